Background: an optimization exercise with open tools, aiming at small area. Do not read the settings as production practice. Where RTL was checked, it was by simulation tests only, not by an equivalence proof against the original. The runs stand in the order in which they began. Some may have run side by side, so a run need not build on the results above it, and the first need not be the original design. Not every run is shown, and edits may drop behaviour that the tests do not exercise. The RTL of runs 8, 9 and 20 was laid out without a check of its function. No driver is modelled on the clock port, so clocking that relies on it looks cheaper here than on a real chip.

==> flow/design.v <==
module phase_accumulator (
	input 			clk,
	input			En,
	input 	[19:0] 	FCW,
	output 			Vld,
	output 	reg [1:0]	Aout,
	output 	reg		ISout
);
	integer i;
    reg     [6:0]   RdyCtl;
	always @(posedge clk) begin
		if(!En) RdyCtl <= 7'b0100000;
		else begin  
			RdyCtl[0] <= RdyCtl[6];
			for (i=0; i<6; i=i+1)
				RdyCtl[i+1] <= RdyCtl[i];
		end	
	end 
	assign Vld = RdyCtl[6];
	reg [19:0] acc_reg;
	reg [11:0] Atmp;
	always @(posedge clk) begin
		if (!En) begin
			acc_reg <= 20'd0;
			Atmp <= 12'd0;
		end
		else begin
			if (RdyCtl[6]) begin
				acc_reg <= acc_reg + FCW; 
				if 		(acc_reg[19:18] == 2'b01) 
					Atmp <= {2'b11, acc_reg[17:8]};  
				else if (acc_reg[19:18] == 2'b10) 
					Atmp <= {2'b00, acc_reg[17:8]};  
				else 
					Atmp <= acc_reg[19:8];
			end
		end
	end
	always @(posedge clk) begin
		if (En && RdyCtl[6]) begin
			if (acc_reg[19]^acc_reg[18]) ISout <= 1;
			else ISout <= 0;
		end
	end
	always @* begin
		if		(RdyCtl[0])		Aout = Atmp[1:0];
		else if (RdyCtl[1]) 	Aout = Atmp[3:2];
		else if (RdyCtl[2]) 	Aout = Atmp[5:4];
		else if (RdyCtl[3]) 	Aout = Atmp[7:6];
		else if (RdyCtl[4]) 	Aout = Atmp[9:8];
		else if (RdyCtl[5]) 	Aout = Atmp[11:10];
		else 					Aout = 2'b00;
	end
endmodule
module cordic_element ( 
	input 			clk,
	input 	[1:0] 	Xin,
	output 	[1:0] 	Xout,
	input 	[1:0] 	Yin,
	output 	[1:0] 	Yout,
	input 	[1:0]	Ain,
	output 	[1:0]	Aout,  
	input 			ISin, 
	output	reg		ISout,  
/*verilator coverage_off*/ 
	input	[2:0]	Stg,  
/*verilator coverage_on*/ 
	input 			Rdy, 
	output 			Vld  
);
/*verilator coverage_off*/ 
	localparam signed [11:0] oneOverK = 12'd1242;
	localparam signed [11:0] atan0 = 12'd511; 
	localparam signed [11:0] atan1 = 12'd301; 
	localparam signed [11:0] atan2 = 12'd159; 
	localparam signed [11:0] atan3 = 12'd80;  
	localparam signed [11:0] atan4 = 12'd40;  
	localparam signed [11:0] atan5 = 12'd19;  
	localparam signed [11:0] atan6 = 12'd9;   
	localparam signed [11:0] atan7 = 12'd4;   
/*verilator coverage_on*/ 
	integer i;
    reg     [6:0]   LoadCtl;
    always @(posedge clk)
    begin
        LoadCtl[0] <= Rdy;
        for (i=0; i<6; i=i+1)
            LoadCtl[i+1] <= LoadCtl[i];
    end
	assign Vld = LoadCtl[6];
	always @(posedge clk) if(LoadCtl[6]) ISout <= ISin;    
	reg [1:0] Xin5, Xin4, Xin3, Xin2, Xin1, Xin0;
	reg [1:0] Yin5, Yin4, Yin3, Yin2, Yin1, Yin0;
	reg [1:0] Ain5, Ain4, Ain3, Ain2, Ain1, Ain0;
	always @(posedge clk) begin
        if 		(LoadCtl[0]) begin Xin0 <= Xin; Yin0 <= Yin; Ain0 <= Ain; end
        else if (LoadCtl[1]) begin Xin1 <= Xin; Yin1 <= Yin; Ain1 <= Ain; end
		else if (LoadCtl[2]) begin Xin2 <= Xin; Yin2 <= Yin; Ain2 <= Ain; end
        else if (LoadCtl[3]) begin Xin3 <= Xin; Yin3 <= Yin; Ain3 <= Ain; end
		else if (LoadCtl[4]) begin Xin4 <= Xin; Yin4 <= Yin; Ain4 <= Ain; end
        else if (LoadCtl[5]) begin Xin5 <= Xin; Yin5 <= Yin; Ain5 <= Ain; end
    end
/*verilator coverage_off*/ 
	reg signed [11:0] atan;
	always@* begin
		case(Stg)
			3'd0:atan = atan0;
			3'd1:atan = atan1;
			3'd2:atan = atan2;
			3'd3:atan = atan3;
			3'd4:atan = atan4;
			3'd5:atan = atan5;
			3'd6:atan = atan6;
			3'd7:atan = atan7;
		endcase
	end
/*verilator coverage_on*/ 
	wire signed [11:0] Xin12b = {Xin5, Xin4, Xin3, Xin2, Xin1, Xin0}; 
	wire signed [11:0] Yin12b = {Yin5, Yin4, Yin3, Yin2, Yin1, Yin0};
	wire signed [11:0] Ain12b = {Ain5, Ain4, Ain3, Ain2, Ain1, Ain0};
	reg signed [11:0] Xcalc, Ycalc, Acalc;
	always@(posedge clk) begin
		if (LoadCtl[6]) begin
			if(Stg != 3'd0) begin
				if(Ain12b[11] == 0) begin  
					Xcalc <= Xin12b - ( Yin12b >>> Stg );
					Ycalc <= Yin12b + ( Xin12b >>> Stg );
					Acalc <= Ain12b - atan;
				end
				else begin
					Xcalc <= Xin12b + ( Yin12b >>> Stg );
					Ycalc <= Yin12b - ( Xin12b >>> Stg );
					Acalc <= Ain12b + atan;
				end
			end
			else begin  
				if(Ain12b[11] == 0) begin  
					Xcalc <= oneOverK;
					Ycalc <= oneOverK;
					Acalc <= Ain12b - atan;
				end
				else begin
					Xcalc <= oneOverK;
					Ycalc <= -oneOverK;
					Acalc <= Ain12b + atan;
				end
			end
		end
	end
	reg [1:0] X_, Y_, A_;
	always@* begin
		if 		(LoadCtl[0]) begin X_ = Xcalc[1:0]  ; Y_ = Ycalc[1:0]  ; A_ = Acalc[1:0]  ; end
		else if (LoadCtl[1]) begin X_ = Xcalc[3:2]  ; Y_ = Ycalc[3:2]  ; A_ = Acalc[3:2]  ; end
		else if (LoadCtl[2]) begin X_ = Xcalc[5:4]  ; Y_ = Ycalc[5:4]  ; A_ = Acalc[5:4]  ; end
		else if (LoadCtl[3]) begin X_ = Xcalc[7:6]  ; Y_ = Ycalc[7:6]  ; A_ = Acalc[7:6]  ; end
		else if (LoadCtl[4]) begin X_ = Xcalc[9:8]  ; Y_ = Ycalc[9:8]  ; A_ = Acalc[9:8]  ; end
		else if (LoadCtl[5]) begin X_ = Xcalc[11:10]; Y_ = Ycalc[11:10]; A_ = Acalc[11:10]; end
		else 				 begin X_ = 2'b00		; Y_ = 2'b00	   ; A_ = 2'b00		  ; end			 
	end
	assign Xout = X_;
	assign Yout = Y_;
	assign Aout = A_;
endmodule
module output_terminal(
	input 			clk,
/*verilator coverage_off*/
	input			selXY, 	 
	input			selSign, 
/*verilator coverage_on*/ 
	input 	[1:0] 	Xin,
	input 	[1:0] 	Yin,
	output 	[11:0] 	Dout,
	input			Rdy,
	output			Vld,
	input			ISin
);
	integer i;
    reg     [6:0]   LoadCtl;
    always @(posedge clk)
    begin
        LoadCtl[0] <= Rdy;
        for (i=0; i<6; i=i+1)
            LoadCtl[i+1] <= LoadCtl[i];
    end
	assign Vld = LoadCtl[6];	
	reg [1:0] Xin5, Xin4, Xin3, Xin2, Xin1, Xin0;
	reg [1:0] Yin5, Yin4, Yin3, Yin2, Yin1, Yin0;
	always @(posedge clk) begin
        if 		(LoadCtl[0]) begin Xin0 <= Xin; Yin0 <= Yin; end
        else if (LoadCtl[1]) begin Xin1 <= Xin; Yin1 <= Yin; end
		else if (LoadCtl[2]) begin Xin2 <= Xin; Yin2 <= Yin; end
        else if (LoadCtl[3]) begin Xin3 <= Xin; Yin3 <= Yin; end
		else if (LoadCtl[4]) begin Xin4 <= Xin; Yin4 <= Yin; end
        else if (LoadCtl[5]) begin Xin5 <= Xin; Yin5 <= Yin; end
    end
/*verilator coverage_off*/ 
	reg [11:0] bias;
/*verilator coverage_on*/ 
	always@* begin
		if(selSign) bias = 12'h800;
		else bias = 12'h000;
	end
	wire [11:0] Xin12b = {Xin5, Xin4, Xin3, Xin2, Xin1, Xin0}; 
	wire [11:0] Yin12b = {Yin5, Yin4, Yin3, Yin2, Yin1, Yin0};
	reg  [11:0] Xcalc, Ycalc;
	always@(posedge clk) begin
		if(LoadCtl[6]) begin
			if(ISin) begin
				Xcalc <= ~Xin12b + 1 + bias;
				Ycalc <= ~Yin12b + 1 + bias;
			end
			else begin
				Xcalc <= Xin12b + bias;
				Ycalc <= Yin12b + bias;
			end
		end
	end
	assign Dout = (selXY) ? Xcalc : Ycalc;
endmodule
module nco(
	input clk,
/*verilator coverage_off*/
	input En,
/*verilator coverage_on*/ 
	input [19:0] FCW,
/*verilator coverage_off*/
	input selXY,
	input selSign,
/*verilator coverage_on*/ 
	output Vld,
	output [11:0] Dout
);
/*verilator coverage_off*/
	wire [1:0] x [8:0];
	wire [1:0] y [8:0];
	wire [1:0] a [8:0];
	wire [8:0] is, rdy;
	wire [2:0] stg [8:0];
/*verilator coverage_on*/ 
	assign stg[0] = 3'd0;
	assign stg[1] = 3'd1;
	assign stg[2] = 3'd2;
	assign stg[3] = 3'd3;
	assign stg[4] = 3'd4;
	assign stg[5] = 3'd5;
	assign stg[6] = 3'd6;
	assign stg[7] = 3'd7;
	assign stg[8] = 3'd0;
	assign x[0] = 2'b00;
	assign y[0] = 2'b00;
	phase_accumulator u_pa(
		.clk(clk),
		.En(En),
		.FCW(FCW),
		.Vld(rdy[0]),
		.Aout(a[0]),
		.ISout(is[0])
	);
	genvar i;
	generate
		for(i=0; i<8; i=i+1) begin
			cordic_element u_ce(
				.clk	(clk),
				.Xin	(x[i]),
				.Xout	(x[i+1]),
				.Yin	(y[i]),
				.Yout	(y[i+1]),
				.Ain	(a[i]),
				.Aout	(a[i+1]),
				.ISin	(is[i]),
				.ISout	(is[i+1]),
				.Stg	(stg[i]),
				.Rdy	(rdy[i]),
				.Vld	(rdy[i+1])
			);
		end
	endgenerate
	output_terminal u_ot(
		.clk(clk),
		.selXY(selXY),
		.selSign(selSign),
		.Xin(x[8]),
		.Yin(y[8]),
		.Dout(Dout),
		.Rdy(rdy[8]),
		.Vld(Vld),
		.ISin(is[8])
	);
endmodule
==> flow/run.sh <==
#!/bin/bash
# synth_recipe.tcl (not shown) runs the flow's synth.tcl, then flattens the netlist and writes it again
# the make line also repeats each setting of config.mk as NAME=value (left out here)
make -C /OpenROAD-flow-scripts/flow DESIGN_CONFIG=/design/flow/config.mk WORK_HOME=/design/flow/orfs CLKGATE_MAP_FILE= SYNTH_SCRIPT=/design/flow/synth_recipe.tcl finish
==> flow/config.mk <==
export PLATFORM = sky130hd
export DESIGN_NAME = nco
export DESIGN_NICKNAME = nco
export VERILOG_FILES = /design/flow/design.v
export SDC_FILE = /design/flow/constraint.sdc
export NUM_CORES = 4
export LEC_CHECK = 0
export CAP_MARGIN = 20
export CORE_MARGIN = 2
export CORE_UTILIZATION = 40
export SLEW_MARGIN = 20
==> flow/constraint.sdc <==
create_clock -name core_clock -period 6.0 [get_ports {clk}]
set_input_delay 1.2000 -clock core_clock [delete_from_list [all_inputs] [get_ports {clk}]]
set_output_delay 1.2000 -clock core_clock [all_outputs]
set_load 0.01 [all_outputs]
==> run_results.csv, run 1 <==
group,metric,value,unit
synth,muxShareOfSynthArea,1.99,%
setup_path,cpMostUsedCell,"clkdlybuf4s50_1",
synth,synth_top_family_by_area,"compound AO/OA/AOI/OAI gates",
cts,cts_tree,"done",
synth,synthAdderAreaFrac,11.1,%
synth,syn-cell-area,34400,µm²
setup_path,cp_num_buf_inv,2,
die,die_w,297,µm
global_routing,grt_pass1_vias,21911,
worst_hold_path,hold_path_class,"reg -> reg",
cells_and_area,largestRegisters,"genblk1.u_ce.Ycalc: 86 flops, genblk1.u_ce.Xcalc: 84 flops, genblk1.u_ce.Acalc: 78 flops",
synth,yosys_warnings,4,
cts,htree_levels,3,
global_routing,overflow,0,
synth,synthFlopType,"edfxtp_1",
die,io_pins,37,
drt,post-route-drc-count,0,
cts,insertion_delay,0.62,ns
setup_path,max_stage_delay,0.78,ns
cts,clock_sinks,659,
synth,synth-seq-cells,659,
timing,fmaxAchievable,246,MHz
synth,synthXorXnorAreaFrac,8.04,%
timing,worst_pin_slew,1.17,ns
synth,synth_compound_area_share,12.5,%
synth,synth_area_per_cell,12.0,µm²
cells_and_area,fin_nets,3250,
setup_path,crit_family,"buffers and inverters",
drt,dr.pass1.iters,5,
timing,setup_viol,0,
cells_and_area,fin_cells,4137,
synth,async_reset_ff_share,0,%
placement,place.gp.congestion,0.870,
setup_path,critical_path_arrival,2.87,ns
cts,clockBufferDepth,3,
cells_and_area,diodes,0,
drt,routedWlPerCell,16.8,µm
timing,slew_headroom,21.2,%
cells_and_area,largest_reg_flops,86,
drt,drt_iter0_drc,1178,
cells_and_area,fin_util,45.2,%
die,die_y,297,µm
setup_path,critPathMaxFanout,12,
cells_and_area,final_common_cell,"edfxtp_1",
cts,postCtsHoldBufs,0,
drt,ant_nets,0,
setup_path,reg2reg_from,"genblk1[4].u_ce.Ain5[1]$_DFFE_PP_",
global_routing,grtUsageTotal,15.5,%
global_routing,grt_pass1_wl,112,mm
global_routing,antenna_found_initial,0,
timing,slew_violations,0,
timing,rsz0062_at_grt,"no",
timing,min_period,4.07,ns
flow_run,cap_violations,0,
drt,via_per_inst,5.25,
placement,dp_hpwl,51.8,mm
timing,fin_crit_sh,67.9,%
placement,place_inst,4002,
placement,io_buffers,36,
synth,ys_seq_area_share,54.5,%
cts,cts_resized,0,
worst_hold_path,hold_start,"u_ot.LoadCtl[5]$_DFF_P_",
setup_path,cp-startpoint,"selXY",
synth,synth_edf_count,558,
setup_path,path_class,"in -> out",
synth,ys_types,71,
cells_and_area,fillCellCount,7643,
setup_path,required,4.80,ns
synth,synthSimpleGateAreaFrac,9.57,%
cells_and_area,area_growth_syn_to_layout,12.0,%
cells_and_area,drive_gt1_share,5.91,%
cells_and_area,layout_common_cells,"edfxtp_1 (558), ha_1 (271), xnor2_1 (219), a21oi_1 (213), nor2_1 (206)",
die,coreArea,85300,µm²
timing,tns,0,ns
status,run_status,"finished clean",
cts,path_clk_slew,0.05,ns
setup_path,startpoint_type,"input port",
synth,syn-instance-count,2874,
die,fp-row-count,107,
cells_and_area,top_register,"genblk1.u_ce.Ycalc",
drt,routed_wl,69.4,mm
setup_path,path_cells,"clkdlybuf4s50_1 > mux2_2 > clkdlybuf4s50_1",
die,die-area,88400,µm²
cts,numCtsBuffers,74,
cts,root_buffer,"clkbuf_16",
drt,vias,21716,
setup_path,worst_path_max_delay_cell,"clkdlybuf4s50_1",
cts,post-cts-setup-buffers,0,
die,start_util,40.4,%
global_routing,grt_max_degree,43,
timing,finalHoldViolations,0,
setup_path,worstSetupEndpointType,"output pin",
timing,finalClockSkew,0.0335,ns
-- Yosys cell counts, types with 6 or more instances --
master      n  area share (%)
edfxtp_1  558              49
ha_1      271             9.8
xnor2_1   219             5.6
a21oi_1   213             3.1
nor2_1    206             2.2
nand2_1   161             1.8
inv_1     140             1.5
o21ai_0   134             1.9
dfxtp_1   101             5.9
xor2_1     97             2.5
nor3_1     74             1.1
nor2b_1    68             1.2
a21o_1     58             1.3
clkbuf_1   57            0.62
mux2i_1    38             1.1
o221ai_1   31            0.79
a22oi_1    30            0.65
nand3_1    28            0.41
mux2_2     27            0.88
o21bai_1   27            0.59
a221o_1    26            0.76
nor3b_1    24            0.52
fa_1       21             1.2
or3_1      21            0.38
nand2b_1   19            0.35
nand3b_1   16            0.35
a31oi_1    15            0.27
nor4_1     14            0.25
and2_1     13            0.24
o211ai_1   12            0.26
o31ai_1    12            0.26
a2111o_1   11            0.36
a211oi_1   11            0.24
o21a_1     11            0.24
a31o_2      8            0.20
buf_1       8           0.087
a221oi_1    7            0.18
o41ai_1     7            0.18
nor4b_1     6            0.15
-- worst paths after layout --
kind         slack, ns                                  end  cells past startpoint
max               1.93                              Dout[3]                      3
max reg2reg       2.15  genblk1[4].u_ce.Xcalc[11]$_DFFE_PP_                      9
min               0.35              u_ot.LoadCtl[6]$_DFF_P_                      0
min reg2reg       0.35              u_ot.LoadCtl[6]$_DFF_P_                      0
-- per-layer routing --
layer | global-route usage (%) | vias to the layer above | share of wire (%)
li1 | - | 10779 | -
met1 | 18.5 | 10427 | 43
met2 | 28.0 | 380 | 50
met3 | 2.02 | 130 | 3.4
met4 | 6.13 | 0 | 3.5
met5 | 0 | - | 0
-- kinds of logic (layout without fill, tap and decap cells) --
kind of cell,after synthesis,count (layout)
and+or+nand+nor,674,674
AOI/OAI and AO/OA,659,659
DFF,659,659
xor gates and xnor gates,316,316
adders and majority gates,292,292
buffers and inverters,209,328
muxes,65,65
-- stage by stage --
stage	hold slack, ns	cell area, µm²	setup slack (ns)
floorplan	0.324	34400	2.70
global placement	0.332	36100	1.96
detailed placement	0.339	36100	1.88
CTS	0.358	38500	1.90
global route	0.363	38600	1.85
finish	0.353	38600	1.93
-- worst register-to-register path, delay by kind of cell (launching register included) --
| kind | cells | cell delay [ns] |
|---|---|---|
| AOI/OAI and AO/OA | 5 | 1.84 |
| adders and majority gates | 1 | 0.26 |
| buffers and inverters | 1 | 0.42 |
| DFF | 1 | 0.80 |
| xor gates and xnor gates | 2 | 0.29 |
-- cell type report --
class	instances	area [µm²]	area share [%]
sequential	659	18800	48.7
multi-input combinational	2006	14900	38.7
clock buffer	112	2110	5.46
tap	1144	1430	3.71
inverter	140	526	1.36
timing repair buffer	53	488	1.27
clock inverter	23	320	0.831
Power of run 1 is not shown: the default activity estimate is doubtful for this run.
==> inputs of run 2 (changes only) <==
==> flow/design.v (replaced) <==
module rca #(parameter W = 12) (
	input  [W-1:0] a,
	input  [W-1:0] b,
	input          ci,
	output [W-1:0] s
);
	wire [W:0] c;
	assign c[0] = ci;
	genvar i;
	generate
		for (i = 0; i < W; i = i + 1) begin : g
			assign s[i] = a[i] ^ b[i] ^ c[i];
			assign c[i+1] = (a[i] & b[i]) | (c[i] & (a[i] ^ b[i]));
		end
	endgenerate
endmodule
module nco(
	input clk,
	input En,
	input [19:0] FCW,
	input selXY,
	input selSign,
	output Vld,
	output [11:0] Dout
);
	reg [2:0] p;
	reg [3:0] f;
	wire p1 = (p == 3'd1);
	always @(posedge clk) begin
		if (!En) begin
			p <= 3'd0;
			f <= 4'd0;
		end else begin
			p <= (p == 3'd6) ? 3'd0 : p + 3'd1;
			if (p == 3'd6 && !(f[3] & f[0])) f <= f + 4'd1;
		end
	end
	assign Vld = p1 & f[3] & f[0];
	reg [19:0] acc;
	wire [19:0] acc_n;
	rca #(20) u_acc (.a(acc), .b(FCW), .ci(1'b0), .s(acc_n));
	always @(posedge clk) begin
		if (!En) acc <= 20'd0;
		else if (p1) acc <= acc_n;
	end
	reg signed [10:0] A;
	reg [8:0] at;
	always @* begin
		case (p)
			3'd2: at = 9'd301;
			3'd3: at = 9'd159;
			3'd4: at = 9'd80;
			3'd5: at = 9'd40;
			3'd6: at = 9'd19;
			default: at = 9'd9;
		endcase
	end
	wire signed [10:0] A0 = {acc[18], acc[17:8]};
	wire signed [10:0] Ab = p1 ? A0 : A;
	wire signed [10:0] Ac = p1 ? 11'sd511 : {2'b00, at};
	wire [10:0] An;
	rca #(11) u_a (.a(Ab), .b(Ac ^ {11{~Ab[10]}}), .ci(~Ab[10]), .s(An));
	always @(posedge clk) A <= An;
	reg [56:0] L;
	always @(posedge clk) L <= {L[55:0], A[10]};
	reg [1:0] Q [0:8];
	integer j;
	always @(posedge clk) if (p1) begin
		Q[0] <= acc[19:18];
		for (j = 1; j < 9; j = j + 1) Q[j] <= Q[j-1];
	end
	wire d0 = Q[8][0];
	wire IS = Q[8][1] ^ Q[8][0];
	reg signed [11:0] X, Y;
	wire dk = L[55];
	wire d1 = L[56];
	reg [2:0] k;
	always @* begin
		case (p)
			3'd4: k = 3'd3;
			3'd5: k = 3'd4;
			3'd6: k = 3'd5;
			3'd0: k = 3'd6;
			default: k = 3'd7;
		endcase
	end
	wire signed [11:0] Ys = Y >>> k;
	wire signed [11:0] Xs = X >>> k;
	wire signed [11:0] Xn, Yn;
	rca #(12) u_x (.a(X), .b(Ys ^ {12{~dk}}), .ci(~dk), .s(Xn));
	rca #(12) u_y (.a(Y), .b(Xs ^ {12{dk}}), .ci(dk), .s(Yn));
	reg signed [11:0] X3, Y3;
	always @* begin
		case ({d0, d1, dk})
			3'b000: begin X3 = 12'sd156;  Y3 = 12'sd2018;  end
			3'b001: begin X3 = 12'sd1086; Y3 = 12'sd1708;  end
			3'b010: begin X3 = 12'sd1708; Y3 = 12'sd1086;  end
			3'b011: begin X3 = 12'sd2018; Y3 = 12'sd156;   end
			3'b100: begin X3 = 12'sd2019; Y3 = -12'sd156;  end
			3'b101: begin X3 = 12'sd1707; Y3 = -12'sd1086; end
			3'b110: begin X3 = 12'sd1087; Y3 = -12'sd1708; end
			default: begin X3 = 12'sd155; Y3 = -12'sd2018; end
		endcase
	end
	always @(posedge clk) begin
		if (p == 3'd3) begin X <= X3; Y <= Y3; end
		else begin X <= Xn; Y <= Yn; end
	end
	reg [11:0] Xo, Yo;
	reg ISo, SSo;
	always @(posedge clk) if (p1) begin
		Xo <= Xn;
		Yo <= Yn;
		ISo <= IS;
		SSo <= selSign;
	end
	wire [11:0] M = (selXY ? Xo : Yo) ^ {12{ISo}};
	wire [12:0] ic;
	wire [11:0] R;
	assign ic[0] = ISo;
	genvar gi;
	generate
		for (gi = 0; gi < 12; gi = gi + 1) begin : ginc
			assign R[gi] = M[gi] ^ ic[gi];
			assign ic[gi+1] = M[gi] & ic[gi];
		end
	endgenerate
	assign Dout = R ^ {SSo, 11'd0};
endmodule
--- a/flow/config.mk
+++ b/flow/config.mk
@@ -5,6 +5,7 @@
 export SDC_FILE = /design/flow/constraint.sdc
 export NUM_CORES = 4
 export LEC_CHECK = 0
+export ABC_AREA = 1
 export CAP_MARGIN = 20
 export CORE_MARGIN = 2
 export CORE_UTILIZATION = 40
==> run 2 against run 1 <==
Now fails the layout checks on negative setup slack. Design area is 77% lower. Critical path depth rose by 21. Critical endpoint is now acc[19]$_SDFFE_PN0P_. Non-clock buffer count rose by 34. Hold slack got worse by 0.031 ns. Cell count down 76%. Die area fell by 78%. Global-route usage fell by 0.20 points. Sequential cell count decreased by 496.
==> run_results.csv, run 2 <==
group,metric,value,unit
placement,dp_hpwl,10.2,mm
timing,slew_violations,0,
timing,min_period,7.79,ns
timing,finalHoldViolations,0,
synth,synth_commonest_cells,"dfxtp_1 (119), nand2_1 (97), inv_1 (79)",
synth,syn-instance-count,692,
timing,fin_crit_sh,130,%
global_routing,grt_pass1_wl,23.5,mm
synth,ys_types,36,
setup_path,path_class,"in -> reg",
drt,drt_iter0_drc,293,
setup_path,critPathMaxFanout,2,
cts,htree_levels,4,
global_routing,antenna_found_initial,0,
timing,whs,0.321,ns
timing,slew_headroom,53.0,%
cts,cts_tree,"done",
synth,synth.top_cell.area_share,32.5,%
status,so_faults,"negative setup slack",
drt,dr.pass1.iters,5,
global_routing,grt-busiest-layer,"met2",
cells_and_area,drive_gt1_share,20.8,%
die,fp-row-count,49,
cts,numCtsBuffers,17,
global_routing,use_met1,18.6,%
setup_path,required,6.31,ns
global_routing,grt_pass1_vias,4985,
timing,finalClockSkew,0.0137,ns
synth,synth-seq-cells,163,
timing,fin_ws,-1.79,ns
global_routing,grt_util_met3,3.82,%
timing,fmaxAchievable,128,MHz
die,die-area,19400,µm²
cts,clock_sinks,163,
setup_path,worstSetupEndpointType,"register",
die,start_util,40.8,%
global_routing,grtUsageTotal,15.3,%
global_routing,overflow,0,
die,io_pins,37,
synth,synth.most_common_cell,"dfxtp_1",
timing,worst_pin_slew,0.703,ns
cts,insertion_delay,0.43,ns
worst_hold_path,hold_path_class,"reg -> reg",
placement,place.gp.congestion,0.840,
timing,setup_viol,6,
placement,placed_area,8240,µm²
cells_and_area,fillCellCount,1584,
placement,io_buffers,36,
die,coreArea,18000,µm²
synth,synth_area_leaders,"dfxtp_1 (33%), edfxtp_1 (18%), fa_1 (13%), nand2_1 (5.0%), inv_1 (4.0%)",
synth,async_reset_ff_share,0,%
synth,synth_area_per_cell,10.6,µm²
drt,via_per_inst,4.78,
synth,yosys.area.top_type,"dfxtp_1",
synth,syn-cell-area,7320,µm²
synth,synth_edf_count,44,
cts,path_clk_slew,0.07,ns
drt,post-route-drc-count,0,
cells_and_area,diodes,0,
flow_run,cap_violations,0,
timing,rsz0062_at_grt,"yes",
cells_and_area,area_growth_syn_to_layout,23.0,%
die,die_y,139,µm
cells_and_area,final_common_cell,"dfxtp_1",
die,die_w,139,µm
cells_and_area,final_cell_area,9010,µm²
drt,routedWlPerCell,13.8,µm
synth,ys_seq_area_share,50.6,%
setup_path,startpoint_type,"input port",
global_routing,grt_max_degree,61,
cells_and_area,top_register,"L",
cells_and_area,largestRegisters,"L: 57 flops, acc: 20 flops, Q: 18 flops",
placement,post-place-ws,-2.59,ns
cells_and_area,largest_reg_flops,57,
cts,clockBufferDepth,2,
synth,synthFlopType,"dfxtp_1",
setup_path,critical_path_arrival,8.10,ns
drt,vias,4841,
cells_and_area,fin_nets,865,
global_routing,use_met2,26.3,%
synth,yosys_warnings,2,
cts,root_buffer,"clkbuf_16",
drt,ant_nets,0,
status,run_status,"finished with violations",
drt,routed_wl,14.0,mm
cells_and_area,layout_common_cells,"dfxtp_1 (117), nand2_1 (93), inv_1 (76), buf_4 (50)",
[run 2: cell types whose count changed after synthesis, moves of 73 or more]
cell      before  now
edfxtp_1     558   44
ha_1         271   23
a21oi_1      213   14
xnor2_1      219   21
nor2_1       206   47
o21ai_0      134   51
nor3_1        74    1
xor2_1        97   24
[run 2: area by class of cell]
cell class / instances / area [µm²] / area share (%)
Clock buffer: 17 / 425 / 4.72
Clock inverter: 15 / 161 / 1.79
Multi-Input combinational cell: 420 / 3370 / 37.4
Sequential cell: 163 / 3710 / 41.2
Tap cell: 229 / 287 / 3.18
Inverter: 82 / 308 / 3.42
Timing Repair Buffer: 87 / 751 / 8.34
[run 2: metrics by stage]
step / cells / setup TNS (ns) / utilization (%)
4_1_cts: 1013 / -6.66 / 49.7
3_5_place_dp: 977 / -14.37 / 45.9
2_1_floorplan: 692 / -7.50 / -
5_1_grt: 1013 / -7.46 / 50.1
3_3_place_gp: 977 / -13.71 / 45.9
6_report: 1013 / -6.62 / 50.1
[run 2: metal layers]
layer  up-vias  share of wire (%)
met1      2309                 44
met5         -                  0
met4         0                1.9
met2       122                 50
met3        19                4.7
li1       2391                  -
[run 2: logic make-up after synthesis]
family	share of synthesized area (%)
XOR/XNOR	5.38
flip-flops	50.6
AO/OA/AOI/OAI	7.69
AND/OR/NAND/NOR	10.5
adder cells (fa/ha/maj)	16.8
multiplexers	2.90
buffers and inverters	6.17
[run 2: repair_timing]
item                       CTS  global route
pin swaps                    4             5
gates resized for setup     29            28
hold buffers                 0             0
setup buffers                4             0
setup endpoints to repair   16            16
[run 2: final timing paths]
path	start	end	slack (ns)	cells past startpoint
setup / recovery	FCW[0]	acc[19]$_SDFFE_PN0P_	-1.79	24
hold / removal	L[49]$_DFF_P_	L[50]$_DFF_P_	0.32	0
hold reg to reg	L[49]$_DFF_P_	L[50]$_DFF_P_	0.32	0
setup reg to reg	acc[0]$_SDFFE_PN0P_	acc[19]$_SDFFE_PN0P_	-1.28	23
[run 2: worst max-delay path: stages]
cell and delay (ns):
buf_6 0.10, ha_4 0.15, fa_2 0.38, fa_2 0.35, fa_2 0.35, fa_2 0.35
fa_2 0.35, fa_2 0.35, fa_2 0.35, fa_2 0.34, fa_2 0.34, fa_2 0.35
fa_2 0.35, fa_2 0.35, fa_2 0.35, fa_2 0.35, fa_2 0.35, fa_2 0.34
fa_2 0.34, fa_2 0.35, a21oi_2 0.11, o21ai_1 0.08, o21ai_1 0.11, a21oi_1 0.06
Power of run 2 is not shown: the default activity estimate is doubtful for this run.
==> inputs of run 3 (changes only) <==
==> flow/design.v (replaced) <==
module rca #(parameter W = 12) (
	input  [W-1:0] a,
	input  [W-1:0] b,
	input          ci,
	output [W-1:0] s
);
	wire [W:0] c;
	assign c[0] = ci;
	genvar i;
	generate
		for (i = 0; i < W; i = i + 1) begin : g
			assign s[i] = a[i] ^ b[i] ^ c[i];
			assign c[i+1] = (a[i] & b[i]) | (c[i] & (a[i] ^ b[i]));
		end
	endgenerate
endmodule
module b_ctrl(input clk, input En, output reg [2:0] s, output Vld);
	reg [3:0] f;
	wire s7 = &s;
	always @(posedge clk) begin
		if (!En) begin
			s <= 3'd6;
			f <= 4'd0;
		end else begin
			s <= s7 ? 3'd1 : s + 3'd1;
			if (s7 && !(f[3] & f[0])) f <= f + 4'd1;
		end
	end
	assign Vld = s7 & f[3] & f[0];
endmodule
module b_acc(input clk, input En, input p1, input [19:0] FCW, output reg [19:0] acc);
	reg c10;
	wire [19:0] b = FCW & {20{p1}};
	wire [9:0] lo;
	wire [9:0] hi;
	wire [10:0] cl;
	wire [10:0] ch;
	assign cl[0] = 1'b0;
	assign ch[0] = c10;
	genvar i;
	generate
		for (i = 0; i < 10; i = i + 1) begin : g
			assign lo[i] = acc[i] ^ b[i] ^ cl[i];
			assign cl[i+1] = (acc[i] & b[i]) | (cl[i] & (acc[i] ^ b[i]));
			assign hi[i] = acc[i+10] ^ b[i+10] ^ ch[i];
			assign ch[i+1] = (acc[i+10] & b[i+10]) | (ch[i] & (acc[i+10] ^ b[i+10]));
		end
	endgenerate
	always @(posedge clk) begin
		acc <= {hi, lo} & {20{En}};
		c10 <= cl[10];
	end
endmodule
module b_ang(input clk, input [2:0] s, input [10:0] A0, output sgn);
	reg signed [10:0] A;
	reg [8:0] at;
	wire p1 = &s;
	always @* begin
		case (s)
			3'd1: at = 9'd301;
			3'd2: at = 9'd159;
			3'd3: at = 9'd80;
			3'd4: at = 9'd40;
			3'd5: at = 9'd19;
			default: at = 9'd9;
		endcase
	end
	wire signed [10:0] Ab = p1 ? A0 : A;
	wire signed [10:0] Ac = p1 ? 11'sd511 : {2'b00, at};
	wire [10:0] An;
	rca #(11) u_a (.a(Ab), .b(Ac ^ {11{~Ab[10]}}), .ci(~Ab[10]), .s(An));
	always @(posedge clk) A <= An;
	assign sgn = A[10];
endmodule
module b_lane(input clk, input p1, input sgn, input [1:0] q, output dk, output [1:0] q7, output [1:0] q8);
	reg [55:0] L;
	always @(posedge clk) L <= {L[54:0], sgn};
	reg [1:0] Q [0:8];
	integer j;
	always @(posedge clk) if (p1) begin
		Q[0] <= q;
		for (j = 1; j < 9; j = j + 1) Q[j] <= Q[j-1];
	end
	assign dk = L[55];
	assign q7 = Q[7];
	assign q8 = Q[8];
endmodule
module b_shr(input [11:0] v, input [2:0] s, output [11:0] o, output st);
	wire [11:0] a = s[0] ? {v[11], v[11:1]} : v;
	wire [11:0] b = s[1] ? {{2{a[11]}}, a[11:2]} : a;
	assign o = s[2] ? {{4{b[11]}}, b[11:4]} : b;
	assign st = (s[0] & v[0]) | (s[1] & (a[1] | a[0])) | (s[2] & (|b[3:0]));
endmodule
module b_xy(input clk, input [2:0] s, input dk, input [1:0] q7, input IS, output [11:0] Xn, output [11:0] Yn);
	reg [11:0] X, Y;
	wire [11:0] Xs, Ys;
	wire stX, stY;
	b_shr u_sx(.v(X), .s(s), .o(Xs), .st(stX));
	b_shr u_sy(.v(Y), .s(s), .o(Ys), .st(stY));
	rca #(12) u_x (.a(X), .b(Ys ^ {12{~dk}}), .ci(~dk ^ (IS & stY)), .s(Xn));
	rca #(12) u_y (.a(Y), .b(Xs ^ {12{dk}}), .ci(dk ^ (IS & stX)), .s(Yn));
	wire nx = q7[0] ^ q7[1];
	wire ny = q7[1];
	wire [11:0] X1 = nx ? 12'hB26 : 12'h4DA;
	wire [11:0] Y1 = ny ? 12'hB26 : 12'h4DA;
	always @(posedge clk) begin
		if (&s) begin X <= X1; Y <= Y1; end
		else begin X <= Xn; Y <= Yn; end
	end
endmodule
module b_out(input clk, input p1, input [11:0] Xn, input [11:0] Yn, input selSign, input selXY, output [11:0] Dout);
	reg [11:0] Xo, Yo;
	always @(posedge clk) if (p1) begin
		Xo <= Xn ^ {selSign, 11'd0};
		Yo <= Yn ^ {selSign, 11'd0};
	end
	assign Dout = selXY ? Xo : Yo;
endmodule
module nco(
	input clk,
	input En,
	input [19:0] FCW,
	input selXY,
	input selSign,
	output Vld,
	output [11:0] Dout
);
	wire [2:0] s;
	wire p1 = &s;
	wire [19:0] acc;
	wire sgn, dk;
	wire [1:0] q7, q8;
	wire [11:0] Xn, Yn;
	b_ctrl u_ctrl(.clk(clk), .En(En), .s(s), .Vld(Vld));
	b_acc u_acc(.clk(clk), .En(En), .p1(p1), .FCW(FCW), .acc(acc));
	b_ang u_ang(.clk(clk), .s(s), .A0({acc[18], acc[17:8]}), .sgn(sgn));
	b_lane u_lane(.clk(clk), .p1(p1), .sgn(sgn), .q(acc[19:18]), .dk(dk), .q7(q7), .q8(q8));
	b_xy u_xy(.clk(clk), .s(s), .dk(dk), .q7(q7), .IS(q8[1] ^ q8[0]), .Xn(Xn), .Yn(Yn));
	b_out u_out(.clk(clk), .p1(p1), .Xn(Xn), .Yn(Yn), .selSign(selSign), .selXY(selXY), .Dout(Dout));
endmodule
==> run 3 against run 2 <==
The run now finishes clean. Sequential cell count is 2 lower. Critical path depth is 2 higher. Global-route usage is 0.86 points higher. Non-clock buffer count is 10 lower. Hold slack better by 0.00093 ns. Fmax is 34% higher. Core utilization is 0.16 points lower. Critical endpoint is now u_out.Xo[11]$_DFFE_PP_.
==> run_results.csv, run 3 <==
group,metric,value,unit
status,run_status,"finished clean",
setup_path,critical_path_arrival,5.98,ns
timing,setup_viol,0,
worst_hold_path,hold_start,"u_lane.L[24]$_DFF_P_",
die,io_pins,37,
global_routing,grtUsageTotal,16.1,%
drt,drt_iter0_drc,314,
synth,yosys.area.top_type,"dfxtp_1",
die,start_util,40.7,%
placement,place.gp.congestion,0.857,
timing,finalClockSkew,0.0106,ns
timing,slew_headroom,57.8,%
cts,clock_sinks,161,
cells_and_area,largest_reg_flops,56,
setup_path,max_stage_delay,0.39,ns
global_routing,use_met2,26.4,%
timing,tns,0,ns
global_routing,use_met1,20.6,%
global_routing,grt_util_met3,4.14,%
drt,via_per_inst,4.63,
worst_hold_path,hold_path_class,"reg -> reg",
timing,fmaxAchievable,172,MHz
cts,path_clk_slew,0.07,ns
worst_hold_path,holdPathEnd,"u_lane.L[25]$_DFF_P_",
drt,routed_wl,13.7,mm
global_routing,overflow,0,
cts,numCtsBuffers,17,
synth,synth_area_leaders,"dfxtp_1 (34%), edfxtp_1 (18%), fa_1 (14%), nand2_1 (7.2%), inv_1 (5.3%)",
die,coreArea,17200,µm²
synth,synth_commonest_cells,"nand2_1 (134), dfxtp_1 (119), inv_1 (98)",
synth,synth-seq-cells,161,
die,die-area,18600,µm²
cts,insertion_delay,0.42,ns
timing,slew_violations,0,
setup_path,critPathMaxFanout,6,
global_routing,grt_pass1_wl,22.7,mm
timing,fin_crit_sh,96.7,%
cts,cts_tree,"done",
timing,min_period,5.80,ns
cells_and_area,top_register,"u_lane.L",
flow_run,cap_violations,0,
global_routing,grt_max_degree,41,
synth,ys_types,28,
setup_path,startpoint_type,"register",
drt,routedWlPerCell,13.8,µm
synth,synth.top_cell.area_share,34.0,%
drt,vias,4600,
synth,syn-cell-area,7000,µm²
drt,ant_nets,0,
drt,dr.pass1.iters,5,
cts,htree_levels,4,
cells_and_area,area_growth_syn_to_layout,22.7,%
synth,async_reset_ff_share,0,%
worst_hold_path,min_path_cells,0,
setup_path,r2r-end,"u_out.Xo[11]$_DFFE_PP_",
cells_and_area,final_common_cell,"nand2_1",
setup_path,cp-startpoint,"u_ctrl.s[0]$_SDFF_PN0_",
placement,io_buffers,36,
setup_path,worst_path_max_delay_cell,"dfxtp_4",
timing,worst_pin_slew,0.629,ns
cts,clockBufferDepth,2,
cts,root_buffer,"clkbuf_16",
setup_path,reg2reg_from,"u_ctrl.s[0]$_SDFF_PN0_",
die,die_y,136,µm
die,fp-row-count,48,
synth,synth_edf_count,42,
cells_and_area,largestRegisters,"u_lane.L: 56 flops, u_acc.acc: 20 flops, u_lane.Q: 18 flops",
timing,finalHoldViolations,0,
die,die_w,136,µm
synth,synthFlopType,"dfxtp_1",
setup_path,required,6.17,ns
cells_and_area,fin_nets,838,
setup_path,cpMostUsedCell,"fa_2",
synth,yosys_warnings,7,
timing,rsz0062_at_grt,"no",
cells_and_area,drive_gt1_share,15.9,%
setup_path,path_class,"reg -> reg",
setup_path,rr_worst_depth,26,
global_routing,grt-busiest-layer,"met2",
synth,synth.most_common_cell,"nand2_1",
placement,dp_hpwl,9.75,mm
global_routing,grt_pass1_vias,4739,
synth,syn-instance-count,686,
cells_and_area,diodes,0,
drt,post-route-drc-count,0,
setup_path,r2r_setup_slack,0.20,ns
cells_and_area,layout_common_cells,"nand2_1 (134), dfxtp_1 (117), inv_1 (97), o21ai_0 (55), edfxtp_1 (42)",
setup_path,worstSetupEndpointType,"register",
synth,ys_seq_area_share,52.1,%
global_routing,antenna_found_initial,0,
synth,synth_area_per_cell,10.2,µm²
## run 3: timing repair
action                                  in CTS  in global routing
hold buffers                                 0                  0
cloned                                       1                  1
resized for setup                           22                 18
hold endpoints to repair                     0                  0
pin swaps                                    4                 16
setup buffers                                2                  1
endpoints found under the setup margin       8                  7
## run 3: layout make-up
type | instances | area, µm²
repair inverters | 1 | 7.51
flip-flops and latches | 161 | 3650
clock buffers | 20 | 468
repair buffers | 77 | 702
well taps | 225 | 282
clock inverters | 12 | 120
fillers | 1584 | 8590
inverters | 102 | 392
multi-input cells | 396 | 2960
## run 3: cells by family (layout without fill, tap and decap cells)
| family | Yosys count | count (layout) | share of synthesized area, % |
|---|---|---|---|
| and+or+nand+nor | 198 | 198 | 11.4 |
| xor gates and xnor gates | 39 | 39 | 4.88 |
| buffers and inverters | 129 | 212 | 7.17 |
| muxes | 17 | 17 | 2.65 |
| AOI/OAI and AO/OA | 84 | 84 | 6.20 |
| adders and majority gates | 58 | 58 | 15.6 |
| DFF | 161 | 161 | 52.1 |
## run 3: per-stage QoR
stage	hold slack, ns	worst slack [ns]	util, %	cells	cell area (µm²)
after floorplan	0.310	-0.00103	-	686	7030
after global placement	0.313	-0.364	45.7	957	7840
after detailed placement	0.312	-0.411	45.7	957	7840
after CTS	0.320	0.00642	49.5	992	8500
after global routing	0.326	0.00541	50.0	994	8580
final	0.322	0.197	50.0	994	8580
## run 3: worst max-delay path by stage
stage	endpoint	slack (ns)	cells past startpoint
detailed placement	u_out.Xo[11]$_DFFE_PP_	-0.41	23
CTS	u_out.Yo[11]$_DFFE_PP_	0.006	26
floorplan	u_acc.acc[19]$_DFF_P_	-0.001	20
global placement	u_out.Xo[11]$_DFFE_PP_	-0.36	23
global route	u_out.Yo[11]$_DFFE_PP_	0.005	27
finish	u_out.Xo[11]$_DFFE_PP_	0.20	26
## run 3: routing by layer
| layer | routed length, µm | up-vias | share of wire [%] |
|---|---|---|---|
| met4 | 311 | 0 | 2.3 |
| li1 | - | 2294 | - |
| met2 | 6420 | 124 | 47 |
| met5 | 0 | - | 0 |
| met1 | 6330 | 2160 | 46 |
| met3 | 638 | 22 | 4.7 |
## run 3: critical path: cells and delay by family (launching register included)
| family | cells | cell delay (ns) |
|---|---|---|
| adder cells (fa/ha/maj) | 11 | 3.82 |
| AND/OR/NAND/NOR | 9 | 0.72 |
| flip-flops | 1 | 0.39 |
| buffers and inverters | 4 | 0.33 |
| XOR/XNOR | 1 | 0.17 |
| AO/OA/AOI/OAI | 1 | 0.11 |
Power of run 3 is not shown: the default activity estimate is doubtful for this run.
==> inputs of run 4 (changes only) <==
--- a/flow/config.mk
+++ b/flow/config.mk
@@ -8,5 +8,8 @@
 export ABC_AREA = 1
 export CAP_MARGIN = 20
 export CORE_MARGIN = 2
-export CORE_UTILIZATION = 40
+export CORE_UTILIZATION = 65
+export CTS_BUF_LIST = sky130_fd_sc_hd__clkbuf_4 sky130_fd_sc_hd__clkbuf_8
+export CTS_CLUSTER_DIAMETER = 100
+export CTS_CLUSTER_SIZE = 30
 export SLEW_MARGIN = 20
==> run 4 against run 3 <==
Critical path type unchanged. Core utilization grew 29 points. Synthesized cell count unchanged. Synthesized area unchanged. Count of clock-buffer cells in the layout fell by 2. Via count rose by 2.4%. Still clean on timing, DRC and antenna.
==> run_results.csv, run 4 <==
group,metric,value,unit
status,run_status,"finished clean",
cells_and_area,area_growth_syn_to_layout,17.5,%
synth,synth_commonest_cells,"nand2_1 (134), dfxtp_1 (119), inv_1 (98)",
cts,clockBufferDepth,2,
die,die_y,108,µm
worst_hold_path,hold_path_class,"reg -> reg",
synth,yosys_warnings,7,
cells_and_area,top_register,"u_lane.L",
global_routing,grt_pass1_vias,4809,
cells_and_area,fin_nets,834,
timing,rsz0062_at_grt,"no",
timing,slew_violations,0,
cts,insertion_delay,0.47,ns
synth,synth.top_cell.area_share,34.0,%
setup_path,crit_family,"adder cells",
placement,placed_area,7720,µm²
synth,synth_area_per_cell,10.2,µm²
cells_and_area,fin_cells,901,
synth,async_reset_ff_share,0,%
setup_path,cpMostUsedCell,"fa_2",
synth,synth.most_common_cell,"nand2_1",
global_routing,antenna_found_initial,0,
setup_path,max_stage_delay,0.39,ns
timing,finalHoldViolations,0,
timing,fmaxAchievable,173,MHz
cts,postCtsHoldBufs,0,
synth,yosys.area.top_type,"dfxtp_1",
die,io_pins,37,
die,die-area,11600,µm²
placement,dp_hpwl,10.3,mm
global_routing,grt_max_degree,52,
global_routing,overflow,0,
cts,cts_tree,"done",
global_routing,grtUsageTotal,26.7,%
drt,routed_wl,14.2,mm
cells_and_area,diodes,0,
cts,clock_sinks,161,
placement,io_buffers,36,
setup_path,critical_path_arrival,6.01,ns
die,start_util,67.5,%
cells_and_area,drive_gt1_share,15.7,%
cts,htree_levels,4,
timing,finalClockSkew,0.0116,ns
setup_path,path_class,"reg -> reg",
drt,ant_nets,0,
setup_path,worst_path_max_delay_cell,"dfxtp_4",
cts,numCtsBuffers,17,
setup_path,cp_num_buf_inv,4,
cells_and_area,largestRegisters,"u_lane.L: 56 flops, u_acc.acc: 20 flops, u_lane.Q: 18 flops",
global_routing,grt_pass1_wl,23.0,mm
timing,fin_ws,0.218,ns
synth,ys_types,28,
setup_path,startpoint_type,"register",
synth,syn-cell-area,7000,µm²
timing,worst_pin_slew,0.612,ns
synth,synth-seq-cells,161,
die,die_w,108,µm
timing,min_period,5.78,ns
cells_and_area,final_cell_area,8220,µm²
placement,place_inst,867,
die,coreArea,10400,µm²
synth,syn-instance-count,686,
flow_run,cap_violations,0,
synth,synthFlopType,"dfxtp_1",
timing,setup_viol,0,
drt,via_per_inst,5.23,
cts,path_clk_slew,0.09,ns
setup_path,critPathMaxFanout,11,
timing,slew_headroom,59.0,%
drt,routedWlPerCell,15.7,µm
setup_path,required,6.23,ns
drt,vias,4712,
cells_and_area,layout_common_cells,"nand2_1 (133), dfxtp_1 (117), inv_1 (95), o21ai_0 (58), edfxtp_1 (42)",
timing,fin_crit_sh,96.4,%
setup_path,worstSetupEndpointType,"register",
drt,post-route-drc-count,0,
drt,drt_iter0_drc,236,
placement,place.gp.congestion,0.898,
cells_and_area,final_common_cell,"nand2_1",
cts,root_buffer,"clkbuf_8",
placement,post-place-ws,-0.335,ns
drt,dr.pass1.iters,5,
die,fp-row-count,37,
cells_and_area,largest_reg_flops,56,
synth,ys_seq_area_share,52.1,%
synth,synth_area_leaders,"dfxtp_1 (34%), edfxtp_1 (18%), fa_1 (14%), nand2_1 (7.2%), inv_1 (5.3%)",
synth,synth_edf_count,42,
-- run 4: cell counts after synthesis --
Identical to the previous run, type by type.
-- run 4: worst paths after layout --
check | from | to | slack, ns | depth (start not counted)
worst max-delay path | u_ctrl.s[0]$_SDFF_PN0_ | u_out.Yo[11]$_DFFE_PP_ | 0.22 | 26
worst min-delay path | u_lane.L[7]$_DFF_P_ | u_lane.L[8]$_DFF_P_ | 0.32 | 0
worst max register to register | u_ctrl.s[0]$_SDFF_PN0_ | u_out.Yo[11]$_DFFE_PP_ | 0.22 | 26
worst min register to register | u_lane.L[7]$_DFF_P_ | u_lane.L[8]$_DFF_P_ | 0.32 | 0
-- run 4: per-stage QoR --
stage | hold slack, ns | util [%] | setup TNS (ns)
4_1_cts | 0.329 | 78.9 | 0
5_1_grt | 0.331 | 79.3 | 0
6_report | 0.325 | 79.3 | 0
2_1_floorplan | 0.310 | - | -0.00103
3_3_place_gp | 0.312 | 74.5 | -0.881
3_5_place_dp | 0.312 | 74.5 | -1.23
-- run 4: repair_timing --
action / 4_1_cts / 5_1_grt
gates cloned: 1 / 0
pin swaps: 2 / 13
resized for setup: 18 / 16
setup buffers: 0 / 1
endpoints found under the setup margin: 8 / 7
-- run 4: cells by family after synthesis --
kind of cell | count (synthesis) | share of synthesized area (%)
muxes | 17 | 2.65
and+or+nand+nor | 198 | 11.4
DFF | 161 | 52.1
buffers and inverters | 129 | 7.17
adders and majority gates | 58 | 15.6
xor gates and xnor gates | 39 | 4.88
AOI/OAI and AO/OA | 84 | 6.20
-- run 4: per-layer routing --
layer | up-vias | part of all wire (%) | GRT usage [%]
met5 | - | 0 | 0
met3 | 22 | 6.3 | 6.60
li1 | 2282 | - | -
met4 | 0 | 1.5 | 9.52
met2 | 153 | 51 | 45.1
met1 | 2255 | 41 | 33.6
-- run 4: area by class of cell --
type	count	area (µm²)
flip-flops and latches	161	3650
multi-input cells	396	2950
fillers	680	2150
repair buffers	73	653
inverters	102	392
clock buffers	18	248
well taps	136	170
clock inverters	14	153
repair inverters	1	7.51
-- run 4: worst register-to-register path: stages (launching register included) --
cell	delay (ns)
dfxtp_4	0.39
buf_8	0.15
nand2_1	0.10
nand3_1	0.11
nand2_1	0.08
nand2_1	0.05
o21ai_1	0.15
nand2_1	0.09
nand3_1	0.08
nand2_1	0.08
fa_2	0.35
fa_2	0.37
fa_2	0.36
fa_2	0.36
fa_2	0.37
fa_2	0.37
fa_2	0.38
fa_2	0.36
inv_2	0.06
fa_1	0.15
inv_1	0.05
fa_2	0.36
fa_2	0.39
xor2_2	0.19
inv_1	0.06
nand2_1	0.05
nand2_1	0.05
Power of run 4 is not shown: the default activity estimate is doubtful for this run.
==> inputs of run 5 (changes only) <==
--- a/flow/config.mk
+++ b/flow/config.mk
@@ -8,7 +8,7 @@
 export ABC_AREA = 1
 export CAP_MARGIN = 20
 export CORE_MARGIN = 2
-export CORE_UTILIZATION = 65
+export CORE_UTILIZATION = 40
 export CTS_BUF_LIST = sky130_fd_sc_hd__clkbuf_4 sky130_fd_sc_hd__clkbuf_8
 export CTS_CLUSTER_DIAMETER = 100
 export CTS_CLUSTER_SIZE = 30
==> run 5 against run 4 <==
Design area up 2.2%. Fmax shrank 0.75%. First-iteration DRC count grew 38%. Via count shrank 3.7%. Sequential cell count did not move. Die area is 60% higher. Clock skew is 0.0063 ns higher. Hold slack better by 0.0019 ns.
==> run_results.csv, run 5 <==
group,metric,value,unit
status,run_status,"finished clean",
cells_and_area,final_common_cell,"nand2_1",
synth,synth_area_per_cell,10.2,µm²
placement,place.gp.congestion,0.857,
setup_path,path_class,"reg -> reg",
synth,yosys.area.top_type,"dfxtp_1",
synth,synth-seq-cells,161,
timing,fin_crit_sh,97.1,%
die,die_y,136,µm
drt,post-route-drc-count,0,
synth,ys_types,28,
setup_path,worstSetupEndpointType,"register",
die,io_pins,37,
setup_path,rr_worst_depth,26,
drt,drt_iter0_drc,325,
flow_run,cap_violations,0,
cells_and_area,area_growth_syn_to_layout,20.1,%
global_routing,grtUsageTotal,16.1,%
die,fp-row-count,48,
drt,via_per_inst,4.56,
global_routing,grt_pass1_wl,22.7,mm
cts,clock_sinks,161,
setup_path,startpoint_type,"register",
cells_and_area,fin_cells,994,
global_routing,grt_pass1_vias,4731,
global_routing,overflow,0,
synth,syn-cell-area,7000,µm²
synth,synthFlopType,"dfxtp_1",
timing,worst_pin_slew,0.628,ns
timing,finalHoldViolations,0,
worst_hold_path,min_path_cells,0,
placement,dp_hpwl,9.75,mm
synth,synth.top_cell.area_share,34.0,%
die,die-area,18600,µm²
cells_and_area,top_register,"u_lane.L",
synth,synth_commonest_cells,"nand2_1 (134), dfxtp_1 (119), inv_1 (98)",
cells_and_area,largestRegisters,"u_lane.L: 56 flops, u_acc.acc: 20 flops, u_lane.Q: 18 flops",
cts,postCtsHoldBufs,0,
global_routing,grt_max_degree,41,
setup_path,required,6.21,ns
drt,ant_nets,0,
cells_and_area,layout_common_cells,"nand2_1 (134), dfxtp_1 (117), inv_1 (97), o21ai_0 (55), edfxtp_1 (42)",
synth,async_reset_ff_share,0,%
cells_and_area,diodes,0,
cts,cts_tree,"done",
cts,clockBufferDepth,2,
placement,placed_area,7840,µm²
setup_path,max_stage_delay,0.40,ns
synth,yosys_warnings,7,
placement,place_inst,957,
timing,fin_ws,0.174,ns
die,die_w,136,µm
setup_path,cpMostUsedCell,"fa_2",
synth,syn-instance-count,686,
synth,synth_area_leaders,"dfxtp_1 (34%), edfxtp_1 (18%), fa_1 (14%), nand2_1 (7.2%), inv_1 (5.3%)",
synth,ys_seq_area_share,52.1,%
drt,routed_wl,13.6,mm
worst_hold_path,hold_path_class,"reg -> reg",
worst_hold_path,holdPathEnd,"u_lane.L[45]$_DFF_P_",
setup_path,critical_path_arrival,6.03,ns
cts,root_buffer,"clkbuf_8",
setup_path,reg2reg_from,"u_ctrl.s[0]$_SDFF_PN0_",
placement,io_buffers,36,
cts,htree_levels,4,
die,coreArea,17200,µm²
synth,synth_edf_count,42,
setup_path,worst_path_max_delay_cell,"dfxtp_4",
drt,vias,4537,
setup_path,cp-startpoint,"u_ctrl.s[0]$_SDFF_PN0_",
timing,setup_viol,0,
setup_path,r2r_setup_slack,0.17,ns
cells_and_area,fin_nets,838,
cts,insertion_delay,0.46,ns
cts,numCtsBuffers,17,
timing,finalClockSkew,0.0179,ns
drt,routedWlPerCell,13.7,µm
timing,whs,0.326,ns
timing,fmaxAchievable,172,MHz
global_routing,antenna_found_initial,0,
timing,slew_headroom,57.9,%
placement,post-place-ws,-0.411,ns
synth,synth.most_common_cell,"nand2_1",
cells_and_area,drive_gt1_share,16.0,%
worst_hold_path,hold_start,"u_lane.L[44]$_DFF_P_",
cts,path_clk_slew,0.08,ns
die,start_util,40.7,%
drt,dr.pass1.iters,6,
timing,slew_violations,0,
timing,min_period,5.83,ns
cells_and_area,largest_reg_flops,56,
cells_and_area,final_cell_area,8400,µm²
setup_path,critPathMaxFanout,6,
setup_path,r2r-end,"u_out.Xo[11]$_DFFE_PP_",
[run 5: cell count changes in the layout (fill, tap and decap cells not counted), sizes merged]
cell      delta
buf          +3
clkbuf       +2
clkinv       +2
clkinvlp     -2
inv          -1
[run 5: per-layer routing]
| layer | vias up | part of all wire (%) | global-route usage, % |
|---|---|---|---|
| met3 | 22 | 4.1 | 3.91 |
| met5 | - | 0 | 0 |
| met2 | 88 | 47 | 26.3 |
| met1 | 2137 | 47 | 20.6 |
| li1 | 2290 | - | - |
| met4 | 0 | 2.1 | 6.71 |
[run 5: cell families (layout without fill, tap and decap cells)]
family | count (synthesis) | count (layout) | share of synthesized area (%)
compound gates | 84 | 84 | 6.20
xor+xnor | 39 | 39 | 4.88
fa+ha+maj | 58 | 58 | 15.6
buf+inv | 129 | 212 | 7.17
flops | 161 | 161 | 52.1
mux | 17 | 17 | 2.65
simple gates | 198 | 198 | 11.4
[run 5: metrics by stage]
step / TNS (ns) / util, %
floorplan: -0.00103 / -
global placement: -1.55 / 45.7
detailed placement: -1.64 / 45.7
CTS: 0 / 48.4
global route: -0.00234 / 48.9
finish: 0 / 48.9
[run 5: how the worst max path moves through the flow]
stage                                        end  slack [ns]  cells after the start
final                     u_out.Xo[11]$_DFFE_PP_        0.17                     26
after global placement    u_out.Xo[11]$_DFFE_PP_       -0.36                     23
after detailed placement  u_out.Xo[11]$_DFFE_PP_       -0.41                     23
after CTS                 u_out.Yo[11]$_DFFE_PP_       0.002                     25
after floorplan            u_acc.acc[19]$_DFF_P_      -0.001                     20
after global routing      u_out.Xo[11]$_DFFE_PP_      -0.002                     27
[run 5: critical path: cells and delay by family (launching register included)]
kind,cells,cell delay [ns]
AOI/OAI and AO/OA,1,0.13
xor gates and xnor gates,1,0.17
adders and majority gates,11,3.84
buffers and inverters,4,0.34
DFF,1,0.40
and+or+nand+nor,9,0.70
[run 5: final cells by class]
class	instances	area, µm²
clock buffer	19	255
clock inverter	13	150
fill	1617	8770
inverter	102	392
multi-input combinational	396	2960
sequential	161	3650
tap	225	282
timing repair buffer	77	704
timing repair inverter	1	7.51
[run 5: what timing repair did]
action,4_1_cts,5_1_grt
pin swaps,4,15
setup endpoints to repair,8,7
setup buffers,2,1
resized for setup,21,19
hold endpoints to repair,0,0
gates cloned,1,1
Power of run 5 is not shown: the default activity estimate is doubtful for this run.
==> inputs of run 6 (changes only) <==
==> flow/flow/run.sh (new file) <==
#!/bin/bash
# Standard ORFS layout with smaller port buffers and a clock tree without dummy loads.
set -euo pipefail
bash standard.sh \
  BUFFER_PORTS_ARGS="-buffer_cell sky130_fd_sc_hd__buf_1" \
  CTS_ARGS="-sink_clustering_enable -repair_clock_nets -dont_use_dummy_load -buf_list sky130_fd_sc_hd__clkbuf_8" \
  finish > make.log 2>&1
==> flow/standard.sh (new file) <==
#!/bin/bash
# synth_recipe.tcl (not shown) runs the flow's synth.tcl, then flattens the netlist and writes it again
# the make line also repeats each setting of config.mk as NAME=value (left out here)
make -C /OpenROAD-flow-scripts/flow DESIGN_CONFIG=/design/flow/config.mk WORK_HOME=/design/flow/orfs CLKGATE_MAP_FILE= SYNTH_SCRIPT=/design/flow/synth_recipe.tcl "${@:-finish}"
==> flow/config.mk (replaced) <==
export PLATFORM = sky130hd
export DESIGN_NAME = nco
export DESIGN_NICKNAME = nco
export VERILOG_FILES = /design/flow/design.v
export SDC_FILE = /design/flow/constraint.sdc
export NUM_CORES = 4
export LEC_CHECK = 0
export ABC_AREA = 1
export CAP_MARGIN = 20
export CORE_MARGIN = 2
export CORE_UTILIZATION = 65
export GPL_TIMING_DRIVEN = 0
export SLEW_MARGIN = 20
removed: flow/run.sh
==> run 6 against run 5 <==
Critical endpoint unchanged. Count of clock-buffer cells in the layout fell by 2. Clock skew is 0.0088 ns higher. Via count is 4.3% higher. Core utilization increased by 26 points. Register-to-register slack got worse by 0.08 ns. Non-clock buffer count down 9.
==> run_results.csv, run 6 <==
group,metric,value,unit
synth,synth_commonest_cells,"nand2_1 (134), dfxtp_1 (119), inv_1 (98)",
synth,yosys.area.top_type,"dfxtp_1",
drt,routedWlPerCell,17.6,µm
setup_path,worst_path_max_delay_cell,"dfxtp_4",
drt,vias,4731,
global_routing,overflow,0,
synth,ys_types,28,
die,die_y,108,µm
setup_path,cpMostUsedCell,"fa_2",
synth,async_reset_ff_share,0,%
die,die-area,11600,µm²
die,die_w,108,µm
drt,drt_iter0_drc,316,
cts,clockBufferDepth,2,
cells_and_area,layout_common_cells,"nand2_1 (134), dfxtp_1 (117), inv_1 (96), o21ai_0 (58), edfxtp_1 (42)",
global_routing,grt_pass1_vias,5008,
drt,ant_nets,0,
timing,setup_viol,0,
setup_path,max_stage_delay,0.41,ns
setup_path,critPathMaxFanout,11,
die,coreArea,10400,µm²
die,start_util,67.5,%
global_routing,grtUsageTotal,29.3,%
setup_path,crit_family,"adder cells",
cells_and_area,final_common_cell,"nand2_1",
setup_path,reg2reg_from,"u_ctrl.s[0]$_SDFF_PN0_",
cells_and_area,drive_gt1_share,12.6,%
timing,tns,0,ns
cells_and_area,largest_reg_flops,56,
cts,clock_sinks,161,
timing,rsz0062_at_grt,"yes",
timing,fmaxAchievable,169,MHz
cts,postCtsHoldBufs,0,
cells_and_area,area_growth_syn_to_layout,11.4,%
cts,root_buffer,"clkbuf_8",
synth,synthFlopType,"dfxtp_1",
cts,cts_tree,"done",
setup_path,required,6.22,ns
synth,synth-seq-cells,161,
setup_path,startpoint_type,"register",
timing,slew_violations,0,
timing,fin_crit_sh,98.4,%
setup_path,cp-startpoint,"u_ctrl.s[0]$_SDFF_PN0_",
drt,via_per_inst,5.38,
setup_path,critical_path_arrival,6.12,ns
cells_and_area,fin_nets,828,
synth,synth_area_leaders,"dfxtp_1 (34%), edfxtp_1 (18%), fa_1 (14%), nand2_1 (7.2%), inv_1 (5.3%)",
placement,place.gp.congestion,0.976,
drt,post-route-drc-count,0,
setup_path,r2r_setup_slack,0.1,ns
cts,htree_levels,4,
cells_and_area,diodes,0,
timing,finalHoldViolations,0,
global_routing,grt_max_degree,22,
worst_hold_path,hold_start,"u_lane.L[51]$_DFF_P_",
status,run_status,"finished clean",
synth,ys_seq_area_share,52.1,%
cts,numCtsBuffers,17,
synth,syn-instance-count,686,
cts,path_clk_slew,0.08,ns
synth,yosys_warnings,7,
synth,synth_edf_count,42,
synth,synth.most_common_cell,"nand2_1",
global_routing,grt_pass1_wl,24.7,mm
die,fp-row-count,37,
global_routing,antenna_found_initial,0,
timing,slew_headroom,53.6,%
timing,worst_pin_slew,0.697,ns
cells_and_area,top_register,"u_lane.L",
placement,io_buffers,35,
synth,synth_area_per_cell,10.2,µm²
timing,min_period,5.90,ns
worst_hold_path,hold_path_class,"reg -> reg",
setup_path,worstSetupEndpointType,"register",
drt,dr.pass1.iters,8,
timing,finalClockSkew,0.0267,ns
synth,synth.top_cell.area_share,34.0,%
drt,routed_wl,15.5,mm
cells_and_area,largestRegisters,"u_lane.L: 56 flops, u_acc.acc: 20 flops, u_lane.Q: 18 flops",
flow_run,cap_violations,0,
synth,syn-cell-area,7000,µm²
die,io_pins,37,
placement,dp_hpwl,11.2,mm
cts,insertion_delay,0.45,ns
setup_path,path_class,"reg -> reg",
setup_path,cp_num_buf_inv,5,
-- run 6: cell counts after synthesis --
No cell type changed its count.
-- run 6: timing repair --
item / in CTS / in global routing
buffers inserted: 3 / 3
pin swaps: 7 / 11
gates resized for setup: 43 / 20
setup endpoints to repair: 22 / 9
-- run 6: layout make-up --
cell class	instances	area (µm²)
Multi-Input combinational cell	396	2970
Clock buffer	17	234
Timing Repair Buffer	41	200
Tap cell	136	170
Buffer	27	188
Sequential cell	161	3650
Inverter	102	388
Fill cell	720	2570
-- run 6: through the flow --
stage | std cells | utilization (%) | setup slack, ns | cell area, µm² | hold WS (ns)
4_1_cts | 877 | 74.4 | 0.0158 | 7720 | 0.318
3_5_place_dp | 857 | 70.7 | -1.25 | 7330 | 0.312
6_report | 880 | 75.2 | 0.0982 | 7800 | 0.315
5_1_grt | 880 | 75.2 | -0.102 | 7800 | 0.322
3_3_place_gp | 857 | 70.7 | -1.10 | 7330 | 0.315
2_1_floorplan | 686 | - | -0.00103 | 7030 | 0.310
-- run 6: cell families after synthesis --
logic type / Yosys count / synth area share (%)
AND/OR/NAND/NOR: 198 / 11.4
flip-flops: 161 / 52.1
buffers and inverters: 129 / 7.17
AO/OA/AOI/OAI: 84 / 6.20
adder cells (fa/ha/maj): 58 / 15.6
XOR/XNOR: 39 / 4.88
multiplexers: 17 / 2.65
-- run 6: per-layer routing --
layer	routed length [µm]	global-route usage [%]	vias up
li1	-	-	2251
met1	6390	35.5	2305
met4	395	12.5	0
met5	0	0	-
met3	859	7.93	30
met2	7820	49.5	145
-- run 6: worst paths after layout --
check,end,depth (start not counted)
min,u_lane.L[52]$_DFF_P_,0
min reg2reg,u_lane.L[52]$_DFF_P_,0
max,u_out.Xo[11]$_DFFE_PP_,27
max reg2reg,u_out.Xo[11]$_DFFE_PP_,27
Power of run 6 is not shown: the default activity estimate is doubtful for this run.
==> inputs of run 7 (changes only) <==
==> flow/flow/run.sh (replaced) <==
#!/bin/bash
# Standard ORFS layout with smaller port buffers and a clock tree without dummy loads.
set -euo pipefail
bash standard.sh \
  BUFFER_PORTS_ARGS="-buffer_cell sky130_fd_sc_hd__buf_1" \
  CTS_ARGS="-sink_clustering_enable -repair_clock_nets -dont_use_dummy_load -buf_list sky130_fd_sc_hd__clkbuf_8 -sink_clustering_size 25 -sink_clustering_max_diameter 60" \
  finish > make.log 2>&1
==> run 7 against run 6 <==
Synthesized area stayed put. Wire length stayed put. Die area stayed put. Fmax stayed put. Synthesized cell count stayed put. Register-to-register slack hardly changed.
==> run_results.csv, run 7 <==
group,metric,value,unit
synth,synth_commonest_cells,"nand2_1 (134), dfxtp_1 (119), inv_1 (98)",
drt,routed_wl,15.5,mm
cells_and_area,largest_reg_flops,56,
cells_and_area,drive_gt1_share,12.6,%
global_routing,overflow,0,
timing,slew_violations,0,
timing,fin_crit_sh,98.4,%
cells_and_area,fin_cells,880,
placement,io_buffers,35,
status,run_status,"finished clean",
setup_path,startpoint_type,"register",
cts,path_clk_slew,0.08,ns
global_routing,grt-busiest-layer,"met2",
timing,slew_headroom,53.6,%
timing,min_period,5.90,ns
cells_and_area,fin_nets,828,
global_routing,antenna_found_initial,0,
drt,vias,4731,
timing,fmaxAchievable,169,MHz
synth,ys_types,28,
die,die-area,11600,µm²
global_routing,grtUsageTotal,29.3,%
cts,clockBufferDepth,2,
cells_and_area,layout_common_cells,"nand2_1 (134), dfxtp_1 (117), inv_1 (96), o21ai_0 (58), edfxtp_1 (42)",
setup_path,cpMostUsedCell,"fa_2",
cells_and_area,diodes,0,
cts,cts_tree,"done",
setup_path,critical_path_arrival,6.12,ns
synth,synth_area_leaders,"dfxtp_1 (34%), edfxtp_1 (18%), fa_1 (14%), nand2_1 (7.2%), inv_1 (5.3%)",
timing,finalHoldViolations,0,
global_routing,use_met2,49.5,%
setup_path,r2r-end,"u_out.Xo[11]$_DFFE_PP_",
setup_path,r2r_setup_slack,0.1,ns
synth,syn-instance-count,686,
setup_path,required,6.22,ns
setup_path,worst_path_max_delay_cell,"dfxtp_4",
drt,dr.pass1.iters,8,
die,start_util,67.5,%
synth,yosys_warnings,7,
cts,htree_levels,4,
setup_path,rr_worst_depth,27,
global_routing,use_met1,35.5,%
drt,ant_nets,0,
synth,synth-seq-cells,161,
cts,insertion_delay,0.45,ns
flow_run,cap_violations,0,
cells_and_area,final_common_cell,"nand2_1",
die,die_y,108,µm
synth,synth_edf_count,42,
worst_hold_path,hold_path_class,"reg -> reg",
cells_and_area,area_growth_syn_to_layout,11.4,%
setup_path,path_class,"reg -> reg",
setup_path,reg2reg_from,"u_ctrl.s[0]$_SDFF_PN0_",
synth,yosys.area.top_type,"dfxtp_1",
synth,ys_seq_area_share,52.1,%
global_routing,grt_util_met3,7.93,%
cells_and_area,largestRegisters,"u_lane.L: 56 flops, u_acc.acc: 20 flops, u_lane.Q: 18 flops",
synth,synthFlopType,"dfxtp_1",
timing,tns,0,ns
setup_path,crit_end,"u_out.Xo[11]$_DFFE_PP_",
synth,synth_area_per_cell,10.2,µm²
setup_path,worstSetupEndpointType,"register",
timing,setup_viol,0,
die,die_w,108,µm
cells_and_area,fin_util,75.2,%
synth,synth.top_cell.area_share,34.0,%
synth,syn-cell-area,7000,µm²
placement,dp_hpwl,11.2,mm
drt,drt_iter0_drc,316,
synth,async_reset_ff_share,0,%
cts,postCtsHoldBufs,0,
global_routing,grt_max_degree,22,
setup_path,critPathMaxFanout,11,
die,fp-row-count,37,
cts,numCtsBuffers,17,
synth,synth.most_common_cell,"nand2_1",
global_routing,grt_pass1_wl,24.7,mm
cells_and_area,top_register,"u_lane.L",
placement,place.gp.congestion,0.976,
drt,post-route-drc-count,0,
cts,root_buffer,"clkbuf_8",
global_routing,grt_pass1_vias,5008,
cts,clock_sinks,161,
setup_path,cp-startpoint,"u_ctrl.s[0]$_SDFF_PN0_",
die,io_pins,37,
timing,rsz0062_at_grt,"yes",
setup_path,max_stage_delay,0.41,ns
timing,worst_pin_slew,0.697,ns
drt,via_per_inst,5.38,
timing,finalClockSkew,0.0267,ns
placement,place_inst,857,
drt,routedWlPerCell,17.6,µm
die,coreArea,10400,µm²
==> run 7: cell counts in the layout (fill, tap and decap cells not counted) <==
No cell type changed its count.
==> run 7: stage by stage <==
step | hold WS [ns] | setup slack, ns | area, µm²
finish | 0.315 | 0.0982 | 7800
global route | 0.322 | -0.102 | 7800
CTS | 0.318 | 0.0158 | 7720
detailed placement | 0.312 | -1.25 | 7330
global placement | 0.315 | -1.10 | 7330
floorplan | 0.310 | -0.00103 | 7030
==> run 7: per-layer routing <==
layer / share of wire [%] / up-vias / wire, µm
li1: - / 2251 / -
met5: 0 / - / 0
met1: 41 / 2305 / 6390
met4: 2.6 / 0 / 395
met2: 51 / 145 / 7820
met3: 5.6 / 30 / 859
==> run 7: worst max-delay path, delay by kind of cell (launching register included) <==
family | cells | cell delay [ns]
xor gates and xnor gates | 1 | 0.17
buffers and inverters | 5 | 0.43
adders and majority gates | 11 | 3.85
AOI/OAI and AO/OA | 1 | 0.15
and+or+nand+nor | 9 | 0.66
DFF | 1 | 0.41
==> run 7: cell families (layout without fill, tap and decap cells) <==
logic type | Yosys count | count (layout) | synth area share [%]
flops | 161 | 161 | 52.1
buf+inv | 129 | 187 | 7.17
xor+xnor | 39 | 39 | 4.88
fa+ha+maj | 58 | 58 | 15.6
simple gates | 198 | 198 | 11.4
mux | 17 | 17 | 2.65
compound gates | 84 | 84 | 6.20
==> run 7: final cells by class <==
type | count | area, µm²
fill | 720 | 2570
timing repair buffer | 41 | 200
inverter | 102 | 388
buffer | 27 | 188
sequential | 161 | 3650
clock buffer | 17 | 234
multi-input combinational | 396 | 2970
tap | 136 | 170
==> run 7: worst min path at each step <==
stage	start	endpoint	slack, ns	depth (start not counted)
floorplan	u_lane.L[9]$_DFF_P_	u_lane.L[10]$_DFF_P_	0.31	0
global placement	u_lane.L[38]$_DFF_P_	u_lane.L[39]$_DFF_P_	0.31	0
detailed placement	u_lane.L[35]$_DFF_P_	u_lane.L[36]$_DFF_P_	0.31	0
CTS	u_lane.L[51]$_DFF_P_	u_lane.L[52]$_DFF_P_	0.32	0
global route	u_lane.L[51]$_DFF_P_	u_lane.L[52]$_DFF_P_	0.32	0
finish	u_lane.L[51]$_DFF_P_	u_lane.L[52]$_DFF_P_	0.32	0
==> run 7: repair_timing <==
item,in CTS,in global routing
pin swaps,7,11
buffers inserted,3,3
setup endpoints to repair,22,9
gates resized for setup,43,20
Power of run 7 is not shown: the default activity estimate is doubtful for this run.
==> inputs of run 8 (changes only) <==
--- a/flow/design.v
+++ b/flow/design.v
@@ -28,27 +28,25 @@
 	end
 	assign Vld = s7 & f[3] & f[0];
 endmodule
-module b_acc(input clk, input En, input p1, input [19:0] FCW, output reg [19:0] acc);
-	reg c10;
+module b_acc(input clk, input En, input p1, input [19:0] FCW, output [19:0] acc);
+	reg [19:0] nacc;
+	reg c7, c14;
+	assign acc = ~nacc;
 	wire [19:0] b = FCW & {20{p1}};
-	wire [9:0] lo;
-	wire [9:0] hi;
-	wire [10:0] cl;
-	wire [10:0] ch;
-	assign cl[0] = 1'b0;
-	assign ch[0] = c10;
+	wire [19:0] sum;
+	wire [20:0] c;
 	genvar i;
 	generate
-		for (i = 0; i < 10; i = i + 1) begin : g
-			assign lo[i] = acc[i] ^ b[i] ^ cl[i];
-			assign cl[i+1] = (acc[i] & b[i]) | (cl[i] & (acc[i] ^ b[i]));
-			assign hi[i] = acc[i+10] ^ b[i+10] ^ ch[i];
-			assign ch[i+1] = (acc[i+10] & b[i+10]) | (ch[i] & (acc[i+10] ^ b[i+10]));
+		for (i = 0; i < 20; i = i + 1) begin : g
+			wire ci = (i == 0) ? 1'b0 : (i == 7) ? c7 : (i == 14) ? c14 : c[i];
+			assign sum[i] = acc[i] ^ b[i] ^ ci;
+			assign c[i+1] = (acc[i] & b[i]) | (ci & (acc[i] ^ b[i]));
 		end
 	endgenerate
 	always @(posedge clk) begin
-		acc <= {hi, lo} & {20{En}};
-		c10 <= cl[10];
+		nacc <= ~(sum & {20{En}});
+		c7 <= c[7];
+		c14 <= c[14];
 	end
 endmodule
 module b_ang(input clk, input [2:0] s, input [10:0] A0, output sgn);
==> flow/flow/run.sh (replaced) <==
#!/bin/bash
# Standard ORFS layout with smaller port buffers and a clock tree without dummy loads.
set -euo pipefail
bash standard.sh \
  BUFFER_PORTS_ARGS="-buffer_cell sky130_fd_sc_hd__buf_1" \
  CTS_ARGS="-sink_clustering_enable -repair_clock_nets -dont_use_dummy_load -buf_list sky130_fd_sc_hd__clkbuf_8" \
  finish > make.log 2>&1
==> run 8 against run 7 <==
Global-route usage down 1.3 points. Synthesized cell count down 0.73%. Hold slack better by 0.0050 ns. Count of clock-buffer cells in the layout unchanged. First-iteration DRC count down 14%. Design area up 0.51%. Wire length down 3.3%. Synthesized area up 0.11%. Cell count down 0.34%. Still clean. Clock skew up 0.011 ns.
==> run_results.csv, run 8 <==
group,metric,value,unit
synth,synth-seq-cells,162,
worst_hold_path,hold_path_class,"reg -> reg",
timing,slew_violations,0,
placement,post-place-ws,-0.709,ns
drt,dr.pass1.iters,4,
die,io_pins,37,
drt,post-route-drc-count,0,
synth,syn-cell-area,7010,µm²
cts,path_clk_slew,0.07,ns
cts,root_buffer,"clkbuf_8",
cells_and_area,seq_area,3670,µm²
synth,async_reset_ff_share,0,%
cells_and_area,diodes,0,
synth,yosys.area.top_type,"dfxtp_1",
placement,place.gp.congestion,0.932,
setup_path,startpoint_type,"register",
cells_and_area,fin_util,75.2,%
cts,postCtsHoldBufs,0,
setup_path,r2r-end,"u_out.Xo[11]$_DFFE_PP_",
timing,setup_viol,0,
die,coreArea,10400,µm²
setup_path,path_class,"reg -> reg",
synth,synthFlopType,"dfxtp_1",
worst_hold_path,hold_start,"u_lane.L[42]$_DFF_P_",
synth,ys_types,28,
synth,syn-instance-count,681,
drt,vias,4749,
cells_and_area,fin_nets,825,
flow_run,cap_violations,0,
global_routing,grt_pass1_wl,23.6,mm
cells_and_area,top_register,"u_lane.L",
setup_path,required,6.20,ns
cts,clock_sinks,162,
synth,synth_edf_count,42,
cells_and_area,multiInputGateArea,2970,µm²
setup_path,reg2reg_from,"u_ctrl.s[0]$_SDFF_PN0_",
drt,drt_iter0_drc,271,
die,die_y,108,µm
worst_hold_path,holdPathEnd,"u_lane.L[43]$_DFF_P_",
drt,routedWlPerCell,17.1,µm
drt,ant_nets,0,
synth,synth.most_common_cell,"nand2_1",
timing,fin_crit_sh,97.6,%
setup_path,worstSetupEndpointType,"register",
setup_path,r2r_setup_slack,0.14,ns
timing,whs,0.320,ns
synth,synth_area_per_cell,10.3,µm²
global_routing,grt_max_degree,37,
setup_path,rr_worst_depth,27,
cts,numCtsBuffers,17,
worst_hold_path,min_path_cells,0,
global_routing,overflow,0,
global_routing,grtUsageTotal,28.0,%
synth,synth.top_cell.area_share,34.3,%
die,fp-row-count,37,
timing,worst_pin_slew,0.786,ns
drt,via_per_inst,5.42,
setup_path,critical_path_arrival,6.06,ns
timing,finalClockSkew,0.0376,ns
cts,cts_tree,"done",
cts,clockBufferDepth,2,
timing,min_period,5.86,ns
synth,synth_area_leaders,"dfxtp_1 (34%), edfxtp_1 (18%), fa_1 (14%), nand2_1 (7.6%), inv_1 (5.3%)",
global_routing,antenna_found_initial,0,
placement,io_buffers,36,
die,start_util,67.3,%
cells_and_area,largestRegisters,"u_lane.L: 56 flops, u_acc.nacc: 20 flops, u_lane.Q: 18 flops",
cells_and_area,area_growth_syn_to_layout,11.9,%
timing,fin_ws,0.144,ns
synth,yosys_warnings,7,
cells_and_area,layout_common_cells,"nand2_1 (139), dfxtp_1 (118), inv_1 (96), o21ai_0 (53), edfxtp_1 (42)",
die,die_w,108,µm
drt,routed_wl,15.0,mm
cells_and_area,fillCellCount,705,
timing,slew_headroom,47.4,%
cells_and_area,drive_gt1_share,13.6,%
cts,htree_levels,4,
cells_and_area,largest_reg_flops,56,
timing,fmaxAchievable,171,MHz
global_routing,grt_pass1_vias,4824,
cells_and_area,final_common_cell,"nand2_1",
status,run_status,"finished clean",
synth,ys_seq_area_share,52.3,%
setup_path,critPathMaxFanout,10,
timing,finalHoldViolations,0,
die,die-area,11600,µm²
synth,synth_commonest_cells,"nand2_1 (142), dfxtp_1 (120), inv_1 (98)",
cts,insertion_delay,0.45,ns
placement,dp_hpwl,11.1,mm
run 8: changes by cell type after synthesis, moves of 2 or more:
cell / previous run / this run
or2_2: 3 / 8
a21oi_1: 9 / 11
nand2_1: 134 / 142
nor2_1: 26 / 6
clkbuf_1: 13 / 10
o21ai_1: 7 / 16
buf_2: 7 / 10
mux2i_1: 5 / 2
o21ai_0: 63 / 57
run 8: critical path, cell delays in order, from the launching register on:
cell and delay (ns):
dfxtp_4 0.44, inv_6 0.08, buf_8 0.13, nand2_1 0.08
nand3_2 0.10, nand2_2 0.08, nand2_1 0.05, o21ai_1 0.13
nand2_1 0.10, nand3_1 0.08, nand2_1 0.07, fa_2 0.35
fa_2 0.37, fa_2 0.37, fa_2 0.35, fa_2 0.36
fa_2 0.38, fa_2 0.35, fa_2 0.36, inv_2 0.07
fa_1 0.16, inv_1 0.05, fa_2 0.34, fa_2 0.41
xnor2_4 0.19, inv_1 0.06, nand2_1 0.06, nand2_1 0.04
run 8: cells by family after synthesis:
| group | Yosys count | synth area share [%] |
|---|---|---|
| compound gates | 90 | 6.70 |
| xor+xnor | 39 | 4.88 |
| fa+ha+maj | 58 | 15.6 |
| buf+inv | 128 | 7.20 |
| flops | 162 | 52.3 |
| mux | 14 | 2.21 |
| simple gates | 190 | 11.1 |
run 8: area by class of cell:
class	instances	share of cell area [%]
buffer	27	2.35
inverter	101	4.93
sequential	162	46.8
clock buffer	17	2.99
tap	136	2.17
timing repair buffer	43	2.78
multi-input combinational	391	37.9
run 8: worst max-delay path by stage:
| stage | end | cells after the start | slack (ns) | start |
|---|---|---|---|---|
| 2_1_floorplan | u_out.Xo[11]$_DFFE_PP_ | 27 | -0.04 | u_ctrl.s[0]$_SDFF_PN0_ |
| 3_3_place_gp | u_out.Xo[11]$_DFFE_PP_ | 22 | -0.62 | u_ctrl.s[0]$_SDFF_PN0_ |
| 3_5_place_dp | u_out.Xo[11]$_DFFE_PP_ | 22 | -0.71 | u_ctrl.s[0]$_SDFF_PN0_ |
| 4_1_cts | u_out.Yo[11]$_DFFE_PP_ | 27 | 0.001 | u_ctrl.s[0]$_SDFF_PN0_ |
| 5_1_grt | u_out.Xo[11]$_DFFE_PP_ | 27 | -0.01 | u_ctrl.s[0]$_SDFF_PN0_ |
| 6_report | u_out.Xo[11]$_DFFE_PP_ | 27 | 0.14 | u_ctrl.s[0]$_SDFF_PN0_ |
run 8: layer usage:
layer  up-vias  wire length [µm]  global-route usage, %
li1       2249                 -                      -
met1      2336              6140                   33.7
met2       137              7760                   47.9
met3        27               733                   6.60
met4         0               340                   12.7
met5         -                 0                      0
run 8: timing repair:
action                                  CTS  global route
resized for setup                        40            20
setup buffers                             4             1
pin swaps                                 9            20
cloned                                    0             1
endpoints found under the setup margin   10             8
run 8: metrics by stage:
| step | instance area (µm²) | instances | setup TNS [ns] |
|---|---|---|---|
| 6_report | 7840 | 877 | 0 |
| 5_1_grt | 7840 | 877 | -0.0109 |
| 2_1_floorplan | 7030 | 681 | -0.0360 |
| 4_1_cts | 7730 | 875 | 0 |
| 3_3_place_gp | 7330 | 853 | -4.28 |
| 3_5_place_dp | 7360 | 854 | -3.92 |
Power of run 8 is not shown: the default activity estimate is doubtful for this run.
==> inputs of run 9 (changes only) <==
--- a/flow/design.v
+++ b/flow/design.v
@@ -30,23 +30,27 @@
 endmodule
 module b_acc(input clk, input En, input p1, input [19:0] FCW, output [19:0] acc);
 	reg [19:0] nacc;
-	reg c7, c14;
+	reg c10;
 	assign acc = ~nacc;
 	wire [19:0] b = FCW & {20{p1}};
-	wire [19:0] sum;
-	wire [20:0] c;
+	wire [9:0] lo;
+	wire [9:0] hi;
+	wire [10:0] cl;
+	wire [10:0] ch;
+	assign cl[0] = 1'b0;
+	assign ch[0] = c10;
 	genvar i;
 	generate
-		for (i = 0; i < 20; i = i + 1) begin : g
-			wire ci = (i == 0) ? 1'b0 : (i == 7) ? c7 : (i == 14) ? c14 : c[i];
-			assign sum[i] = acc[i] ^ b[i] ^ ci;
-			assign c[i+1] = (acc[i] & b[i]) | (ci & (acc[i] ^ b[i]));
+		for (i = 0; i < 10; i = i + 1) begin : g
+			assign lo[i] = acc[i] ^ b[i] ^ cl[i];
+			assign cl[i+1] = (acc[i] & b[i]) | (cl[i] & (acc[i] ^ b[i]));
+			assign hi[i] = acc[i+10] ^ b[i+10] ^ ch[i];
+			assign ch[i+1] = (acc[i+10] & b[i+10]) | (ch[i] & (acc[i+10] ^ b[i+10]));
 		end
 	endgenerate
 	always @(posedge clk) begin
-		nacc <= ~(sum & {20{En}});
-		c7 <= c[7];
-		c14 <= c[14];
+		nacc <= ~({hi, lo} & {20{En}});
+		c10 <= cl[10];
 	end
 endmodule
 module b_ang(input clk, input [2:0] s, input [10:0] A0, output sgn);
@@ -108,11 +112,13 @@
 endmodule
 module b_out(input clk, input p1, input [11:0] Xn, input [11:0] Yn, input selSign, input selXY, output [11:0] Dout);
 	reg [11:0] Xo, Yo;
+	reg SSo;
 	always @(posedge clk) if (p1) begin
-		Xo <= Xn ^ {selSign, 11'd0};
-		Yo <= Yn ^ {selSign, 11'd0};
+		Xo <= Xn;
+		Yo <= Yn;
+		SSo <= selSign;
 	end
-	assign Dout = selXY ? Xo : Yo;
+	assign Dout = (selXY ? Xo : Yo) ^ {SSo, 11'd0};
 endmodule
 module nco(
 	input clk,
==> run 9 against run 8 <==
Critical endpoint unchanged. Design area shrank 1.3%. Non-clock buffer count fell by 4. Synthesized cell count is 0.59% lower. Critical path type unchanged.
==> run_results.csv, run 9 <==
group,metric,value,unit
die,die-area,11600,µm²
synth,syn-instance-count,677,
cts,clockBufferDepth,2,
cells_and_area,final_cell_area,7740,µm²
setup_path,path_class,"reg -> reg",
cells_and_area,area_growth_syn_to_layout,10.6,%
placement,placed_area,7310,µm²
timing,fin_crit_sh,97.4,%
cts,htree_levels,4,
cts,numCtsBuffers,17,
drt,via_per_inst,5.36,
synth,synth_edf_count,43,
setup_path,worst_path_max_delay_cell,"fa_2",
global_routing,grt_pass1_vias,4820,
die,start_util,67.4,%
cells_and_area,final_common_cell,"nand2_1",
status,run_status,"finished clean",
cts,path_clk_slew,0.08,ns
drt,routedWlPerCell,16.4,µm
drt,routed_wl,14.2,mm
setup_path,critPathMaxFanout,10,
cts,insertion_delay,0.46,ns
setup_path,required,6.22,ns
setup_path,cp_num_buf_inv,4,
setup_path,max_stage_delay,0.43,ns
setup_path,startpoint_type,"register",
drt,ant_nets,0,
synth,yosys.area.top_type,"dfxtp_1",
synth,synth_area_leaders,"dfxtp_1 (34%), edfxtp_1 (18%), fa_1 (14%), nand2_1 (7.6%), inv_1 (5.2%)",
die,die_y,108,µm
timing,worst_pin_slew,0.719,ns
timing,finalClockSkew,0.0187,ns
synth,synth.top_cell.area_share,34.1,%
setup_path,crit_family,"adder cells",
synth,synth-seq-cells,162,
setup_path,cpMostUsedCell,"fa_2",
synth,synth.most_common_cell,"nand2_1",
synth,synthFlopType,"dfxtp_1",
die,io_pins,37,
timing,finalHoldViolations,0,
cells_and_area,diodes,0,
timing,slew_headroom,52.1,%
drt,vias,4658,
global_routing,grt_max_degree,23,
die,die_w,108,µm
cells_and_area,top_register,"u_lane.L",
setup_path,path_cells,"buf_4 > o21ai_1 > o21ai_1 > o21ai_1 > xor2_1 > fa_2 > fa_2 > fa_2 > fa_2 > fa_2 > fa_2 > fa_2 > fa_1 > inv_1 > fa_1 > inv_1 > fa_1 > fa_2 > xnor2_2 > inv_1",
synth,ys_types,28,
setup_path,critical_path_arrival,6.06,ns
drt,dr.pass1.iters,8,
cts,cts_tree,"done",
synth,synth_area_per_cell,10.3,µm²
setup_path,worstSetupEndpointType,"register",
timing,tns,0,ns
timing,slew_violations,0,
die,fp-row-count,37,
cts,clock_sinks,162,
cells_and_area,drive_gt1_share,12.1,%
cells_and_area,largestRegisters,"u_lane.L: 56 flops, u_acc.nacc: 20 flops, u_lane.Q: 18 flops",
timing,setup_viol,0,
timing,min_period,5.84,ns
synth,async_reset_ff_share,0,%
placement,io_buffers,36,
global_routing,antenna_found_initial,0,
global_routing,grtUsageTotal,27.3,%
cells_and_area,fin_nets,817,
timing,fmaxAchievable,171,MHz
global_routing,grt_pass1_wl,23.1,mm
synth,synth_commonest_cells,"nand2_1 (141), dfxtp_1 (119), inv_1 (96)",
worst_hold_path,hold_path_class,"reg -> reg",
synth,syn-cell-area,6990,µm²
cells_and_area,layout_common_cells,"nand2_1 (139), dfxtp_1 (117), inv_1 (96), edfxtp_1 (43), o21ai_0 (42)",
die,coreArea,10400,µm²
drt,post-route-drc-count,0,
cells_and_area,fillCellCount,736,
global_routing,overflow,0,
drt,drt_iter0_drc,353,
cts,root_buffer,"clkbuf_8",
synth,yosys_warnings,7,
placement,place.gp.congestion,0.921,
flow_run,cap_violations,0,
synth,ys_seq_area_share,52.5,%
cells_and_area,largest_reg_flops,56,
placement,dp_hpwl,10.4,mm
## run 9: changes by cell type after synthesis, moves of 3 or more
cell	change
o21ai_0	-12
o21ai_1	+10
buf_2	+3
buf_1	-4
## run 9: layout make-up
cell class / instances / area (µm²) / area share (%)
clock buffers: 17 / 234 / 3.02
multi-input cells: 389 / 2920 / 37.7
inverters: 99 / 379 / 4.90
plain buffers: 27 / 171 / 2.22
repair buffers: 39 / 181 / 2.35
flip-flops and latches: 162 / 3680 / 47.6
well taps: 136 / 170 / 2.20
## run 9: stage by stage
stage	setup slack, ns	hold WS (ns)	std cells	utilization, %
2_1_floorplan	0.00219	0.310	677	-
3_3_place_gp	-0.503	0.313	849	70.5
3_5_place_dp	-0.624	0.314	849	70.5
4_1_cts	0.0155	0.322	869	74.2
5_1_grt	-0.00985	0.329	869	74.6
6_report	0.158	0.322	869	74.6
## run 9: routing by layer
layer	wire length (µm)	GRT usage, %
met1	5670	33.3
met4	221	9.43
met2	7260	47.2
met5	0	0
met3	1100	7.02
## run 9: kinds of logic after synthesis
logic type | after synthesis | share of synthesized area [%]
AOI/OAI and AO/OA | 85 | 6.26
xor gates and xnor gates | 39 | 4.89
adders and majority gates | 58 | 15.6
buffers and inverters | 126 | 7.12
DFF | 162 | 52.5
muxes | 14 | 2.20
and+or+nand+nor | 193 | 11.3
## run 9: path summary, 6_finish.rpt
check                               from                     end  slack, ns  depth (start not counted)
setup reg to reg  u_ctrl.s[0]$_SDFF_PN0_  u_out.Xo[11]$_DFFE_PP_       0.16                         20
hold / removal       u_lane.L[2]$_DFF_P_     u_lane.L[3]$_DFF_P_       0.32                          0
hold reg to reg      u_lane.L[2]$_DFF_P_     u_lane.L[3]$_DFF_P_       0.32                          0
setup / recovery  u_ctrl.s[0]$_SDFF_PN0_  u_out.Xo[11]$_DFFE_PP_       0.16                         20
## run 9: timing repair
action,in CTS,in global routing
pin swaps,3,10
resized for setup,39,12
endpoints found under the setup margin,17,9
setup buffers,3,0
hold buffers,0,0
Power of run 9 is not shown: the default activity estimate is doubtful for this run.
==> inputs of run 10 (changes only) <==
--- a/flow/design.v
+++ b/flow/design.v
@@ -112,13 +112,11 @@
 endmodule
 module b_out(input clk, input p1, input [11:0] Xn, input [11:0] Yn, input selSign, input selXY, output [11:0] Dout);
 	reg [11:0] Xo, Yo;
-	reg SSo;
 	always @(posedge clk) if (p1) begin
-		Xo <= Xn;
-		Yo <= Yn;
-		SSo <= selSign;
+		Xo <= Xn ^ {selSign, 11'd0};
+		Yo <= Yn ^ {selSign, 11'd0};
 	end
-	assign Dout = (selXY ? Xo : Yo) ^ {SSo, 11'd0};
+	assign Dout = selXY ? Xo : Yo;
 endmodule
 module nco(
 	input clk,
==> run 10 against run 9 <==
Still clean. Global-route usage is 0.14 points lower. Die area down 0.18%. Fmax up 0.12%. Non-clock buffer count is 4 higher. Clock skew is 0.0076 ns higher. Critical path depth rose by 4. Count of clock-buffer cells in the layout is the same. Synthesized cell count up 0.89%. Cell count increased by 1.2%. Core utilization up 0.62 points. Hold slack improved by 0.0046 ns. Wire length up 1.6%. Largest cell class unchanged.
==> run_results.csv, run 10 <==
group,metric,value,unit
placement,post-place-ws,-0.771,ns
cells_and_area,fin_util,75.2,%
worst_hold_path,holdPathEnd,"u_lane.L[32]$_DFF_P_",
die,fp-row-count,37,
placement,place.gp.congestion,0.919,
cells_and_area,top_register,"u_lane.L",
timing,whs,0.327,ns
setup_path,startpoint_type,"register",
cells_and_area,fillCellCount,709,
global_routing,overflow,0,
synth,yosys.area.top_type,"dfxtp_1",
setup_path,critical_path_arrival,6.04,ns
cells_and_area,area_growth_syn_to_layout,11.8,%
cts,htree_levels,4,
cells_and_area,final_common_cell,"nand2_1",
setup_path,required,6.20,ns
global_routing,antenna_found_initial,0,
global_routing,grt_pass1_wl,23.1,mm
synth,synth_commonest_cells,"nand2_1 (148), dfxtp_1 (119), inv_1 (98)",
drt,dr.pass1.iters,5,
global_routing,grtUsageTotal,27.2,%
drt,via_per_inst,5.26,
setup_path,rr_worst_depth,24,
die,die_w,108,µm
die,io_pins,37,
setup_path,critPathMaxFanout,10,
synth,synth_area_per_cell,10.2,µm²
cells_and_area,drive_gt1_share,13.3,%
cts,root_buffer,"clkbuf_8",
timing,fin_ws,0.165,ns
global_routing,grt_pass1_vias,4870,
cts,clock_sinks,161,
setup_path,reg2reg_from,"u_ctrl.s[0]$_SDFF_PN0_",
synth,synth_area_leaders,"dfxtp_1 (34%), edfxtp_1 (18%), fa_1 (14%), nand2_1 (8.0%), inv_1 (5.3%)",
timing,min_period,5.83,ns
synth,async_reset_ff_share,0,%
synth,synthFlopType,"dfxtp_1",
cells_and_area,fin_cells,879,
setup_path,path_class,"reg -> reg",
cells_and_area,largestRegisters,"u_lane.L: 56 flops, u_acc.nacc: 20 flops, u_lane.Q: 18 flops",
worst_hold_path,hold_start,"u_lane.L[31]$_DFF_P_",
drt,vias,4626,
synth,synth.most_common_cell,"nand2_1",
drt,post-route-drc-count,0,
synth,syn-instance-count,683,
cts,clockBufferDepth,2,
cts,cts_tree,"done",
timing,finalClockSkew,0.0263,ns
cells_and_area,fin_nets,827,
synth,synth_edf_count,42,
synth,synth.top_cell.area_share,34.1,%
cells_and_area,seq_area,3650,µm²
timing,setup_viol,0,
cts,path_clk_slew,0.07,ns
flow_run,cap_violations,0,
die,start_util,67.3,%
worst_hold_path,min_path_cells,0,
worst_hold_path,hold_path_class,"reg -> reg",
timing,slew_violations,0,
drt,routedWlPerCell,16.5,µm
cts,postCtsHoldBufs,0,
timing,rsz0062_at_grt,"yes",
synth,ys_seq_area_share,52.2,%
placement,io_buffers,36,
timing,fin_crit_sh,97.2,%
cells_and_area,layout_common_cells,"nand2_1 (147), dfxtp_1 (117), inv_1 (95), o21ai_0 (51), edfxtp_1 (42)",
timing,worst_pin_slew,0.683,ns
cts,insertion_delay,0.45,ns
synth,synth-seq-cells,161,
placement,place_inst,855,
timing,finalHoldViolations,0,
synth,ys_types,28,
setup_path,r2r-end,"u_out.Yo[11]$_DFFE_PP_",
setup_path,worstSetupEndpointType,"register",
synth,yosys_warnings,7,
cells_and_area,diodes,0,
synth,syn-cell-area,6980,µm²
placement,dp_hpwl,10.3,mm
drt,ant_nets,0,
die,die-area,11600,µm²
timing,fmaxAchievable,171,MHz
die,die_y,108,µm
status,run_status,"finished clean",
global_routing,grt_max_degree,22,
timing,slew_headroom,54.5,%
drt,routed_wl,14.5,mm
drt,drt_iter0_drc,206,
cells_and_area,multiInputGateArea,2950,µm²
cts,numCtsBuffers,17,
setup_path,r2r_setup_slack,0.17,ns
die,coreArea,10400,µm²
cells_and_area,largest_reg_flops,56,
run 10: worst max-delay path by stage:
stage | start | to | slack (ns)
after floorplan | u_ctrl.s[0]$_SDFF_PN0_ | u_out.Xo[11]$_DFFE_PP_ | -0.14
after global placement | u_ctrl.s[2]$_SDFF_PN1_ | u_out.Xo[11]$_DFFE_PP_ | -0.69
after detailed placement | u_ctrl.s[2]$_SDFF_PN1_ | u_out.Xo[11]$_DFFE_PP_ | -0.77
after CTS | u_ctrl.s[0]$_SDFF_PN0_ | u_out.Yo[11]$_DFFE_PP_ | -0.04
after global routing | u_ctrl.s[0]$_SDFF_PN0_ | u_out.Xo[11]$_DFFE_PP_ | -0.04
final | u_ctrl.s[0]$_SDFF_PN0_ | u_out.Yo[11]$_DFFE_PP_ | 0.17
run 10: final cells by class:
class                   instances  area share, %
plain buffers                  27           2.52
well taps                     136           2.18
multi-input cells             395           37.8
inverters                     100           4.94
repair buffers                 43           2.71
flip-flops and latches        161           46.8
clock buffers                  17           3.00
run 10: layer usage:
metal / vias to the layer above / part of all wire, % / GRT usage [%]
met5: - / 0 / 0
met1: 2233 / 42 / 33.0
li1: 2252 / - / -
met2: 115 / 50 / 47.3
met4: 0 / 2.4 / 8.97
met3: 26 / 5.0 / 6.96
run 10: worst max-delay path, cell delays in order (launching register included):
cell and delay, ns:
dfxtp_4 0.42, buf_6 0.17, nand2_1 0.06, o21ai_1 0.10
nand2_1 0.10, nand3_1 0.10, o21ai_0 0.12, xor2_1 0.18
fa_2 0.43, fa_2 0.37, fa_2 0.36, fa_2 0.36
fa_2 0.36, fa_2 0.36, fa_2 0.35, fa_2 0.35
inv_1 0.09, fa_1 0.16, inv_1 0.05, fa_2 0.36
fa_2 0.37, xor2_2 0.20, inv_1 0.07, nand2_1 0.06
nand2_1 0.04
run 10: cells by family after synthesis:
family | count (synthesis) | share of synthesized area (%)
XOR/XNOR | 37 | 4.64
AO/OA/AOI/OAI | 86 | 6.35
multiplexers | 14 | 2.22
AND/OR/NAND/NOR | 200 | 11.7
buffers and inverters | 127 | 7.17
adder cells (fa/ha/maj) | 58 | 15.7
flip-flops | 161 | 52.2
run 10: per-stage QoR:
stage	cell area, µm²	TNS [ns]
floorplan	7000	-0.139
global placement	7300	-4.95
detailed placement	7300	-6.27
CTS	7740	-0.0696
global route	7800	-0.0631
finish	7800	0
run 10: repair_timing:
item                                    4_1_cts  5_1_grt
pin swaps                                     5       17
endpoints found under the setup margin       17       10
endpoints found under the hold margin         0        0
gates resized for setup                      48       22
buffers inserted                              7        0
Power of run 10 is not shown: the default activity estimate is doubtful for this run.
==> inputs of run 11 (changes only) <==
--- a/flow/design.v
+++ b/flow/design.v
@@ -74,18 +74,20 @@
 	always @(posedge clk) A <= An;
 	assign sgn = A[10];
 endmodule
-module b_lane(input clk, input p1, input sgn, input [1:0] q, output dk, output [1:0] q7, output [1:0] q8);
+module b_lane(input clk, input p1, input sgn, input [1:0] q, output dk, output [1:0] q7, output IS);
 	reg [55:0] L;
 	always @(posedge clk) L <= {L[54:0], sgn};
-	reg [1:0] Q [0:8];
+	reg [1:0] Q [0:7];
+	reg ISr;
 	integer j;
 	always @(posedge clk) if (p1) begin
 		Q[0] <= q;
-		for (j = 1; j < 9; j = j + 1) Q[j] <= Q[j-1];
+		for (j = 1; j < 8; j = j + 1) Q[j] <= Q[j-1];
+		ISr <= Q[7][1] ^ Q[7][0];
 	end
 	assign dk = L[55];
 	assign q7 = Q[7];
-	assign q8 = Q[8];
+	assign IS = ISr;
 endmodule
 module b_shr(input [11:0] v, input [2:0] s, output [11:0] o, output st);
 	wire [11:0] a = s[0] ? {v[11], v[11:1]} : v;
@@ -111,12 +113,12 @@
 	end
 endmodule
 module b_out(input clk, input p1, input [11:0] Xn, input [11:0] Yn, input selSign, input selXY, output [11:0] Dout);
-	reg [11:0] Xo, Yo;
+	reg [11:0] NXo, NYo;
 	always @(posedge clk) if (p1) begin
-		Xo <= Xn ^ {selSign, 11'd0};
-		Yo <= Yn ^ {selSign, 11'd0};
+		NXo <= ~(Xn ^ {selSign, 11'd0});
+		NYo <= ~(Yn ^ {selSign, 11'd0});
 	end
-	assign Dout = selXY ? Xo : Yo;
+	assign Dout = ~(selXY ? NXo : NYo);
 endmodule
 module nco(
 	input clk,
@@ -131,12 +133,13 @@
 	wire p1 = &s;
 	wire [19:0] acc;
 	wire sgn, dk;
-	wire [1:0] q7, q8;
+	wire [1:0] q7;
+	wire IS;
 	wire [11:0] Xn, Yn;
 	b_ctrl u_ctrl(.clk(clk), .En(En), .s(s), .Vld(Vld));
 	b_acc u_acc(.clk(clk), .En(En), .p1(p1), .FCW(FCW), .acc(acc));
 	b_ang u_ang(.clk(clk), .s(s), .A0({acc[18], acc[17:8]}), .sgn(sgn));
-	b_lane u_lane(.clk(clk), .p1(p1), .sgn(sgn), .q(acc[19:18]), .dk(dk), .q7(q7), .q8(q8));
-	b_xy u_xy(.clk(clk), .s(s), .dk(dk), .q7(q7), .IS(q8[1] ^ q8[0]), .Xn(Xn), .Yn(Yn));
+	b_lane u_lane(.clk(clk), .p1(p1), .sgn(sgn), .q(acc[19:18]), .dk(dk), .q7(q7), .IS(IS));
+	b_xy u_xy(.clk(clk), .s(s), .dk(dk), .q7(q7), .IS(IS), .Xn(Xn), .Yn(Yn));
 	b_out u_out(.clk(clk), .p1(p1), .Xn(Xn), .Yn(Yn), .selSign(selSign), .selXY(selXY), .Dout(Dout));
 endmodule
==> run 11 against run 10 <==
Count of clock-buffer cells in the layout unchanged. Synthesized cell count down 1.9%. First-iteration DRC count up 17%. Clock skew about the same. Register-to-register slack worse by 0.20 ns. Global-route usage up 0.33 points. Non-clock buffer count up 2. Now fails the layout checks on negative setup slack. Synthesized area about the same. Sequential cell count down 1. Design area up 0.59%.
==> run_results.csv, run 11 <==
group,metric,value,unit
status,so_faults,"negative setup slack",
synth,synth_area_leaders,"dfxtp_1 (34%), edfxtp_1 (18%), fa_1 (14%), nand2_1 (7.9%), inv_1 (4.3%)",
die,die_w,108,µm
synth,async_reset_ff_share,0,%
placement,io_buffers,36,
cts,numCtsBuffers,17,
cells_and_area,top_register,"u_lane.L",
drt,vias,4606,
timing,min_period,6.03,ns
synth,synth.top_cell.area_share,34.1,%
cells_and_area,drive_gt1_share,16.3,%
cts,clock_sinks,160,
synth,synth_area_per_cell,10.4,µm²
die,die_y,108,µm
timing,finalHoldViolations,0,
die,fp-row-count,37,
global_routing,grt_pass1_wl,23.2,mm
synth,synthFlopType,"dfxtp_1",
cells_and_area,layout_common_cells,"nand2_1 (141), dfxtp_1 (117), inv_1 (79), edfxtp_1 (41), buf_1 (36)",
timing,fin_ws,-0.0340,ns
timing,finalClockSkew,0.0264,ns
die,coreArea,10400,µm²
timing,whs,0.317,ns
worst_hold_path,hold_path_class,"reg -> reg",
cells_and_area,fin_nets,816,
setup_path,critPathMaxFanout,10,
setup_path,startpoint_type,"register",
cells_and_area,multiInputGateArea,3060,µm²
drt,routedWlPerCell,16.8,µm
synth,yosys.area.top_type,"dfxtp_1",
cells_and_area,diodes,0,
global_routing,grt_max_degree,22,
setup_path,required,6.20,ns
placement,place.gp.congestion,0.931,
cts,cts_tree,"done",
drt,post-route-drc-count,0,
timing,fmaxAchievable,166,MHz
timing,slew_headroom,56.4,%
timing,tns,-0.0340,ns
synth,ys_seq_area_share,51.8,%
cells_and_area,seq_area,3620,µm²
drt,via_per_inst,5.31,
global_routing,grt_pass1_vias,4732,
global_routing,overflow,0,
cts,insertion_delay,0.45,ns
setup_path,rr_worst_depth,20,
setup_path,worstSetupEndpointType,"register",
synth,syn-cell-area,6980,µm²
synth,synth-seq-cells,160,
die,io_pins,37,
setup_path,reg2reg_from,"u_ctrl.s[0]$_SDFF_PN0_",
timing,rsz0062_at_grt,"yes",
cells_and_area,final_common_cell,"nand2_1",
cells_and_area,largest_reg_flops,56,
placement,dp_hpwl,10.3,mm
flow_run,cap_violations,0,
cts,clockBufferDepth,2,
timing,worst_pin_slew,0.654,ns
drt,drt_iter0_drc,240,
synth,yosys_warnings,7,
synth,syn-instance-count,670,
global_routing,antenna_found_initial,0,
setup_path,r2r_setup_slack,-0.03,ns
status,run_status,"finished with violations",
cells_and_area,area_growth_syn_to_layout,12.5,%
setup_path,critical_path_arrival,6.23,ns
cts,postCtsHoldBufs,0,
die,start_util,67.3,%
synth,synth.most_common_cell,"nand2_1",
synth,ys_types,32,
cts,path_clk_slew,0.08,ns
setup_path,crit_end,"u_out.NXo[11]$_DFFE_PP_",
timing,slew_violations,0,
cts,root_buffer,"clkbuf_8",
synth,synth_commonest_cells,"nand2_1 (147), dfxtp_1 (119), inv_1 (79)",
synth,synth_edf_count,41,
cells_and_area,largestRegisters,"u_lane.L: 56 flops, u_acc.nacc: 20 flops, u_lane.Q: 16 flops",
timing,fin_crit_sh,101,%
die,die-area,11600,µm²
setup_path,cp-startpoint,"u_ctrl.s[0]$_SDFF_PN0_",
drt,routed_wl,14.5,mm
global_routing,grtUsageTotal,27.5,%
setup_path,path_class,"reg -> reg",
placement,post-place-ws,-0.542,ns
drt,ant_nets,0,
drt,dr.pass1.iters,4,
timing,setup_viol,1,
setup_path,r2r-end,"u_out.NXo[11]$_DFFE_PP_",
cells_and_area,fillCellCount,737,
cts,htree_levels,4,
==> run 11: final cells by class <==
type | count | share of cell area (%)
inverter | 83 | 4.16
timing repair buffer | 47 | 3.25
sequential | 160 | 46.1
clock buffer | 17 | 2.98
tap | 136 | 2.17
buffer | 25 | 2.34
multi-input combinational | 400 | 38.9
==> run 11: how the worst min path moves through the flow <==
stage / start / end / depth (start not counted)
5_1_grt: u_lane.L[28]$_DFF_P_ / u_lane.L[29]$_DFF_P_ / 0
3_3_place_gp: u_lane.L[13]$_DFF_P_ / u_lane.L[14]$_DFF_P_ / 0
6_report: u_lane.L[28]$_DFF_P_ / u_lane.L[29]$_DFF_P_ / 0
2_1_floorplan: u_lane.L[9]$_DFF_P_ / u_lane.L[10]$_DFF_P_ / 0
3_5_place_dp: u_lane.L[38]$_DFF_P_ / u_lane.L[39]$_DFF_P_ / 0
4_1_cts: u_lane.L[38]$_DFF_P_ / u_lane.L[39]$_DFF_P_ / 0
==> run 11: cell families after synthesis <==
kind of cell | after synthesis | share of synthesized area [%]
flops | 160 | 51.8
buf+inv | 110 | 6.81
simple gates | 208 | 12.5
xor+xnor | 37 | 4.75
fa+ha+maj | 58 | 15.7
mux | 12 | 1.72
compound gates | 85 | 6.74
==> run 11: stage by stage <==
step	cells	cell area, µm²	util [%]
finish	868	7850	75.7
global route	868	7850	75.7
CTS	860	7630	73.6
detailed placement	842	7300	70.4
global placement	842	7300	70.4
floorplan	670	6990	-
==> run 11: worst max-delay path, cell delays in order (launching register included) <==
cell	delay (ns)
dfxtp_4	0.37
buf_8	0.13
buf_6	0.16
nand2_1	0.08
nand3_1	0.10
nand2_1	0.12
o21ai_2	0.17
xor2_1	0.13
fa_2	0.43
fa_2	0.40
fa_2	0.38
fa_2	0.35
fa_2	0.36
fa_2	0.41
fa_2	0.40
fa_2	0.34
fa_2	0.36
fa_2	0.38
fa_2	0.37
xor2_2	0.19
xor2_1	0.15
==> run 11: timing repair <==
action | 4_1_cts | 5_1_grt
setup buffers | 2 | 8
gates cloned | 0 | 1
pin swaps | 5 | 25
gates resized for setup | 21 | 43
endpoints found under the setup margin | 17 | 12
==> run 11: layer usage <==
metal	track usage, %	wire length, µm
met4	10.3	322
met2	46.3	7200
met1	35.3	6180
met5	0	0
met3	5.69	839
Power of run 11 is not shown: the default activity estimate is doubtful for this run.
==> inputs of run 12 (changes only) <==
--- a/flow/design.v
+++ b/flow/design.v
@@ -74,20 +74,18 @@
 	always @(posedge clk) A <= An;
 	assign sgn = A[10];
 endmodule
-module b_lane(input clk, input p1, input sgn, input [1:0] q, output dk, output [1:0] q7, output IS);
+module b_lane(input clk, input p1, input sgn, input [1:0] q, output dk, output [1:0] q7, output [1:0] q8);
 	reg [55:0] L;
 	always @(posedge clk) L <= {L[54:0], sgn};
-	reg [1:0] Q [0:7];
-	reg ISr;
+	reg [1:0] Q [0:8];
 	integer j;
 	always @(posedge clk) if (p1) begin
 		Q[0] <= q;
-		for (j = 1; j < 8; j = j + 1) Q[j] <= Q[j-1];
-		ISr <= Q[7][1] ^ Q[7][0];
+		for (j = 1; j < 9; j = j + 1) Q[j] <= Q[j-1];
 	end
 	assign dk = L[55];
 	assign q7 = Q[7];
-	assign IS = ISr;
+	assign q8 = Q[8];
 endmodule
 module b_shr(input [11:0] v, input [2:0] s, output [11:0] o, output st);
 	wire [11:0] a = s[0] ? {v[11], v[11:1]} : v;
@@ -133,13 +131,12 @@
 	wire p1 = &s;
 	wire [19:0] acc;
 	wire sgn, dk;
-	wire [1:0] q7;
-	wire IS;
+	wire [1:0] q7, q8;
 	wire [11:0] Xn, Yn;
 	b_ctrl u_ctrl(.clk(clk), .En(En), .s(s), .Vld(Vld));
 	b_acc u_acc(.clk(clk), .En(En), .p1(p1), .FCW(FCW), .acc(acc));
 	b_ang u_ang(.clk(clk), .s(s), .A0({acc[18], acc[17:8]}), .sgn(sgn));
-	b_lane u_lane(.clk(clk), .p1(p1), .sgn(sgn), .q(acc[19:18]), .dk(dk), .q7(q7), .IS(IS));
-	b_xy u_xy(.clk(clk), .s(s), .dk(dk), .q7(q7), .IS(IS), .Xn(Xn), .Yn(Yn));
+	b_lane u_lane(.clk(clk), .p1(p1), .sgn(sgn), .q(acc[19:18]), .dk(dk), .q7(q7), .q8(q8));
+	b_xy u_xy(.clk(clk), .s(s), .dk(dk), .q7(q7), .IS(q8[1] ^ q8[0]), .Xn(Xn), .Yn(Yn));
 	b_out u_out(.clk(clk), .p1(p1), .Xn(Xn), .Yn(Yn), .selSign(selSign), .selXY(selXY), .Dout(Dout));
 endmodule
--- a/flow/flow/run.sh
+++ b/flow/flow/run.sh
@@ -4,4 +4,5 @@
 bash standard.sh \
   BUFFER_PORTS_ARGS="-buffer_cell sky130_fd_sc_hd__buf_1" \
   CTS_ARGS="-sink_clustering_enable -repair_clock_nets -dont_use_dummy_load -buf_list sky130_fd_sc_hd__clkbuf_8" \
+  REMOVE_ABC_BUFFERS=1 \
   finish > make.log 2>&1
==> run 12 against run 11 <==
Now clean on timing, DRC and antenna. Worst setup slack improved by 0.23 ns. Count of clock-buffer cells in the layout unchanged. Synthesized area increased by 0.68%. Die area increased by 0.66%. Sequential share of layout area increased by 1.4 points. Global-route usage decreased by 4.0 points. Design area decreased by 2.1%. Critical endpoint unchanged.
==> run_results.csv, run 12 <==
group,metric,value,unit
status,run_status,"finished clean",
cts,htree_levels,4,
cells_and_area,seq_area,3660,µm²
die,coreArea,10400,µm²
cts,cts_tree,"done",
timing,min_period,5.81,ns
setup_path,worstSetupEndpointType,"register",
timing,finalClockSkew,0.0246,ns
die,io_pins,37,
drt,drt_iter0_drc,209,
cts,clock_sinks,161,
cts,root_buffer,"clkbuf_8",
drt,top_layer,"met4",
global_routing,grt_pass1_vias,4455,
die,fp-row-count,37,
synth,async_reset_ff_share,0,%
timing,tns,0,ns
cells_and_area,area_growth_syn_to_layout,9.35,%
synth,synth_edf_count,42,
timing,setup_viol,0,
worst_hold_path,hold_path_class,"reg -> reg",
global_routing,antenna_found_initial,0,
cts,clockBufferDepth,2,
drt,routed-wl-met2,6.24,mm
setup_path,crit_family,"adder cells",
placement,placed_area,7210,µm²
synth,ys_seq_area_share,51.9,%
cts,postCtsHoldBufs,0,
setup_path,cp_num_buf_inv,1,
setup_path,r2r_setup_slack,0.19,ns
timing,fin_crit_sh,96.8,%
global_routing,overflow,0,
synth,synth_commonest_cells,"nand2_1 (142), dfxtp_1 (119), inv_1 (75)",
synth,synth_area_leaders,"dfxtp_1 (34%), edfxtp_1 (18%), fa_1 (14%), nand2_1 (7.6%), inv_1 (4.0%)",
cells_and_area,drive_gt1_share,13.3,%
cells_and_area,final_common_cell,"nand2_1",
cells_and_area,diodes,0,
drt,routedWlPerCell,14.8,µm
setup_path,required,6.19,ns
drt,via_per_inst,5.25,
timing,worst_pin_slew,1.03,ns
synth,synth.most_common_cell,"nand2_1",
cells_and_area,fillCellCount,755,
synth,syn-cell-area,7020,µm²
drt,post-route-drc-count,0,
die,die-area,11700,µm²
flow_run,cap_violations,0,
timing,whs,0.314,ns
placement,io_buffers,36,
timing,rsz0062_at_grt,"no",
synth,yosys.area.top_type,"dfxtp_1",
cts,numCtsBuffers,17,
cells_and_area,largest_reg_flops,56,
drt,drt-met1-wl,5.40,mm
placement,dp_hpwl,8.25,mm
die,die_w,108,µm
setup_path,path_cells,"buf_4 > nand2_1 > nand3_2 > nand2_1 > nand2_1 > o21ai_1 > nand2_1 > nand3_1 > nand2_1 > fa_2 > fa_2 > fa_2 > fa_2 > fa_2 > fa_2 > fa_2 > fa_2 > fa_2 > fa_2 > fa_2 > xor2_2 > xor2_1",
synth,synthFlopType,"dfxtp_1",
setup_path,cpMostUsedCell,"fa_2",
drt,dr_wl_met3,565,µm
synth,synth_area_per_cell,10.6,µm²
global_routing,grtUsageTotal,23.5,%
cts,insertion_delay,0.46,ns
cells_and_area,final_cell_area,7680,µm²
setup_path,path_class,"reg -> reg",
cells_and_area,layout_common_cells,"nand2_1 (141), dfxtp_1 (115), inv_1 (74), edfxtp_1 (42), buf_1 (36)",
setup_path,worst_path_max_delay_cell,"fa_2",
global_routing,grt_pass1_wl,20.5,mm
die,die_y,108,µm
global_routing,grt_max_degree,63,
synth,synth-seq-cells,161,
die,start_util,67.4,%
setup_path,startpoint_type,"register",
cells_and_area,fin_nets,793,
setup_path,critical_path_arrival,6.00,ns
cells_and_area,top_register,"u_lane.L",
timing,finalHoldViolations,0,
synth,syn-instance-count,665,
timing,slew_violations,0,
drt,vias,4440,
drt,routed_wl,12.5,mm
cells_and_area,multiInputGateArea,2990,µm²
cts,path_clk_slew,0.08,ns
cells_and_area,largestRegisters,"u_lane.L: 56 flops, u_acc.nacc: 20 flops, u_lane.Q: 18 flops",
timing,fmaxAchievable,172,MHz
drt,dr.pass1.iters,5,
synth,ys_types,35,
timing,slew_headroom,31.1,%
drt,ant_nets,0,
placement,place.gp.congestion,0.818,
setup_path,critPathMaxFanout,4,
synth,yosys_warnings,7,
setup_path,max_stage_delay,0.40,ns
synth,synth.top_cell.area_share,33.9,%
-- run 12: layout make-up --
| type | instances | share of cell area [%] |
|---|---|---|
| flip-flops and latches | 161 | 47.6 |
| multi-input cells | 398 | 38.9 |
| inverters | 79 | 4.37 |
| repair buffers | 53 | 3.78 |
| clock buffers | 17 | 3.05 |
| well taps | 136 | 2.22 |
| repair inverters | 1 | 0.0652 |
-- run 12: worst reg2reg max path: cells and delay by family, from the launching register on --
family | cells | cell delay, ns
AOI/OAI and AO/OA | 1 | 0.13
adders and majority gates | 11 | 3.97
buffers and inverters | 1 | 0.16
DFF | 1 | 0.38
xor gates and xnor gates | 2 | 0.34
and+or+nand+nor | 7 | 0.57
-- run 12: metal layers --
layer,track usage (%),up-vias
li1,-,2190
met1,28.9,2134
met2,39.3,94
met3,6.69,22
met4,9.62,0
met5,0,-
-- run 12: worst paths after layout --
check / start / cells after the start / endpoint
max: u_ctrl.s[0]$_SDFF_PN0_ / 22 / u_out.NXo[11]$_DFFE_PP_
min: u_lane.L[15]$_DFF_P_ / 0 / u_lane.L[16]$_DFF_P_
max reg2reg: u_ctrl.s[0]$_SDFF_PN0_ / 22 / u_out.NXo[11]$_DFFE_PP_
min reg2reg: u_lane.L[15]$_DFF_P_ / 0 / u_lane.L[16]$_DFF_P_
-- run 12: repair_timing --
item | CTS | global route
endpoints found under the hold margin | 0 | 0
cloned | 1 | 0
resized for setup | 31 | 9
setup endpoints to repair | 21 | 11
setup buffers | 7 | 9
pin swaps | 0 | 17
-- run 12: cells by family after synthesis --
| logic type | count (synthesis) | synth area share [%] |
|---|---|---|
| mux | 12 | 1.71 |
| fa+ha+maj | 58 | 15.6 |
| xor+xnor | 38 | 5.22 |
| compound gates | 86 | 6.72 |
| simple gates | 204 | 12.3 |
| buf+inv | 106 | 6.66 |
| flops | 161 | 51.9 |
-- run 12: stage by stage --
stage,cells,util (%),setup WS (ns)
3_3_place_gp,810,68.8,-3.83
4_1_cts,836,72.8,0.0153
3_5_place_dp,811,69.2,-1.57
2_1_floorplan,638,-,-1.98
5_1_grt,845,73.7,0.00286
6_report,845,73.7,0.194
Power of run 12 is not shown: the default activity estimate is doubtful for this run.
==> inputs of run 13 (changes only) <==
--- a/flow/design.v
+++ b/flow/design.v
@@ -74,18 +74,20 @@
 	always @(posedge clk) A <= An;
 	assign sgn = A[10];
 endmodule
-module b_lane(input clk, input p1, input sgn, input [1:0] q, output dk, output [1:0] q7, output [1:0] q8);
+module b_lane(input clk, input p1, input sgn, input [1:0] q, output dk, output [1:0] q7, output IS);
 	reg [55:0] L;
 	always @(posedge clk) L <= {L[54:0], sgn};
-	reg [1:0] Q [0:8];
+	reg [1:0] Q [0:7];
+	reg ISr;
 	integer j;
 	always @(posedge clk) if (p1) begin
 		Q[0] <= q;
-		for (j = 1; j < 9; j = j + 1) Q[j] <= Q[j-1];
+		for (j = 1; j < 8; j = j + 1) Q[j] <= Q[j-1];
+		ISr <= Q[7][1] ^ Q[7][0];
 	end
 	assign dk = L[55];
 	assign q7 = Q[7];
-	assign q8 = Q[8];
+	assign IS = ISr;
 endmodule
 module b_shr(input [11:0] v, input [2:0] s, output [11:0] o, output st);
 	wire [11:0] a = s[0] ? {v[11], v[11:1]} : v;
@@ -131,12 +133,13 @@
 	wire p1 = &s;
 	wire [19:0] acc;
 	wire sgn, dk;
-	wire [1:0] q7, q8;
+	wire [1:0] q7;
+	wire IS;
 	wire [11:0] Xn, Yn;
 	b_ctrl u_ctrl(.clk(clk), .En(En), .s(s), .Vld(Vld));
 	b_acc u_acc(.clk(clk), .En(En), .p1(p1), .FCW(FCW), .acc(acc));
 	b_ang u_ang(.clk(clk), .s(s), .A0({acc[18], acc[17:8]}), .sgn(sgn));
-	b_lane u_lane(.clk(clk), .p1(p1), .sgn(sgn), .q(acc[19:18]), .dk(dk), .q7(q7), .q8(q8));
-	b_xy u_xy(.clk(clk), .s(s), .dk(dk), .q7(q7), .IS(q8[1] ^ q8[0]), .Xn(Xn), .Yn(Yn));
+	b_lane u_lane(.clk(clk), .p1(p1), .sgn(sgn), .q(acc[19:18]), .dk(dk), .q7(q7), .IS(IS));
+	b_xy u_xy(.clk(clk), .s(s), .dk(dk), .q7(q7), .IS(IS), .Xn(Xn), .Yn(Yn));
 	b_out u_out(.clk(clk), .p1(p1), .Xn(Xn), .Yn(Yn), .selSign(selSign), .selXY(selXY), .Dout(Dout));
 endmodule
==> run 13 against run 12 <==
Die area decreased by 0.66%. Via count decreased by 1.3%. Still clean. Count of clock-buffer cells in the layout unchanged. Design area decreased by 0.64%. Wire length decreased by 0.80%. Non-clock buffer count decreased by 6.
==> run_results.csv, run 13 <==
group,metric,value,unit
setup_path,r2r_setup_slack,0.18,ns
worst_hold_path,hold_path_class,"reg -> reg",
cts,root_buffer,"clkbuf_8",
drt,post-route-drc-count,0,
setup_path,crit_end,"u_out.NXo[11]$_DFFE_PP_",
cts,clockBufferDepth,2,
synth,synth_edf_count,41,
die,die-area,11600,µm²
setup_path,max_stage_delay,0.40,ns
cts,htree_levels,4,
timing,worst_pin_slew,0.965,ns
drt,vias,4383,
die,fp-row-count,37,
placement,dp_hpwl,8.36,mm
setup_path,path_cells,"buf_12 > buf_4 > buf_6 > nand2_1 > nand2_1 > o21ai_1 > o21ai_1 > xor2_1 > fa_2 > fa_2 > fa_2 > fa_2 > fa_2 > fa_2 > fa_2 > fa_2 > fa_2 > fa_2 > xor2_2 > xor2_1",
synth,syn-instance-count,670,
worst_hold_path,hold_start,"u_lane.L[33]$_DFF_P_",
die,start_util,67.3,%
timing,finalClockSkew,0.0239,ns
setup_path,cpMostUsedCell,"fa_2",
setup_path,rr_worst_depth,20,
timing,rsz0062_at_grt,"no",
cts,postCtsHoldBufs,0,
global_routing,grt_max_degree,56,
timing,slew_headroom,35.7,%
cts,clock_sinks,160,
synth,syn-cell-area,6980,µm²
timing,finalHoldViolations,0,
synth,synth-seq-cells,160,
cells_and_area,diodes,0,
setup_path,path_class,"reg -> reg",
drt,routed_wl,12.4,mm
drt,dr.pass1.iters,5,
setup_path,reg2reg_from,"u_ctrl.s[0]$_SDFF_PN0_",
setup_path,startpoint_type,"register",
synth,ys_seq_area_share,51.8,%
placement,place_inst,816,
synth,synth_area_leaders,"dfxtp_1 (34%), edfxtp_1 (18%), fa_1 (14%), nand2_1 (7.9%), inv_1 (4.3%)",
synth,ys_types,32,
global_routing,overflow,0,
synth,synth_commonest_cells,"nand2_1 (147), dfxtp_1 (119), inv_1 (79)",
drt,via_per_inst,5.20,
synth,synth_area_per_cell,10.4,µm²
setup_path,r2r-end,"u_out.NXo[11]$_DFFE_PP_",
setup_path,cp-startpoint,"u_ctrl.s[0]$_SDFF_PN0_",
status,run_status,"finished clean",
drt,ant_nets,0,
cts,numCtsBuffers,17,
cts,insertion_delay,0.45,ns
timing,slew_violations,0,
global_routing,grt-busiest-layer,"met2",
placement,place.gp.congestion,0.911,
placement,io_buffers,36,
cells_and_area,largestRegisters,"u_lane.L: 56 flops, u_acc.nacc: 20 flops, u_lane.Q: 16 flops",
cells_and_area,largest_reg_flops,56,
synth,synth.most_common_cell,"nand2_1",
cells_and_area,fin_nets,791,
global_routing,grt_pass1_vias,4300,
die,die_w,108,µm
synth,yosys_warnings,7,
timing,fmaxAchievable,172,MHz
setup_path,crit_cells,20,
timing,whs,0.318,ns
setup_path,worstSetupEndpointType,"register",
drt,routedWlPerCell,14.7,µm
cts,cts_tree,"done",
setup_path,crit_family,"adder cells",
setup_path,critical_path_arrival,6.01,ns
timing,fin_crit_sh,97.0,%
global_routing,use_met2,39.4,%
cts,path_clk_slew,0.09,ns
setup_path,worst_path_max_delay_cell,"fa_2",
cells_and_area,area_growth_syn_to_layout,9.40,%
synth,yosys.area.top_type,"dfxtp_1",
placement,post-place-ws,-1.54,ns
die,io_pins,37,
cells_and_area,final_common_cell,"nand2_1",
setup_path,cp_num_buf_inv,3,
synth,synth.top_cell.area_share,34.1,%
cells_and_area,top_register,"u_lane.L",
cells_and_area,drive_gt1_share,13.3,%
cells_and_area,fin_cells,843,
drt,drt_iter0_drc,257,
cells_and_area,layout_common_cells,"nand2_1 (147), dfxtp_1 (115), inv_1 (79), edfxtp_1 (41), buf_1 (36)",
global_routing,use_met1,30.9,%
timing,fin_ws,0.178,ns
die,coreArea,10400,µm²
setup_path,critPathMaxFanout,16,
synth,synthFlopType,"dfxtp_1",
die,die_y,108,µm
global_routing,grtUsageTotal,23.9,%
global_routing,antenna_found_initial,0,
synth,async_reset_ff_share,0,%
global_routing,grt_pass1_wl,20.5,mm
global_routing,grt_util_met3,6.36,%
timing,min_period,5.82,ns
setup_path,required,6.19,ns
timing,setup_viol,0,
flow_run,cap_violations,0,
timing,tns,0,ns
run 13: changes by cell type after synthesis, moves of 2 or more:
| cell | before | now |
|---|---|---|
| o21ai_0 | 35 | 33 |
| nand2_1 | 142 | 147 |
| xor2_1 | 31 | 33 |
| buf_2 | 10 | 13 |
| inv_1 | 75 | 79 |
run 13: worst min-delay path by stage:
stage | to | slack (ns) | cells after the start
final | u_lane.L[34]$_DFF_P_ | 0.32 | 0
after global routing | u_lane.L[34]$_DFF_P_ | 0.33 | 0
after CTS | u_lane.L[34]$_DFF_P_ | 0.32 | 0
after detailed placement | u_lane.L[34]$_DFF_P_ | 0.31 | 0
after global placement | u_lane.L[29]$_DFF_P_ | 0.31 | 0
after floorplan | u_lane.L[10]$_DFF_P_ | 0.31 | 0
run 13: metal layers:
metal | part of all wire (%) | vias up
met1 | 44 | 2065
li1 | - | 2186
met2 | 49 | 112
met5 | 0 | -
met3 | 5.2 | 20
met4 | 1.4 | 0
run 13: what timing repair did:
action	CTS	global route
setup endpoints to repair	22	12
pin swaps	3	19
resized for setup	34	13
setup buffers	10	0
run 13: area by class of cell:
| type | count | area (µm²) |
|---|---|---|
| tap | 136 | 170 |
| timing repair buffer | 47 | 258 |
| sequential | 160 | 3630 |
| multi-input combinational | 400 | 3000 |
| clock buffer | 17 | 234 |
| fill | 784 | 2740 |
| inverter | 83 | 342 |
run 13: cells by family (layout without fill, tap and decap cells):
group | count (synthesis) | after routing | share of synthesized area (%)
AOI/OAI and AO/OA | 85 | 85 | 6.74
xor gates and xnor gates | 37 | 37 | 4.75
adders and majority gates | 58 | 58 | 15.7
buffers and inverters | 110 | 147 | 6.81
DFF | 160 | 160 | 51.8
muxes | 12 | 12 | 1.72
and+or+nand+nor | 208 | 208 | 12.5
run 13: per-stage QoR:
step	utilization, %	cell area (µm²)
after floorplan	-	6830
after global placement	68.8	7130
after detailed placement	69.1	7160
after CTS	73.2	7590
after global routing	73.6	7630
final	73.6	7630
Power of run 13 is not shown: the default activity estimate is doubtful for this run.
==> inputs of run 14 (changes only) <==
==> flow/flow/run.sh (replaced) <==
#!/bin/bash
# Standard ORFS layout (standard.sh) with: port buffers of buf_1, no buffer removal at
# floorplan beyond yosys/abc's own buffers, a clock tree of clkbuf_4 without dummy loads, and a
# POST_CTS hook (flow/post_cts.tcl) that upsizes any clock buffer whose sinks see too slow a slew.
# make's output goes to make.log; each ORFS step keeps its own log under orfs/logs.
set -euo pipefail
here=$(pwd)
bash standard.sh \
  BUFFER_PORTS_ARGS="-buffer_cell sky130_fd_sc_hd__buf_1" \
  CTS_ARGS="-sink_clustering_enable -repair_clock_nets -dont_use_dummy_load -buf_list sky130_fd_sc_hd__clkbuf_4" \
  POST_CTS_TCL="$here/flow/post_cts.tcl" \
  REMOVE_ABC_BUFFERS=1 \
  finish > make.log 2>&1
==> flow/flow/post_cts.tcl (new file) <==
estimate_parasitics -placement
set my_upsized 0
foreach inst [get_cells -filter "ref_name == sky130_fd_sc_hd__clkbuf_4"] {
  set outp [get_pins -of_objects $inst -filter "direction == output"]
  set worst 0
  foreach p [get_pins -of_objects [get_nets -of_objects $outp] -filter "direction == input"] {
    set s [get_property $p slew_max]
    if {$s > $worst} { set worst $s }
  }
  if {$worst > 0.115} {
    puts "post_cts: [get_property $inst name] load slew $worst, upsized to clkbuf_8"
    replace_cell $inst sky130_fd_sc_hd__clkbuf_8
    incr my_upsized
  }
}
if {$my_upsized > 0} {
  detailed_placement
  check_placement -verbose
  estimate_parasitics -placement
}
==> run 14 against run 13 <==
Worst setup slack improved by 0.011 ns. Wire length decreased by 0.76%. Sequential share of layout area is 0.55 points higher. Fmax is 0.19% higher. Core utilization decreased by 0.84 points. Cell count unchanged. Sequential cell count did not move. Die area unchanged. Clock skew up 0.0089 ns. Global-route usage fell by 0.18 points. Critical path depth increased by 2. Synthesized area is the same. Highest routed layer unchanged.
==> run_results.csv, run 14 <==
group,metric,value,unit
timing,finalClockSkew,0.0328,ns
setup_path,rr_worst_depth,22,
cells_and_area,fin_cells,843,
flow_run,cap_violations,0,
setup_path,r2r-end,"u_out.NYo[11]$_DFFE_PP_",
timing,fin_ws,0.189,ns
die,die_w,108,µm
die,die_y,108,µm
worst_hold_path,hold_path_class,"reg -> reg",
synth,synth.top_cell.area_share,34.1,%
setup_path,path_class,"reg -> reg",
cells_and_area,fin_util,72.8,%
drt,routedWlPerCell,14.6,µm
cts,path_clk_slew,0.11,ns
cells_and_area,largest_reg_flops,56,
cells_and_area,seq_area,3630,µm²
placement,io_buffers,36,
timing,finalHoldViolations,0,
setup_path,cp-startpoint,"u_ctrl.s[0]$_SDFF_PN0_",
setup_path,crit_end,"u_out.NYo[11]$_DFFE_PP_",
die,coreArea,10400,µm²
timing,min_period,5.81,ns
synth,async_reset_ff_share,0,%
drt,top_layer,"met4",
drt,drt-met1-wl,5.52,mm
global_routing,antenna_found_initial,0,
synth,synth_edf_count,41,
cells_and_area,diodes,0,
cells_and_area,multiInputGateArea,3000,µm²
die,io_pins,37,
placement,place.gp.congestion,0.911,
setup_path,critical_path_arrival,5.99,ns
drt,drt_iter0_drc,200,
cts,cts_tree,"done",
synth,synth-seq-cells,160,
drt,post-route-drc-count,0,
synth,ys_seq_area_share,51.8,%
cells_and_area,layout_common_cells,"nand2_1 (147), dfxtp_1 (115), inv_1 (79), edfxtp_1 (41), buf_1 (36)",
cells_and_area,final_common_cell,"nand2_1",
cells_and_area,top_register,"u_lane.L",
synth,synth_commonest_cells,"nand2_1 (147), dfxtp_1 (119), inv_1 (79)",
drt,via_per_inst,5.17,
placement,dp_hpwl,8.36,mm
worst_hold_path,min_path_cells,0,
timing,tns,0,ns
synth,yosys.area.top_type,"dfxtp_1",
timing,slew_headroom,34.5,%
global_routing,grt_pass1_wl,20.4,mm
setup_path,r2r_setup_slack,0.19,ns
setup_path,startpoint_type,"register",
die,die-area,11600,µm²
drt,routed_wl,12.3,mm
cells_and_area,largestRegisters,"u_lane.L: 56 flops, u_acc.nacc: 20 flops, u_lane.Q: 16 flops",
synth,synth_area_per_cell,10.4,µm²
synth,yosys_warnings,7,
global_routing,grt_max_degree,56,
synth,synthFlopType,"dfxtp_1",
timing,fmaxAchievable,172,MHz
status,run_status,"finished clean",
die,fp-row-count,37,
die,start_util,67.3,%
placement,post-place-ws,-1.54,ns
cells_and_area,area_growth_syn_to_layout,8.14,%
setup_path,reg2reg_from,"u_ctrl.s[0]$_SDFF_PN0_",
timing,worst_pin_slew,0.983,ns
setup_path,critPathMaxFanout,9,
global_routing,grt_pass1_vias,4266,
cts,clock_sinks,160,
global_routing,grtUsageTotal,23.7,%
cells_and_area,fillCellCount,807,
setup_path,required,6.18,ns
synth,synth.most_common_cell,"nand2_1",
drt,dr.pass1.iters,5,
timing,fin_crit_sh,96.9,%
drt,ant_nets,0,
global_routing,overflow,0,
timing,slew_violations,0,
setup_path,worstSetupEndpointType,"register",
placement,place_inst,816,
timing,setup_viol,0,
drt,routed-wl-met2,6.07,mm
drt,vias,4358,
synth,syn-instance-count,670,
cells_and_area,fin_nets,791,
cts,insertion_delay,0.43,ns
synth,synth_area_leaders,"dfxtp_1 (34%), edfxtp_1 (18%), fa_1 (14%), nand2_1 (7.9%), inv_1 (4.3%)",
cells_and_area,drive_gt1_share,13.3,%
timing,rsz0062_at_grt,"no",
drt,dr_wl_met3,570,µm
synth,syn-cell-area,6980,µm²
synth,ys_types,32,
==> run 14: cell counts after synthesis <==
Identical to the previous run, type by type.
==> run 14: cells by family after synthesis <==
logic type / share of synthesized area (%)
AND/OR/NAND/NOR: 12.5
flip-flops: 51.8
buffers and inverters: 6.81
AO/OA/AOI/OAI: 6.74
adder cells (fa/ha/maj): 15.7
XOR/XNOR: 4.75
multiplexers: 1.72
==> run 14: critical path, stage by stage (launching register included) <==
cell and delay [ns]:
dfxtp_4 0.38, buf_12 0.14, buf_4 0.18, or2_1 0.25, o21ai_2 0.07, nand2_1 0.08
nand3_1 0.08, o21ai_1 0.09, xor2_1 0.21, fa_2 0.25, fa_2 0.21, inv_1 0.07
fa_2 0.36, fa_2 0.36, fa_2 0.37, fa_2 0.36, fa_2 0.37, fa_2 0.36
fa_2 0.37, fa_2 0.35, fa_2 0.36, xnor2_2 0.16, xor2_1 0.14
==> run 14: cell type report <==
type	count	share of cell area, %
well taps	136	2.26
flip-flops and latches	160	48.1
inverters	83	4.53
clock buffers	17	1.94
repair buffers	47	3.42
multi-input cells	400	39.8
==> run 14: how the worst min path moves through the flow <==
stage,start,end,slack (ns)
global placement,u_lane.L[28]$_DFF_P_,u_lane.L[29]$_DFF_P_,0.31
floorplan,u_lane.L[9]$_DFF_P_,u_lane.L[10]$_DFF_P_,0.31
detailed placement,u_lane.L[33]$_DFF_P_,u_lane.L[34]$_DFF_P_,0.31
global route,u_lane.L[19]$_DFF_P_,u_lane.L[20]$_DFF_P_,0.31
finish,u_lane.L[15]$_DFF_P_,u_lane.L[16]$_DFF_P_,0.29
==> run 14: stage by stage <==
step | hold slack (ns) | area, µm²
2_1_floorplan | 0.310 | 6830
3_3_place_gp | 0.313 | 7130
3_5_place_dp | 0.312 | 7160
5_1_grt | 0.315 | 7540
6_report | 0.293 | 7540
==> run 14: routing by layer <==
metal  vias to the layer above  GRT usage, %
met3                        15          5.57
met5                         -             0
met4                         0          8.52
met1                      2053          30.7
met2                       104          39.1
li1                       2186             -
Power of run 14 is not shown: the default activity estimate is doubtful for this run.
==> inputs of run 15 (changes only) <==
--- a/flow/config.mk
+++ b/flow/config.mk
@@ -8,6 +8,6 @@
 export ABC_AREA = 1
 export CAP_MARGIN = 20
 export CORE_MARGIN = 2
-export CORE_UTILIZATION = 65
+export CORE_UTILIZATION = 75
 export GPL_TIMING_DRIVEN = 0
 export SLEW_MARGIN = 20
==> run 15 against run 14 <==
Now fails the layout checks on negative setup slack. Synthesized area is the same. First-iteration DRC count rose by 35%. Die area is 13% lower. Wire length grew 7.7%. Design area grew 0.43%. Hold slack worse by 0.0030 ns. Critical path type unchanged. Critical endpoint is now u_out.NXo[11]$_DFFE_PP_. Largest cell class unchanged.
==> run_results.csv, run 15 <==
group,metric,value,unit
synth,synth_edf_count,41,
drt,dr_wl_met3,813,µm
timing,finalHoldViolations,0,
synth,synth.most_common_cell,"nand2_1",
global_routing,grt_max_degree,67,
setup_path,critPathMaxFanout,6,
cells_and_area,fin_nets,789,
synth,async_reset_ff_share,0,%
cells_and_area,multiInputGateArea,3010,µm²
global_routing,grt_pass1_wl,21.8,mm
die,io_pins,37,
cells_and_area,final_cell_area,7580,µm²
timing,min_period,6.00,ns
placement,dp_hpwl,9.09,mm
setup_path,cp-startpoint,"u_ctrl.s[0]$_SDFF_PN0_",
synth,synthAdderAreaFrac,15.7,%
cells_and_area,diodes,0,
setup_path,critical_path_arrival,6.15,ns
cells_and_area,area_growth_syn_to_layout,8.61,%
synth,synthSimpleGateAreaFrac,12.5,%
synth,synth_compound_area_share,6.74,%
cts,cts_tree,"done",
synth,syn-instance-count,670,
die,die_y,100,µm
timing,fin_crit_sh,100,%
synth,synthFlopType,"dfxtp_1",
cts,path_clk_slew,0.11,ns
setup_path,r2r-end,"u_out.NXo[11]$_DFFE_PP_",
cells_and_area,final_common_cell,"nand2_1",
synth,synth_area_per_cell,10.4,µm²
cells_and_area,fillCellCount,511,
drt,routed_wl,13.3,mm
setup_path,crit_end,"u_out.NXo[11]$_DFFE_PP_",
placement,io_buffers,36,
drt,dr.pass1.iters,5,
placement,place.gp.congestion,0.911,
timing,setup_viol,1,
setup_path,reg2reg_from,"u_ctrl.s[0]$_SDFF_PN0_",
synth,muxShareOfSynthArea,1.72,%
status,run_status,"finished with violations",
placement,placed_area,7170,µm²
timing,finalClockSkew,0.0361,ns
die,die_w,100,µm
cells_and_area,layout_common_cells,"nand2_1 (142), dfxtp_1 (115), inv_1 (79), edfxtp_1 (41), buf_1 (36)",
drt,drt-met1-wl,5.16,mm
timing,slew_violations,0,
timing,tns,-0.00202,ns
cells_and_area,largestRegisters,"u_lane.L: 56 flops, u_acc.nacc: 20 flops, u_lane.Q: 16 flops",
synth,ys_types,32,
synth,synthXorXnorAreaFrac,4.75,%
flow_run,cap_violations,0,
drt,routedWlPerCell,16.3,µm
synth,synth-seq-cells,160,
worst_hold_path,hold_path_class,"reg -> reg",
cts,insertion_delay,0.42,ns
synth,yosys_warnings,7,
synth,synth_area_leaders,"dfxtp_1 (34%), edfxtp_1 (18%), fa_1 (14%), nand2_1 (7.9%), inv_1 (4.3%)",
cts,clock_sinks,160,
timing,rsz0062_at_grt,"yes",
setup_path,path_class,"reg -> reg",
setup_path,startpoint_type,"register",
timing,whs,0.290,ns
timing,fin_ws,-0.00202,ns
cells_and_area,top_register,"u_lane.L",
die,fp-row-count,35,
drt,drt_iter0_drc,269,
drt,ant_nets,0,
drt,top_layer,"met4",
synth,synth_commonest_cells,"nand2_1 (147), dfxtp_1 (119), inv_1 (79)",
cells_and_area,largest_reg_flops,56,
worst_hold_path,min_path_cells,0,
global_routing,grtUsageTotal,28.9,%
worst_hold_path,hold_start,"u_lane.L[23]$_DFF_P_",
global_routing,grt_pass1_vias,4683,
timing,slew_headroom,31.7,%
status,so_faults,"negative setup slack",
die,die-area,10100,µm²
synth,ys_seq_area_share,51.8,%
global_routing,overflow,0,
timing,fmaxAchievable,167,MHz
die,start_util,76.2,%
setup_path,worstSetupEndpointType,"register",
timing,worst_pin_slew,1.02,ns
cells_and_area,drive_gt1_share,13.3,%
setup_path,rr_worst_depth,23,
placement,place_inst,792,
cells_and_area,seq_area,3630,µm²
die,coreArea,9150,µm²
setup_path,r2r_setup_slack,-0.002,ns
global_routing,antenna_found_initial,0,
cells_and_area,fin_cells,816,
drt,via_per_inst,5.62,
setup_path,required,6.15,ns
drt,post-route-drc-count,0,
synth,syn-cell-area,6980,µm²
synth,yosys.area.top_type,"dfxtp_1",
drt,vias,4585,
synth,synth_top_family_by_area,"adder cells",
synth,synth.top_cell.area_share,34.1,%
drt,routed-wl-met2,7.08,mm
-- run 15: cell types whose count changed in the layout (fill, tap and decap cells not counted), moves of 5 or more --
cell	change
nand2_1	-5
nand3_1	-6
fa_2	-7
nand2_2	+5
nand3_2	+6
fa_1	+7
-- run 15: cells by family (layout without fill, tap and decap cells) --
| kind of cell | Yosys count | in the layout |
|---|---|---|
| buf+inv | 110 | 145 |
| simple gates | 208 | 208 |
| mux | 12 | 12 |
| xor+xnor | 37 | 37 |
| flops | 160 | 160 |
| compound gates | 85 | 85 |
| fa+ha+maj | 58 | 58 |
-- run 15: area by class of cell --
class / instances / area share (%)
Sequential cell: 160 / 47.9
Timing Repair inverter: 1 / 0.0826
Timing Repair Buffer: 44 / 3.80
Inverter: 83 / 4.47
Tap cell: 111 / 1.83
Clock buffer: 17 / 2.18
Multi-Input combinational cell: 400 / 39.8
-- run 15: metrics by stage --
stage	setup WS, ns	utilization, %
finish	-0.00202	82.8
global route	-0.152	82.8
detailed placement	-1.54	78.3
global placement	-3.09	77.6
floorplan	-1.44	-
-- run 15: worst min path at each step --
stage,end,slack [ns]
after floorplan,u_lane.L[10]$_DFF_P_,0.31
after global placement,u_lane.L[42]$_DFF_P_,0.31
final,u_lane.L[24]$_DFF_P_,0.29
after global routing,u_lane.L[24]$_DFF_P_,0.29
after detailed placement,u_lane.L[22]$_DFF_P_,0.31
-- run 15: critical path, stage by stage (launching register included) --
cell and delay (ns):
dfxtp_4 0.47, buf_16 0.15, nand2_1 0.08, nand3_1 0.12, nand2_1 0.07, nand2_1 0.06
o21ai_1 0.06, nand2_1 0.12, nand2_1 0.08, nand2_2 0.08, nand2_2 0.06, fa_2 0.36
fa_2 0.36, fa_2 0.36, fa_2 0.38, fa_2 0.36, fa_2 0.39, fa_2 0.41
fa_2 0.37, fa_2 0.36, fa_2 0.35, fa_2 0.36, xor2_2 0.19, xor2_1 0.16
-- run 15: layer usage --
metal  vias up  track usage [%]
met5         -                0
met3        27             6.93
met4         0             9.48
met1      2205             34.7
met2       171             51.3
li1       2182                -
Power of run 15 is not shown: the default activity estimate is doubtful for this run.
==> inputs of run 16 (changes only) <==
==> flow/design.v (replaced) <==
module rca #(parameter W = 12) (
	input  [W-1:0] a,
	input  [W-1:0] b,
	input          ci,
	output [W-1:0] s
);
	wire [W:0] c;
	assign c[0] = ci;
	genvar i;
	generate
		for (i = 0; i < W; i = i + 1) begin : g
			assign s[i] = a[i] ^ b[i] ^ c[i];
			assign c[i+1] = (a[i] & b[i]) | (c[i] & (a[i] ^ b[i]));
		end
	endgenerate
endmodule
module b_ctrl(input clk, input En, output reg [2:0] t, output Vld);
	reg [3:0] f;
	wire p1 = (t == 3'd6);
	always @(posedge clk) begin
		if (!En) begin
			t <= 3'd5;
			f <= 4'd0;
		end else begin
			t <= p1 ? 3'd0 : t + 3'd1;
			if (p1 && !(f[3] & f[0])) f <= f + 4'd1;
		end
	end
	assign Vld = p1 & f[3] & f[0];
endmodule
module b_acc(input clk, input En, input p1, input [19:0] FCW, output reg [19:0] acc);
	reg c10;
	wire [19:0] b = FCW & {20{p1}};
	wire [9:0] lo;
	wire [9:0] hi;
	wire [10:0] cl;
	wire [10:0] ch;
	assign cl[0] = 1'b0;
	assign ch[0] = c10;
	genvar i;
	generate
		for (i = 0; i < 10; i = i + 1) begin : g
			assign lo[i] = acc[i] ^ b[i] ^ cl[i];
			assign cl[i+1] = (acc[i] & b[i]) | (cl[i] & (acc[i] ^ b[i]));
			assign hi[i] = acc[i+10] ^ b[i+10] ^ ch[i];
			assign ch[i+1] = (acc[i+10] & b[i+10]) | (ch[i] & (acc[i+10] ^ b[i+10]));
		end
	endgenerate
	always @(posedge clk) begin
		acc <= {hi, lo} & {20{En}};
		c10 <= cl[10];
	end
endmodule
module b_ang(input clk, input [2:0] t, input [10:0] A0, output sgn);
	reg signed [10:0] A;
	reg [8:0] at;
	wire p1 = (t == 3'd6);
	always @* begin
		case (t)
			3'd0: at = 9'd301;
			3'd1: at = 9'd159;
			3'd2: at = 9'd80;
			3'd3: at = 9'd40;
			3'd4: at = 9'd19;
			default: at = 9'd9;
		endcase
	end
	wire signed [10:0] Ab = p1 ? A0 : A;
	wire signed [10:0] Ac = p1 ? 11'sd511 : {2'b00, at};
	wire [10:0] An;
	rca #(11) u_a (.a(Ab), .b(Ac ^ {11{~Ab[10]}}), .ci(~Ab[10]), .s(An));
	always @(posedge clk) A <= An;
	assign sgn = A[10];
endmodule
module b_lane(input clk, input p1, input sgn, input [1:0] q, output dk, output [1:0] q7, output IS);
	reg [55:0] L;
	always @(posedge clk) L <= {L[54:0], sgn};
	reg [1:0] Q [0:7];
	reg ISr;
	integer j;
	always @(posedge clk) if (p1) begin
		Q[0] <= q;
		for (j = 1; j < 8; j = j + 1) Q[j] <= Q[j-1];
		ISr <= Q[7][1] ^ Q[7][0];
	end
	assign dk = L[55];
	assign q7 = Q[7];
	assign IS = ISr;
endmodule
module b_shr(input [11:0] v, input [2:0] t, output [11:0] o, output st);
	wire [11:0] w = {v[11], v[11:1]};
	wire [11:0] a = t[0] ? {w[11], w[11:1]} : w;
	wire [11:0] b = t[1] ? {{2{a[11]}}, a[11:2]} : a;
	assign o = t[2] ? {{4{b[11]}}, b[11:4]} : b;
	assign st = v[0] | (t[0] & w[0]) | (t[1] & (a[1] | a[0])) | (t[2] & (|b[3:0]));
endmodule
module b_xy(input clk, input [2:0] t, input dk, input [1:0] q7, input IS, output [11:0] Xn, output [11:0] Yn);
	reg [11:0] NX, NY;
	wire [11:0] X = ~NX;
	wire [11:0] Y = ~NY;
	wire [11:0] Xs, Ys;
	wire stX, stY;
	b_shr u_sx(.v(X), .t(t), .o(Xs), .st(stX));
	b_shr u_sy(.v(Y), .t(t), .o(Ys), .st(stY));
	rca #(12) u_x (.a(X), .b(Ys ^ {12{~dk}}), .ci(~dk ^ (IS & stY)), .s(Xn));
	rca #(12) u_y (.a(Y), .b(Xs ^ {12{dk}}), .ci(dk ^ (IS & stX)), .s(Yn));
	wire nx = q7[0] ^ q7[1];
	wire ny = q7[1];
	wire [11:0] X1 = nx ? 12'hB26 : 12'h4DA;
	wire [11:0] Y1 = ny ? 12'hB26 : 12'h4DA;
	always @(posedge clk) begin
		if (t == 3'd6) begin NX <= ~X1; NY <= ~Y1; end
		else begin NX <= ~Xn; NY <= ~Yn; end
	end
endmodule
module b_out(input clk, input p1, input [11:0] Xn, input [11:0] Yn, input selSign, input selXY, output [11:0] Dout);
	reg [11:0] NXo, NYo;
	always @(posedge clk) if (p1) begin
		NXo <= ~(Xn ^ {selSign, 11'd0});
		NYo <= ~(Yn ^ {selSign, 11'd0});
	end
	assign Dout = ~(selXY ? NXo : NYo);
endmodule
module nco(
	input clk,
	input En,
	input [19:0] FCW,
	input selXY,
	input selSign,
	output Vld,
	output [11:0] Dout
);
	wire [2:0] t;
	wire p1 = (t == 3'd6);
	wire [19:0] acc;
	wire sgn, dk;
	wire [1:0] q7;
	wire IS;
	wire [11:0] Xn, Yn;
	b_ctrl u_ctrl(.clk(clk), .En(En), .t(t), .Vld(Vld));
	b_acc u_acc(.clk(clk), .En(En), .p1(p1), .FCW(FCW), .acc(acc));
	b_ang u_ang(.clk(clk), .t(t), .A0({acc[18], acc[17:8]}), .sgn(sgn));
	b_lane u_lane(.clk(clk), .p1(p1), .sgn(sgn), .q(acc[19:18]), .dk(dk), .q7(q7), .IS(IS));
	b_xy u_xy(.clk(clk), .t(t), .dk(dk), .q7(q7), .IS(IS), .Xn(Xn), .Yn(Yn));
	b_out u_out(.clk(clk), .p1(p1), .Xn(Xn), .Yn(Yn), .selSign(selSign), .selXY(selXY), .Dout(Dout));
endmodule
--- a/flow/config.mk
+++ b/flow/config.mk
@@ -8,6 +8,7 @@
 export ABC_AREA = 1
 export CAP_MARGIN = 20
 export CORE_MARGIN = 2
-export CORE_UTILIZATION = 75
+export CORE_UTILIZATION = 65
 export GPL_TIMING_DRIVEN = 0
+export SETUP_SLACK_MARGIN = 0.1
 export SLEW_MARGIN = 20
==> run 16 against run 15 <==
Now clean on timing, DRC and antenna. Clock skew increased by 0.0069 ns. Via count decreased by 5.8%. Synthesized cell count decreased by 2.7%. Critical path depth increased by 2. Count of clock-buffer cells in the layout unchanged. Fmax increased by 2.8%. Critical path type unchanged. Largest cell class unchanged.
==> run_results.csv, run 16 <==
group,metric,value,unit
cts,insertion_delay,0.43,ns
setup_path,critical_path_arrival,6.00,ns
timing,slew_headroom,47.7,%
cells_and_area,largestRegisters,"u_lane.L: 56 flops, u_acc.acc: 20 flops, u_lane.Q: 16 flops",
timing,fmaxAchievable,171,MHz
cells_and_area,drive_gt1_share,13.5,%
worst_hold_path,holdPathEnd,"u_lane.L[18]$_DFF_P_",
timing,finalHoldViolations,0,
synth,synth_area_leaders,"dfxtp_1 (35%), edfxtp_1 (18%), fa_1 (14%), nand2_1 (8.4%), xor2_1 (3.3%)",
drt,via_per_inst,5.23,
synth,syn-instance-count,652,
status,run_status,"finished clean",
synth,synthFlopType,"dfxtp_1",
placement,place.gp.congestion,0.889,
synth,synth_commonest_cells,"nand2_1 (152), dfxtp_1 (119), inv_1 (56)",
cts,cts_tree,"done",
cells_and_area,fin_cells,826,
cells_and_area,layout_common_cells,"nand2_1 (143), dfxtp_1 (115), inv_1 (54), edfxtp_1 (41), buf_1 (36)",
timing,tns,0,ns
drt,dr.pass1.iters,5,
cells_and_area,area_growth_syn_to_layout,9.75,%
die,coreArea,10300,µm²
global_routing,grt_max_degree,52,
synth,syn-cell-area,6820,µm²
worst_hold_path,hold_path_class,"reg -> reg",
cells_and_area,top_register,"u_lane.L",
drt,ant_nets,0,
timing,rsz0062_at_grt,"yes",
timing,worst_pin_slew,0.785,ns
timing,finalClockSkew,0.0430,ns
global_routing,overflow,0,
timing,min_period,5.84,ns
worst_hold_path,hold_start,"u_lane.L[17]$_DFF_P_",
synth,ys_seq_area_share,53.0,%
global_routing,antenna_found_initial,0,
cells_and_area,largest_reg_flops,56,
synth,synth.top_cell.area_share,34.9,%
cells_and_area,diodes,0,
synth,synth-seq-cells,160,
setup_path,rr_worst_depth,25,
global_routing,grt_pass1_wl,20.2,mm
flow_run,cap_violations,0,
drt,routedWlPerCell,14.7,µm
synth,async_reset_ff_share,0,%
drt,drt_iter0_drc,270,
worst_hold_path,min_path_cells,0,
cells_and_area,seq_area,3630,µm²
synth,yosys.area.top_type,"dfxtp_1",
synth,synth_edf_count,41,
setup_path,reg2reg_from,"u_ctrl.t[0]$_SDFF_PN1_",
die,io_pins,37,
global_routing,grt_pass1_vias,4381,
placement,place_inst,798,
synth,yosys_warnings,7,
synth,synth.most_common_cell,"nand2_1",
die,die_y,106,µm
timing,fin_crit_sh,97.3,%
cells_and_area,multiInputGateArea,2990,µm²
setup_path,r2r_setup_slack,0.16,ns
drt,vias,4319,
cells_and_area,fin_nets,773,
setup_path,path_class,"reg -> reg",
timing,setup_viol,0,
die,fp-row-count,37,
setup_path,critPathMaxFanout,13,
drt,routed_wl,12.2,mm
placement,io_buffers,36,
die,start_util,66.4,%
drt,post-route-drc-count,0,
synth,ys_types,27,
cells_and_area,final_common_cell,"nand2_1",
setup_path,r2r-end,"u_out.NYo[11]$_DFFE_PP_",
setup_path,worstSetupEndpointType,"register",
cts,path_clk_slew,0.11,ns
timing,slew_violations,0,
die,die_w,106,µm
die,die-area,11300,µm²
cts,clock_sinks,160,
setup_path,startpoint_type,"register",
placement,dp_hpwl,7.73,mm
global_routing,grtUsageTotal,23.6,%
synth,synth_area_per_cell,10.5,µm²
cells_and_area,fillCellCount,783,
setup_path,required,6.16,ns
==> run 16: cell types whose count changed after synthesis, moves of 3 or more <==
cell,change
nor2_1,+25
inv_1,-23
o21ai_2,-8
xnor2_1,+7
xor2_1,-7
nand2_2,-6
nand2_1,+5
o21ai_1,-3
==> run 16: kinds of logic after synthesis <==
family                   Yosys count  synth area share (%)
adder cells (fa/ha/maj)           57                  15.8
AND/OR/NAND/NOR                  225                  13.3
AO/OA/AOI/OAI                     69                  5.12
flip-flops                       160                  53.0
buffers and inverters             90                  5.90
XOR/XNOR                          37                  4.86
multiplexers                      14                  2.05
==> run 16: worst max-delay path by stage <==
| stage | from | to | slack [ns] | cells past startpoint |
|---|---|---|---|---|
| 6_report | u_ctrl.t[0]$_SDFF_PN1_ | u_out.NYo[11]$_DFFE_PP_ | 0.16 | 25 |
| 5_1_grt | u_ctrl.t[0]$_SDFF_PN1_ | u_out.NYo[11]$_DFFE_PP_ | 0.001 | 25 |
| 3_5_place_dp | u_ctrl.t[0]$_SDFF_PN1_ | u_ang.A[9]$_DFF_P_ | -1.84 | 18 |
| 3_3_place_gp | u_ctrl.t[0]$_SDFF_PN1_ | u_ang.A[9]$_DFF_P_ | -2.66 | 17 |
| 2_1_floorplan | u_ctrl.t[0]$_SDFF_PN1_ | u_ang.A[9]$_DFF_P_ | -1.15 | 17 |
==> run 16: through the flow <==
stage | setup WS, ns | hold WS (ns) | utilization, % | instance area [µm²]
after floorplan | -1.15 | 0.310 | - | 6660
after global placement | -2.66 | 0.313 | 67.8 | 6970
after detailed placement | -1.84 | 0.312 | 68.0 | 6990
after global routing | 0.00113 | 0.309 | 72.9 | 7490
final | 0.161 | 0.307 | 72.9 | 7490
==> run 16: worst max-delay path: stages, from the launching register on <==
cell	delay, ns
dfxtp_4	0.42
inv_8	0.12
nand2_2	0.08
nand3_1	0.11
nand2_1	0.09
nor2_2	0.16
nand2_1	0.08
nand2_1	0.07
nand2_2	0.05
nand3_1	0.08
nand2_2	0.07
fa_2	0.37
fa_2	0.35
fa_2	0.36
fa_2	0.35
fa_2	0.39
fa_2	0.37
fa_2	0.36
fa_2	0.35
fa_2	0.36
inv_2	0.06
fa_1	0.15
inv_1	0.06
fa_2	0.40
xnor2_2	0.16
xnor2_1	0.13
==> run 16: layout make-up <==
class | count | share of cell area, %
clock buffer | 17 | 2.04
tap | 136 | 2.27
timing repair inverter | 1 | 0.0835
timing repair buffer | 46 | 3.68
multi-input combinational | 403 | 40.0
inverter | 63 | 3.54
sequential | 160 | 48.4
==> run 16: per-layer routing <==
| metal | vias up | global-route usage [%] | wire, µm |
|---|---|---|---|
| li1 | 2131 | - | - |
| met1 | 2029 | 29.6 | 5350 |
| met2 | 128 | 39.1 | 5990 |
| met3 | 31 | 5.89 | 556 |
| met4 | 0 | 10.1 | 268 |
| met5 | - | 0 | 0 |
Power of run 16 is not shown: the default activity estimate is doubtful for this run.
==> inputs of run 17 (changes only) <==
--- a/flow/config.mk
+++ b/flow/config.mk
@@ -10,5 +10,4 @@
 export CORE_MARGIN = 2
 export CORE_UTILIZATION = 65
 export GPL_TIMING_DRIVEN = 0
-export SETUP_SLACK_MARGIN = 0.1
 export SLEW_MARGIN = 20
==> run 17 against run 16 <==
Via count fell by 0.74%. Global-route usage fell by 0.067 points. Fmax fell by 1.1%. Cell count fell by 0.48%. Worst setup slack got worse by 0.066 ns. Synthesized cell count did not move. Clock skew fell by 0.00065 ns. Core utilization fell by 1.1 points. Critical path depth fell by 1. Die area did not move. Synthesized area did not move.
==> run_results.csv, run 17 <==
group,metric,value,unit
setup_path,r2r_setup_slack,0.1,ns
synth,synth_commonest_cells,"nand2_1 (152), dfxtp_1 (119), inv_1 (56)",
timing,slew_violations,0,
global_routing,overflow,0,
timing,tns,0,ns
worst_hold_path,hold_path_class,"reg -> reg",
die,die_y,106,µm
timing,rsz0062_at_grt,"yes",
synth,synthFlopType,"dfxtp_1",
timing,finalClockSkew,0.0423,ns
synth,syn-cell-area,6820,µm²
status,run_status,"finished clean",
timing,worst_pin_slew,0.785,ns
setup_path,max_stage_delay,0.52,ns
synth,synth-seq-cells,160,
die,fp-row-count,37,
cells_and_area,top_register,"u_lane.L",
cells_and_area,area_growth_syn_to_layout,8.16,%
synth,ys_seq_area_share,53.0,%
flow_run,cap_violations,0,
placement,place.gp.congestion,0.889,
cts,cts_tree,"done",
synth,synth.top_cell.area_share,34.9,%
drt,drt_iter0_drc,197,
drt,routed_wl,11.8,mm
die,die_w,106,µm
cts,insertion_delay,0.44,ns
global_routing,antenna_found_initial,0,
drt,ant_nets,0,
cells_and_area,largestRegisters,"u_lane.L: 56 flops, u_acc.acc: 20 flops, u_lane.Q: 16 flops",
synth,yosys_warnings,7,
global_routing,grt_pass1_vias,4384,
cells_and_area,largest_reg_flops,56,
setup_path,path_cells,"inv_8 > nand3_1 > nand2_1 > nor2_2 > nand2_1 > nand2_1 > nand2_2 > nand3_1 > nand2_1 > fa_2 > fa_2 > fa_2 > fa_2 > fa_2 > fa_2 > fa_2 > fa_2 > fa_1 > inv_2 > fa_1 > inv_1 > fa_2 > xnor2_2 > xnor2_1",
timing,min_period,5.90,ns
global_routing,grt_max_degree,52,
synth,synth_edf_count,41,
cells_and_area,final_common_cell,"nand2_1",
global_routing,grt_pass1_wl,20.1,mm
setup_path,worstSetupEndpointType,"register",
timing,slew_headroom,47.7,%
setup_path,startpoint_type,"register",
drt,routedWlPerCell,14.4,µm
timing,fin_crit_sh,98.4,%
die,start_util,66.4,%
synth,ys_types,27,
setup_path,cpMostUsedCell,"fa_2",
setup_path,worst_path_max_delay_cell,"dfxtp_4",
setup_path,critical_path_arrival,6.07,ns
drt,dr.pass1.iters,5,
die,die-area,11300,µm²
cells_and_area,layout_common_cells,"nand2_1 (147), dfxtp_1 (115), inv_1 (54), edfxtp_1 (41), buf_1 (36)",
die,coreArea,10300,µm²
die,io_pins,37,
cells_and_area,diodes,0,
setup_path,critPathMaxFanout,18,
cells_and_area,drive_gt1_share,11.2,%
synth,synth.most_common_cell,"nand2_1",
synth,synth_area_leaders,"dfxtp_1 (35%), edfxtp_1 (18%), fa_1 (14%), nand2_1 (8.4%), xor2_1 (3.3%)",
timing,setup_viol,0,
setup_path,required,6.16,ns
cts,path_clk_slew,0.09,ns
cts,clock_sinks,160,
drt,vias,4287,
synth,async_reset_ff_share,0,%
synth,syn-instance-count,652,
placement,dp_hpwl,7.73,mm
global_routing,grtUsageTotal,23.5,%
cells_and_area,fin_nets,769,
drt,post-route-drc-count,0,
setup_path,path_class,"reg -> reg",
synth,synth_area_per_cell,10.5,µm²
timing,fmaxAchievable,169,MHz
timing,finalHoldViolations,0,
placement,io_buffers,36,
drt,via_per_inst,5.22,
synth,yosys.area.top_type,"dfxtp_1",
run 17: cells by family after synthesis:
| kind of cell | after synthesis | synth area share, % |
|---|---|---|
| AND/OR/NAND/NOR | 225 | 13.3 |
| flip-flops | 160 | 53.0 |
| buffers and inverters | 90 | 5.90 |
| AO/OA/AOI/OAI | 69 | 5.12 |
| adder cells (fa/ha/maj) | 57 | 15.8 |
| XOR/XNOR | 37 | 4.86 |
| multiplexers | 14 | 2.05 |
run 17: final cells by class:
cell class | count | area (µm²)
Inverter | 63 | 267
Timing Repair Buffer | 42 | 211
Fill cell | 812 | 2900
Sequential cell | 160 | 3630
Tap cell | 136 | 170
Multi-Input combinational cell | 403 | 2950
Timing Repair inverter | 1 | 6.26
Clock buffer | 17 | 153
run 17: worst paths after layout:
check / to / startpoint / cells after the start
hold / removal: u_lane.L[18]$_DFF_P_ / u_lane.L[17]$_DFF_P_ / 0
hold reg to reg: u_lane.L[18]$_DFF_P_ / u_lane.L[17]$_DFF_P_ / 0
setup / recovery: u_out.NYo[11]$_DFFE_PP_ / u_ctrl.t[1]$_SDFF_PP0_ / 24
setup reg to reg: u_out.NYo[11]$_DFFE_PP_ / u_ctrl.t[1]$_SDFF_PP0_ / 24
run 17: through the flow:
step	instances	worst slack [ns]	cell area [µm²]	util [%]	hold WS (ns)
2_1_floorplan	625	-1.15	6660	-	0.310
3_3_place_gp	797	-2.66	6970	67.8	0.313
3_5_place_dp	798	-1.84	6990	68.0	0.312
5_1_grt	822	-0.0588	7380	71.8	0.309
6_report	822	0.0952	7380	71.8	0.308
run 17: metal layers:
metal	share of wire, %	vias up	GRT usage, %	wire length [µm]
met3	5.5	34	5.82	653
met2	48	151	38.3	5710
li1	-	2132	-	-
met4	2.6	0	11.4	301
met5	0	-	0	0
met1	43	1970	29.6	5130
run 17: critical path: cells and delay by family (launching register included):
kind	cells	cell delay (ns)
adder cells (fa/ha/maj)	11	3.85
AND/OR/NAND/NOR	8	0.75
flip-flops	1	0.52
XOR/XNOR	2	0.29
buffers and inverters	3	0.23
Power of run 17 is not shown: the default activity estimate is doubtful for this run.
==> inputs of run 18 (changes only) <==
--- a/flow/config.mk
+++ b/flow/config.mk
@@ -8,6 +8,6 @@
 export ABC_AREA = 1
 export CAP_MARGIN = 20
 export CORE_MARGIN = 2
-export CORE_UTILIZATION = 65
+export CORE_UTILIZATION = 55
 export GPL_TIMING_DRIVEN = 0
 export SLEW_MARGIN = 20
==> run 18 against run 17 <==
Hold slack barely moved. Synthesized cell count did not move. Wire length rose by 1.8%. Sequential cell count did not move. Non-clock buffer count rose by 3. Critical path type unchanged. Largest cell class unchanged. Highest routed layer unchanged.
==> run_results.csv, run 18 <==
group,metric,value,unit
worst_hold_path,hold_path_class,"reg -> reg",
synth,synth_area_per_cell,10.5,µm²
drt,routedWlPerCell,14.0,µm
die,die_w,115,µm
timing,finalClockSkew,0.0299,ns
drt,routed_wl,12.0,mm
timing,slew_violations,0,
die,coreArea,12100,µm²
cells_and_area,top_register,"u_lane.L",
timing,worst_pin_slew,0.804,ns
synth,syn-instance-count,652,
timing,fmaxAchievable,174,MHz
cells_and_area,area_growth_syn_to_layout,9.08,%
synth,synth-seq-cells,160,
drt,dr.pass1.iters,5,
cells_and_area,largestRegisters,"u_lane.L: 56 flops, u_acc.acc: 20 flops, u_lane.Q: 16 flops",
global_routing,grt_pass1_wl,19.7,mm
synth,synthXorXnorAreaFrac,4.86,%
setup_path,r2r-end,"u_out.NYo[11]$_DFFE_PP_",
flow_run,cap_violations,0,
synth,synthAdderAreaFrac,15.8,%
setup_path,reg2reg_from,"u_ctrl.t[0]$_SDFF_PN1_",
global_routing,overflow,0,
synth,muxShareOfSynthArea,2.05,%
placement,post-place-ws,-1.68,ns
cts,insertion_delay,0.42,ns
global_routing,grt_max_degree,54,
cells_and_area,seq_area,3630,µm²
cts,clock_sinks,160,
synth,yosys_warnings,7,
cells_and_area,diodes,0,
setup_path,startpoint_type,"register",
drt,drt_iter0_drc,192,
worst_hold_path,holdPathEnd,"u_lane.L[1]$_DFF_P_",
worst_hold_path,min_path_cells,0,
die,die_y,115,µm
timing,fin_ws,0.238,ns
timing,tns,0,ns
synth,syn-cell-area,6820,µm²
synth,ys_types,27,
synth,synthSimpleGateAreaFrac,13.3,%
timing,fin_crit_sh,96.0,%
timing,rsz0062_at_grt,"yes",
synth,synth_commonest_cells,"nand2_1 (152), dfxtp_1 (119), inv_1 (56)",
cells_and_area,drive_gt1_share,11.3,%
placement,place.gp.congestion,0.831,
cells_and_area,multiInputGateArea,2940,µm²
synth,synth_compound_area_share,5.12,%
setup_path,critical_path_arrival,5.94,ns
global_routing,antenna_found_initial,0,
timing,min_period,5.76,ns
die,start_util,56.6,%
global_routing,grt_pass1_vias,4238,
cells_and_area,fillCellCount,1026,
setup_path,worstSetupEndpointType,"register",
setup_path,critPathMaxFanout,13,
synth,synth_edf_count,41,
cts,path_clk_slew,0.10,ns
synth,synth.top_cell.area_share,34.9,%
drt,ant_nets,0,
cells_and_area,fin_nets,772,
global_routing,grtUsageTotal,19.4,%
setup_path,path_class,"reg -> reg",
setup_path,required,6.18,ns
die,io_pins,37,
drt,post-route-drc-count,0,
status,run_status,"finished clean",
synth,synth_top_family_by_area,"adder cells",
cells_and_area,layout_common_cells,"nand2_1 (150), dfxtp_1 (115), inv_1 (55), edfxtp_1 (41), buf_1 (36)",
die,fp-row-count,40,
cells_and_area,final_common_cell,"nand2_1",
worst_hold_path,hold_start,"u_lane.L[0]$_DFF_P_",
cells_and_area,final_cell_area,7440,µm²
timing,setup_viol,0,
synth,synthFlopType,"dfxtp_1",
timing,finalHoldViolations,0,
synth,synth_area_leaders,"dfxtp_1 (35%), edfxtp_1 (18%), fa_1 (14%), nand2_1 (8.4%), xor2_1 (3.3%)",
synth,synth.most_common_cell,"nand2_1",
drt,vias,4325,
timing,slew_headroom,46.4,%
cells_and_area,largest_reg_flops,56,
drt,via_per_inst,5.05,
synth,yosys.area.top_type,"dfxtp_1",
die,die-area,13300,µm²
placement,io_buffers,36,
cells_and_area,fin_util,61.7,%
synth,ys_seq_area_share,53.0,%
setup_path,rr_worst_depth,21,
synth,async_reset_ff_share,0,%
placement,dp_hpwl,7.98,mm
setup_path,r2r_setup_slack,0.24,ns
placement,placed_area,7030,µm²
cts,cts_tree,"done",
## run 18: area by class of cell
class | count | share of cell area (%)
multi-input combinational | 403 | 39.5
timing repair buffer | 45 | 3.21
sequential | 160 | 48.7
clock buffer | 17 | 2.13
timing repair inverter | 1 | 0.118
inverter | 63 | 3.51
tap | 168 | 2.82
## run 18: worst max-delay path by stage
stage / slack, ns / cells after the start / start / to
floorplan: -1.15 / 17 / u_ctrl.t[0]$_SDFF_PN1_ / u_ang.A[9]$_DFF_P_
global placement: -2.82 / 17 / u_ctrl.t[0]$_SDFF_PN1_ / u_ang.A[9]$_DFF_P_
detailed placement: -1.68 / 17 / u_ctrl.t[0]$_SDFF_PN1_ / u_ang.A[9]$_DFF_P_
global route: -0.04 / 25 / u_ctrl.t[0]$_SDFF_PN1_ / u_out.NYo[11]$_DFFE_PP_
finish: 0.24 / 21 / u_ctrl.t[0]$_SDFF_PN1_ / u_out.NYo[11]$_DFFE_PP_
## run 18: per-layer routing
layer	up-vias	wire (µm)	GRT usage [%]
met1	2073	5500	24.9
li1	2125	-	-
met2	105	5750	31.9
met5	-	0	0
met3	22	491	4.53
met4	0	265	8.27
## run 18: cells by family (layout without fill, tap and decap cells)
family	after synthesis	in the layout
AOI/OAI and AO/OA	69	69
xor gates and xnor gates	37	37
adders and majority gates	57	57
buffers and inverters	90	126
DFF	160	160
muxes	14	14
and+or+nand+nor	225	226
## run 18: stage by stage
step	hold WS [ns]	std cells
finish	0.308	857
global placement	0.314	829
detailed placement	0.313	830
global route	0.320	857
floorplan	0.310	625
## run 18: worst max-delay path, cell delays in order, from the launching register on
cell	delay, ns
dfxtp_4	0.49
inv_6	0.10
nand2_1	0.07
o21ai_1	0.09
o21ai_1	0.21
o21ai_1	0.11
xor2_1	0.18
fa_2	0.41
fa_2	0.35
fa_2	0.36
fa_2	0.37
fa_2	0.36
fa_2	0.38
fa_2	0.36
fa_2	0.37
fa_2	0.36
inv_1	0.08
fa_1	0.17
inv_1	0.06
fa_2	0.37
xnor2_2	0.15
xnor2_1	0.13
Power of run 18 is not shown: the default activity estimate is doubtful for this run.
==> inputs of run 19 (changes only) <==
--- a/flow/config.mk
+++ b/flow/config.mk
@@ -8,6 +8,6 @@
 export ABC_AREA = 1
 export CAP_MARGIN = 20
 export CORE_MARGIN = 2
-export CORE_UTILIZATION = 55
+export CORE_UTILIZATION = 70
 export GPL_TIMING_DRIVEN = 0
 export SLEW_MARGIN = 20
==> run 19 against run 18 <==
Register-to-register slack worse by 0.09 ns. Design area grew 1.1%. Cell count shrank 3.0%. Critical path type unchanged. Synthesized cell count is the same. Wire length grew 6.0%. Global-route usage increased by 6.3 points. Sequential share of layout area is 0.55 points lower. Via count increased by 2.3%. Die area fell by 21%. Still clean on timing, DRC and antenna. Hold slack better by 0.0057 ns.
==> run_results.csv, run 19 <==
group,metric,value,unit
status,run_status,"finished clean",
synth,yosys.area.top_type,"dfxtp_1",
cells_and_area,diodes,0,
timing,fin_crit_sh,97.4,%
setup_path,critPathMaxFanout,5,
flow_run,cap_violations,0,
timing,slew_violations,0,
synth,synth_area_per_cell,10.5,µm²
synth,synthXorXnorAreaFrac,4.86,%
drt,routed_wl,12.7,mm
cells_and_area,fin_util,78.5,%
worst_hold_path,holdPathEnd,"u_lane.L[44]$_DFF_P_",
drt,post-route-drc-count,0,
synth,yosys_warnings,7,
synth,synth_commonest_cells,"nand2_1 (152), dfxtp_1 (119), inv_1 (56)",
cells_and_area,top_register,"u_lane.L",
die,io_pins,37,
timing,finalClockSkew,0.0323,ns
cells_and_area,area_growth_syn_to_layout,10.3,%
drt,vias,4425,
global_routing,grt_pass1_vias,4390,
cts,clock_sinks,160,
synth,synth_edf_count,41,
worst_hold_path,min_path_cells,0,
global_routing,grt_max_degree,57,
timing,fin_ws,0.153,ns
setup_path,rr_worst_depth,25,
worst_hold_path,hold_path_class,"reg -> reg",
synth,synth_compound_area_share,5.12,%
setup_path,r2r_setup_slack,0.15,ns
die,fp-row-count,36,
drt,ant_nets,0,
die,die_w,103,µm
die,die-area,10600,µm²
die,start_util,71.1,%
synth,synth.top_cell.area_share,34.9,%
synth,ys_types,27,
synth,synth.most_common_cell,"nand2_1",
global_routing,grt_pass1_wl,20.2,mm
synth,synthSimpleGateAreaFrac,13.3,%
timing,setup_viol,0,
placement,place.gp.congestion,0.897,
placement,io_buffers,36,
cells_and_area,drive_gt1_share,13.6,%
cells_and_area,largestRegisters,"u_lane.L: 56 flops, u_acc.acc: 20 flops, u_lane.Q: 16 flops",
timing,fmaxAchievable,171,MHz
synth,synth-seq-cells,160,
timing,rsz0062_at_grt,"yes",
cells_and_area,largest_reg_flops,56,
synth,syn-instance-count,652,
placement,place_inst,795,
timing,finalHoldViolations,0,
synth,syn-cell-area,6820,µm²
timing,tns,0,ns
setup_path,critical_path_arrival,6.02,ns
drt,drt_iter0_drc,279,
worst_hold_path,hold_start,"u_lane.L[43]$_DFF_P_",
cts,cts_tree,"done",
setup_path,startpoint_type,"register",
cells_and_area,fin_nets,781,
setup_path,path_class,"reg -> reg",
synth,muxShareOfSynthArea,2.05,%
placement,dp_hpwl,8.43,mm
die,die_y,103,µm
setup_path,r2r-end,"u_out.NYo[11]$_DFFE_PP_",
cells_and_area,layout_common_cells,"nand2_1 (149), dfxtp_1 (115), inv_1 (54), edfxtp_1 (41), buf_1 (36)",
setup_path,reg2reg_from,"u_ctrl.t[0]$_SDFF_PN1_",
cts,path_clk_slew,0.10,ns
cts,insertion_delay,0.43,ns
synth,synthAdderAreaFrac,15.8,%
synth,async_reset_ff_share,0,%
timing,slew_headroom,46.7,%
setup_path,worstSetupEndpointType,"register",
setup_path,required,6.18,ns
synth,synthFlopType,"dfxtp_1",
cells_and_area,fin_cells,831,
cells_and_area,final_common_cell,"nand2_1",
drt,dr.pass1.iters,5,
drt,routedWlPerCell,15.3,µm
synth,synth_top_family_by_area,"adder cells",
global_routing,grtUsageTotal,25.8,%
timing,worst_pin_slew,0.799,ns
synth,ys_seq_area_share,53.0,%
die,coreArea,9590,µm²
global_routing,overflow,0,
global_routing,antenna_found_initial,0,
placement,post-place-ws,-1.81,ns
drt,via_per_inst,5.32,
timing,min_period,5.85,ns
synth,synth_area_leaders,"dfxtp_1 (35%), edfxtp_1 (18%), fa_1 (14%), nand2_1 (8.4%), xor2_1 (3.3%)",
## run 19: cell counts after synthesis
No cell type changed its count.
## run 19: final cells by class
cell class              instances  area, µm²
inverters                      63        269
flip-flops and latches        160       3630
multi-input cells             403       2970
well taps                     133        166
repair buffers                 55        353
clock buffers                  17        146
fillers                       640       2070
## run 19: critical path, stage by stage (launching register included)
cell and delay, ns:
dfxtp_4 0.46, clkbuf_16 0.17, nand2_1 0.08, nand3_1 0.11, nand2_1 0.05, nor2_1 0.11, nand2_1 0.07, nand2_1 0.05
nand2_1 0.07, nand3_1 0.07, nand2_1 0.07, fa_2 0.35, fa_2 0.37, fa_2 0.37, fa_2 0.36, fa_2 0.37
fa_2 0.39, fa_2 0.37, fa_2 0.35, fa_2 0.36, inv_2 0.07, fa_2 0.19, inv_1 0.06, fa_2 0.37
xnor2_2 0.16, xnor2_1 0.13
## run 19: per-layer routing
layer,up-vias,track usage [%],part of all wire (%)
met2,145,44.7,51
met3,20,7.12,5.8
met5,-,0,0
met1,2113,31.4,41
met4,0,8.60,1.8
li1,2147,-,-
## run 19: logic make-up (layout without fill, tap and decap cells)
family / count (synthesis) / count (layout)
simple gates: 225 / 226
flops: 160 / 160
buf+inv: 90 / 135
compound gates: 69 / 69
fa+ha+maj: 57 / 57
xor+xnor: 37 / 37
mux: 14 / 14
## run 19: worst max-delay path by stage
stage | startpoint | cells after the start | slack [ns] | to
finish | u_ctrl.t[0]$_SDFF_PN1_ | 25 | 0.15 | u_out.NYo[11]$_DFFE_PP_
global route | u_ctrl.t[0]$_SDFF_PN1_ | 25 | -0.08 | u_out.NYo[11]$_DFFE_PP_
detailed placement | u_ctrl.t[0]$_SDFF_PN1_ | 18 | -1.81 | u_ang.A[9]$_DFF_P_
global placement | u_ctrl.t[0]$_SDFF_PN1_ | 17 | -2.66 | u_ang.A[9]$_DFF_P_
floorplan | u_ctrl.t[0]$_SDFF_PN1_ | 17 | -1.15 | u_ang.A[9]$_DFF_P_
## run 19: per-stage QoR
stage          instance area, µm²  hold slack [ns]
3_5_place_dp                 6990            0.312
5_1_grt                      7530            0.321
2_1_floorplan                6660            0.310
6_report                     7530            0.314
3_3_place_gp                 6960            0.314
Power of run 19 is not shown: the default activity estimate is doubtful for this run.
==> inputs of run 20 (changes only) <==
--- a/flow/design.v
+++ b/flow/design.v
@@ -51,8 +51,8 @@
 		c10 <= cl[10];
 	end
 endmodule
-module b_ang(input clk, input [2:0] t, input [10:0] A0, output sgn);
-	reg signed [10:0] A;
+module b_ang(input clk, input [2:0] t, input d0, input [9:0] a0, output sgn);
+	reg signed [9:0] A;
 	reg [8:0] at;
 	wire p1 = (t == 3'd6);
 	always @* begin
@@ -65,12 +65,14 @@
 			default: at = 9'd9;
 		endcase
 	end
-	wire signed [10:0] Ab = p1 ? A0 : A;
-	wire signed [10:0] Ac = p1 ? 11'sd511 : {2'b00, at};
-	wire [10:0] An;
-	rca #(11) u_a (.a(Ab), .b(Ac ^ {11{~Ab[10]}}), .ci(~Ab[10]), .s(An));
+	wire edge0 = d0 ? ~|a0 : &a0;
+	wire sg = p1 ? d0 : A[9];
+	wire [9:0] Ab = p1 ? a0 : A;
+	wire [9:0] Ac = p1 ? 10'd511 : {1'b0, at};
+	wire [9:0] An;
+	rca #(10) u_a (.a(Ab), .b(Ac ^ {10{~sg}}), .ci(~sg ^ (p1 & edge0)), .s(An));
 	always @(posedge clk) A <= An;
-	assign sgn = A[10];
+	assign sgn = A[9];
 endmodule
 module b_lane(input clk, input p1, input sgn, input [1:0] q, output dk, output [1:0] q7, output IS);
 	reg [55:0] L;
@@ -139,7 +141,7 @@
 	wire [11:0] Xn, Yn;
 	b_ctrl u_ctrl(.clk(clk), .En(En), .t(t), .Vld(Vld));
 	b_acc u_acc(.clk(clk), .En(En), .p1(p1), .FCW(FCW), .acc(acc));
-	b_ang u_ang(.clk(clk), .t(t), .A0({acc[18], acc[17:8]}), .sgn(sgn));
+	b_ang u_ang(.clk(clk), .t(t), .d0(acc[18]), .a0(acc[17:8]), .sgn(sgn));
 	b_lane u_lane(.clk(clk), .p1(p1), .sgn(sgn), .q(acc[19:18]), .dk(dk), .q7(q7), .IS(IS));
 	b_xy u_xy(.clk(clk), .t(t), .dk(dk), .q7(q7), .IS(IS), .Xn(Xn), .Yn(Yn));
 	b_out u_out(.clk(clk), .p1(p1), .Xn(Xn), .Yn(Yn), .selSign(selSign), .selXY(selXY), .Dout(Dout));
--- a/flow/config.mk
+++ b/flow/config.mk
@@ -8,6 +8,6 @@
 export ABC_AREA = 1
 export CAP_MARGIN = 20
 export CORE_MARGIN = 2
-export CORE_UTILIZATION = 70
+export CORE_UTILIZATION = 65
 export GPL_TIMING_DRIVEN = 0
 export SLEW_MARGIN = 20
==> run 20 against run 19 <==
Via count is 2.4% higher. Clock skew is 0.0052 ns higher. Wire length is 0.17% lower. Largest cell class unchanged. Highest routed layer unchanged.
==> run_results.csv, run 20 <==
group,metric,value,unit
die,coreArea,10300,µm²
timing,whs,0.316,ns
synth,synth_area_per_cell,10.4,µm²
global_routing,grtUsageTotal,24.0,%
synth,synth.most_common_cell,"nand2_1",
synth,ys_types,33,
drt,drt_iter0_drc,194,
cells_and_area,diodes,0,
cells_and_area,final_cell_area,7600,µm²
drt,vias,4532,
die,die_y,106,µm
cells_and_area,largestRegisters,"u_lane.L: 56 flops, u_acc.acc: 20 flops, u_lane.Q: 16 flops",
setup_path,worst_path_max_delay_cell,"fa_2",
worst_hold_path,hold_start,"u_lane.L[10]$_DFF_P_",
drt,via_per_inst,5.41,
timing,min_period,5.87,ns
setup_path,critical_path_arrival,6.04,ns
drt,routed_wl,12.7,mm
synth,synthFlopType,"dfxtp_1",
timing,setup_viol,0,
setup_path,crit_family,"adder cells",
synth,synth_commonest_cells,"nand2_1 (144), dfxtp_1 (118), inv_1 (61)",
global_routing,grt_pass1_vias,4513,
worst_hold_path,holdPathEnd,"u_lane.L[11]$_DFF_P_",
worst_hold_path,hold_path_class,"reg -> reg",
global_routing,overflow,0,
timing,fmaxAchievable,170,MHz
setup_path,required,6.17,ns
cells_and_area,fin_cells,837,
setup_path,path_cells,"buf_12 > buf_12 > inv_6 > o21ai_2 > o21ai_1 > o21ai_1 > xor2_1 > fa_2 > fa_2 > fa_2 > fa_2 > fa_2 > fa_2 > fa_2 > fa_2 > fa_2 > inv_2 > fa_1 > inv_1 > fa_2 > xnor2_2 > xor2_1",
timing,finalClockSkew,0.0375,ns
timing,finalHoldViolations,0,
placement,place_inst,802,
cells_and_area,largest_reg_flops,56,
placement,place.gp.congestion,0.918,
placement,placed_area,7030,µm²
cts,path_clk_slew,0.10,ns
cells_and_area,area_growth_syn_to_layout,11.3,%
drt,routedWlPerCell,15.2,µm
die,io_pins,37,
drt,dr.pass1.iters,6,
setup_path,startpoint_type,"register",
flow_run,cap_violations,0,
global_routing,grt_pass1_wl,20.7,mm
cts,insertion_delay,0.44,ns
drt,routed-wl-met2,6.31,mm
status,run_status,"finished clean",
setup_path,reg2reg_from,"u_ctrl.t[0]$_SDFF_PN1_",
setup_path,critPathMaxFanout,12,
die,die_w,106,µm
setup_path,cp_num_buf_inv,5,
drt,top_layer,"met4",
timing,rsz0062_at_grt,"yes",
setup_path,cpMostUsedCell,"fa_2",
die,fp-row-count,37,
cts,cts_tree,"done",
cells_and_area,top_register,"u_lane.L",
synth,synth.top_cell.area_share,34.6,%
synth,yosys.area.top_type,"dfxtp_1",
cells_and_area,drive_gt1_share,14.3,%
setup_path,worstSetupEndpointType,"register",
cells_and_area,layout_common_cells,"nand2_1 (134), dfxtp_1 (114), inv_1 (59), o21ai_0 (49), edfxtp_1 (41)",
die,die-area,11300,µm²
cells_and_area,final_common_cell,"nand2_1",
timing,fin_crit_sh,97.8,%
synth,ys_seq_area_share,52.7,%
placement,dp_hpwl,8.20,mm
setup_path,max_stage_delay,0.41,ns
timing,slew_headroom,46.0,%
synth,syn-cell-area,6820,µm²
global_routing,antenna_found_initial,0,
setup_path,r2r-end,"u_out.NYo[11]$_DFFE_PP_",
drt,post-route-drc-count,0,
synth,synth-seq-cells,159,
setup_path,path_class,"reg -> reg",
global_routing,grt_max_degree,66,
synth,syn-instance-count,655,
placement,io_buffers,36,
synth,async_reset_ff_share,0,%
timing,slew_violations,0,
cts,clock_sinks,159,
drt,dr_wl_met3,677,µm
synth,yosys_warnings,7,
setup_path,r2r_setup_slack,0.13,ns
worst_hold_path,min_path_cells,0,
synth,synth_edf_count,41,
die,start_util,66.4,%
timing,worst_pin_slew,0.809,ns
synth,synth_area_leaders,"dfxtp_1 (35%), edfxtp_1 (18%), fa_1 (14%), nand2_1 (7.9%), o21ai_0 (3.9%)",
setup_path,cp-startpoint,"u_ctrl.t[0]$_SDFF_PN1_",
drt,drt-met1-wl,5.29,mm
cells_and_area,fin_nets,783,
setup_path,rr_worst_depth,22,
drt,ant_nets,0,
[run 20: cell count changes after synthesis, sizes merged, moves of 3 or more]
cell	before	now
nand4	0	4
nand2	154	147
inv	62	65
clkbuf	6	10
buf	21	16
[run 20: routing by layer]
layer / vias to the layer above / GRT usage (%)
li1: 2168 / -
met1: 2146 / 29.2
met2: 174 / 39.8
met3: 44 / 6.87
met4: 0 / 10.8
met5: - / 0
[run 20: per-stage QoR]
step / utilization [%] / setup slack (ns) / TNS [ns]
final: 73.9 / 0.133 / 0
after detailed placement: 68.4 / -1.44 / -19.36
after floorplan: - / -0.681 / -4.88
after global routing: 73.9 / -0.0560 / -0.0714
after global placement: 68.1 / -1.85 / -28.08
[run 20: logic make-up (layout without fill, tap and decap cells)]
group | after synthesis | count (layout) | share of synthesized area, %
buffers and inverters | 91 | 136 | 5.43
AO/OA/AOI/OAI | 73 | 73 | 5.46
multiplexers | 15 | 15 | 2.22
flip-flops | 159 | 159 | 52.7
XOR/XNOR | 37 | 37 | 4.86
adder cells (fa/ha/maj) | 56 | 56 | 15.7
AND/OR/NAND/NOR | 224 | 225 | 13.7
[run 20: area by class of cell]
| type | instances | area, µm² |
|---|---|---|
| Tap cell | 136 | 170 |
| Sequential cell | 159 | 3610 |
| Fill cell | 743 | 2680 |
| Clock buffer | 17 | 153 |
| Multi-Input combinational cell | 406 | 3040 |
| Timing Repair inverter | 3 | 22.5 |
| Timing Repair Buffer | 51 | 325 |
| Inverter | 65 | 279 |
[run 20: worst max-delay path by stage]
stage                                    endpoint  cells after the start  slack (ns)
after global placement         u_ang.A[8]$_DFF_P_                     18       -1.85
after global routing      u_out.NXo[11]$_DFFE_PP_                     27       -0.06
final                     u_out.NYo[11]$_DFFE_PP_                     22        0.13
after detailed placement  u_out.NXo[11]$_DFFE_PP_                     21       -1.44
after floorplan                u_ang.A[9]$_DFF_P_                     18       -0.68
[run 20: worst reg2reg max path, delay by kind of cell (launching register included)]
kind	cells	cell delay [ns]
adder cells (fa/ha/maj)	11	3.81
flip-flops	1	0.38
XOR/XNOR	3	0.49
AO/OA/AOI/OAI	3	0.42
buffers and inverters	5	0.49
Power of run 20 is not shown: the default activity estimate is doubtful for this run.
==> inputs of run 21 (changes only) <==
--- a/flow/design.v
+++ b/flow/design.v
@@ -51,8 +51,8 @@
 		c10 <= cl[10];
 	end
 endmodule
-module b_ang(input clk, input [2:0] t, input d0, input [9:0] a0, output sgn);
-	reg signed [9:0] A;
+module b_ang(input clk, input [2:0] t, input [10:0] A0, output sgn);
+	reg signed [10:0] A;
 	reg [8:0] at;
 	wire p1 = (t == 3'd6);
 	always @* begin
@@ -65,14 +65,12 @@
 			default: at = 9'd9;
 		endcase
 	end
-	wire edge0 = d0 ? ~|a0 : &a0;
-	wire sg = p1 ? d0 : A[9];
-	wire [9:0] Ab = p1 ? a0 : A;
-	wire [9:0] Ac = p1 ? 10'd511 : {1'b0, at};
-	wire [9:0] An;
-	rca #(10) u_a (.a(Ab), .b(Ac ^ {10{~sg}}), .ci(~sg ^ (p1 & edge0)), .s(An));
+	wire signed [10:0] Ab = p1 ? A0 : A;
+	wire signed [10:0] Ac = p1 ? 11'sd511 : {2'b00, at};
+	wire [10:0] An;
+	rca #(11) u_a (.a(Ab), .b(Ac ^ {11{~Ab[10]}}), .ci(~Ab[10]), .s(An));
 	always @(posedge clk) A <= An;
-	assign sgn = A[9];
+	assign sgn = A[10];
 endmodule
 module b_lane(input clk, input p1, input sgn, input [1:0] q, output dk, output [1:0] q7, output IS);
 	reg [55:0] L;
@@ -141,7 +139,7 @@
 	wire [11:0] Xn, Yn;
 	b_ctrl u_ctrl(.clk(clk), .En(En), .t(t), .Vld(Vld));
 	b_acc u_acc(.clk(clk), .En(En), .p1(p1), .FCW(FCW), .acc(acc));
-	b_ang u_ang(.clk(clk), .t(t), .d0(acc[18]), .a0(acc[17:8]), .sgn(sgn));
+	b_ang u_ang(.clk(clk), .t(t), .A0({acc[18], acc[17:8]}), .sgn(sgn));
 	b_lane u_lane(.clk(clk), .p1(p1), .sgn(sgn), .q(acc[19:18]), .dk(dk), .q7(q7), .IS(IS));
 	b_xy u_xy(.clk(clk), .t(t), .dk(dk), .q7(q7), .IS(IS), .Xn(Xn), .Yn(Yn));
 	b_out u_out(.clk(clk), .p1(p1), .Xn(Xn), .Yn(Yn), .selSign(selSign), .selXY(selXY), .Dout(Dout));
--- a/flow/config.mk
+++ b/flow/config.mk
@@ -6,8 +6,8 @@
 export NUM_CORES = 4
 export LEC_CHECK = 0
 export ABC_AREA = 1
-export CAP_MARGIN = 20
+export CAP_MARGIN = 0
 export CORE_MARGIN = 2
 export CORE_UTILIZATION = 65
 export GPL_TIMING_DRIVEN = 0
-export SLEW_MARGIN = 20
+export SLEW_MARGIN = 0
==> run 21 against run 20 <==
Clock skew is 0.0087 ns lower. Largest cell class unchanged. Highest routed layer unchanged. Sequential share of layout area is 1.6 points higher. Critical endpoint unchanged. Die area stayed put. Synthesized area stayed put. Non-clock buffer count is 10 lower. Design area is 2.7% lower.
==> run_results.csv, run 21 <==
group,metric,value,unit
setup_path,required,6.18,ns
global_routing,antenna_found_initial,0,
cells_and_area,fillCellCount,809,
synth,synth_area_per_cell,10.5,µm²
drt,routed-wl-met2,5.82,mm
synth,ys_types,27,
drt,top_layer,"met4",
synth,synth.most_common_cell,"nand2_1",
synth,synthFlopType,"dfxtp_1",
die,coreArea,10300,µm²
setup_path,path_class,"reg -> reg",
synth,muxShareOfSynthArea,2.05,%
cts,clock_sinks,160,
cts,cts_tree,"done",
setup_path,startpoint_type,"register",
timing,finalHoldViolations,0,
drt,routed_wl,11.7,mm
drt,drt-met1-wl,5.05,mm
cells_and_area,drive_gt1_share,12.1,%
cells_and_area,fin_nets,768,
cells_and_area,top_register,"u_lane.L",
cts,path_clk_slew,0.10,ns
die,die_w,106,µm
synth,synth_top_family_by_area,"adder cells",
timing,slew_headroom,47.5,%
global_routing,grtUsageTotal,23.1,%
drt,post-route-drc-count,0,
drt,ant_nets,0,
timing,slew_violations,0,
setup_path,critical_path_arrival,6.00,ns
synth,yosys_warnings,7,
synth,synth_edf_count,41,
placement,place.gp.congestion,0.889,
synth,synth_commonest_cells,"nand2_1 (152), dfxtp_1 (119), inv_1 (56)",
timing,fin_crit_sh,97.1,%
cells_and_area,area_growth_syn_to_layout,8.34,%
drt,dr_wl_met3,601,µm
timing,setup_viol,0,
drt,via_per_inst,5.25,
global_routing,overflow,0,
synth,yosys.area.top_type,"dfxtp_1",
cells_and_area,final_common_cell,"nand2_1",
synth,syn-cell-area,6820,µm²
flow_run,cap_violations,0,
drt,vias,4312,
timing,fmaxAchievable,172,MHz
die,io_pins,37,
cells_and_area,layout_common_cells,"nand2_1 (147), dfxtp_1 (115), inv_1 (54), edfxtp_1 (41), buf_1 (36)",
placement,dp_hpwl,7.56,mm
worst_hold_path,hold_path_class,"reg -> reg",
cells_and_area,largest_reg_flops,56,
global_routing,grt_max_degree,92,
synth,synthAdderAreaFrac,15.8,%
die,die-area,11300,µm²
synth,ys_seq_area_share,53.0,%
global_routing,grt_pass1_wl,19.9,mm
synth,synth.top_cell.area_share,34.9,%
synth,synth_compound_area_share,5.12,%
placement,post-place-ws,-2.40,ns
die,start_util,66.4,%
cts,insertion_delay,0.42,ns
synth,synth_area_leaders,"dfxtp_1 (35%), edfxtp_1 (18%), fa_1 (14%), nand2_1 (8.4%), xor2_1 (3.3%)",
timing,min_period,5.82,ns
synth,synth-seq-cells,160,
setup_path,critPathMaxFanout,5,
cells_and_area,diodes,0,
die,die_y,106,µm
timing,finalClockSkew,0.0289,ns
timing,fin_ws,0.177,ns
setup_path,worstSetupEndpointType,"register",
drt,routedWlPerCell,14.3,µm
drt,dr.pass1.iters,7,
synth,synthSimpleGateAreaFrac,13.3,%
timing,worst_pin_slew,0.788,ns
global_routing,grt_pass1_vias,4408,
synth,async_reset_ff_share,0,%
placement,io_buffers,36,
status,run_status,"finished clean",
synth,synthXorXnorAreaFrac,4.86,%
synth,syn-instance-count,652,
die,fp-row-count,37,
drt,drt_iter0_drc,209,
timing,rsz0062_at_grt,"yes",
cells_and_area,largestRegisters,"u_lane.L: 56 flops, u_acc.acc: 20 flops, u_lane.Q: 16 flops",
-- run 21: cell types whose count changed after synthesis, sizes merged, moves of 2 or more --
cell | previous run | this run
xnor2 | 8 | 10
nand2 | 147 | 154
buf | 16 | 21
inv | 65 | 62
nor3 | 2 | 0
xor2 | 29 | 27
clkbuf | 10 | 6
nand4 | 4 | 0
o21ai | 59 | 57
-- run 21: through the flow --
step / area, µm² / hold slack (ns) / std cells / util (%) / TNS, ns
6_report: 7390 / 0.309 / 821 / 71.9 / 0
5_1_grt: 7390 / 0.326 / 821 / 71.9 / -0.0223
2_1_floorplan: 6660 / 0.310 / 625 / - / -7.64
3_3_place_gp: 6970 / 0.313 / 797 / 67.8 / -36.35
3_5_place_dp: 6970 / 0.312 / 797 / 67.8 / -31.89
-- run 21: path summary, 6_finish.rpt --
| kind | startpoint | slack, ns | to | cells after the start |
|---|---|---|---|---|
| worst max-delay path | u_ctrl.t[0]$_SDFF_PN1_ | 0.18 | u_out.NYo[11]$_DFFE_PP_ | 25 |
| worst min-delay path | u_lane.L[53]$_DFF_P_ | 0.31 | u_lane.L[54]$_DFF_P_ | 0 |
| worst max register to register | u_ctrl.t[0]$_SDFF_PN1_ | 0.18 | u_out.NYo[11]$_DFFE_PP_ | 25 |
| worst min register to register | u_lane.L[53]$_DFF_P_ | 0.31 | u_lane.L[54]$_DFF_P_ | 0 |
-- run 21: final cells by class --
class | count | area [µm²] | share of cell area (%)
multi-input combinational | 403 | 2970 | 40.2
timing repair inverter | 1 | 11.3 | 0.152
timing repair buffer | 41 | 209 | 2.83
clock buffer | 17 | 140 | 1.90
inverter | 63 | 268 | 3.62
tap | 136 | 170 | 2.30
sequential | 160 | 3630 | 49.0
-- run 21: routing by layer --
metal  track usage [%]  up-vias
met1              29.5     2028
met2              37.6      125
met4              9.37        0
li1                  -     2137
met3              6.56       22
met5                 0        -
-- run 21: cell families (layout without fill, tap and decap cells) --
group | Yosys count | in the layout
fa+ha+maj | 57 | 57
compound gates | 69 | 69
buf+inv | 90 | 122
xor+xnor | 37 | 37
flops | 160 | 160
mux | 14 | 14
simple gates | 225 | 226
-- run 21: critical path, stage by stage, from the launching register on --
cell and delay, ns:
dfxtp_4 0.47, buf_6 0.15, nand2_1 0.08, nand3_2 0.10
nand2_1 0.08, nor2_2 0.13, nand2_1 0.08, nand2_1 0.08
nand2_2 0.06, nand3_2 0.06, nand2_2 0.07, fa_2 0.35
fa_2 0.36, fa_2 0.37, fa_2 0.38, fa_2 0.36
fa_2 0.36, fa_2 0.36, fa_2 0.37, fa_2 0.36
inv_2 0.06, fa_1 0.15, inv_1 0.05, fa_2 0.40
xnor2_2 0.15, xnor2_1 0.13
Power of run 21 is not shown: the default activity estimate is doubtful for this run.
==> inputs of run 22 (changes only) <==
--- a/flow/config.mk
+++ b/flow/config.mk
@@ -6,8 +6,9 @@
 export NUM_CORES = 4
 export LEC_CHECK = 0
 export ABC_AREA = 1
-export CAP_MARGIN = 0
+export CAP_MARGIN = 20
 export CORE_MARGIN = 2
 export CORE_UTILIZATION = 65
+export GPL_ROUTABILITY_DRIVEN = 0
 export GPL_TIMING_DRIVEN = 0
-export SLEW_MARGIN = 0
+export SLEW_MARGIN = 20
==> run 22 against run 21 <==
Wire length increased by 0.51%. Synthesized area unchanged. Design area fell by 0.17%. Core utilization fell by 0.12 points. Count of clock-buffer cells in the layout unchanged. Register-to-register slack got worse by 0.08 ns. Sequential cell count is the same. Critical path depth is 1 lower. Non-clock buffer count up 1. Synthesized cell count unchanged. Global-route usage rose by 0.38 points. Via count fell by 0.58%. Critical path type unchanged. Critical endpoint unchanged. Largest cell class unchanged. Highest routed layer unchanged.
==> run_results.csv, run 22 <==
group,metric,value,unit
drt,vias,4287,
synth,yosys.area.top_type,"dfxtp_1",
timing,worst_pin_slew,0.785,ns
drt,routedWlPerCell,14.4,µm
cells_and_area,drive_gt1_share,11.2,%
setup_path,max_stage_delay,0.52,ns
timing,rsz0062_at_grt,"yes",
placement,io_buffers,36,
global_routing,grt_max_degree,52,
die,coreArea,10300,µm²
cts,insertion_delay,0.44,ns
timing,slew_headroom,47.7,%
placement,placed_area,6990,µm²
timing,slew_violations,0,
drt,via_per_inst,5.22,
drt,dr.pass1.iters,5,
cells_and_area,fin_nets,769,
die,die-area,11300,µm²
synth,synth_commonest_cells,"nand2_1 (152), dfxtp_1 (119), inv_1 (56)",
drt,post-route-drc-count,0,
cells_and_area,top_register,"u_lane.L",
synth,syn-instance-count,652,
die,die_y,106,µm
flow_run,cap_violations,0,
synth,synthFlopType,"dfxtp_1",
setup_path,startpoint_type,"register",
die,start_util,66.4,%
global_routing,grtUsageTotal,23.5,%
setup_path,critPathMaxFanout,18,
cells_and_area,final_cell_area,7380,µm²
cells_and_area,area_growth_syn_to_layout,8.16,%
setup_path,cpMostUsedCell,"fa_2",
timing,min_period,5.90,ns
setup_path,required,6.16,ns
timing,setup_viol,0,
drt,routed_wl,11.8,mm
drt,drt_iter0_drc,197,
cells_and_area,largestRegisters,"u_lane.L: 56 flops, u_acc.acc: 20 flops, u_lane.Q: 16 flops",
die,io_pins,37,
cts,cts_tree,"done",
global_routing,grt_pass1_wl,20.1,mm
synth,yosys_warnings,7,
status,run_status,"finished clean",
synth,synth_edf_count,41,
setup_path,path_cells,"inv_8 > nand3_1 > nand2_1 > nor2_2 > nand2_1 > nand2_1 > nand2_2 > nand3_1 > nand2_1 > fa_2 > fa_2 > fa_2 > fa_2 > fa_2 > fa_2 > fa_2 > fa_2 > fa_1 > inv_2 > fa_1 > inv_1 > fa_2 > xnor2_2 > xnor2_1",
synth,synth.most_common_cell,"nand2_1",
die,fp-row-count,37,
setup_path,path_class,"reg -> reg",
synth,ys_seq_area_share,53.0,%
timing,finalHoldViolations,0,
synth,synth_area_per_cell,10.5,µm²
synth,syn-cell-area,6820,µm²
cells_and_area,final_common_cell,"nand2_1",
setup_path,critical_path_arrival,6.07,ns
global_routing,overflow,0,
die,die_w,106,µm
cells_and_area,fin_util,71.8,%
synth,ys_types,27,
timing,fmaxAchievable,169,MHz
synth,async_reset_ff_share,0,%
synth,synth.top_cell.area_share,34.9,%
global_routing,grt_pass1_vias,4384,
drt,ant_nets,0,
cells_and_area,diodes,0,
global_routing,antenna_found_initial,0,
setup_path,worst_path_max_delay_cell,"dfxtp_4",
synth,synth_area_leaders,"dfxtp_1 (35%), edfxtp_1 (18%), fa_1 (14%), nand2_1 (8.4%), xor2_1 (3.3%)",
cts,clock_sinks,160,
placement,place_inst,798,
cells_and_area,layout_common_cells,"nand2_1 (147), dfxtp_1 (115), inv_1 (54), edfxtp_1 (41), buf_1 (36)",
cts,path_clk_slew,0.09,ns
cells_and_area,largest_reg_flops,56,
cells_and_area,fin_cells,822,
worst_hold_path,hold_path_class,"reg -> reg",
timing,finalClockSkew,0.0423,ns
synth,synth-seq-cells,160,
placement,dp_hpwl,7.73,mm
setup_path,worstSetupEndpointType,"register",
timing,fin_crit_sh,98.4,%
==> run 22: through the flow <==
step                setup TNS (ns)  hold WS [ns]  setup slack [ns]
global placement            -36.35         0.313             -2.66
finish                           0         0.308            0.0952
global route               -0.0804         0.309           -0.0588
detailed placement          -23.51         0.312             -1.84
floorplan                    -7.64         0.310             -1.15
==> run 22: cell type report <==
type | count | area (µm²)
fill | 812 | 2900
timing repair inverter | 1 | 6.26
inverter | 63 | 267
multi-input combinational | 403 | 2950
clock buffer | 17 | 153
tap | 136 | 170
timing repair buffer | 42 | 211
sequential | 160 | 3630
==> run 22: per-layer routing <==
metal,track usage (%),up-vias,routed length [µm]
met2,38.3,151,5710
met4,11.4,0,301
met1,29.6,1970,5130
met3,5.82,34,653
li1,-,2132,-
met5,0,-,0
==> run 22: logic make-up (layout without fill, tap and decap cells) <==
kind of cell / after synthesis / after routing / share of synthesized area (%)
simple gates: 225 / 226 / 13.3
fa+ha+maj: 57 / 57 / 15.8
mux: 14 / 14 / 2.05
flops: 160 / 160 / 53.0
buf+inv: 90 / 123 / 5.90
xor+xnor: 37 / 37 / 4.86
compound gates: 69 / 69 / 5.12
==> run 22: worst paths after layout <==
kind / start / to / slack (ns) / cells past startpoint
max: u_ctrl.t[1]$_SDFF_PP0_ / u_out.NYo[11]$_DFFE_PP_ / 0.1 / 24
min: u_lane.L[17]$_DFF_P_ / u_lane.L[18]$_DFF_P_ / 0.31 / 0
max reg2reg: u_ctrl.t[1]$_SDFF_PP0_ / u_out.NYo[11]$_DFFE_PP_ / 0.1 / 24
min reg2reg: u_lane.L[17]$_DFF_P_ / u_lane.L[18]$_DFF_P_ / 0.31 / 0
==> run 22: worst max-delay path, delay by kind of cell, from the launching register on <==
kind | cells | cell delay, ns
fa+ha+maj | 11 | 3.85
simple gates | 8 | 0.75
flops | 1 | 0.52
xor+xnor | 2 | 0.29
buf+inv | 3 | 0.23
Power of run 22 is not shown: the default activity estimate is doubtful for this run.
==> inputs of run 23 (changes only) <==
--- a/flow/config.mk
+++ b/flow/config.mk
@@ -9,6 +9,5 @@
 export CAP_MARGIN = 20
 export CORE_MARGIN = 2
 export CORE_UTILIZATION = 65
-export GPL_ROUTABILITY_DRIVEN = 0
-export GPL_TIMING_DRIVEN = 0
+export GPL_TIMING_DRIVEN = 1
 export SLEW_MARGIN = 20
==> run 23 against run 22 <==
Critical path depth up 1. Critical endpoint is now u_out.NXo[11]$_DFFE_PP_. Via count is 3.2% higher. Worst setup slack improved by 0.11 ns. Non-clock buffer count up 40. Global-route usage increased by 1.2 points. Sequential cell count did not move. Still clean. Synthesized cell count unchanged.
==> run_results.csv, run 23 <==
group,metric,value,unit
drt,drt_iter0_drc,231,
drt,post-route-drc-count,0,
cells_and_area,largest_reg_flops,56,
setup_path,cpMostUsedCell,"fa_2",
setup_path,startpoint_type,"register",
global_routing,antenna_found_initial,0,
drt,ant_nets,0,
synth,ys_types,27,
die,fp-row-count,37,
global_routing,overflow,0,
cells_and_area,drive_gt1_share,14.6,%
setup_path,path_class,"reg -> reg",
timing,fmaxAchievable,173,MHz
cts,insertion_delay,0.44,ns
timing,finalHoldViolations,0,
worst_hold_path,hold_path_class,"reg -> reg",
timing,worst_pin_slew,0.819,ns
synth,syn-instance-count,652,
placement,io_buffers,36,
cts,path_clk_slew,0.11,ns
die,die_y,106,µm
drt,routed_wl,12.4,mm
setup_path,critPathMaxFanout,14,
cells_and_area,diodes,0,
placement,placed_area,7320,µm²
global_routing,grt_max_degree,85,
synth,synth_area_per_cell,10.5,µm²
setup_path,crit_family,"adder cells",
die,coreArea,10300,µm²
cells_and_area,layout_common_cells,"nand2_1 (152), dfxtp_1 (118), inv_1 (55), buf_4 (44), edfxtp_1 (41)",
setup_path,worst_path_max_delay_cell,"dfxtp_4",
cells_and_area,area_growth_syn_to_layout,11.3,%
setup_path,critical_path_arrival,5.99,ns
synth,synth.top_cell.area_share,34.9,%
cts,clock_sinks,160,
drt,vias,4424,
die,die_w,106,µm
cells_and_area,final_cell_area,7590,µm²
global_routing,grtUsageTotal,24.7,%
timing,min_period,5.79,ns
synth,ys_seq_area_share,53.0,%
synth,synthFlopType,"dfxtp_1",
cells_and_area,fillCellCount,732,
die,io_pins,37,
setup_path,max_stage_delay,0.40,ns
setup_path,required,6.20,ns
timing,fin_crit_sh,96.6,%
status,run_status,"finished clean",
placement,place.gp.congestion,0.871,
global_routing,grt_pass1_vias,4519,
global_routing,grt_pass1_wl,21.0,mm
timing,finalClockSkew,0.0347,ns
placement,dp_hpwl,9.07,mm
timing,setup_viol,0,
synth,synth_area_leaders,"dfxtp_1 (35%), edfxtp_1 (18%), fa_1 (14%), nand2_1 (8.4%), xor2_1 (3.3%)",
cells_and_area,fin_nets,807,
timing,rsz0062_at_grt,"yes",
drt,dr.pass1.iters,5,
synth,synth_commonest_cells,"nand2_1 (152), dfxtp_1 (119), inv_1 (56)",
synth,synth.most_common_cell,"nand2_1",
synth,yosys_warnings,7,
timing,slew_headroom,45.4,%
die,die-area,11300,µm²
synth,syn-cell-area,6820,µm²
cells_and_area,final_common_cell,"nand2_1",
cells_and_area,largestRegisters,"u_lane.L: 56 flops, u_acc.acc: 20 flops, u_lane.Q: 16 flops",
synth,yosys.area.top_type,"dfxtp_1",
cells_and_area,top_register,"u_lane.L",
synth,synth-seq-cells,160,
flow_run,cap_violations,0,
synth,async_reset_ff_share,0,%
drt,via_per_inst,5.14,
timing,slew_violations,0,
die,start_util,66.4,%
setup_path,worstSetupEndpointType,"register",
synth,synth_edf_count,41,
cts,cts_tree,"done",
setup_path,cp_num_buf_inv,3,
drt,routedWlPerCell,14.4,µm
[run 23: changes by cell type in the layout (fill, tap and decap cells not counted), sizes merged]
cell | before | now
buf | 42 | 82
nand2 | 155 | 154
inv | 63 | 62
[run 23: kinds of logic (layout without fill, tap and decap cells)]
logic type / count (synthesis) / after routing / synth area share [%]
DFF: 160 / 160 / 53.0
and+or+nand+nor: 225 / 225 / 13.3
xor gates and xnor gates: 37 / 37 / 4.86
adders and majority gates: 57 / 57 / 15.8
AOI/OAI and AO/OA: 69 / 69 / 5.12
buffers and inverters: 90 / 162 / 5.90
muxes: 14 / 14 / 2.05
[run 23: final timing paths]
| path | startpoint | end | slack, ns | depth (start not counted) |
|---|---|---|---|---|
| worst min-delay path | u_lane.L[14]$_DFF_P_ | u_lane.L[15]$_DFF_P_ | 0.29 | 0 |
| worst max register to register | u_ctrl.t[0]$_SDFF_PN1_ | u_out.NXo[11]$_DFFE_PP_ | 0.21 | 25 |
| worst min register to register | u_lane.L[14]$_DFF_P_ | u_lane.L[15]$_DFF_P_ | 0.29 | 0 |
| worst max-delay path | u_ctrl.t[0]$_SDFF_PN1_ | u_out.NXo[11]$_DFFE_PP_ | 0.21 | 25 |
[run 23: metal layers]
metal	track usage [%]	share of wire, %	vias to the layer above
li1	-	-	2190
met1	30.0	42	2096
met2	42.1	50	117
met3	6.74	5.8	21
met4	9.46	2.0	0
met5	0	0	-
[run 23: stage by stage]
| stage | cells | util [%] | setup TNS, ns | setup slack (ns) | hold WS, ns |
|---|---|---|---|---|---|
| floorplan | 625 | - | -7.64 | -1.15 | 0.310 |
| global placement | 843 | 71.3 | -1.80 | -0.361 | 0.313 |
| detailed placement | 843 | 71.3 | -2.32 | -0.466 | 0.312 |
| global route | 860 | 73.9 | -0.0370 | -0.0370 | 0.291 |
| finish | 860 | 73.9 | 0 | 0.206 | 0.291 |
[run 23: area by class of cell]
cell class | count | area, µm² | share of cell area (%)
well taps | 136 | 170 | 2.24
inverters | 63 | 246 | 3.25
flip-flops and latches | 160 | 3620 | 47.6
clock buffers | 17 | 159 | 2.09
multi-input cells | 402 | 2900 | 38.1
repair buffers | 82 | 505 | 6.66
Power of run 23 is not shown: the default activity estimate is doubtful for this run.

## port drivers added, routing unchanged
The results above use ideal ports. As a check the final layouts listed here were re-extracted and re-timed, cells and wires unchanged.
Step 1, drivers: a clkbuf_16 drives clk and a buf_2 each remaining input, both assumed.
Step 2 adds t to the input delays and takes it off the output delays; t is the mean of the earliest and latest rising clock arrival at the registers after step 1. Input paths then give back, and output paths get back, about the clock's delay inside the block.
Slacks: ideal ports / drivers / drivers and shift; pairs: ideal ports / drivers.
run	t (ns)	slack for setup (ns)	worst data-port slew with drivers (ns)
run 1	0.668	1.928 / 1.904 / 1.904	0.06
run 2	0.463	-1.788 / -1.782 / -2.245	0.04
run 3	0.458	0.197 / 0.197 / 0.197	0.04
run 4	0.493	0.218 / 0.218 / 0.159	0.03
run 5	0.485	0.174 / 0.174 / 0.174	0.04
run 6	0.475	0.098 / 0.098 / 0.098	0.04
run 7	0.475	0.098 / 0.098 / 0.098	0.04
run 8	0.467	0.144 / 0.144 / 0.144	0.03
run 9	0.483	0.158 / 0.158 / 0.158	0.04
run 10	0.471	0.165 / 0.165 / 0.165	0.03
run 11	0.469	-0.034 / -0.034 / -0.034	0.03
run 12	0.481	0.194 / 0.194 / 0.194	0.03
run 13	0.478	0.178 / 0.178 / 0.178	0.03
run 14	0.449	0.189 / 0.189 / 0.189	0.03
run 15	0.441	-0.002 / -0.002 / -0.002	0.03
run 16	0.446	0.161 / 0.161 / 0.161	0.03
run 17	0.450	0.095 / 0.095 / 0.095	0.03
run 18	0.441	0.238 / 0.238 / 0.238	0.03
run 19	0.449	0.153 / 0.153 / 0.153	0.03
run 20	0.452	0.133 / 0.133 / 0.133	0.03
run 21	0.446	0.177 / 0.177 / 0.177	0.03
run 22	0.450	0.095 / 0.095 / 0.095	0.03
run 23	0.457	0.206 / 0.206 / 0.206	0.03
The setup slack of run 2, which loses most, moves by +0.006 ns with the drivers and by -0.457 ns with both steps.
